Background: an optimization exercise with open tools, aiming at small area. Do not read the settings as production practice.
Where RTL was checked, it was by simulation tests only, not by an equivalence proof against the original.
Order is by start time. A run may have started before the one above it ended, and the first run may already hold edits.
The series may have gaps, and a smaller design here may also do less where the tests do not look.
Function not checked in runs 1, 9 to 11, 13, 24 and 25: the RTL went through the layout flow alone.
The clock port is modelled as an ideal driver; clocking choices that lean on that would not hold on a real chip.
Power is estimated from default activity; no workload was simulated.

`design/flow/config.mk`:
```
export PLATFORM = sky130hd
export DESIGN_NAME = main
export DESIGN_NICKNAME = main
export VERILOG_FILES = /design/flow/design.v
export SDC_FILE = /design/flow/constraint.sdc
export NUM_CORES = 4
export LEC_CHECK = 0
export ABC_AREA = 1
export CAP_MARGIN = 20
export CORE_MARGIN = 2
export CORE_UTILIZATION = 40
export SLEW_MARGIN = 20
```
`design/flow/constraint.sdc`:
```
create_clock -name core_clock -period 150.0 [get_ports {clk}]
set_input_delay 30.0000 -clock core_clock [delete_from_list [all_inputs] [get_ports {clk}]]
set_output_delay 30.0000 -clock core_clock [all_outputs]
set_load 0.01 [all_outputs]
```
`design/flow/design.v`:
```
`timescale 1ns / 1ps
module main
(clk, rst, JA,Left, Right,Up, Down,  sw,led, seg, an );
input clk,rst,Up,Down,Left,Right;
input [7:0] sw;
parameter BeginState = 0;
parameter Upp = 10;
parameter Downn = 11;
parameter Leftt = 12;
parameter Rightt = 13;
parameter UpandDown = 14;
parameter UpandLeft = 15; 
parameter upandRight = 16;
parameter DownandLeft = 17;
parameter DownandRight = 18;
parameter LeftandRight = 19;
parameter NO = 20;
output [7:0] JA;
output [7:0] led;
output [6:0] seg;
output [3:0] an;
wire oneHz;
wire display;
wire combo_en;
wire [13:0] score;
wire [13:0] comboCount;
wire [6:0] randomNum;
wire [4:0] randomArrow;
wire [1:0] state;
wire [4:0] curArrow0;
wire [4:0] curArrow1;
wire [4:0] curArrow2;
wire [4:0] curArrow3;
wire correctHit;
wire incorrectHit;
wire [3:0] multiplier;
wire partialArrow;
wire left_key_press,right_key_press,up_key_press,down_key_press;
clock firstclock ( 
.clk(clk),
 .rst(rst),
 .state(state),
 .oneHz_CLK(oneHz),
 .display_CLK(display)
 );
stateGenerator Findstate (
.output_state(state), 
.display_combo_en(combo_en), 
.clk(clk), .rst(rst), .pauseSwitch(sw[6]), 
.Right(Right), 
.Left(Left),
.combo(sw[7]));
random Numberrandom(
.clk(clk), 
.rst(rst), 
.metronome_clk(oneHz), 
.sw(sw[7:1]), 
.random_num(randomNum), 
.random_arrow(randomArrow), 
.state(state));
score Findscore (
.clk(clk), 
.rst(rst), 
.state(state), 
.multiplier(multiplier), 
.comboCount(comboCount),
 .score(score),
 .correctHit(correctHit),
 .incorrectHit(incorrectHit));
arrow Calarrow(
.state(state),
 .clk(clk),
 .rst(rst),
 .metronome_clk(oneHz),
 .next_arrow(randomArrow),
 .arrow0(curArrow0),
 .arrow1(curArrow1),
 .arrow2(curArrow2),
 .arrow3(curArrow3));
display Display (
.seg(seg),
 .an(an),
 .clk(clk),
 .rst(rst),
 .tick(display),
 .metronome_clk(oneHz),
 .state(state),
 .cur_arrow0(curArrow0),
 .cur_arrow1(curArrow1),
 .cur_arrow2(curArrow2),
 .cur_arrow3(curArrow3),
 .score(score),
 .comboCount(comboCount)
 , .combo_enable(combo_en));
collision Calmatch(
.partialArrow(partialArrow),
 .clk(clk),
 .rst(rst),
 .state(state),
 .metronome_clk(oneHz),
 .Up(Up),
 .Down(Down),
 .Left(Left),
 .Right(Right),
 .arrow(curArrow3),
 .correctHit(correctHit),
 .incorrectHit(incorrectHit));
music music(.clk(clk), .rst(rst),
    .speaker(JA[0]));
assign JA[4] = 0;
assign JA[3:1] = 3'b000;
assign JA[7:5] = 3'b000;
assign led[7] = correctHit;assign led[6] = incorrectHit;assign led[5] = state[1];assign led[4] = state[0];assign led[3] = multiplier[3];assign led[2] = multiplier[2];assign led[1] = multiplier[1];assign led[0] = multiplier[0];
endmodule
`timescale 1ns / 1ps             
module clock 
( clk, rst, state,oneHz_CLK,display_CLK);
input clk;
input rst;
input [1:0] state;
parameter ResetState = 2;
parameter val=7;    
wire [2:0] Cscreen;
output oneHz_CLK;
output display_CLK;
wire [8:0]  CountOneHz;
reg [7:0]   DividOneHz;
reg   OneHz_reg;   
reg   Screen_reg; 
reg [2:0] ScreenDivid;
assign CountOneHz= DividOneHz+ 1;
assign Cscreen = ScreenDivid + 1;
always @ (posedge clk)
    if (rst || state == ResetState)     
		begin
			Screen_reg <= 0;ScreenDivid<= 0;DividOneHz<= 0;OneHz_reg<= 0;				
        end
    else                          
		begin
			if(ScreenDivid== val)       
				begin
				  Screen_reg <= 1;ScreenDivid<= 0;           
				end
			else
				begin
					ScreenDivid<= Cscreen[2:0];Screen_reg <= 0; 
				end
			if( Screen_reg)               
				begin
					DividOneHz<= CountOneHz[7:0];OneHz_reg<= ~CountOneHz[8];
				end
		end
assign oneHz_CLK = OneHz_reg;
assign display_CLK =  Screen_reg;
endmodule
module stateGenerator 
(output_state, display_combo_en,Right, clk, rst, Left, pauseSwitch,combo
	);
output [1:0] output_state;
output display_combo_en;
input combo,Right,Left,pauseSwitch,clk,rst;
parameter BeginState = 0;
parameter PauseState = 1;
parameter ResetState = 2;
wire Reset_press;
reg display_combo_reg;
reg [1:0] state;
wire 			Reset;         
reg [1:0]	 Reset_tmp_reg;
assign Reset_press = Right;
assign Reset = Reset_tmp_reg[0];
wire 			ShowCombo;
wire			ShowCombotmp;
reg [1:0]	ShowComboReg;
always @ (posedge clk)              
	if (rst)
		Reset_tmp_reg<= 2'b00;
	else if (Reset_press)
   begin
		Reset_tmp_reg<= 2'b11;
	end
	else begin
		Reset_tmp_reg <= {1'b0, Reset_tmp_reg[1]};
   end
assign ShowCombotmp = combo;
assign ShowCombo = ShowComboReg[0];
always @ (posedge clk)     
	if (rst)
		ShowComboReg <= 2'b00;
	else if (ShowCombotmp)
	begin
		ShowComboReg <= 2'b11;
	end
	else begin
		ShowComboReg <= {1'b0, ShowComboReg[1]};
   end
always @ (posedge clk)  
    if (rst)
        begin
            state <= ResetState;
            display_combo_reg <= 0;
        end
    else
    begin
        if (!pauseSwitch)                                  
            begin
                state <= BeginState;                           
            end
        else
		       begin
                if (Reset)                                 
                    state <= ResetState;                   
                else
                    state <= PauseState;                   
             end
        if (pauseSwitch && ShowCombo)                       
            display_combo_reg <= 1;                                
        else 
            display_combo_reg <= 0;                               
    end   
assign output_state = state;
assign display_combo_en = display_combo_reg;
endmodule 
`timescale 1ns / 1ps
module random
(clk, rst, metronome_clk, sw, state,random_num,random_arrow);
input clk;
input rst;
input metronome_clk;
input [1:0] state;
input [6:0] sw;
output [6:0] random_num;
output [4:0] random_arrow;
parameter Resetstate = 2;
reg [6:0] RandomR;
reg Re;
reg metronome_prev;
wire metronome_rise;
always @ (posedge clk)
    if (rst)
        metronome_prev <= 0;
    else
        metronome_prev <= metronome_clk;
assign metronome_rise = metronome_clk & ~metronome_prev;
always @ (posedge clk)
begin
    if (rst) begin
        RandomR <= 0;
        Re <= 0;
    end
    else if(state == Resetstate)
        RandomR <= sw;
    else if (metronome_rise) begin
        Re <= random_num[6] + RandomR[6-1] + 1;
       RandomR <= {Re, RandomR[6:1]};
    end
end
assign random_num = RandomR;
assign random_arrow = (RandomR % 11) + 10;
endmodule
`timescale 1ns / 1ps 
module score
(clk, rst, correctHit, incorrectHit, state,score, comboCount, multiplier);
input [1:0] state;
input correctHit,incorrectHit,clk,rst;
parameter BeginState = 0;
parameter ResetState = 2;
output [13:0] score;
output [13:0] comboCount;
output [3:0] multiplier;
reg [13:0] score_reg;
reg [3:0] multiplier_reg;
reg [13:0] combos;
reg [2:0] MMissed;
reg [2:0] HHit;
reg isHit;
reg isMissed;
always @ (posedge clk) if (rst) begin
    MMissed <= 0;
    isMissed <= 0;
end else begin                              
    MMissed <= {incorrectHit, MMissed[2:1]};
    isMissed <= ~MMissed[0] & MMissed[1];
end
always @ (posedge clk) if (rst) begin
    HHit <= 0;
    isHit <= 0;
end else begin                              
    HHit <= {correctHit, HHit[2:1]};
    isHit <= ~HHit[0] & HHit[1];
end
reg [13:0] score_reg_n;
reg [3:0] multiplier_reg_n;
reg [13:0] combos_n;
always @(posedge clk) if (rst) begin
    score_reg <= 0;
    multiplier_reg <= 1;
    combos <= 0;
end else begin
    score_reg_n = score_reg; multiplier_reg_n = multiplier_reg; combos_n = combos;
    if (isHit) begin                                       
        if (combos_n >= 6)
            multiplier_reg_n = 4;
        else if (combos_n >= 3)
            multiplier_reg_n = 2;
        else
            multiplier_reg_n = 1;
    end
    if (isMissed) begin                                 
        multiplier_reg_n = 1;   
        combos_n = 0;
    end
    case(state)                                                           
        BeginState: begin 
            score_reg_n = score_reg_n + (isHit * multiplier_reg_n);
            combos_n = combos_n + isHit;
        end
		  ResetState: begin                                                    
            multiplier_reg_n = 1;
				score_reg_n = 0;
            combos_n = 0;
        end
    endcase
    score_reg <= score_reg_n; multiplier_reg <= multiplier_reg_n; combos <= combos_n;
end
assign score = score_reg;
assign comboCount = combos;
assign multiplier = multiplier_reg;
endmodule
`timescale 1ns / 1ps
module arrow
(arrow0, arrow1, arrow2, arrow3,clk, rst, metronome_clk, next_arrow, state);
input clk,rst,metronome_clk;
input [4:0] next_arrow;
input [1:0] state;
parameter BeginState = 0;
parameter ResetState = 2;
output [4:0] arrow0;
output [4:0] arrow1;
output [4:0] arrow2;
output [4:0] arrow3;
reg [4:0] Regtmp;
reg [4:0] Reg1tmp;
reg [4:0] Reg2tmp;
reg [4:0] Reg3tmp;
reg [2:0] clockReg;
reg Isposclock;
always @ (posedge clk) if (rst) begin
    clockReg <= 0;
    Isposclock <= 0;
end else begin                             
    clockReg <= {metronome_clk, clockReg[2:1]};
	 Isposclock <= ~clockReg[0] & clockReg[1];
end
reg [4:0] Regtmp_n, Reg1tmp_n, Reg2tmp_n, Reg3tmp_n;
always @ (posedge clk) if (rst) begin
    Reg3tmp <= 20;Reg2tmp <= 20;Reg1tmp <= 20;Regtmp <= 20;
end else begin
    Regtmp_n = Regtmp; Reg1tmp_n = Reg1tmp; Reg2tmp_n = Reg2tmp; Reg3tmp_n = Reg3tmp;
    case(state)                               
        BeginState: begin
            if(Isposclock) begin
            Reg3tmp_n = Reg2tmp_n;Reg2tmp_n = Reg1tmp_n;Reg1tmp_n = Regtmp_n;Regtmp_n = next_arrow;
            end
        end
        ResetState: begin
            Reg3tmp_n = 20;Reg2tmp_n = 20;Reg1tmp_n = 20;Regtmp_n = 20;
        end
    endcase
    Regtmp <= Regtmp_n; Reg1tmp <= Reg1tmp_n; Reg2tmp <= Reg2tmp_n; Reg3tmp <= Reg3tmp_n;
end
assign arrow0 = Regtmp,arrow1 = Reg1tmp,arrow2 = Reg2tmp,arrow3 = Reg3tmp;
endmodule
`timescale 1ns / 1ps
module display
(seg, an,clk, rst, tick, metronome_clk, state, cur_arrow0, cur_arrow1, cur_arrow2, cur_arrow3, score, comboCount, combo_enable);
input clk,rst,tick,metronome_clk, combo_enable;
input [1:0] state;
input [4:0] cur_arrow3;
input [4:0] cur_arrow2;
input [4:0] cur_arrow1;
input [4:0] cur_arrow0;
input [13:0] score;
input [13:0] comboCount;
parameter BeginState = 0;
parameter PauseState = 1;
parameter NUM_ARROWS = 11,ARROW_UP = 10,ARROW_DOWN = 11,ARROW_LEFT = 12,ARROW_RIGHT = 13,ARROW_UP_DOWN = 14,ARROW_UP_LEFT = 15,ARROW_UP_RIGHT = 16,ARROW_DOWN_LEFT = 17,ARROW_DOWN_RIGHT = 18,ARROW_LEFT_RIGHT = 19,ARROW_NONE = 20;
output [6:0] seg;
output [3:0] an;
reg [1:0] DisReg;  
reg [4:0] NumToBeDis;  
reg [3:0] anToDisplay;
reg [6:0] segToDisplay;
reg [4:0] tmpx;
reg [4:0] tmpy;
reg [4:0] tmpz;
reg [4:0] tmpq;
reg [2:0] PosClockReg;
reg isPosClock;
always @ (posedge clk)
  if (rst) begin
    PosClockReg <= 0;
    isPosClock <= 0;
  end else if (tick) begin
    PosClockReg <= {metronome_clk,PosClockReg[2:1]};
    isPosClock <= ~PosClockReg[1] & PosClockReg[2];
  end
always @(posedge clk)
  if (rst) begin
    DisReg = 0;
    NumToBeDis = 20;
    anToDisplay = 4'b1111;
    segToDisplay = 7'b1111111;
    tmpx = 20;
    tmpy = 20;
    tmpz = 20;
    tmpq = 20;
  end else if (tick) begin
    case(state)
        PauseState: begin       
            if (!combo_enable)
            begin
	            tmpq = score % 10;tmpx = score / 1000;
	            tmpy = (score % 1000) / 100;tmpz = (score % 100) / 10;
            end
				else
            begin
	            tmpq = comboCount % 10;tmpx = comboCount / 1000;
					tmpz = (comboCount % 100) / 10;tmpy = (comboCount % 1000) / 100;
            end
        end
		  BeginState: begin
            if(isPosClock) begin 
                tmpx = cur_arrow0;tmpq = cur_arrow3; 
                tmpz = cur_arrow2;tmpy = cur_arrow1;
            end
        end
    endcase
	DisReg = DisReg + 1;
	case(DisReg)
		3: begin
			anToDisplay = 4'b1110;NumToBeDis = tmpq;
		end
		2: begin
			anToDisplay = 4'b1101;NumToBeDis = tmpz;
		end
		0: begin
			anToDisplay = 4'b0111;NumToBeDis = tmpx;
		end
		1: begin
			anToDisplay = 4'b1011;NumToBeDis = tmpy;
		end
	endcase
    case(NumToBeDis)
        0: segToDisplay = 7'b1000000;                       
        1: segToDisplay = 7'b1111001;                       
        2: segToDisplay = 7'b0100100;                       
        3: segToDisplay = 7'b0110000;                       
        4: segToDisplay = 7'b0011001;                       
        5: segToDisplay = 7'b0010010;                       
        6: segToDisplay = 7'b0000010;                       
        7: segToDisplay = 7'b1111000;                       
        8: segToDisplay = 7'b0000000;                       
        9: segToDisplay = 7'b0011000;                       
        10: segToDisplay = 7'b1111110;                      
        11: segToDisplay = 7'b1110111;                      
        12: segToDisplay = 7'b1001111;                      
        13: segToDisplay = 7'b1111001;                      
        14: segToDisplay = 7'b1111110 & 7'b1110111;         
        15: segToDisplay = 7'b1111110 & 7'b1001111;         
        16: segToDisplay = 7'b1111110 & 7'b1111001;         
        17: segToDisplay = 7'b1110111 & 7'b1001111;         
        18: segToDisplay = 7'b1110111 & 7'b1111001;         
        19: segToDisplay = 7'b1001111 & 7'b1111001;         
        20: segToDisplay =7'b1111111;                       
    endcase
end
assign seg = segToDisplay;
assign an = anToDisplay;
endmodule
`timescale 1ns / 1ps
module collision
(clk, rst, metronome_clk, Up,correctHit, Down, Left, Right, arrow,partialArrow, state, incorrectHit);
input clk,rst,metronome_clk,Up,Down,Left,Right;
input [1:0] state;
input [4:0] arrow;
output correctHit,incorrectHit,partialArrow;
parameter BeginState = 0;
parameter Upp = 10;
parameter Downn = 11;
parameter Leftt = 12;
parameter Rightt = 13;
parameter UpandDown = 14;
parameter UpandLeft = 15; 
parameter upandRight = 16;
parameter DownandLeft = 17;
parameter DownandRight = 18;
parameter LeftandRight = 19;
parameter NO = 20;
reg [2:0] posedge_up;
reg is_posedge_up;
reg [2:0] posedge_down;
reg is_posedge_down;
reg [2:0] posedge_left;
reg is_posedge_left;
reg [2:0] posedge_right;
reg is_posedge_right;
reg [2:0] posedge_metronome_clk;
reg is_posedge_metronome_clk;
reg hasPressedPartialArrow;
reg [4:0] keysPressed;
reg correctHit_reg;
reg incorrectHit_reg;
always @ (posedge clk) if (rst) begin
    posedge_right <= 0;
    is_posedge_right <= 0;
end else begin
    posedge_right <= {Right, posedge_right[2:1]};                  
    is_posedge_right <= ~posedge_right[0] & posedge_right[1];
end
always @ (posedge clk) if (rst) begin
    posedge_left <= 0;
    is_posedge_left <= 0;
end else begin
    posedge_left <= {Left, posedge_left[2:1]};                   
    is_posedge_left <= ~posedge_left[0] & posedge_left[1];
end
always @ (posedge clk) if (rst) begin
    posedge_up <= 0;
    is_posedge_up <= 0;
end else begin                   
    posedge_up <= {Up, posedge_up[2:1]};                   
    is_posedge_up <= ~posedge_up[0] & posedge_up[1];
end
always @ (posedge clk) if (rst) begin
    posedge_down <= 0;
    is_posedge_down <= 0;
end else begin
    posedge_down <= {Down, posedge_down[2:1]};                   
    is_posedge_down <= ~posedge_down[0] & posedge_down[1];
end
always @ (posedge clk) if (rst) begin
    posedge_metronome_clk <= 0;
    is_posedge_metronome_clk <= 0;
end else begin          
    posedge_metronome_clk <= {metronome_clk, posedge_metronome_clk[2:1]};     
    is_posedge_metronome_clk <= ~posedge_metronome_clk[0] & posedge_metronome_clk[1];
end
reg [4:0] keysPressed_n;
reg correctHit_reg_n, incorrectHit_reg_n, hasPressedPartialArrow_n;
always @(posedge clk) if (rst) begin
    keysPressed <= 20;correctHit_reg <= 0;
    hasPressedPartialArrow <= 0;incorrectHit_reg <= 0;
end else begin
    keysPressed_n = keysPressed; correctHit_reg_n = correctHit_reg; incorrectHit_reg_n = incorrectHit_reg; hasPressedPartialArrow_n = hasPressedPartialArrow;
    if(is_posedge_metronome_clk) begin                  
        keysPressed_n = 20;correctHit_reg_n = 0;
        hasPressedPartialArrow_n = 0;incorrectHit_reg_n = 0;
    end
    if(state == BeginState) begin
        if(metronome_clk && !correctHit_reg_n && !incorrectHit_reg_n) begin
             if(is_posedge_left) begin                          
                case(keysPressed_n) 
                    NO: keysPressed_n = Leftt;Rightt: keysPressed_n = LeftandRight;
                    Upp: keysPressed_n = UpandLeft;Downn: keysPressed_n = DownandLeft;
                    default: incorrectHit_reg_n = 1;
                endcase
            end
            if(is_posedge_right) begin
                case(keysPressed_n)                               
                    NO: keysPressed_n = Rightt;Leftt: keysPressed_n = LeftandRight;
                    Upp: keysPressed_n = upandRight;Downn: keysPressed_n = DownandRight;
                    default: incorrectHit_reg_n = 1;
                endcase
            end
				if(is_posedge_up) begin 
                case(keysPressed_n)                               
                    Leftt: keysPressed_n = UpandLeft; NO: keysPressed_n = Upp; 
                    Rightt: keysPressed_n = upandRight;Downn: keysPressed_n = UpandDown;
                    default: incorrectHit_reg_n = 1;
                endcase
            end
            if(is_posedge_down) begin                            
                case(keysPressed_n) 
                    NO: keysPressed_n = Downn;Leftt: keysPressed_n = DownandLeft;
                    Rightt: keysPressed_n = DownandRight;Upp: keysPressed_n = UpandDown;
                    default: incorrectHit_reg_n = 1;
                endcase
            end
            if(keysPressed_n == arrow) begin       
                correctHit_reg_n = 1;
                hasPressedPartialArrow_n = 0;
            end
            else if(keysPressed_n != NO) begin
                        hasPressedPartialArrow_n = 0;
                if(!hasPressedPartialArrow_n && !correctHit_reg_n)
                    incorrectHit_reg_n = 1;
            end  
        end 
        else if(!metronome_clk) begin    
            if(is_posedge_up || is_posedge_down || is_posedge_left || is_posedge_right) begin
                incorrectHit_reg_n = 1;
            end                       
            if(!incorrectHit_reg_n && !correctHit_reg_n) begin
                incorrectHit_reg_n = 1;
            end
        end
    end 
    keysPressed <= keysPressed_n; correctHit_reg <= correctHit_reg_n; incorrectHit_reg <= incorrectHit_reg_n; hasPressedPartialArrow <= hasPressedPartialArrow_n;
end
assign partialArrow = hasPressedPartialArrow;assign correctHit = correctHit_reg;assign incorrectHit = incorrectHit_reg;
endmodule
 module music(
	input clk,
	input rst,
	output reg speaker
);
reg [1:0] q;
always @(posedge clk)
begin 
    if (rst)
        q <= 0;
    else
        q <= q+1;
end
wire clk25MHz_rise = (q == 2'd2);
reg [19:0] tone;
always @(posedge clk)
    if (rst)
        tone <= 0;
    else if (clk25MHz_rise)
        tone <= tone+20'd1;
wire [7:0] fullnote;
music_ROM get_fullnote(.clk(clk), .rst(rst), .address(tone[19:12]), .note(fullnote));
wire [2:0] octave;
wire [3:0] note;
divide_by12 get_octave_and_note(.numerator(fullnote[5:0]), .quotient(octave), .remainder(note));
reg [8:0] clkdivider;
always @*
case(note)
	 0: clkdivider = 9'd511; 
	 1: clkdivider = 9'd482; 
	 2: clkdivider = 9'd455; 
	 3: clkdivider = 9'd430; 
	 4: clkdivider = 9'd405; 
	 5: clkdivider = 9'd383; 
	 6: clkdivider = 9'd361; 
	 7: clkdivider = 9'd341; 
	 8: clkdivider = 9'd322; 
	 9: clkdivider = 9'd303; 
	10: clkdivider = 9'd286; 
	11: clkdivider = 9'd270; 
	default: clkdivider = 9'd0;
endcase
reg [8:0] counter_note;
reg [7:0] counter_octave;
always @(posedge clk) if (rst) counter_note <= 0; else counter_note <= counter_note==0 ? clkdivider : counter_note-9'd1;
always @(posedge clk) if (rst) counter_octave <= 0; else if(counter_note==0) counter_octave <= counter_octave==0 ? 8'd255 >> octave : counter_octave-8'd1;
always @(posedge clk) if (rst) speaker <= 0; else if(counter_note==0 && counter_octave==0 && fullnote!=0 && tone[11:8]!=0) speaker <= ~speaker;
endmodule
module music_ROM(
	input clk,
	input rst,
	input [7:0] address,
	output reg [7:0] note
);
always @(posedge clk)
if (rst)
	note <= 8'd0;
else
case(address)
      0: note<= 8'd31;   
      1: note<= 8'd31;   
	  2: note<= 8'd31;   
	  3: note<= 8'd31;   
	  4: note<= 8'd31;   
	  5: note<= 8'd31;   
      6: note<= 8'd31;   
      7: note<= 8'd31;   
      8: note<= 8'd31;   
      9: note<= 8'd31;   
      10: note<= 8'd31;   
      11: note<= 8'd31;   
      12: note<= 8'd31;   
	  13: note<= 8'd31;   
	  14: note<= 8'd31;   
	  15: note<= 8'd31;   
	  16: note<= 8'd31;   
	  17: note<= 8'd31;   
      18: note<= 8'd31;   
      19: note<= 8'd31;   
      20: note<= 8'd31;   
      21: note<= 8'd31;   
      22: note<= 8'd21;   
      23: note<= 8'd21;   
      24: note<= 8'd31;   
	  25: note<= 8'd31;   
	  26: note<= 8'd31;   
	  27: note<= 8'd31;   
	  28: note<= 8'd31;   
	  29: note<= 8'd31;   
      30: note<= 8'd31;   
      31: note<= 8'd31;   
      32: note<= 8'd31;   
      33: note<= 8'd31;   
      34: note<= 8'd31;   
      35: note<= 8'd31;   
      36: note<= 8'd31;   
	  37: note<= 8'd31;   
      38: note<= 8'd31;   
	  39: note<= 8'd31;   
      40: note<= 8'd25;   
      41: note<= 8'd25;   
      42: note<= 8'd25;   
      43: note<= 8'd25;   
      44: note<= 8'd23;   
      45: note<= 8'd23;   
      46: note<= 8'd21;  
      47: note<= 8'd21;  
      48: note<= 8'd31;   
      49: note<= 8'd31;   
      50:  note<= 8'd31;   
      51: note<= 8'd31;   
      52: note<= 8'd31;   
      53: note<= 8'd31;   
      54: note<= 8'd28;  
      55: note<= 8'd28;  
      56: note<= 8'd31;  
      57: note<= 8'd31;  
      58: note<= 8'd31;  
      59: note<= 8'd31;  
      60: note<= 8'd21;  
      61: note<= 8'd21;  
      62: note<= 8'd23;  
      63: note<= 8'd23;  
      64: note<= 8'd31;  
      65: note<= 8'd31;  
      66: note<= 8'd21;  
      67: note<= 8'd21;  
      68: note<= 8'd31;  
      69: note<= 8'd31;  
      70: note<= 8'd31;  
      71: note<= 8'd31;  
      72: note<= 8'd25;  
      73: note<= 8'd25;  
      74: note<= 8'd23;  
      75: note<= 8'd23;  
      76: note<= 8'd28;   
      77: note<= 8'd28;   
      78: note<= 8'd26;  
      79: note<= 8'd26;  
      80: note<= 8'd26;  
      81: note<= 8'd26;  
      82: note<= 8'd23;  
      83: note<= 8'd23;  
      84: note<= 8'd21;  
      85: note<= 8'd21;  
      86: note<= 8'd31;   
      87: note <= 8'd31;     
      88: note<= 8'd31;   
      89: note <= 8'd31;     
      90: note<= 8'd31;  
      91: note<= 8'd31;  
      92: note<= 8'd31;  
	  93: note<= 8'd31;  
      94: note<= 8'd31;   
      95: note<= 8'd31;  
      96: note<= 8'd28;   
      97: note<= 8'd28;   
	  98: note<= 8'd26;  
      100: note<= 8'd26;  
      101: note<= 8'd31;  
      102: note<= 8'd31;  
	default: note <= 8'd0;
endcase
endmodule
module divide_by12(
	input [5:0] numerator,   
	output reg [2:0] quotient, 
	output [3:0] remainder
);
reg [1:0] remainder3to2;
always @(numerator[5:2])
case(numerator[5:2])
	 0: begin quotient=0; remainder3to2=0; end
	 1: begin quotient=0; remainder3to2=1; end
	 2: begin quotient=0; remainder3to2=2; end
	 3: begin quotient=1; remainder3to2=0; end
	 4: begin quotient=1; remainder3to2=1; end
	 5: begin quotient=1; remainder3to2=2; end
	 6: begin quotient=2; remainder3to2=0; end
	 7: begin quotient=2; remainder3to2=1; end
	 8: begin quotient=2; remainder3to2=2; end
	 9: begin quotient=3; remainder3to2=0; end
	10: begin quotient=3; remainder3to2=1; end
	11: begin quotient=3; remainder3to2=2; end
	12: begin quotient=4; remainder3to2=0; end
	13: begin quotient=4; remainder3to2=1; end
	14: begin quotient=4; remainder3to2=2; end
	15: begin quotient=5; remainder3to2=0; end
endcase
assign remainder[1:0] = numerator[1:0];   
assign remainder[3:2] = remainder3to2;   
endmodule
```
`design/flow/run.sh`:
```
#!/bin/bash
# synth_recipe.tcl (not shown) runs the flow's synth.tcl, then flattens the netlist and writes it again
# the make line also repeats each setting of config.mk as NAME=value (left out here)
make -C /OpenROAD-flow-scripts/flow DESIGN_CONFIG=/design/flow/config.mk WORK_HOME=/design/flow/orfs CLKGATE_MAP_FILE= SYNTH_SCRIPT=/design/flow/synth_recipe.tcl finish
```
==> results of run 1 <==
[logic make-up (layout without fill, tap and decap cells)]
kind of cell               count (synthesis)  in the layout  share of synthesized area (%)
AOI/OAI and AO/OA                        415            415                           15.9
xor gates and xnor gates                  64             64                           3.76
buffers and inverters                    467            479                           12.4
DFF                                      195            195                           25.8
and+or+nand+nor                         1243           1243                           38.1
muxes                                      2              2                          0.133
adders and majority gates                 45             45                           3.78
other                                      1              8                         0.0248
[final cells by class]
type / instances / area share, %
Multi-Input combinational cell: 1777 / 57.2
Sequential cell: 195 / 23.9
Inverter: 407 / 9.36
Tap cell: 511 / 3.91
Clock buffer: 22 / 2.84
Timing Repair Buffer: 41 / 2.36
Clock inverter: 9 / 0.444
[cell usage after synthesis, types with 44 or more instances]
| master | number | area share (%) |
|---|---|---|
| o21ai_0 | 136 | 4.5 |
| nand2_2 | 54 | 2.2 |
| ha_1 | 44 | 3.6 |
| nor2_1 | 281 | 7.0 |
| inv_2 | 52 | 1.3 |
| nor3_1 | 53 | 1.8 |
| a21oi_1 | 138 | 4.6 |
| inv_1 | 340 | 8.5 |
| nand3_1 | 144 | 4.8 |
| xor2_1 | 56 | 3.2 |
| nand2_1 | 558 | 14 |
| dfxtp_1 | 195 | 26 |
[where the power goes]
group	switching, mW	total, mW	internal (mW)
clock	0.0202	0.0425	0.0223
sequential	0.00202	0.0564	0.0544
combinational	0.0999	0.150	0.0500
total	0.122	0.249	0.127
[layer usage]
| metal | up-vias | wire length (µm) | global-route usage, % |
|---|---|---|---|
| met4 | 0 | 584 | 5.12 |
| met5 | - | 0 | 0 |
| li1 | 7865 | - | - |
| met1 | 6730 | 16700 | 22.5 |
| met3 | 35 | 990 | 1.87 |
| met2 | 219 | 17000 | 33.2 |
[worst reg2reg max path: cells and delay by family, from the launching register on]
family / cells / cell delay, ns
buf+inv: 10 / 1.49
compound gates: 5 / 0.90
fa+ha+maj: 1 / 0.25
simple gates: 67 / 7.69
flops: 1 / 0.32
[path summary, 6_finish.rpt]
| kind | cells after the start | from | to |
|---|---|---|---|
| setup reg to reg | 83 | Findstate.display_combo_reg | Display.segToDisplay[2] |
| setup / recovery | 1 | Findstate.state[0] | led[4] |
| hold reg to reg | 1 | Findscore.HHit[0] | Findscore.isHit |
| hold / removal | 1 | Findscore.HHit[0] | Findscore.isHit |
[stage by stage]
step / setup WS (ns) / utilization, % / instance area, µm² / power, mW / hold WS (ns)
2_1_floorplan: 118.97 / - / 15100 / 0.183 / 0.373
3_3_place_gp: 118.35 / 42.3 / 15800 / 0.203 / 0.376
6_report: 118.21 / 43.7 / 16300 / 0.249 / 0.385
4_1_cts: 118.18 / 43.7 / 16300 / 0.250 / 0.390
5_1_grt: 118.12 / 43.7 / 16300 / 0.276 / 0.397
3_5_place_dp: 118.37 / 42.3 / 15800 / 0.207 / 0.381
==> out/qor.csv, run 1 <==
metric;value;unit
final.min_clock_period;31.79;ns
max_stage_delay;0.70;ns
cts_tree;yes;
cts_max_level;4;
p_leak;7.89;nW
drive_gt1_share;9.83;%
timing.max_cap.violations;0;
ctsHoldBuffers;0;
startpoint_type;flop;
hold_viol_final;0;
multi_input_area;9350;µm²
drc;0;
n_antenna_cell;0;
dieArea;39300;µm²
synth_flop_cell;dfxtp_1;
layout_common_cells;nand2_1, inv_1, nor2_1;
wl;35300;µm
cp_max_fo;13;
path_cells;clkdlybuf4s50_1;
synthArstFlopShare;0;%
syn_inst;2432;
setup.worst_path.class;reg -> out;
die_w;198;µm
max_clock_freq;31.5;MHz
critPathSlowestCell;dfxtp_1;
synth-edff-count;0;
rsz0062_at_grt;false;
cts-root-buf;clkbuf_16;
avgViaCountPerCell;5.01;
fin_crit_sh;21.2;%
grt_pass1_wl;60500;µm
yosysUniqueCellTypes;74;
power_density;15.2;nW/µm²
slew_viol_final;0;
irDropWorstVdd;0.0227;mV
post_cts_resized;0;
clk_pin_slew_worst_paths;0.07;ns
globalplace.congestion;0.852;
antenna_found_initial;0;
numClockSinks;195;
netlist_area;15100;µm²
grt_max_degree;70;
detail-route-antenna-nets;0;
cp_top_family;flip-flops;
io_buffers;32;
final_common_cell;nand2_1;
grt_overflow;0;
initial_utilization;40.4;%
grt_pass1_vias;13619;
r2r_slack;139.21;ns
area_growth;8.26;%
post_cts_buffers;0;
tightest_slew;1.01;ns
finalClockSkew;0.0129;ns
gr-usage-all-layers;18.2;%
setup_tns;0;ns
relSlewSlack;32.3;%
fillers;4004;
worstPathArrival;1.79;ns
dp_hpwl;26800;µm
nets;2498;
vias;14849;
core.rowCount;71;
required;120.00;ns
synth_seq_cells;195;
critPathCaptureType;primary output;
setup_viol;0;
hold_class;reg -> reg;
first_pass_iters;5;
pin_count;41;
cts_made_buffers;17;
register_area;3900;µm²
avgSynthCellArea;6.21;µm²
wire_per_inst;11.9;µm
yosysSeqAreaShare;25.8;%
dp_cells;2931;
outcome;no timing/DRC/antenna violations;
cts.path.max_buffers;2;
core;37400;µm²
fin_cells;2962;
dieHeight;198;µm
clock_latency;0.44;ns
first_iter_violations;728;
cp.buffers_inverters;1;
largest_reg_flops;20;
yosys_warnings;10;
==> run 2: changes to the inputs <==
==> design/flow/design.v (replaced) <==
`timescale 1ns / 1ps
module main
(clk, rst, JA,Left, Right,Up, Down,  sw,led, seg, an );
input clk,rst,Up,Down,Left,Right;
input [7:0] sw;
output [7:0] JA;
output [7:0] led;
output [6:0] seg;
output [3:0] an;
wire oneHz, tick;
wire [1:0] state;
wire combo_en;
wire [2:0] mtr;             
wire is_pm;                 
wire [3:0] nextArrow, a0, a1, a2, a3;
wire correctHit, incorrectHit;
wire [2:0] multiplier;
wire [4:0] s_th, c_th;
wire [3:0] s_h, s_t, s_u, c_h, c_t, c_u;
wire right_d1, right_d2;
clock firstclock (.clk(clk), .rst(rst), .state(state), .oneHz_CLK(oneHz), .display_CLK(tick),
    .mtr(mtr), .is_pm(is_pm));
stateGenerator Findstate (.clk(clk), .rst(rst), .pauseSwitch(sw[6]), .combo(sw[7]),
    .right_d1(right_d1), .right_d2(right_d2), .output_state(state), .display_combo_en(combo_en));
random Numberrandom (.clk(clk), .rst(rst), .metronome_clk(oneHz), .metronome_prev(mtr[2]),
    .sw(sw[7:1]), .state(state), .random_arrow(nextArrow));
arrow Calarrow (.clk(clk), .rst(rst), .state(state), .shift(is_pm), .next_arrow(nextArrow),
    .arrow0(a0), .arrow1(a1), .arrow2(a2), .arrow3(a3));
collision Calmatch (.clk(clk), .rst(rst), .state(state), .metronome_clk(oneHz), .is_pm(is_pm),
    .Up(Up), .Down(Down), .Left(Left), .Right(Right), .arrow(a3),
    .right_d1(right_d1), .right_d2(right_d2),
    .correctHit(correctHit), .incorrectHit(incorrectHit));
score Findscore (.clk(clk), .rst(rst), .state(state), .correctHit(correctHit),
    .incorrectHit(incorrectHit), .multiplier(multiplier),
    .s_th(s_th), .s_h(s_h), .s_t(s_t), .s_u(s_u),
    .c_th(c_th), .c_h(c_h), .c_t(c_t), .c_u(c_u));
display Display (.clk(clk), .rst(rst), .tick(tick), .metronome_clk(oneHz), .state(state),
    .combo_enable(combo_en), .a0(a0), .a1(a1), .a2(a2), .a3(a3),
    .s_th(s_th), .s_h(s_h), .s_t(s_t), .s_u(s_u),
    .c_th(c_th), .c_h(c_h), .c_t(c_t), .c_u(c_u), .seg(seg), .an(an));
music music (.clk(clk), .rst(rst), .speaker(JA[0]));
assign JA[7:1] = 7'b0000000;
assign led = {correctHit, incorrectHit, state, 1'b0, multiplier};
endmodule
`timescale 1ns / 1ps
module clock (clk, rst, state, oneHz_CLK, display_CLK, mtr, is_pm);
input clk, rst;
input [1:0] state;
output oneHz_CLK, display_CLK;
output reg [2:0] mtr;
output reg is_pm;
reg [2:0] ScreenDivid;
reg Screen_reg;
reg [7:0] DividOneHz;
always @(posedge clk)
    if (rst || state == 2'd2) begin
        ScreenDivid <= 0; Screen_reg <= 0; DividOneHz <= 0;
    end else begin
        ScreenDivid <= ScreenDivid + 3'd1;
        Screen_reg <= (ScreenDivid == 3'd7);
        if (Screen_reg) DividOneHz <= DividOneHz + 8'd1;
    end
assign oneHz_CLK = |DividOneHz;
assign display_CLK = Screen_reg;
always @(posedge clk)
    if (rst) begin
        mtr <= 0; is_pm <= 0;
    end else begin
        mtr <= {oneHz_CLK, mtr[2:1]};
        is_pm <= ~mtr[0] & mtr[1];
    end
endmodule
module stateGenerator (clk, rst, pauseSwitch, combo, right_d1, right_d2, output_state, display_combo_en);
input clk, rst, pauseSwitch, combo, right_d1, right_d2;
output reg [1:0] output_state;
output reg display_combo_en;
reg [1:0] ShowComboReg;
wire Reset = right_d1 | right_d2;
always @(posedge clk)
    if (rst)
        ShowComboReg <= 2'b00;
    else if (combo)
        ShowComboReg <= 2'b11;
    else
        ShowComboReg <= {1'b0, ShowComboReg[1]};
always @(posedge clk)
    if (rst) begin
        output_state <= 2'd2;
        display_combo_en <= 0;
    end else begin
        output_state <= !pauseSwitch ? 2'd0 : Reset ? 2'd2 : 2'd1;
        display_combo_en <= pauseSwitch & ShowComboReg[0];
    end
endmodule
`timescale 1ns / 1ps
module random (clk, rst, metronome_clk, metronome_prev, sw, state, random_arrow);
input clk, rst, metronome_clk, metronome_prev;
input [1:0] state;
input [6:0] sw;
output reg [3:0] random_arrow;
reg [6:0] RandomR;
reg Re;
always @(posedge clk)
    if (rst) begin
        RandomR <= 0; Re <= 0;
    end else if (state == 2'd2)
        RandomR <= sw;
    else if (metronome_clk & ~metronome_prev) begin
        Re <= ~(RandomR[6] ^ RandomR[5]);
        RandomR <= {Re, RandomR[6:1]};
    end
always @*
    case (RandomR % 7'd11)
        7'd0: random_arrow = 4'b1000;    
        7'd1: random_arrow = 4'b0100;    
        7'd2: random_arrow = 4'b0010;    
        7'd3: random_arrow = 4'b0001;    
        7'd4: random_arrow = 4'b1100;    
        7'd5: random_arrow = 4'b1010;    
        7'd6: random_arrow = 4'b1001;    
        7'd7: random_arrow = 4'b0110;    
        7'd8: random_arrow = 4'b0101;    
        7'd9: random_arrow = 4'b0011;    
        default: random_arrow = 4'b0000;  
    endcase
endmodule
`timescale 1ns / 1ps
module score (clk, rst, state, correctHit, incorrectHit, multiplier,
    s_th, s_h, s_t, s_u, c_th, c_h, c_t, c_u);
input clk, rst, correctHit, incorrectHit;
input [1:0] state;
output [2:0] multiplier;               
output reg [4:0] s_th, c_th;
output reg [3:0] s_h, s_t, s_u, c_h, c_t, c_u;
reg [2:0] MMissed, HHit;
reg isMissed, isHit;
always @(posedge clk)
    if (rst) begin
        MMissed <= 0; isMissed <= 0; HHit <= 0; isHit <= 0;
    end else begin
        MMissed <= {incorrectHit, MMissed[2:1]};
        isMissed <= ~MMissed[0] & MMissed[1];
        HHit <= {correctHit, HHit[2:1]};
        isHit <= ~HHit[0] & HHit[1];
    end
reg [1:0] mult;                        
assign multiplier = {mult == 2'd2, mult == 2'd1, mult == 2'd0};
function [16:0] dec_add;
    input [4:0] th; input [3:0] h, t, u; input [2:0] k;
    reg [4:0] us; reg [3:0] nu, nt, nh; reg [4:0] nth; reg cu, ct, ch;
    begin
        us = u + k;
        cu = us >= 5'd10;
        nu = cu ? us - 5'd10 : us;
        ct = cu && t == 4'd9;
        nt = ct ? 4'd0 : t + cu;
        ch = ct && h == 4'd9;
        nh = ch ? 4'd0 : h + ct;
        nth = th + ch;
        if (nth == 5'd16 && nh == 4'd3 && nt == 4'd8 && nu >= 4'd4)
            dec_add = {5'd0, 4'd0, 4'd0, nu - 4'd4};
        else
            dec_add = {nth, nh, nt, nu};
    end
endfunction
wire combo_ge3 = c_th != 0 || c_h != 0 || c_t != 0 || c_u >= 4'd3;
wire combo_ge6 = c_th != 0 || c_h != 0 || c_t != 0 || c_u >= 4'd6;
reg [1:0] m;
reg [16:0] cz;
always @(posedge clk)
    if (rst) begin
        mult <= 0;
        {s_th, s_h, s_t, s_u} <= 0;
        {c_th, c_h, c_t, c_u} <= 0;
    end else begin
        m = mult;
        cz = {c_th, c_h, c_t, c_u};
        if (isHit)
            m = combo_ge6 ? 2'd2 : combo_ge3 ? 2'd1 : 2'd0;
        if (isMissed) begin
            m = 0; cz = 0;
        end
        case (state)
            2'd0: begin
                {s_th, s_h, s_t, s_u} <= dec_add(s_th, s_h, s_t, s_u,
                                                 isHit ? (3'd1 << m) : 3'd0);
                {c_th, c_h, c_t, c_u} <= dec_add(cz[16:12], cz[11:8], cz[7:4], cz[3:0],
                                                 {2'b00, isHit});
            end
            2'd2: begin
                m = 0;
                {s_th, s_h, s_t, s_u} <= 0;
                {c_th, c_h, c_t, c_u} <= 0;
            end
            default: {c_th, c_h, c_t, c_u} <= cz;
        endcase
        mult <= m;
    end
endmodule
`timescale 1ns / 1ps
module arrow (clk, rst, state, shift, next_arrow, arrow0, arrow1, arrow2, arrow3);
input clk, rst, shift;
input [1:0] state;
input [3:0] next_arrow;
output reg [3:0] arrow0, arrow1, arrow2, arrow3;
always @(posedge clk)
    if (rst || state == 2'd2) begin
        arrow0 <= 0; arrow1 <= 0; arrow2 <= 0; arrow3 <= 0;
    end else if (state == 2'd0 && shift) begin
        arrow3 <= arrow2; arrow2 <= arrow1; arrow1 <= arrow0; arrow0 <= next_arrow;
    end
endmodule
`timescale 1ns / 1ps
module display (clk, rst, tick, metronome_clk, state, combo_enable, a0, a1, a2, a3,
    s_th, s_h, s_t, s_u, c_th, c_h, c_t, c_u, seg, an);
input clk, rst, tick, metronome_clk, combo_enable;
input [1:0] state;
input [3:0] a0, a1, a2, a3;
input [4:0] s_th, c_th;
input [3:0] s_h, s_t, s_u, c_h, c_t, c_u;
output reg [6:0] seg;
output [3:0] an;
reg [1:0] PosClockReg;
reg isPosClock;
always @(posedge clk)
    if (rst) begin
        PosClockReg <= 0; isPosClock <= 0;
    end else if (tick) begin
        PosClockReg <= {metronome_clk, PosClockReg[1]};
        isPosClock <= ~PosClockReg[0] & PosClockReg[1];
    end
function [4:0] enc_th;
    input [4:0] v;
    case (v)
        5'd10: enc_th = 5'b11000;
        5'd11: enc_th = 5'b10100;
        5'd12: enc_th = 5'b10010;
        5'd13: enc_th = 5'b10001;
        5'd14: enc_th = 5'b11100;
        5'd15: enc_th = 5'b11010;
        5'd16: enc_th = 5'b11001;
        default: enc_th = {1'b0, v[3:0]};
    endcase
endfunction
reg [4:0] tmpx, tmpy, tmpz, tmpq;
reg [1:0] DisReg;
reg ticked;
wire [4:0] th = combo_enable ? c_th : s_th;
wire [3:0] h = combo_enable ? c_h : s_h;
wire [3:0] t = combo_enable ? c_t : s_t;
wire [3:0] u = combo_enable ? c_u : s_u;
always @(posedge clk)
    if (rst) begin
        DisReg <= 0; ticked <= 0;
        tmpx <= 5'b10000; tmpy <= 5'b10000; tmpz <= 5'b10000; tmpq <= 5'b10000;
    end else if (tick) begin
        if (state == 2'd1) begin
            tmpx <= enc_th(th); tmpy <= {1'b0, h}; tmpz <= {1'b0, t}; tmpq <= {1'b0, u};
        end else if (state == 2'd0 && isPosClock) begin
            tmpx <= {1'b1, a0}; tmpy <= {1'b1, a1}; tmpz <= {1'b1, a2}; tmpq <= {1'b1, a3};
        end
        DisReg <= DisReg + 2'd1;
        ticked <= 1;
    end
assign an = ticked ? ~(4'b1000 >> DisReg) : 4'b1111;
reg [4:0] num;
always @*
    case (DisReg)
        2'd0: num = tmpx;
        2'd1: num = tmpy;
        2'd2: num = tmpz;
        default: num = tmpq;
    endcase
always @*
    if (num[4])
        seg = {1'b1, ~num[1], ~num[1], ~num[2], ~num[0], ~num[0], ~num[3]};
    else
        case (num[3:0])
            4'd0: seg = 7'b1000000;
            4'd1: seg = 7'b1111001;
            4'd2: seg = 7'b0100100;
            4'd3: seg = 7'b0110000;
            4'd4: seg = 7'b0011001;
            4'd5: seg = 7'b0010010;
            4'd6: seg = 7'b0000010;
            4'd7: seg = 7'b1111000;
            4'd8: seg = 7'b0000000;
            4'd9: seg = 7'b0011000;
            default: seg = 7'b1111111;
        endcase
endmodule
`timescale 1ns / 1ps
module collision (clk, rst, state, metronome_clk, is_pm, Up, Down, Left, Right, arrow,
    right_d1, right_d2, correctHit, incorrectHit);
input clk, rst, metronome_clk, is_pm, Up, Down, Left, Right;
input [1:0] state;
input [3:0] arrow;
output right_d1, right_d2;
output reg correctHit, incorrectHit;
reg [2:0] pu, pd, pl, pr;
reg eu, ed, el, er;
always @(posedge clk)
    if (rst) begin
        pu <= 0; pd <= 0; pl <= 0; pr <= 0;
        eu <= 0; ed <= 0; el <= 0; er <= 0;
    end else begin
        pu <= {Up, pu[2:1]}; pd <= {Down, pd[2:1]};
        pl <= {Left, pl[2:1]}; pr <= {Right, pr[2:1]};
        eu <= ~pu[0] & pu[1]; ed <= ~pd[0] & pd[1];
        el <= ~pl[0] & pl[1]; er <= ~pr[0] & pr[1];
    end
assign right_d1 = pr[2];
assign right_d2 = pr[1];
reg [3:0] keys;
reg [3:0] k;
reg c, i;
function [4:0] press;    
    input [3:0] m;
    input [3:0] key;
    if ((m & key) != 0 || (m[3] + m[2] + m[1] + m[0]) == 2)
        press = {1'b1, m};
    else
        press = {1'b0, m | key};
endfunction
always @(posedge clk)
    if (rst) begin
        keys <= 0; correctHit <= 0; incorrectHit <= 0;
    end else begin
        k = keys; c = correctHit; i = incorrectHit;
        if (is_pm) begin
            k = 0; c = 0; i = 0;
        end
        if (state == 2'd0) begin
            if (metronome_clk && !c && !i) begin
                if (el) begin {i, k} = press(k, 4'b0010) | {i, 4'b0000}; end
                if (er) begin {i, k} = press(k, 4'b0001) | {i, 4'b0000}; end
                if (eu) begin {i, k} = press(k, 4'b1000) | {i, 4'b0000}; end
                if (ed) begin {i, k} = press(k, 4'b0100) | {i, 4'b0000}; end
                if (k == arrow)
                    c = 1;
                else if (k != 0)
                    i = 1;
            end else if (!metronome_clk) begin
                if (eu | ed | el | er | !c)
                    i = 1;
            end
        end
        keys <= k; correctHit <= c; incorrectHit <= i;
    end
endmodule
module music(
    input clk,
    input rst,
    output reg speaker
);
reg [21:0] tone_cnt;
always @(posedge clk)
    if (rst) tone_cnt <= 22'd1;
    else tone_cnt <= tone_cnt + 22'd1;
wire [2:0] rom_code;
music_ROM get_fullnote(.address(tone_cnt[21:14]), .code(rom_code));
reg [2:0] note_code;           
always @(posedge clk)
    if (rst) note_code <= 0;
    else note_code <= rom_code;
wire [8:0] clkdivider;
wire [7:0] octave_reload;
divide_by12 get_divider(.code(note_code), .clkdivider(clkdivider), .octave_reload(octave_reload));
reg [8:0] counter_note;
reg [7:0] counter_octave;
always @(posedge clk) if (rst) counter_note <= 0; else counter_note <= counter_note == 0 ? clkdivider : counter_note - 9'd1;
always @(posedge clk) if (rst) counter_octave <= 0; else if (counter_note == 0) counter_octave <= counter_octave == 0 ? octave_reload : counter_octave - 8'd1;
always @(posedge clk) if (rst) speaker <= 0; else if (counter_note == 0 && counter_octave == 0 && note_code != 0 && tone_cnt[13:10] != 0) speaker <= ~speaker;
endmodule
module music_ROM(input [7:0] address, output reg [2:0] code);
always @*
case (address)
  8'd0: code = 3'd6;
  8'd1: code = 3'd6;
  8'd2: code = 3'd6;
  8'd3: code = 3'd6;
  8'd4: code = 3'd6;
  8'd5: code = 3'd6;
  8'd6: code = 3'd6;
  8'd7: code = 3'd6;
  8'd8: code = 3'd6;
  8'd9: code = 3'd6;
  8'd10: code = 3'd6;
  8'd11: code = 3'd6;
  8'd12: code = 3'd6;
  8'd13: code = 3'd6;
  8'd14: code = 3'd6;
  8'd15: code = 3'd6;
  8'd16: code = 3'd6;
  8'd17: code = 3'd6;
  8'd18: code = 3'd6;
  8'd19: code = 3'd6;
  8'd20: code = 3'd6;
  8'd21: code = 3'd6;
  8'd22: code = 3'd1;
  8'd23: code = 3'd1;
  8'd24: code = 3'd6;
  8'd25: code = 3'd6;
  8'd26: code = 3'd6;
  8'd27: code = 3'd6;
  8'd28: code = 3'd6;
  8'd29: code = 3'd6;
  8'd30: code = 3'd6;
  8'd31: code = 3'd6;
  8'd32: code = 3'd6;
  8'd33: code = 3'd6;
  8'd34: code = 3'd6;
  8'd35: code = 3'd6;
  8'd36: code = 3'd6;
  8'd37: code = 3'd6;
  8'd38: code = 3'd6;
  8'd39: code = 3'd6;
  8'd40: code = 3'd3;
  8'd41: code = 3'd3;
  8'd42: code = 3'd3;
  8'd43: code = 3'd3;
  8'd44: code = 3'd2;
  8'd45: code = 3'd2;
  8'd46: code = 3'd1;
  8'd47: code = 3'd1;
  8'd48: code = 3'd6;
  8'd49: code = 3'd6;
  8'd50: code = 3'd6;
  8'd51: code = 3'd6;
  8'd52: code = 3'd6;
  8'd53: code = 3'd6;
  8'd54: code = 3'd5;
  8'd55: code = 3'd5;
  8'd56: code = 3'd6;
  8'd57: code = 3'd6;
  8'd58: code = 3'd6;
  8'd59: code = 3'd6;
  8'd60: code = 3'd1;
  8'd61: code = 3'd1;
  8'd62: code = 3'd2;
  8'd63: code = 3'd2;
  8'd64: code = 3'd6;
  8'd65: code = 3'd6;
  8'd66: code = 3'd1;
  8'd67: code = 3'd1;
  8'd68: code = 3'd6;
  8'd69: code = 3'd6;
  8'd70: code = 3'd6;
  8'd71: code = 3'd6;
  8'd72: code = 3'd3;
  8'd73: code = 3'd3;
  8'd74: code = 3'd2;
  8'd75: code = 3'd2;
  8'd76: code = 3'd5;
  8'd77: code = 3'd5;
  8'd78: code = 3'd4;
  8'd79: code = 3'd4;
  8'd80: code = 3'd4;
  8'd81: code = 3'd4;
  8'd82: code = 3'd2;
  8'd83: code = 3'd2;
  8'd84: code = 3'd1;
  8'd85: code = 3'd1;
  8'd86: code = 3'd6;
  8'd87: code = 3'd6;
  8'd88: code = 3'd6;
  8'd89: code = 3'd6;
  8'd90: code = 3'd6;
  8'd91: code = 3'd6;
  8'd92: code = 3'd6;
  8'd93: code = 3'd6;
  8'd94: code = 3'd6;
  8'd95: code = 3'd6;
  8'd96: code = 3'd5;
  8'd97: code = 3'd5;
  8'd98: code = 3'd4;
  8'd100: code = 3'd4;
  8'd101: code = 3'd6;
  8'd102: code = 3'd6;
  default: code = 3'd0;
endcase
endmodule
module divide_by12(
    input [2:0] code,
    output reg [8:0] clkdivider,
    output reg [7:0] octave_reload
);
always @*
    case (code)
        3'd1: begin clkdivider = 9'd303; octave_reload = 8'd127; end    
        3'd2: begin clkdivider = 9'd270; octave_reload = 8'd127; end    
        3'd3: begin clkdivider = 9'd482; octave_reload = 8'd63;  end    
        3'd4: begin clkdivider = 9'd455; octave_reload = 8'd63;  end    
        3'd5: begin clkdivider = 9'd405; octave_reload = 8'd63;  end    
        3'd6: begin clkdivider = 9'd341; octave_reload = 8'd63;  end    
        default: begin clkdivider = 9'd511; octave_reload = 8'd255; end  
    endcase
endmodule
==> out/qor.csv, run 2 <==
metric;value;unit
dieArea;26300;µm²
io_buffers;31;
dp_cells;1704;
globalplace.congestion;0.825;
r2r_slack;142.39;ns
die_w;162;µm
finalClockSkew;0.0112;ns
routed.top_layer;met4;
netlist_area;10000;µm²
avgSynthCellArea;7.23;µm²
grt_pass1_vias;7967;
swShare;33.3;%
cts_max_level;4;
comb_power_share;21.5;%
core.rowCount;57;
synth_top_area_share;35.6;%
ys_top_cells_by_area;dfxtp_1, nand2_1, ha_1;
clock_latency;0.43;ns
min-delay-start;Calmatch.pd[0];
pin_count;41;
clk_pin_slew_worst_paths;0.08;ns
fillers;2455;
grt_overflow;0;
layout_common_cells;nand2_1, inv_1, dfxtp_1;
drive_gt1_share;7.22;%
setup_viol;0;
numClockSinks;178;
ctsHoldBuffers;0;
timing.rr.start;firstclock.is_pm;
final.min_clock_period;33.24;ns
cts-root-buf;clkbuf_16;
rr_worst_depth;40;
timing.max_cap.violations;0;
met2_length;10100;µm
cp_top_family;compound AO/OA/AOI/OAI gates;
top_register;music.tone_cnt;
wire_per_inst;12.7;µm
cts_tree;yes;
synth_flop_cell;dfxtp_1;
wl;22100;µm
synth_common_cells;nand2_1, inv_1, dfxtp_1;
fin_crit_sh;22.2;%
holdPathEnd;Calmatch.ed;
max_clock_freq;30.1;MHz
outcome;no timing/DRC/antenna violations;
gr-usage-all-layers;17.3;%
grt_pass1_wl;37700;µm
yosysUniqueCellTypes;59;
yosysMostFrequentCell;nand2_1;
hold_viol_final;0;
antenna_found_initial;0;
cp_max_fo;7;
tightest_slew;0.860;ns
detail-route-antenna-nets;0;
startpoint_type;flop;
dp_hpwl;16100;µm
clock_power_share;36.4;%
vias;8641;
avgViaCountPerCell;4.98;
critPathSlowestCell;clkdlybuf4s50_1;
switchingPower;41.0;µW
required;120.00;ns
dr_wl_met3;739;µm
rsz0062_at_grt;false;
first_pass_iters;4;
first_iter_violations;557;
setup_tns;0;ns
relSlewSlack;42.4;%
p_seq_share;42.0;%
n_antenna_cell;0;
largest_reg_flops;22;
synthArstFlopShare;0;%
place_ws;117.20;ns
cp.buffers_inverters;3;
post_cts_resized;0;
setup_slack;116.76;ns
worst_hold_slack;0.389;ns
yosysSeqAreaShare;35.6;%
synth_seq_cells;178;
final_common_cell;nand2_1;
grt_max_degree;65;
slew_viol_final;0;
initial_utilization;40.9;%
finalCoreUtilization;45.7;%
post_cts_buffers;0;
drc;0;
synth_area_leader_cell;dfxtp_1;
setup.worst_path.class;reg -> out;
dieHeight;162;µm
fin_cells;1736;
irDropWorstVdd;0.00864;mV
synth-edff-count;0;
path_cells;inv_1 > ha_1 > a22o_1 > o22ai_1 > inv_1 > ha_1 > or2_2 > o211ai_1 > nand3_1 > clkdlybuf4s50_1;
r2r_end;Calmatch.incorrectHit;
cts_made_buffers;17;
holdPathStages;1;
syn_inst;1385;
power_density;11.0;nW/µm²
worstPathArrival;3.24;ns
p_int;82.2;µW
area_growth;11.8;%
cts.path.max_buffers;2;
core;24500;µm²
p_leak;4.82;nW
drt-met1-wl;11000;µm
yosys_warnings;10;
nets;1479;
max_stage_delay;0.51;ns
critPathCaptureType;primary output;
hold_class;reg -> reg;
-- run 2: power groups by stage --
stage | Combinational, mW | Clock [mW] | Sequential [mW]
finish | 0.0265 | 0.0449 | 0.0518
global route | 0.0307 | 0.0481 | 0.0521
CTS | 0.0267 | 0.0461 | 0.0518
floorplan | 0.0222 | 0 | 0.0524
global placement | 0.0264 | 0 | 0.0529
detailed placement | 0.0266 | 0 | 0.0528
-- run 2: stage by stage --
stage / power [mW] / instance area (µm²)
final: 0.123 / 11200
after global routing: 0.131 / 11200
after CTS: 0.125 / 11200
after detailed placement: 0.0794 / 10600
after global placement: 0.0792 / 10600
after floorplan: 0.0746 / 10000
-- run 2: final cells by class --
cell class / count / area, µm² / area share, %
multi-input combinational: 969 / 5510 / 49.2
sequential: 178 / 3560 / 31.8
inverter: 194 / 731 / 6.53
clock buffer: 17 / 425 / 3.80
tap: 324 / 405 / 3.62
timing repair buffer: 39 / 368 / 3.29
clock inverter: 15 / 188 / 1.68
-- run 2: per-layer routing --
metal	global-route usage, %	vias up
met3	2.71	17
met2	28.6	124
met4	4.51	0
met5	0	-
li1	-	4596
met1	23.7	3904
-- run 2: cell families after synthesis --
logic type                 count (synthesis)  synth area share [%]
other                                      1                0.0375
adders and majority gates                 66                  8.63
DFF                                      178                  35.6
AOI/OAI and AO/OA                        288                  16.8
and+or+nand+nor                          577                  26.7
buffers and inverters                    245                  9.64
xor gates and xnor gates                  30                  2.70
-- run 2: worst max path at each step --
stage,from,to,slack (ns),cells after the start
after floorplan,Display.DisReg[0],seg[6],117.95,9
after global placement,Display.DisReg[0],seg[6],117.18,10
after detailed placement,Display.DisReg[0],seg[6],117.20,10
after CTS,Display.DisReg[0],seg[6],116.73,10
after global routing,Display.DisReg[0],seg[3],116.48,9
final,Display.DisReg[0],seg[6],116.76,10
==> run 3: changes to the inputs <==
--- a/design/flow/design.v
+++ b/design/flow/design.v
@@ -52,14 +52,25 @@
 reg [2:0] ScreenDivid;
 reg Screen_reg;
 reg [7:0] DividOneHz;
-always @(posedge clk)
-    if (rst || state == 2'd2) begin
-        ScreenDivid <= 0; Screen_reg <= 0; DividOneHz <= 0;
-    end else begin
-        ScreenDivid <= ScreenDivid + 3'd1;
-        Screen_reg <= (ScreenDivid == 3'd7);
-        if (Screen_reg) DividOneHz <= DividOneHz + 8'd1;
+function [7:0] inc8;
+    input [7:0] x; input ci;
+    integer j; reg c;
+    begin
+        c = ci;
+        for (j = 0; j < 8; j = j + 1) begin
+            inc8[j] = x[j] ^ c;
+            c = c & x[j];
+        end
     end
+endfunction
+wire clr = rst | (state == 2'd2);
+wire [7:0] sd_n = inc8({5'd0, ScreenDivid}, 1'b1);
+wire [7:0] dv_n = inc8(DividOneHz, Screen_reg);
+always @(posedge clk) begin
+    ScreenDivid <= clr ? 3'd0 : sd_n[2:0];
+    Screen_reg <= ~clr & (ScreenDivid == 3'd7);
+    DividOneHz <= clr ? 8'd0 : dv_n;
+end
 assign oneHz_CLK = |DividOneHz;
 assign display_CLK = Screen_reg;
 always @(posedge clk)
@@ -97,7 +108,7 @@
 input clk, rst, metronome_clk, metronome_prev;
 input [1:0] state;
 input [6:0] sw;
-output reg [3:0] random_arrow;
+output [3:0] random_arrow;
 reg [6:0] RandomR;
 reg Re;
 always @(posedge clk)
@@ -109,20 +120,15 @@
         Re <= ~(RandomR[6] ^ RandomR[5]);
         RandomR <= {Re, RandomR[6:1]};
     end
-always @*
-    case (RandomR % 7'd11)
-        7'd0: random_arrow = 4'b1000;    
-        7'd1: random_arrow = 4'b0100;    
-        7'd2: random_arrow = 4'b0010;    
-        7'd3: random_arrow = 4'b0001;    
-        7'd4: random_arrow = 4'b1100;    
-        7'd5: random_arrow = 4'b1010;    
-        7'd6: random_arrow = 4'b1001;    
-        7'd7: random_arrow = 4'b0110;    
-        7'd8: random_arrow = 4'b0101;    
-        7'd9: random_arrow = 4'b0011;    
-        default: random_arrow = 4'b0000;  
-    endcase
+localparam [63:0] HI_MOD = 64'ha2580369147a2580;    
+localparam [127:0] MASK = 128'h3569ac124803569ac124803569ac1248;
+wire [3:0] h = HI_MOD[RandomR[6:3] * 4 +: 4];
+wire [2:0] l = RandomR[2:0];
+wire c1 = l[0] & h[0];
+wire c2 = (l[1] & h[1]) | (c1 & (l[1] ^ h[1]));
+wire c3 = (l[2] & h[2]) | (c2 & (l[2] ^ h[2]));
+wire [4:0] s = {h[3] & c3, h[3] ^ c3, l[2] ^ h[2] ^ c2, l[1] ^ h[1] ^ c1, l[0] ^ h[0]};
+assign random_arrow = MASK[s * 4 +: 4];
 endmodule
 `timescale 1ns / 1ps
 module score (clk, rst, state, correctHit, incorrectHit, multiplier,
@@ -144,58 +150,113 @@
         isHit <= ~HHit[0] & HHit[1];
     end
 reg [1:0] mult;                        
-assign multiplier = {mult == 2'd2, mult == 2'd1, mult == 2'd0};
-function [16:0] dec_add;
-    input [4:0] th; input [3:0] h, t, u; input [2:0] k;
-    reg [4:0] us; reg [3:0] nu, nt, nh; reg [4:0] nth; reg cu, ct, ch;
+assign multiplier = {mult[1], mult[0], ~mult[1] & ~mult[0]};
+function [4:0] dinc;
+    input [3:0] d; input ci;
+    reg co, c1, c2, c3;
     begin
-        us = u + k;
-        cu = us >= 5'd10;
-        nu = cu ? us - 5'd10 : us;
-        ct = cu && t == 4'd9;
-        nt = ct ? 4'd0 : t + cu;
-        ch = ct && h == 4'd9;
-        nh = ch ? 4'd0 : h + ct;
-        nth = th + ch;
-        if (nth == 5'd16 && nh == 4'd3 && nt == 4'd8 && nu >= 4'd4)
-            dec_add = {5'd0, 4'd0, 4'd0, nu - 4'd4};
-        else
-            dec_add = {nth, nh, nt, nu};
+        co = ci & d[3] & d[0];
+        c1 = ci & d[0]; c2 = c1 & d[1]; c3 = c2 & d[2];
+        dinc = {co, (d[3] ^ c3) & ~co, d[2] ^ c2, (d[1] ^ c1) & ~co, d[0] ^ ci};
     end
 endfunction
-wire combo_ge3 = c_th != 0 || c_h != 0 || c_t != 0 || c_u >= 4'd3;
-wire combo_ge6 = c_th != 0 || c_h != 0 || c_t != 0 || c_u >= 4'd6;
-reg [1:0] m;
-reg [16:0] cz;
-always @(posedge clk)
-    if (rst) begin
-        mult <= 0;
-        {s_th, s_h, s_t, s_u} <= 0;
-        {c_th, c_h, c_t, c_u} <= 0;
-    end else begin
-        m = mult;
-        cz = {c_th, c_h, c_t, c_u};
-        if (isHit)
-            m = combo_ge6 ? 2'd2 : combo_ge3 ? 2'd1 : 2'd0;
-        if (isMissed) begin
-            m = 0; cz = 0;
-        end
-        case (state)
-            2'd0: begin
-                {s_th, s_h, s_t, s_u} <= dec_add(s_th, s_h, s_t, s_u,
-                                                 isHit ? (3'd1 << m) : 3'd0);
-                {c_th, c_h, c_t, c_u} <= dec_add(cz[16:12], cz[11:8], cz[7:4], cz[3:0],
-                                                 {2'b00, isHit});
-            end
-            2'd2: begin
-                m = 0;
-                {s_th, s_h, s_t, s_u} <= 0;
-                {c_th, c_h, c_t, c_u} <= 0;
-            end
-            default: {c_th, c_h, c_t, c_u} <= cz;
-        endcase
-        mult <= m;
+function [4:0] uadd;
+    input [3:0] u; input [1:0] sel;
+    case ({u, sel})
+        6'd0: uadd = 5'd0;
+        6'd1: uadd = 5'd1;
+        6'd2: uadd = 5'd2;
+        6'd3: uadd = 5'd4;
+        6'd4: uadd = 5'd1;
+        6'd5: uadd = 5'd2;
+        6'd6: uadd = 5'd3;
+        6'd7: uadd = 5'd5;
+        6'd8: uadd = 5'd2;
+        6'd9: uadd = 5'd3;
+        6'd10: uadd = 5'd4;
+        6'd11: uadd = 5'd6;
+        6'd12: uadd = 5'd3;
+        6'd13: uadd = 5'd4;
+        6'd14: uadd = 5'd5;
+        6'd15: uadd = 5'd7;
+        6'd16: uadd = 5'd4;
+        6'd17: uadd = 5'd5;
+        6'd18: uadd = 5'd6;
+        6'd19: uadd = 5'd8;
+        6'd20: uadd = 5'd5;
+        6'd21: uadd = 5'd6;
+        6'd22: uadd = 5'd7;
+        6'd23: uadd = 5'd9;
+        6'd24: uadd = 5'd6;
+        6'd25: uadd = 5'd7;
+        6'd26: uadd = 5'd8;
+        6'd27: uadd = 5'd16;
+        6'd28: uadd = 5'd7;
+        6'd29: uadd = 5'd8;
+        6'd30: uadd = 5'd9;
+        6'd31: uadd = 5'd17;
+        6'd32: uadd = 5'd8;
+        6'd33: uadd = 5'd9;
+        6'd34: uadd = 5'd16;
+        6'd35: uadd = 5'd18;
+        6'd36: uadd = 5'd9;
+        6'd37: uadd = 5'd16;
+        6'd38: uadd = 5'd17;
+        6'd39: uadd = 5'd19;
+        6'd40: uadd = 5'd10;
+        6'd41: uadd = 5'd11;
+        6'd42: uadd = 5'd12;
+        6'd43: uadd = 5'd14;
+        6'd44: uadd = 5'd11;
+        6'd45: uadd = 5'd12;
+        6'd46: uadd = 5'd13;
+        6'd47: uadd = 5'd15;
+        6'd48: uadd = 5'd12;
+        6'd49: uadd = 5'd13;
+        6'd50: uadd = 5'd14;
+        6'd51: uadd = 5'd0;
+        6'd52: uadd = 5'd13;
+        6'd53: uadd = 5'd14;
+        6'd54: uadd = 5'd15;
+        6'd55: uadd = 5'd1;
+        6'd56: uadd = 5'd14;
+        6'd57: uadd = 5'd15;
+        6'd58: uadd = 5'd0;
+        6'd59: uadd = 5'd2;
+        6'd60: uadd = 5'd15;
+        6'd61: uadd = 5'd0;
+        6'd62: uadd = 5'd1;
+        6'd63: uadd = 5'd3;
+    endcase
+endfunction
+function [16:0] dnext;
+    input [4:0] th; input [3:0] h, t; input [4:0] ures;
+    reg [4:0] rt, rh; reg [4:0] nth; reg c4, w;
+    begin
+        rt = dinc(t, ures[4]);
+        rh = dinc(h, rt[4]);
+        c4 = rh[4];
+        nth = {th[4] ^ (c4 & th[3] & th[2] & th[1] & th[0]), th[3] ^ (c4 & th[2] & th[1] & th[0]),
+               th[2] ^ (c4 & th[1] & th[0]), th[1] ^ (c4 & th[0]), th[0] ^ c4};
+        w = th[4] & h[1] & h[0] & t[3] & ures[2];
+        dnext = {nth[4] & ~w, nth[3:0], rh[3:2], rh[1:0] & ~{w, w}, rt[3] & ~w, rt[2:0],
+                 ures[3], ures[2] & ~w, ures[1:0]};
     end
+endfunction
+wire clr = rst | (state == 2'd2);
+wire hit = isHit & (state == 2'd0) & ~rst;
+wire combo_big = (c_th != 0) | (c_h != 0) | (c_t != 0);
+wire combo_ge3 = combo_big | (c_u >= 4'd3);
+wire combo_ge6 = combo_big | (c_u >= 4'd6);
+wire [1:0] m = (isMissed | clr) ? 2'd0 : isHit ? {combo_ge6, ~combo_ge6 & combo_ge3} : mult;
+wire [16:0] sb = clr ? 17'd0 : {s_th, s_h, s_t, s_u};
+wire [16:0] cb = (clr | isMissed) ? 17'd0 : {c_th, c_h, c_t, c_u};
+always @(posedge clk) begin
+    mult <= m;
+    {s_th, s_h, s_t, s_u} <= dnext(sb[16:12], sb[11:8], sb[7:4],
+                                   uadd(sb[3:0], hit ? m + 2'd1 : 2'd0));
+    {c_th, c_h, c_t, c_u} <= dnext(cb[16:12], cb[11:8], cb[7:4], dinc(cb[3:0], hit));
+end
 endmodule
 `timescale 1ns / 1ps
 module arrow (clk, rst, state, shift, next_arrow, arrow0, arrow1, arrow2, arrow3);
@@ -294,7 +355,7 @@
     right_d1, right_d2, correctHit, incorrectHit);
 input clk, rst, metronome_clk, is_pm, Up, Down, Left, Right;
 input [1:0] state;
-input [3:0] arrow;
+input [3:0] arrow;                    
 output right_d1, right_d2;
 output reg correctHit, incorrectHit;
 reg [2:0] pu, pd, pl, pr;
@@ -311,41 +372,21 @@
     end
 assign right_d1 = pr[2];
 assign right_d2 = pr[1];
-reg [3:0] keys;
-reg [3:0] k;
-reg c, i;
-function [4:0] press;    
-    input [3:0] m;
-    input [3:0] key;
-    if ((m & key) != 0 || (m[3] + m[2] + m[1] + m[0]) == 2)
-        press = {1'b1, m};
-    else
-        press = {1'b0, m | key};
-endfunction
+wire any = eu | ed | el | er;
+wire many = (eu & ed & (el | er)) | (el & er & (eu | ed));
+wire [3:0] keys = !many ? {eu, ed, el, er} : (el & er) ? 4'b0011 : {2'b10, el, er};
+wire match = keys == arrow;
+wire c = correctHit & ~is_pm;
+wire i = incorrectHit & ~is_pm;
+wire play = state == 2'd0;
+wire judge = play & metronome_clk & ~c & ~i;
 always @(posedge clk)
     if (rst) begin
-        keys <= 0; correctHit <= 0; incorrectHit <= 0;
+        correctHit <= 0; incorrectHit <= 0;
     end else begin
-        k = keys; c = correctHit; i = incorrectHit;
-        if (is_pm) begin
-            k = 0; c = 0; i = 0;
-        end
-        if (state == 2'd0) begin
-            if (metronome_clk && !c && !i) begin
-                if (el) begin {i, k} = press(k, 4'b0010) | {i, 4'b0000}; end
-                if (er) begin {i, k} = press(k, 4'b0001) | {i, 4'b0000}; end
-                if (eu) begin {i, k} = press(k, 4'b1000) | {i, 4'b0000}; end
-                if (ed) begin {i, k} = press(k, 4'b0100) | {i, 4'b0000}; end
-                if (k == arrow)
-                    c = 1;
-                else if (k != 0)
-                    i = 1;
-            end else if (!metronome_clk) begin
-                if (eu | ed | el | er | !c)
-                    i = 1;
-            end
-        end
-        keys <= k; correctHit <= c; incorrectHit <= i;
+        correctHit <= judge ? match : c;
+        incorrectHit <= judge ? (many | (~match & (keys != 4'b0000)))
+                      : (play & ~metronome_clk) ? (i | any | ~c) : i;
     end
 endmodule
 module music(
@@ -353,24 +394,50 @@
     input rst,
     output reg speaker
 );
+function [21:0] inc22;
+    input [21:0] x;
+    integer j; reg c;
+    begin
+        c = 1'b1;
+        for (j = 0; j < 22; j = j + 1) begin
+            inc22[j] = x[j] ^ c;
+            c = c & x[j];
+        end
+    end
+endfunction
+function [8:0] dec9;
+    input [8:0] x;
+    integer j; reg b;
+    begin
+        b = 1'b1;
+        for (j = 0; j < 9; j = j + 1) begin
+            dec9[j] = x[j] ^ b;
+            b = b & ~x[j];
+        end
+    end
+endfunction
 reg [21:0] tone_cnt;
 always @(posedge clk)
-    if (rst) tone_cnt <= 22'd1;
-    else tone_cnt <= tone_cnt + 22'd1;
+    tone_cnt <= rst ? 22'd1 : inc22(tone_cnt);
 wire [2:0] rom_code;
 music_ROM get_fullnote(.address(tone_cnt[21:14]), .code(rom_code));
 reg [2:0] note_code;           
 always @(posedge clk)
-    if (rst) note_code <= 0;
-    else note_code <= rom_code;
+    note_code <= rst ? 3'd0 : rom_code;
 wire [8:0] clkdivider;
 wire [7:0] octave_reload;
 divide_by12 get_divider(.code(note_code), .clkdivider(clkdivider), .octave_reload(octave_reload));
 reg [8:0] counter_note;
 reg [7:0] counter_octave;
-always @(posedge clk) if (rst) counter_note <= 0; else counter_note <= counter_note == 0 ? clkdivider : counter_note - 9'd1;
-always @(posedge clk) if (rst) counter_octave <= 0; else if (counter_note == 0) counter_octave <= counter_octave == 0 ? octave_reload : counter_octave - 8'd1;
-always @(posedge clk) if (rst) speaker <= 0; else if (counter_note == 0 && counter_octave == 0 && note_code != 0 && tone_cnt[13:10] != 0) speaker <= ~speaker;
+wire note_zero = counter_note == 9'd0;
+wire octave_zero = counter_octave == 8'd0;
+wire [8:0] note_dec = dec9(counter_note);
+wire [8:0] octave_dec = dec9({1'b0, counter_octave});
+always @(posedge clk) begin
+    counter_note <= rst ? 9'd0 : note_zero ? clkdivider : note_dec;
+    counter_octave <= rst ? 8'd0 : !note_zero ? counter_octave : octave_zero ? octave_reload : octave_dec[7:0];
+    speaker <= rst ? 1'b0 : speaker ^ (note_zero & octave_zero & (note_code != 3'd0) & (tone_cnt[13:10] != 4'd0));
+end
 endmodule
 module music_ROM(input [7:0] address, output reg [2:0] code);
 always @*
==> out/qor.csv, run 3 <==
metric;value;unit
outcome;no timing/DRC/antenna violations;
p_int;79.5;µW
final.min_clock_period;33.48;ns
largest_reg_flops;22;
worstPathArrival;33.81;ns
n_antenna_cell;0;
synthArstFlopShare;0;%
switchingPower;35.2;µW
hold_viol_final;0;
vias;7139;
cts_max_level;4;
wl;18500;µm
dieHeight;153;µm
final_common_cell;inv_1;
avgViaCountPerCell;4.84;
die_w;153;µm
setup_viol;0;
numClockSinks;174;
yosysMostFrequentCell;inv_1;
required;150.33;ns
gr-usage-all-layers;16.0;%
critPathCaptureType;flop;
cts_made_buffers;17;
fin_cells;1474;
syn_inst;1166;
core;21800;µm²
io_buffers;31;
layout_common_cells;inv_1, dfxtp_1, nor2_1;
swShare;30.7;%
synth-edff-count;0;
irDropWorstVdd;0.00648;mV
finalClockSkew;0.00942;ns
synth_seq_cells;174;
post_cts_resized;0;
yosysSeqAreaShare;39.2;%
fin_crit_sh;22.3;%
synth_area_leader_cell;dfxtp_1;
place_ws;116.04;ns
dp_cells;1442;
synth_flop_cell;dfxtp_1;
dp_hpwl;13300;µm
detail-route-antenna-nets;0;
ctsHoldBuffers;0;
hold_class;reg -> reg;
clk_pin_slew_worst_paths;0.07;ns
synth_top_area_share;39.2;%
wire_per_inst;12.5;µm
design_area;9980;µm²
setup_slack;116.52;ns
grt_pass1_wl;31100;µm
setup_tns;0;ns
finalCoreUtilization;45.7;%
globalplace.congestion;0.844;
pin_count;41;
drc;0;
core.rowCount;54;
p_seq_share;43.7;%
yosysUniqueCellTypes;53;
drive_gt1_share;5.44;%
rsz0062_at_grt;false;
dpl_cell_area;9370;µm²
cp_max_fo;81;
relSlewSlack;34.9;%
timing.max_cap.violations;0;
power_density;11.5;nW/µm²
initial_utilization;40.7;%
cts-root-buf;clkbuf_16;
grt_pass1_vias;6459;
grt_overflow;0;
p_leak;4.50;nW
cts_tree;yes;
startpoint_type;primary input;
max_clock_freq;29.9;MHz
synth_common_cells;inv_1, dfxtp_1, nor2_1;
antenna_found_initial;0;
post_cts_buffers;0;
area_growth;12.4;%
tightest_slew;0.975;ns
clock_power_share;38.9;%
grt_max_degree;82;
comb_power_share;17.5;%
cts.path.max_buffers;2;
slew_viol_final;0;
dieArea;23400;µm²
yosys_warnings;10;
ys_top_cells_by_area;dfxtp_1, ha_1, inv_1;
clock_latency;0.43;ns
setup.worst_path.class;in -> reg;
nets;1290;
first_iter_violations;371;
first_pass_iters;5;
netlist_area;8880;µm²
top_register;music.tone_cnt;
avgSynthCellArea;7.62;µm²
run 3: changes by cell type after synthesis, sizes merged, moves of 11 or more:
| cell | delta |
|---|---|
| ha | +32 |
| nand2 | -132 |
| nand3 | -33 |
| nor2 | +19 |
| xor2 | -13 |
| o211ai | -11 |
| a21oi | -51 |
run 3: power groups by stage:
| stage | clock [mW] | combinational (mW) | sequential [mW] |
|---|---|---|---|
| after floorplan | 0 | 0.0160 | 0.0507 |
| after global placement | 0 | 0.0195 | 0.0511 |
| after detailed placement | 0 | 0.0198 | 0.0511 |
| after CTS | 0.0457 | 0.0202 | 0.0501 |
| after global routing | 0.0478 | 0.0230 | 0.0504 |
| final | 0.0446 | 0.0201 | 0.0501 |
run 3: kinds of logic (layout without fill, tap and decap cells):
logic type,after synthesis,in the layout,share of synthesized area (%)
flops,174,174,39.2
simple gates,412,412,20.3
xor+xnor,17,17,1.68
buf+inv,242,263,10.8
compound gates,225,225,14.5
fa+ha+maj,95,95,13.5
other cells,1,8,0.0422
run 3: worst paths after layout:
check | from | cells after the start | slack, ns | end
worst max-delay path | rst | 22 | 116.52 | Findscore.s_h[3]
worst min-delay path | firstclock.mtr[0] | 1 | 0.39 | firstclock.is_pm
worst max register to register | music.tone_cnt[0] | 22 | 145.35 | music.tone_cnt[21]
worst min register to register | firstclock.mtr[0] | 1 | 0.39 | firstclock.is_pm
run 3: per-stage QoR:
stage,hold WS (ns),power [mW]
floorplan,0.371,0.0667
finish,0.386,0.115
global route,0.395,0.121
global placement,0.378,0.0706
CTS,0.389,0.116
detailed placement,0.378,0.0709
run 3: layout make-up:
type	instances	area (µm²)
Multi-Input combinational cell	757	4470
Fill cell	2182	11800
Timing Repair Buffer	33	320
Tap cell	280	350
Clock inverter	14	171
Inverter	198	746
Clock buffer	18	439
Sequential cell	174	3480
run 3: critical path, cell delays in order:
cell	delay [ns]
buf_2	0.08
buf_4	0.63
inv_2	0.47
nand2_4	0.48
nor2_8	0.09
inv_4	0.20
nor2_4	0.05
nand3_2	0.11
nand2_1	0.11
inv_1	0.09
ha_1	0.14
nand2_1	0.08
nand4_2	0.12
nand2_2	0.11
nand2_1	0.08
inv_1	0.07
ha_1	0.20
ha_1	0.19
ha_1	0.20
xor2_1	0.16
nand2_1	0.07
inv_1	0.03
run 3: per-layer routing:
layer | part of all wire, % | track usage (%)
met5 | 0 | 0
met4 | 0.75 | 4.10
met3 | 4.2 | 3.71
met2 | 44 | 24.9
met1 | 51 | 22.4
==> run 4: changes to the inputs <==
==> design/flow/flow/run.sh (new file) <==
#!/bin/bash
# Own flow: the standard synthesis, the logic (not the flip-flops) mapped again with a
# stronger ABC area script, then the standard layout from floorplan to finish.
set -euo pipefail
W=$PWD
R=$W/orfs/results/$FLOW_PLATFORM/main/base
YOSYS=$FLOW_HOME/../tools/install/yosys/bin/yosys
LIB=$FLOW_HOME/platforms/sky130hd/lib/sky130_fd_sc_hd__tt_025C_1v80.lib

bash standard.sh synth > synth.log 2>&1
cp "$R/1_2_yosys.v" std.v
sed "s#@LIB@#$LIB#g; s#@DIR@#$W/flow#g" flow/remap1.ys > remap1.ys
sed "s#@LIB@#$LIB#g; s#@DIR@#$W/flow#g" flow/remap2.ys > remap2.ys
"$YOSYS" -s remap1.ys > remap1.log 2>&1
"$YOSYS" -s remap2.ys > remap2.log 2>&1
cp new.v "$R/1_2_yosys.v"
rm -f "$R/1_synth.odb" "$R/1_synth.sdc"
bash standard.sh finish > finish.log 2>&1
==> design/flow/flow/remap.abc (new file) <==
strash
dc2
balance; rewrite; refactor; balance; rewrite; rewrite -z; balance; refactor -z; rewrite -z; balance
dch -f
map -a
strash
balance; resub -K 6; rewrite; resub -K 6 -N 2; refactor; resub -K 8; balance; resub -K 8 -N 2; rewrite; resub -K 10; rewrite -z; resub -K 10 -N 2; balance; resub -K 12; refactor -z; resub -K 12 -N 2; rewrite -z; balance
dch -f
map -a
mfs2
strash
dch -f
map -a
topo
==> design/flow/flow/remap1.ys (new file) <==
# Flatten the standard synthesis netlist's logic cells into generic gates; flip-flops stay cells.
read_liberty -ignore_miss_func @LIB@
blackbox sky130_fd_sc_hd__df* sky130_fd_sc_hd__dl* sky130_fd_sc_hd__sdf* sky130_fd_sc_hd__edf*
read_verilog std.v
hierarchy -top main
flatten
opt_clean -purge
write_verilog -noattr generic.v
==> design/flow/flow/remap2.ys (new file) <==
# Map the logic again with a stronger ABC area script; the flip-flops are untouched.
read_liberty -lib @LIB@
read_verilog generic.v
hierarchy -top main
opt_clean -purge
techmap
opt -fast
abc -script @DIR@/remap.abc -liberty @LIB@ -dont_use sky130_fd_sc_hd__probe_p_8 -dont_use sky130_fd_sc_hd__probec_p_8 -dont_use sky130_fd_sc_hd__lpflow_bleeder_1 -dont_use sky130_fd_sc_hd__lpflow_clkbufkapwr_1 -dont_use sky130_fd_sc_hd__lpflow_clkbufkapwr_16 -dont_use sky130_fd_sc_hd__lpflow_clkbufkapwr_2 -dont_use sky130_fd_sc_hd__lpflow_clkbufkapwr_4 -dont_use sky130_fd_sc_hd__lpflow_clkbufkapwr_8 -dont_use sky130_fd_sc_hd__lpflow_clkinvkapwr_1 -dont_use sky130_fd_sc_hd__lpflow_clkinvkapwr_16 -dont_use sky130_fd_sc_hd__lpflow_clkinvkapwr_2 -dont_use sky130_fd_sc_hd__lpflow_clkinvkapwr_4 -dont_use sky130_fd_sc_hd__lpflow_clkinvkapwr_8 -dont_use sky130_fd_sc_hd__lpflow_decapkapwr_12 -dont_use sky130_fd_sc_hd__lpflow_decapkapwr_3 -dont_use sky130_fd_sc_hd__lpflow_decapkapwr_4 -dont_use sky130_fd_sc_hd__lpflow_decapkapwr_6 -dont_use sky130_fd_sc_hd__lpflow_decapkapwr_8 -dont_use sky130_fd_sc_hd__lpflow_inputiso0n_1 -dont_use sky130_fd_sc_hd__lpflow_inputiso0p_1 -dont_use sky130_fd_sc_hd__lpflow_inputiso1n_1 -dont_use sky130_fd_sc_hd__lpflow_inputiso1p_1 -dont_use sky130_fd_sc_hd__lpflow_inputisolatch_1 -dont_use sky130_fd_sc_hd__lpflow_isobufsrc_1 -dont_use sky130_fd_sc_hd__lpflow_isobufsrc_16 -dont_use sky130_fd_sc_hd__lpflow_isobufsrc_2 -dont_use sky130_fd_sc_hd__lpflow_isobufsrc_4 -dont_use sky130_fd_sc_hd__lpflow_isobufsrc_8 -dont_use sky130_fd_sc_hd__lpflow_isobufsrckapwr_16 -dont_use sky130_fd_sc_hd__lpflow_lsbuf_lh_hl_isowell_tap_1 -dont_use sky130_fd_sc_hd__lpflow_lsbuf_lh_hl_isowell_tap_2 -dont_use sky130_fd_sc_hd__lpflow_lsbuf_lh_hl_isowell_tap_4 -dont_use sky130_fd_sc_hd__lpflow_lsbuf_lh_isowell_4 -dont_use sky130_fd_sc_hd__lpflow_lsbuf_lh_isowell_tap_1 -dont_use sky130_fd_sc_hd__lpflow_lsbuf_lh_isowell_tap_2 -dont_use sky130_fd_sc_hd__lpflow_lsbuf_lh_isowell_tap_4 
opt_clean -purge
hilomap -singleton -hicell sky130_fd_sc_hd__conb_1 HI -locell sky130_fd_sc_hd__conb_1 LO
insbuf -buf sky130_fd_sc_hd__buf_4 A X
splitnets
opt_clean -purge
tee -o remap.stat stat -liberty @LIB@
check -assert
write_verilog -noattr -nohex -nodec new.v
==> design/flow/standard.sh (new file) <==
#!/bin/bash
# synth_recipe.tcl (not shown) runs the flow's synth.tcl, then flattens the netlist and writes it again
# the make line also repeats each setting of config.mk as NAME=value (left out here)
make -C /OpenROAD-flow-scripts/flow DESIGN_CONFIG=/design/flow/config.mk WORK_HOME=/design/flow/orfs CLKGATE_MAP_FILE= SYNTH_SCRIPT=/design/flow/synth_recipe.tcl "${@:-finish}"
removed: design/flow/run.sh
==> out/qor.csv, run 4 <==
metric;value;unit
outcome;no timing/DRC/antenna violations;
hold_viol_final;0;
core.rowCount;50;
cp_max_fo;13;
top_register;music.tone_cnt;
io_buffers;31;
startpoint_type;primary input;
worstPathArrival;34.54;ns
n_antenna_cell;0;
grt_pass1_wl;27200;µm
final_common_cell;nor2_1;
avgSynthCellArea;7.16;µm²
dieHeight;142;µm
syn_inst;1059;
wl;16100;µm
p_leak;3.11;nW
ctsHoldBuffers;0;
first_iter_violations;315;
post_cts_buffers;0;
numClockSinks;174;
hold_class;reg -> reg;
grt_max_degree;49;
timing.max_cap.violations;0;
cts_max_level;4;
worst_hold_slack;0.382;ns
cts_made_buffers;17;
dp_hpwl;11900;µm
core;18600;µm²
tightest_slew;1.02;ns
setup_viol;0;
netlist_area;7590;µm²
cts-root-buf;clkbuf_16;
relSlewSlack;31.9;%
dieArea;20100;µm²
die_w;142;µm
yosys_warnings;10;
slew_viol_final;0;
first_pass_iters;5;
critPathCaptureType;flop;
setup.worst_path.class;in -> reg;
globalplace.congestion;0.849;
pin_count;41;
drc;0;
cts_tree;yes;
avgViaCountPerCell;4.90;
clk_pin_slew_worst_paths;0.06;ns
cts.path.max_buffers;2;
post_cts_resized;0;
wire_per_inst;12.1;µm
grt_overflow;0;
largest_reg_flops;22;
fin_crit_sh;22.8;%
drive_gt1_share;3.71;%
grt_pass1_vias;5772;
clock_latency;0.43;ns
detail-route-antenna-nets;0;
max_clock_freq;29.2;MHz
vias;6553;
finalClockSkew;0.0172;ns
irDropWorstVdd;0.00791;mV
final.min_clock_period;34.21;ns
nets;1106;
power_density;12.4;nW/µm²
rsz0062_at_grt;false;
initial_utilization;40.7;%
gr-usage-all-layers;16.7;%
required;150.33;ns
area_growth;13.8;%
antenna_found_initial;0;
layout_common_cells;nor2_1, clkinv_1, dfxtp_1;
setup_tns;0;ns
## run 4: final cells by class
cell class | instances | area (µm²)
inverters | 183 | 687
fillers | 1904 | 10000
flip-flops and latches | 174 | 3480
repair buffers | 34 | 328
clock buffers | 20 | 457
clock inverters | 11 | 141
well taps | 234 | 293
multi-input cells | 682 | 3240
## run 4: path summary, 6_finish.rpt
check | startpoint | endpoint | slack [ns] | cells past startpoint
min reg2reg | Findscore.HHit[0] | Findscore.isHit | 0.38 | 1
max reg2reg | Findstate.output_state[0] | Findscore.s_th[4] | 144.55 | 26
max | rst | Findscore.s_th[4] | 115.79 | 24
min | Findscore.HHit[0] | Findscore.isHit | 0.38 | 1
## run 4: power by group
part / switching (mW) / total (mW) / internal (mW)
Sequential: 0.00133 / 0.0500 / 0.0486
Clock: 0.0178 / 0.0447 / 0.0269
Combinational: 0.00795 / 0.0123 / 0.00435
## run 4: through the flow
step           instances  setup slack [ns]  total power [mW]  utilization [%]  cell area (µm²)
2_1_floorplan       1066            115.63            0.0605                -             7610
3_3_place_gp        1307            115.42            0.0631             43.1             8030
3_5_place_dp        1307            115.43            0.0633             43.1             8030
4_1_cts             1338            115.82             0.108             46.3             8630
5_1_grt             1338            115.25             0.112             46.3             8630
6_report            1338            115.79             0.107             46.3             8630
## run 4: metal layers
layer,share of wire (%),global-route usage (%)
met1,51,22.4
met2,45,26.9
met3,2.8,3.64
met4,1.3,5.21
met5,0,0
## run 4: worst max-delay path: stages
cell	delay, ns
buf_2	0.20
nor2_2	0.16
clkinv_1	0.43
nor2_1	0.83
clkinv_1	0.50
a21oi_1	0.29
nand2_1	0.10
nand2_1	0.11
a21oi_1	0.07
nor3_1	0.25
a21oi_1	0.07
clkinv_1	0.09
nand2_1	0.07
clkinv_1	0.11
nand2_1	0.08
clkinv_1	0.08
nand2_1	0.07
nor3_1	0.33
nand2_1	0.10
clkinv_1	0.09
nand2_1	0.07
nor2_1	0.20
a21oi_1	0.06
a211oi_1	0.17
==> run 5: changes to the inputs <==
==> design/flow/run.sh (new file) <==
#!/bin/bash
# synth_recipe.tcl (not shown) runs the flow's synth.tcl, then flattens the netlist and writes it again
# the make line also repeats each setting of config.mk as NAME=value (left out here)
make -C /OpenROAD-flow-scripts/flow DESIGN_CONFIG=/design/flow/config.mk WORK_HOME=/design/flow/orfs CLKGATE_MAP_FILE= SYNTH_SCRIPT=/design/flow/synth_recipe.tcl finish
--- a/design/flow/config.mk
+++ b/design/flow/config.mk
@@ -9,4 +9,5 @@
 export CAP_MARGIN = 20
 export CORE_MARGIN = 2
 export CORE_UTILIZATION = 40
+export CTS_BUF_LIST = sky130_fd_sc_hd__clkbuf_8
 export SLEW_MARGIN = 20
removed: design/flow/flow/run.sh
removed: design/flow/flow/remap.abc
removed: design/flow/flow/remap1.ys
removed: design/flow/flow/remap2.ys
removed: design/flow/standard.sh
==> out/qor.csv, run 5 <==
metric;value;unit
yosysMostFrequentCell;inv_1;
dpl_cell_area;9370;µm²
rsz0062_at_grt;false;
startpoint_type;primary input;
synth_flop_cell;dfxtp_1;
synth_top_area_share;39.2;%
gr-usage-all-layers;15.8;%
n_antenna_cell;0;
initial_utilization;40.7;%
clock_latency;0.46;ns
required;150.36;ns
design_area;9790;µm²
critPathSlowestCell;buf_4;
synthArstFlopShare;0;%
cts_made_buffers;17;
grt_overflow;0;
dieArea;23400;µm²
r2r_slack;145.35;ns
grt_pass1_wl;30800;µm
tightest_slew;0.986;ns
r2r_end;music.tone_cnt[21];
avgViaCountPerCell;4.81;
timing.max_cap.violations;0;
timing.rr.start;music.tone_cnt[0];
drive_gt1_share;5.44;%
syn_inst;1166;
largest_reg_flops;22;
cp_top_family;buffers and inverters;
power_density;10.6;nW/µm²
worst_hold_slack;0.390;ns
cts_tree;yes;
nets;1290;
path_cells;buf_2 > buf_4 > inv_2 > nand2_4 > nor2_8 > inv_4 > nor2_4 > nand3_2 > nand2_1 > inv_1 > ha_1 > nand2_1 > nand4_2 > nand2_2 > nand2_1 > inv_1 > ha_1 > ha_1 > ha_1 > xor2_1 > nand2_1 > inv_1;
post_cts_resized;0;
clk_pin_slew_worst_paths;0.10;ns
cts_max_level;4;
irDropWorstVdd;0.00554;mV
die_w;153;µm
yosysSeqAreaShare;39.2;%
dieHeight;153;µm
yosys_warnings;10;
yosysUniqueCellTypes;53;
setup.worst_path.class;in -> reg;
max_stage_delay;0.62;ns
slew_viol_final;0;
drc;0;
ctsHoldBuffers;0;
cp_max_fo;81;
synth_common_cells;inv_1, dfxtp_1, nor2_1;
final_common_cell;inv_1;
max_clock_freq;29.9;MHz
p_leak;4.41;nW
first_iter_violations;351;
holdPathStages;1;
antenna_found_initial;0;
worstPathArrival;33.83;ns
synth_area_leader_cell;dfxtp_1;
worst-path-stages;22;
fin_cells;1474;
hold_class;reg -> reg;
synth-edff-count;0;
rr_worst_depth;22;
cts.path.max_buffers;2;
grt_max_degree;82;
wire_per_inst;12.4;µm
dp_hpwl;13300;µm
final.min_clock_period;33.47;ns
area_growth;10.2;%
synth_seq_cells;174;
layout_common_cells;inv_1, dfxtp_1, nor2_1;
relSlewSlack;34.2;%
ys_top_cells_by_area;dfxtp_1, ha_1, inv_1;
avgSynthCellArea;7.62;µm²
io_buffers;31;
numClockSinks;174;
post_cts_buffers;0;
vias;7087;
netlist_area;8880;µm²
cts-root-buf;clkbuf_8;
globalplace.congestion;0.844;
startpoint;rst;
dp_cells;1442;
core.rowCount;54;
finalClockSkew;0.0153;ns
critPathCaptureType;flop;
place_ws;116.04;ns
setup_slack;116.53;ns
critPathCapture;Findscore.s_h[3];
wl;18300;µm
top_register;music.tone_cnt;
hold_viol_final;0;
core;21800;µm²
outcome;no timing/DRC/antenna violations;
detail-route-antenna-nets;0;
first_pass_iters;5;
pin_count;41;
setup_viol;0;
setup_tns;0;ns
fin_crit_sh;22.3;%
cp.buffers_inverters;7;
grt_pass1_vias;6420;
==> run 5: cell types whose count changed in the layout (fill, tap and decap cells not counted), sizes merged, moves of 32 or more <==
cell	delta
nor2	-33
clkinv	-185
o21ai	-40
nand2	+32
inv	+203
ha	+93
==> run 5: worst register-to-register path: stages (launching register included) <==
cell,delay (ns)
dfxtp_1,0.33
ha_1,0.19
ha_1,0.19
ha_1,0.20
ha_1,0.20
ha_1,0.20
ha_1,0.20
ha_1,0.20
ha_1,0.20
ha_1,0.20
ha_1,0.20
ha_1,0.20
ha_1,0.19
ha_1,0.21
ha_1,0.21
ha_1,0.20
ha_1,0.20
ha_1,0.19
ha_1,0.21
ha_1,0.21
ha_1,0.21
xnor2_1,0.14
nor2_1,0.05
==> run 5: cell families after synthesis <==
group	share of synthesized area, %
AND/OR/NAND/NOR	20.3
buffers and inverters	10.8
AO/OA/AOI/OAI	14.5
flip-flops	39.2
adder cells (fa/ha/maj)	13.5
XOR/XNOR	1.68
other	0.0422
==> run 5: per-layer routing <==
layer / global-route usage (%) / part of all wire [%]
met1: 22.3 / 51
met2: 24.4 / 44
met3: 3.80 / 4.1
met4: 3.70 / 0.80
met5: 0 / 0
==> run 5: worst min path at each step <==
| stage | start | end | slack, ns |
|---|---|---|---|
| global route | Calmatch.pr[0] | Calmatch.er | 0.40 |
| CTS | firstclock.mtr[0] | firstclock.is_pm | 0.39 |
| finish | firstclock.mtr[0] | firstclock.is_pm | 0.39 |
| global placement | firstclock.mtr[0] | firstclock.is_pm | 0.38 |
| floorplan | music.tone_cnt[0] | music.tone_cnt[0] | 0.37 |
| detailed placement | firstclock.mtr[0] | firstclock.is_pm | 0.38 |
==> run 5: area by class of cell <==
cell class                      count  area, µm²
Timing Repair Buffer               33        320
Clock inverter                     14        171
Fill cell                        2211      12000
Multi-Input combinational cell    757       4470
Clock buffer                       18        248
Inverter                          198        746
Sequential cell                   174       3480
Tap cell                          280        350
==> run 5: power by group <==
| group | leakage (nW) | total [mW] | internal [mW] | switching [mW] |
|---|---|---|---|---|
| sequential | 1.41 | 0.0500 | 0.0487 | 0.00138 |
| combinational | 2.80 | 0.0201 | 0.00779 | 0.0123 |
| clock | 0.201 | 0.0332 | 0.0132 | 0.0199 |
| total | 4.41 | 0.103 | 0.0697 | 0.0336 |
==> run 5: metrics by stage <==
step | util, % | power (mW)
finish | 44.9 | 0.103
global route | 44.9 | 0.110
CTS | 44.9 | 0.105
detailed placement | 42.9 | 0.0709
global placement | 42.9 | 0.0706
floorplan | - | 0.0667
==> run 6: changes to the inputs <==
==> design/flow/flow/run.sh (new file) <==
#!/bin/bash
# Own flow: the standard synthesis, the logic (not the flip-flops) mapped again with a
# stronger ABC area script, then the standard layout from floorplan to finish.
set -euo pipefail
W=$PWD
R=$W/orfs/results/$FLOW_PLATFORM/main/base
YOSYS=$FLOW_HOME/../tools/install/yosys/bin/yosys
LIB=$FLOW_HOME/platforms/sky130hd/lib/sky130_fd_sc_hd__tt_025C_1v80.lib

bash standard.sh synth > synth.log 2>&1
cp "$R/1_2_yosys.v" std.v
sed "s#@LIB@#$LIB#g; s#@DIR@#$W/flow#g" flow/remap1.ys > remap1.ys
sed "s#@LIB@#$LIB#g; s#@DIR@#$W/flow#g" flow/remap2.ys > remap2.ys
"$YOSYS" -s remap1.ys > remap1.log 2>&1
"$YOSYS" -s remap2.ys > remap2.log 2>&1
cp new.v "$R/1_2_yosys.v"
rm -f "$R/1_synth.odb" "$R/1_synth.sdc"
bash standard.sh finish > finish.log 2>&1
==> design/flow/flow/remap.abc (new file) <==
strash
&get -n
&deepsyn -T 60
&put
&get -n
&dch -f
&nf -R 1000 -a
&put
==> design/flow/flow/remap1.ys (new file) <==
# Flatten the standard synthesis netlist's logic cells into generic gates; flip-flops stay cells.
read_liberty -ignore_miss_func @LIB@
blackbox sky130_fd_sc_hd__df* sky130_fd_sc_hd__dl* sky130_fd_sc_hd__sdf* sky130_fd_sc_hd__edf*
read_verilog std.v
hierarchy -top main
flatten
opt_clean -purge
write_verilog -noattr generic.v
==> design/flow/flow/remap2.ys (new file) <==
# Map the logic again with a stronger ABC area script; the flip-flops are untouched.
read_liberty -lib @LIB@
read_verilog generic.v
hierarchy -top main
opt_clean -purge
techmap
opt -fast
abc -script @DIR@/remap.abc -liberty @LIB@ -dont_use sky130_fd_sc_hd__probe_p_8 -dont_use sky130_fd_sc_hd__probec_p_8 -dont_use sky130_fd_sc_hd__lpflow_bleeder_1 -dont_use sky130_fd_sc_hd__lpflow_clkbufkapwr_1 -dont_use sky130_fd_sc_hd__lpflow_clkbufkapwr_16 -dont_use sky130_fd_sc_hd__lpflow_clkbufkapwr_2 -dont_use sky130_fd_sc_hd__lpflow_clkbufkapwr_4 -dont_use sky130_fd_sc_hd__lpflow_clkbufkapwr_8 -dont_use sky130_fd_sc_hd__lpflow_clkinvkapwr_1 -dont_use sky130_fd_sc_hd__lpflow_clkinvkapwr_16 -dont_use sky130_fd_sc_hd__lpflow_clkinvkapwr_2 -dont_use sky130_fd_sc_hd__lpflow_clkinvkapwr_4 -dont_use sky130_fd_sc_hd__lpflow_clkinvkapwr_8 -dont_use sky130_fd_sc_hd__lpflow_decapkapwr_12 -dont_use sky130_fd_sc_hd__lpflow_decapkapwr_3 -dont_use sky130_fd_sc_hd__lpflow_decapkapwr_4 -dont_use sky130_fd_sc_hd__lpflow_decapkapwr_6 -dont_use sky130_fd_sc_hd__lpflow_decapkapwr_8 -dont_use sky130_fd_sc_hd__lpflow_inputiso0n_1 -dont_use sky130_fd_sc_hd__lpflow_inputiso0p_1 -dont_use sky130_fd_sc_hd__lpflow_inputiso1n_1 -dont_use sky130_fd_sc_hd__lpflow_inputiso1p_1 -dont_use sky130_fd_sc_hd__lpflow_inputisolatch_1 -dont_use sky130_fd_sc_hd__lpflow_isobufsrc_1 -dont_use sky130_fd_sc_hd__lpflow_isobufsrc_16 -dont_use sky130_fd_sc_hd__lpflow_isobufsrc_2 -dont_use sky130_fd_sc_hd__lpflow_isobufsrc_4 -dont_use sky130_fd_sc_hd__lpflow_isobufsrc_8 -dont_use sky130_fd_sc_hd__lpflow_isobufsrckapwr_16 -dont_use sky130_fd_sc_hd__lpflow_lsbuf_lh_hl_isowell_tap_1 -dont_use sky130_fd_sc_hd__lpflow_lsbuf_lh_hl_isowell_tap_2 -dont_use sky130_fd_sc_hd__lpflow_lsbuf_lh_hl_isowell_tap_4 -dont_use sky130_fd_sc_hd__lpflow_lsbuf_lh_isowell_4 -dont_use sky130_fd_sc_hd__lpflow_lsbuf_lh_isowell_tap_1 -dont_use sky130_fd_sc_hd__lpflow_lsbuf_lh_isowell_tap_2 -dont_use sky130_fd_sc_hd__lpflow_lsbuf_lh_isowell_tap_4 
opt_clean -purge
hilomap -singleton -hicell sky130_fd_sc_hd__conb_1 HI -locell sky130_fd_sc_hd__conb_1 LO
insbuf -buf sky130_fd_sc_hd__buf_4 A X
splitnets
opt_clean -purge
tee -o remap.stat stat -liberty @LIB@
check -assert
write_verilog -noattr -nohex -nodec new.v
==> design/flow/standard.sh (new file) <==
#!/bin/bash
# synth_recipe.tcl (not shown) runs the flow's synth.tcl, then flattens the netlist and writes it again
# the make line also repeats each setting of config.mk as NAME=value (left out here)
make -C /OpenROAD-flow-scripts/flow DESIGN_CONFIG=/design/flow/config.mk WORK_HOME=/design/flow/orfs CLKGATE_MAP_FILE= SYNTH_SCRIPT=/design/flow/synth_recipe.tcl "${@:-finish}"
removed: design/flow/run.sh
==> out/qor.csv, run 6 <==
metric;value;unit
cts_tree;yes;
initial_utilization;40.5;%
irDropWorstVdd;0.00594;mV
detail-route-antenna-nets;0;
slew_viol_final;0;
p_leak;3.09;nW
first_pass_iters;9;
nets;882;
hold_class;reg -> reg;
drt-met1-wl;7560;µm
antenna_found_initial;0;
p_int;70.6;µW
register_area;3480;µm²
required;150.35;ns
syn_inst;835;
post_cts_resized;0;
dp_cells;1078;
wire_per_inst;13.5;µm
pin_count;41;
numClockSinks;174;
netlist_area;7200;µm²
core.rowCount;49;
dp_hpwl;10600;µm
ctsHoldBuffers;0;
dieArea;19100;µm²
gr-usage-all-layers;16.0;%
post_cts_buffers;0;
dpl_cell_area;7630;µm²
worstPathArrival;34.07;ns
fin_crit_sh;22.5;%
final.min_clock_period;33.72;ns
swShare;24.8;%
finalCoreUtilization;45.4;%
worst_hold_slack;0.383;ns
grt_pass1_wl;25300;µm
cp_max_fo;78;
outcome;no timing/DRC/antenna violations;
die_w;138;µm
switchingPower;23.3;µW
clk_pin_slew_worst_paths;0.08;ns
place_ws;115.81;ns
top_register;music.tone_cnt;
layout_common_cells;dfxtp_1, nand2_1, nor2_1;
core;17800;µm²
startpoint_type;primary input;
grt_overflow;0;
max_clock_freq;29.7;MHz
fin_cells;1110;
drc;0;
final_common_cell;dfxtp_1;
drive_gt1_share;3.97;%
largest_reg_flops;22;
timing.max_cap.violations;0;
dr_wl_met3;521;µm
tightest_slew;1.11;ns
cts_made_buffers;17;
cts_max_level;4;
wl;15000;µm
setup_viol;0;
clock_power_share;37.6;%
critPathCaptureType;flop;
clock_latency;0.45;ns
p_seq_share;53.1;%
globalplace.congestion;0.828;
routed.top_layer;met4;
setup_tns;0;ns
cts-root-buf;clkbuf_8;
grt_max_degree;79;
power_density;11.6;nW/µm²
n_antenna_cell;0;
fillers;1776;
dieHeight;138;µm
area_growth;12.2;%
cts.path.max_buffers;2;
design_area;8070;µm²
total_power;93.9;µW
multi_input_area;3460;µm²
io_buffers;31;
holdPathStages;1;
grt_pass1_vias;5241;
hold_viol_final;0;
finalClockSkew;0.0105;ns
relSlewSlack;25.9;%
comb_power_share;9.3;%
avgViaCountPerCell;5.22;
rsz0062_at_grt;false;
setup.worst_path.class;in -> reg;
first_iter_violations;414;
avgSynthCellArea;8.62;µm²
met2_length;6740;µm
setup_slack;116.28;ns
rr_worst_depth;15;
yosys_warnings;10;
vias;5794;
-- run 6: per-layer routing --
metal | up-vias | GRT usage [%]
li1 | 3043 | -
met1 | 2640 | 21.8
met2 | 100 | 24.8
met3 | 11 | 3.78
met4 | 0 | 5.75
met5 | - | 0
-- run 6: layout make-up --
| class | instances | area share [%] |
|---|---|---|
| flip-flops and latches | 174 | 43.2 |
| multi-input cells | 621 | 42.9 |
| repair buffers | 34 | 4.06 |
| well taps | 229 | 3.55 |
| clock buffers | 18 | 3.07 |
| clock inverters | 14 | 2.34 |
| inverters | 20 | 0.930 |
-- run 6: final timing paths --
check | from | end | slack, ns
setup / recovery | rst | Findscore.s_th[4] | 116.28
hold / removal | Calmatch.pl[0] | Calmatch.el | 0.38
hold reg to reg | Calmatch.pl[0] | Calmatch.el | 0.38
setup reg to reg | Findstate.output_state[0] | Findscore.s_th[4] | 145.84
-- run 6: critical path, cell delays in order --
cell,delay (ns)
buf_2,0.09
buf_4,0.34
nand2b_1,0.51
nor2_1,0.66
nand3_1,0.24
nor3_1,0.22
nor2_1,0.08
a21oi_1,0.30
and2_0,0.37
and3_1,0.30
and3_1,0.25
nand2_1,0.10
nor2_1,0.19
nand2_1,0.09
xnor2_1,0.12
and3_1,0.17
-- run 6: power groups by stage --
stage	Clock, mW	Sequential [mW]	Combinational (mW)
floorplan	0	0.0506	0.00688
global placement	0	0.0509	0.00861
detailed placement	0	0.0509	0.00870
CTS	0.0365	0.0499	0.00873
global route	0.0384	0.0502	0.0101
finish	0.0353	0.0499	0.00872
==> run 7: changes to the inputs <==
--- a/design/flow/flow/run.sh
+++ b/design/flow/flow/run.sh
@@ -15,4 +15,4 @@
 "$YOSYS" -s remap2.ys > remap2.log 2>&1
 cp new.v "$R/1_2_yosys.v"
 rm -f "$R/1_synth.odb" "$R/1_synth.sdc"
-bash standard.sh finish > finish.log 2>&1
+bash standard.sh finish "BUFFER_PORTS_ARGS=-buffer_cell sky130_fd_sc_hd__buf_1" "CTS_ARGS=-sink_clustering_enable -repair_clock_nets -buf_list sky130_fd_sc_hd__clkbuf_8 -dont_use_dummy_load" > finish.log 2>&1
==> out/qor.csv, run 7 <==
metric;value;unit
outcome;no timing/DRC/antenna violations;
slew_viol_final;0;
clk_pin_slew_worst_paths;0.06;ns
vias;5871;
cts_max_level;4;
grt_pass1_vias;5234;
relSlewSlack;30.7;%
fin_crit_sh;22.4;%
wl;15500;µm
n_antenna_cell;0;
ctsHoldBuffers;0;
worstPathArrival;33.91;ns
cts-root-buf;clkbuf_8;
grt_overflow;0;
avgViaCountPerCell;5.37;
comb_power_share;11.3;%
nets;881;
grtUsageMet3;4.64;%
setup_slack;116.43;ns
wire_per_inst;14.2;µm
io_buffers;31;
largest_reg_flops;22;
core;17800;µm²
holdPathEnd;Calmatch.eu;
dieArea;19100;µm²
grt_use_met2;26.4;%
r2r_slack;145.73;ns
top_register;music.tone_cnt;
min-delay-start;Calmatch.pu[0];
numClockSinks;174;
netlist_area;7220;µm²
area_growth;6.71;%
hold_viol_final;0;
max_clock_freq;29.8;MHz
pin_count;41;
p_seq_share;59.9;%
required;150.33;ns
cts.path.max_buffers;2;
worst_hold_slack;0.388;ns
met1_usage;21.2;%
timing.rr.start;Findstate.output_state[0];
rr_worst_depth;13;
layout_common_cells;dfxtp_1, nor2_1, nand2_1;
clock_latency;0.46;ns
hold_class;reg -> reg;
swShare;25.5;%
p_leak;2.90;nW
total_power;83.7;µW
dp_hpwl;11100;µm
tightest_slew;1.03;ns
rsz0062_at_grt;false;
irDropWorstVdd;0.00746;mV
initial_utilization;40.5;%
syn_inst;834;
clock_power_share;28.7;%
first_iter_violations;405;
avgSynthCellArea;8.65;µm²
setup.worst_path.class;in -> reg;
final.min_clock_period;33.58;ns
finalClockSkew;0.0262;ns
holdPathStages;1;
switchingPower;21.3;µW
post_cts_resized;0;
critPathCaptureType;flop;
dieHeight;138;µm
grt_max_degree;60;
die_w;138;µm
post_cts_buffers;0;
cp_max_fo;19;
power_density;10.9;nW/µm²
core.rowCount;49;
antenna_found_initial;0;
drive_gt1_share;2.43;%
cts_tree;yes;
place_ws;115.99;ns
first_pass_iters;6;
cts_made_buffers;17;
top_usage_layer;met2;
setup_viol;0;
setup_tns;0;ns
yosys_warnings;10;
final_common_cell;dfxtp_1;
p_int;62.4;µW
detail-route-antenna-nets;0;
grt_pass1_wl;25600;µm
startpoint_type;primary input;
gr-usage-all-layers;16.4;%
r2r_end;Findscore.s_th[4];
drc;0;
globalplace.congestion;0.830;
timing.max_cap.violations;0;
-- run 7: worst max-delay path by stage --
stage               startpoint                 to  slack [ns]
finish                     rst  Findscore.s_th[4]      116.43
floorplan                  rst  Findscore.s_th[4]      116.97
CTS                        rst  Findscore.s_th[4]      116.46
global placement           rst  Findscore.s_th[4]      115.97
detailed placement         rst  Findscore.s_th[4]      115.99
global route               rst  Findscore.s_th[4]      116.20
-- run 7: layout make-up --
type	count	area, µm²
flip-flops and latches	174	3480
inverters	18	67.6
well taps	229	287
multi-input cells	622	3490
fillers	1809	10100
clock buffers	17	234
repair buffers	34	140
-- run 7: layer usage --
metal	vias to the layer above	wire length [µm]
met1	2726	7520
met2	76	7140
met4	0	172
met3	16	652
met5	-	0
li1	3053	-
-- run 7: metrics by stage --
stage	cells	util [%]	instance area, µm²
detailed placement	1077	41.9	7470
global placement	1077	41.9	7470
global route	1094	43.2	7700
floorplan	841	-	7240
CTS	1094	43.2	7700
finish	1094	43.2	7700
-- run 7: power groups by stage --
stage	logic (mW)	registers (mW)	clock network (mW)
2_1_floorplan	0.00769	0.0508	0
3_3_place_gp	0.00941	0.0512	0
3_5_place_dp	0.00948	0.0513	0
4_1_cts	0.00955	0.0502	0.0254
5_1_grt	0.0108	0.0505	0.0271
6_report	0.00948	0.0502	0.0241
-- run 7: critical path, cell delays in order --
cell and delay [ns]:
clkbuf_2 0.26, nand2b_1 0.60, nor2_1 0.65, and3_1 0.30, and3_1 0.16, o221a_1 0.30, and2_0 0.37, and3_1 0.31
and3_1 0.25, and2_0 0.26, and3_1 0.24, xnor2_1 0.14, nor2_1 0.05
==> run 8: changes to the inputs <==
--- a/design/flow/flow/run.sh
+++ b/design/flow/flow/run.sh
@@ -15,4 +15,4 @@
 "$YOSYS" -s remap2.ys > remap2.log 2>&1
 cp new.v "$R/1_2_yosys.v"
 rm -f "$R/1_synth.odb" "$R/1_synth.sdc"
-bash standard.sh finish "BUFFER_PORTS_ARGS=-buffer_cell sky130_fd_sc_hd__buf_1" "CTS_ARGS=-sink_clustering_enable -repair_clock_nets -buf_list sky130_fd_sc_hd__clkbuf_8 -dont_use_dummy_load" > finish.log 2>&1
+bash standard.sh finish "BUFFER_PORTS_ARGS=-buffer_cell sky130_fd_sc_hd__buf_1" "CTS_ARGS=-sink_clustering_enable -repair_clock_nets -buf_list {sky130_fd_sc_hd__clkbuf_4 sky130_fd_sc_hd__clkbuf_8} -dont_use_dummy_load" > finish.log 2>&1
==> out/qor.csv, run 8 <==
metric;value;unit
clk_pin_slew_worst_paths;0.09;ns
ctsHoldBuffers;0;
yosys_warnings;10;
dieHeight;138;µm
p_seq_share;60.5;%
worstPathArrival;33.58;ns
grt_overflow;0;
relSlewSlack;33.6;%
post_cts_buffers;0;
holdPathStages;1;
final.min_clock_period;33.25;ns
cts.path.max_buffers;2;
first_iter_violations;425;
irDropWorstVdd;0.00583;mV
total_power;82.5;µW
swShare;25.1;%
met1_usage;21.7;%
cts_tree;yes;
core.rowCount;49;
area_growth;6.87;%
startpoint;rst;
required;150.33;ns
numClockSinks;174;
n_antenna_cell;0;
hold_viol_final;0;
pin_count;41;
r2r_slack;146.03;ns
power_density;10.7;nW/µm²
critPathSlowestCell;nor3_1;
wl;15000;µm
path_cells;clkbuf_2 > nor3_1 > and2_0 > nand3_1 > nor3_1 > nor2_1 > a21oi_1 > and2_0 > and3_1 > and3_1 > nand2_1 > nor2_1 > nand2_1 > xnor2_1 > and3_1;
top_usage_layer;met2;
max_clock_freq;30.1;MHz
die_w;138;µm
grt_max_degree;65;
gr-usage-all-layers;15.9;%
wire_per_inst;13.7;µm
clock_latency;0.45;ns
cts_max_level;4;
tightest_slew;0.995;ns
slew_viol_final;0;
syn_inst;835;
fin_crit_sh;22.2;%
grtUsageMet3;3.71;%
core;17800;µm²
setup_tns;0;ns
avgViaCountPerCell;5.29;
critPathCaptureType;flop;
initial_utilization;40.5;%
rr_worst_depth;12;
final_common_cell;dfxtp_1;
dp_hpwl;10500;µm
io_buffers;31;
layout_common_cells;dfxtp_1, nand2_1, nor2_1;
setup_viol;0;
cp_top_family;simple AND/OR/NAND/NOR gates;
hold_class;reg -> reg;
p_leak;2.91;nW
drive_gt1_share;2.65;%
vias;5797;
setup.worst_path.class;in -> reg;
antenna_found_initial;0;
post_cts_resized;0;
first_pass_iters;7;
p_int;61.8;µW
cp_max_fo;15;
cts-root-buf;clkbuf_8;
outcome;no timing/DRC/antenna violations;
grt_use_met2;25.2;%
drc;0;
cp.buffers_inverters;1;
startpoint_type;primary input;
cts_made_buffers;17;
grt_pass1_vias;5213;
timing.rr.start;music.counter_note[0];
max_stage_delay;0.51;ns
worst-path-stages;15;
detail-route-antenna-nets;0;
netlist_area;7200;µm²
comb_power_share;10.3;%
nets;883;
timing.max_cap.violations;0;
switchingPower;20.7;µW
globalplace.congestion;0.849;
avgSynthCellArea;8.62;µm²
min-delay-start;Calmatch.pr[0];
finalClockSkew;0.0214;ns
crit_top_cell;and3_1;
largest_reg_flops;22;
clock_power_share;29.2;%
top_register;music.tone_cnt;
dieArea;19100;µm²
grt_pass1_wl;25100;µm
rsz0062_at_grt;false;
run 8: path summary, 6_finish.rpt:
kind | end
min | Calmatch.er
max | Findscore.s_th[4]
min reg2reg | Calmatch.er
max reg2reg | music.speaker
run 8: layer usage:
metal  vias to the layer above  wire (µm)
li1                       3029          -
met1                      2665       7470
met2                        92       6730
met3                        11        608
met4                         0        161
met5                         -          0
run 8: worst register-to-register path, cell delays in order (launching register included):
cell,delay (ns)
dfxtp_1,0.34
or3_1,0.38
or2_0,0.31
or4_1,0.51
or3_1,0.49
or3_1,0.43
or3_1,0.35
nor2_1,0.16
nand2b_1,0.12
nor2_1,0.20
nor4b_1,0.38
o21bai_1,0.10
a21oi_1,0.11
run 8: per-stage QoR:
step	worst slack [ns]	instances	utilization, %	area (µm²)	hold slack [ns]
2_1_floorplan	116.91	842	-	7220	0.367
4_1_cts	116.76	1096	43.2	7690	0.374
3_5_place_dp	116.29	1079	41.9	7450	0.371
6_report	116.75	1096	43.3	7690	0.373
3_3_place_gp	116.32	1079	41.9	7450	0.370
5_1_grt	116.46	1096	43.3	7690	0.391
run 8: layout make-up:
class | count | area [µm²]
flip-flops and latches | 174 | 3480
repair buffers | 35 | 148
inverters | 20 | 75.1
fillers | 1831 | 10100
well taps | 229 | 287
clock buffers | 17 | 234
multi-input cells | 621 | 3460
run 8: power by group through the flow:
stage / clock, mW / sequential (mW) / combinational, mW
2_1_floorplan: 0 / 0.0506 / 0.00688
5_1_grt: 0.0269 / 0.0502 / 0.00992
4_1_cts: 0.0253 / 0.0499 / 0.00857
3_3_place_gp: 0 / 0.0509 / 0.00837
6_report: 0.0241 / 0.0499 / 0.00849
3_5_place_dp: 0 / 0.0510 / 0.00851
==> run 9: changes to the inputs <==
--- a/design/flow/design.v
+++ b/design/flow/design.v
@@ -112,14 +112,15 @@
 reg [6:0] RandomR;
 reg Re;
 always @(posedge clk)
-    if (rst) begin
-        RandomR <= 0; Re <= 0;
-    end else if (state == 2'd2)
+    if (state == 2'd2)
         RandomR <= sw;
-    else if (metronome_clk & ~metronome_prev) begin
-        Re <= ~(RandomR[6] ^ RandomR[5]);
+    else if (metronome_clk & ~metronome_prev)
         RandomR <= {Re, RandomR[6:1]};
-    end
+always @(posedge clk)
+    if (rst)
+        Re <= 0;
+    else if (state != 2'd2 && metronome_clk & ~metronome_prev)
+        Re <= ~(RandomR[6] ^ RandomR[5]);
 localparam [63:0] HI_MOD = 64'ha2580369147a2580;    
 localparam [127:0] MASK = 128'h3569ac124803569ac124803569ac1248;
 wire [3:0] h = HI_MOD[RandomR[6:3] * 4 +: 4];
@@ -243,12 +244,12 @@
                  ures[3], ures[2] & ~w, ures[1:0]};
     end
 endfunction
-wire clr = rst | (state == 2'd2);
-wire hit = isHit & (state == 2'd0) & ~rst;
+wire clr = state == 2'd2;
+wire hit = isHit & (state == 2'd0);
 wire combo_big = (c_th != 0) | (c_h != 0) | (c_t != 0);
 wire combo_ge3 = combo_big | (c_u >= 4'd3);
 wire combo_ge6 = combo_big | (c_u >= 4'd6);
-wire [1:0] m = (isMissed | clr) ? 2'd0 : isHit ? {combo_ge6, ~combo_ge6 & combo_ge3} : mult;
+wire [1:0] m = (rst | isMissed | clr) ? 2'd0 : isHit ? {combo_ge6, ~combo_ge6 & combo_ge3} : mult;
 wire [16:0] sb = clr ? 17'd0 : {s_th, s_h, s_t, s_u};
 wire [16:0] cb = (clr | isMissed) ? 17'd0 : {c_th, c_h, c_t, c_u};
 always @(posedge clk) begin
@@ -265,7 +266,7 @@
 input [3:0] next_arrow;
 output reg [3:0] arrow0, arrow1, arrow2, arrow3;
 always @(posedge clk)
-    if (rst || state == 2'd2) begin
+    if (state == 2'd2) begin    
         arrow0 <= 0; arrow1 <= 0; arrow2 <= 0; arrow3 <= 0;
     end else if (state == 2'd0 && shift) begin
         arrow3 <= arrow2; arrow2 <= arrow1; arrow1 <= arrow0; arrow0 <= next_arrow;
@@ -283,13 +284,16 @@
 output [3:0] an;
 reg [1:0] PosClockReg;
 reg isPosClock;
-always @(posedge clk)
-    if (rst) begin
-        PosClockReg <= 0; isPosClock <= 0;
-    end else if (tick) begin
-        PosClockReg <= {metronome_clk, PosClockReg[1]};
+always @(posedge clk) begin
+    if (rst)
+        PosClockReg[1] <= 1'b0;
+    else if (tick)
+        PosClockReg[1] <= metronome_clk;
+    if (tick) begin
+        PosClockReg[0] <= PosClockReg[1];
         isPosClock <= ~PosClockReg[0] & PosClockReg[1];
     end
+end
 function [4:0] enc_th;
     input [4:0] v;
     case (v)
@@ -358,18 +362,18 @@
 input [3:0] arrow;                    
 output right_d1, right_d2;
 output reg correctHit, incorrectHit;
-reg [2:0] pu, pd, pl, pr;
+reg [2:0] pu, pd, pl;
+reg [2:1] pr;
+reg pr0;
 reg eu, ed, el, er;
+always @(posedge clk) begin
+    pu <= {Up, pu[2:1]}; pd <= {Down, pd[2:1]}; pl <= {Left, pl[2:1]};
+    pr0 <= pr[1];
+    eu <= ~pu[0] & pu[1]; ed <= ~pd[0] & pd[1];
+    el <= ~pl[0] & pl[1]; er <= ~pr0 & pr[1];
+end
 always @(posedge clk)
-    if (rst) begin
-        pu <= 0; pd <= 0; pl <= 0; pr <= 0;
-        eu <= 0; ed <= 0; el <= 0; er <= 0;
-    end else begin
-        pu <= {Up, pu[2:1]}; pd <= {Down, pd[2:1]};
-        pl <= {Left, pl[2:1]}; pr <= {Right, pr[2:1]};
-        eu <= ~pu[0] & pu[1]; ed <= ~pd[0] & pd[1];
-        el <= ~pl[0] & pl[1]; er <= ~pr[0] & pr[1];
-    end
+    pr <= rst ? 2'b00 : {Right, pr[2]};
 assign right_d1 = pr[2];
 assign right_d2 = pr[1];
 wire any = eu | ed | el | er;
--- a/design/flow/flow/run.sh
+++ b/design/flow/flow/run.sh
@@ -15,4 +15,4 @@
 "$YOSYS" -s remap2.ys > remap2.log 2>&1
 cp new.v "$R/1_2_yosys.v"
 rm -f "$R/1_synth.odb" "$R/1_synth.sdc"
-bash standard.sh finish "BUFFER_PORTS_ARGS=-buffer_cell sky130_fd_sc_hd__buf_1" "CTS_ARGS=-sink_clustering_enable -repair_clock_nets -buf_list {sky130_fd_sc_hd__clkbuf_4 sky130_fd_sc_hd__clkbuf_8} -dont_use_dummy_load" > finish.log 2>&1
+bash standard.sh finish "BUFFER_PORTS_ARGS=-buffer_cell sky130_fd_sc_hd__buf_1" "CTS_ARGS=-sink_clustering_enable -repair_clock_nets -buf_list sky130_fd_sc_hd__clkbuf_8 -dont_use_dummy_load" > finish.log 2>&1
==> out/qor.csv, run 9 <==
metric;value;unit
post_cts_resized;0;
cp_max_fo;73;
pin_count;41;
worstPathArrival;33.49;ns
max_stage_delay;0.49;ns
io_buffers;31;
syn_inst;825;
setup_slack;116.84;ns
relSlewSlack;24.8;%
drive_gt1_share;2.68;%
die_w;139;µm
startpoint;rst;
power_density;11.0;nW/µm²
cts_made_buffers;17;
first_pass_iters;8;
finalCoreUtilization;43.3;%
hold_viol_final;0;
fillers;1833;
cts.path.max_buffers;2;
grt_pass1_wl;25700;µm
required;150.32;ns
wire_per_inst;14.1;µm
dieArea;19200;µm²
p_leak;2.86;nW
path_cells;clkbuf_2 > buf_4 > nand2b_1 > or3_1 > nor2_1 > o311a_1 > and2_0 > o21a_1 > and2_0 > nand3_1 > nor2_1 > and2_0 > and3_1 > xor2_1 > nor2_1;
setup_viol;0;
vias;5802;
cts-root-buf;clkbuf_8;
outcome;no timing/DRC/antenna violations;
gr-usage-all-layers;16.4;%
clock_latency;0.45;ns
post_cts_buffers;0;
antenna_found_initial;0;
fin_crit_sh;22.1;%
final_common_cell;dfxtp_1;
initial_utilization;40.5;%
setup_tns;0;ns
numClockSinks;174;
largest_reg_flops;22;
place_ws;116.42;ns
first_iter_violations;342;
tightest_slew;1.12;ns
max_clock_freq;30.2;MHz
grt_pass1_vias;5188;
area_growth;6.81;%
timing.max_cap.violations;0;
drc;0;
core.rowCount;49;
avgViaCountPerCell;5.34;
netlist_area;7260;µm²
wl;15400;µm
finalClockSkew;0.0181;ns
grt_overflow;0;
globalplace.congestion;0.860;
layout_common_cells;dfxtp_1, nor2_1, nand2_1;
dieHeight;139;µm
timing.rr.start;Findscore.c_th[4];
core;17900;µm²
critPathCaptureType;flop;
dp_hpwl;10900;µm
detail-route-antenna-nets;0;
n_antenna_cell;0;
holdPathStages;0;
avgSynthCellArea;8.80;µm²
cts_max_level;4;
startpoint_type;primary input;
rsz0062_at_grt;false;
nets;873;
clk_pin_slew_worst_paths;0.08;ns
yosys_warnings;10;
critPathSlowestCell;or3_1;
slew_viol_final;0;
rr_worst_depth;14;
r2r_end;Findscore.s_th[4];
grt_max_degree;74;
ctsHoldBuffers;0;
r2r_slack;146.15;ns
setup.worst_path.class;in -> reg;
irDropWorstVdd;0.00683;mV
critPathCapture;Findscore.s_th[4];
top_register;music.tone_cnt;
final.min_clock_period;33.16;ns
hold_class;reg -> reg;
cts_tree;yes;
## run 9: stage by stage
stage | instances | power [mW] | instance area, µm² | hold WS (ns)
2_1_floorplan | 832 | 0.0601 | 7280 | 0.310
3_3_place_gp | 1069 | 0.0623 | 7510 | 0.310
3_5_place_dp | 1069 | 0.0626 | 7510 | 0.312
4_1_cts | 1086 | 0.0867 | 7750 | 0.332
5_1_grt | 1086 | 0.0906 | 7750 | 0.349
6_report | 1086 | 0.0856 | 7750 | 0.331
## run 9: layer usage
| layer | up-vias | track usage, % | part of all wire (%) |
|---|---|---|---|
| met5 | - | 0 | 0 |
| met3 | 19 | 3.66 | 5.3 |
| li1 | 3003 | - | - |
| met2 | 135 | 24.0 | 42 |
| met1 | 2645 | 23.9 | 52 |
| met4 | 0 | 5.53 | 1.4 |
## run 9: power by group
group          internal, mW  switching (mW)
Clock                0.0100          0.0141
Combinational       0.00418         0.00638
Sequential           0.0491         0.00186
## run 9: how the worst min path moves through the flow
stage,startpoint,endpoint,slack [ns]
finish,Calmatch.pd[2],Calmatch.pd[1],0.33
global route,Calmatch.pl[2],Calmatch.pl[1],0.35
CTS,Calmatch.pu[2],Calmatch.pu[1],0.33
detailed placement,Calmatch.pu[2],Calmatch.pu[1],0.31
global placement,Calmatch.pd[2],Calmatch.pd[1],0.31
floorplan,Calmatch.pd[2],Calmatch.pd[1],0.31
## run 9: worst max-delay path: cells and delay by family
| kind | cells | cell delay (ns) |
|---|---|---|
| compound gates | 2 | 0.46 |
| buf+inv | 2 | 0.40 |
| simple gates | 10 | 2.44 |
| xor+xnor | 1 | 0.15 |
## run 9: cell type report
type                       count  area [µm²]  area share (%)
multi-input combinational    620        3470            44.7
sequential                   174        3570            46.1
clock buffer                  17         234            3.02
inverter                      11        41.3           0.533
tap                          229         287            3.70
timing repair buffer          35         148            1.90
==> run 10: changes to the inputs <==
--- a/design/flow/flow/run.sh
+++ b/design/flow/flow/run.sh
@@ -15,4 +15,4 @@
 "$YOSYS" -s remap2.ys > remap2.log 2>&1
 cp new.v "$R/1_2_yosys.v"
 rm -f "$R/1_synth.odb" "$R/1_synth.sdc"
-bash standard.sh finish "BUFFER_PORTS_ARGS=-buffer_cell sky130_fd_sc_hd__buf_1" "CTS_ARGS=-sink_clustering_enable -repair_clock_nets -buf_list sky130_fd_sc_hd__clkbuf_8 -dont_use_dummy_load" > finish.log 2>&1
+bash standard.sh finish "BUFFER_PORTS_ARGS=-buffer_cell sky130_fd_sc_hd__buf_1" "CTS_ARGS=-sink_clustering_enable -repair_clock_nets -buf_list sky130_fd_sc_hd__clkbuf_8 -sink_clustering_size 30 -sink_clustering_max_diameter 80 -dont_use_dummy_load" > finish.log 2>&1
==> out/qor.csv, run 10 <==
metric;value;unit
final_common_cell;dfxtp_1;
wire_per_inst;14.1;µm
first_iter_violations;342;
io_buffers;31;
ctsHoldBuffers;0;
cp.buffers_inverters;2;
max_clock_freq;30.2;MHz
design_area;7750;µm²
n_antenna_cell;0;
finalCoreUtilization;43.3;%
power_density;11.0;nW/µm²
timing.max_cap.violations;0;
tightest_slew;1.12;ns
dieArea;19200;µm²
p_leak;2.86;nW
vias;5802;
setup_viol;0;
antenna_found_initial;0;
place_ws;116.42;ns
top_register;music.tone_cnt;
avgViaCountPerCell;5.34;
gr-usage-all-layers;16.4;%
cts_max_level;4;
final.min_clock_period;33.16;ns
grt_overflow;0;
cp_max_fo;73;
drive_gt1_share;2.68;%
slew_viol_final;0;
grt_pass1_vias;5188;
cts_tree;yes;
dpl_cell_area;7510;µm²
syn_inst;825;
relSlewSlack;24.8;%
cts_made_buffers;17;
cts.path.max_buffers;2;
fillers;1833;
pin_count;41;
layout_common_cells;dfxtp_1, nor2_1, nand2_1;
finalClockSkew;0.0181;ns
die_w;139;µm
fin_crit_sh;22.1;%
cts-root-buf;clkbuf_8;
area_growth;6.81;%
cp_top_family;simple AND/OR/NAND/NOR gates;
hold_viol_final;0;
max_stage_delay;0.49;ns
yosys_warnings;10;
dieHeight;139;µm
first_pass_iters;8;
setup_tns;0;ns
post_cts_buffers;0;
netlist_area;7260;µm²
numClockSinks;174;
holdPathStages;0;
rr_worst_depth;14;
path_cells;clkbuf_2 > buf_4 > nand2b_1 > or3_1 > nor2_1 > o311a_1 > and2_0 > o21a_1 > and2_0 > nand3_1 > nor2_1 > and2_0 > and3_1 > xor2_1 > nor2_1;
hold_class;reg -> reg;
largest_reg_flops;22;
nets;873;
rsz0062_at_grt;false;
critPathSlowestCell;or3_1;
critPathCaptureType;flop;
clock_latency;0.45;ns
setup_slack;116.84;ns
worst_hold_slack;0.331;ns
wl;15400;µm
worst-path-stages;15;
dp_hpwl;10900;µm
required;150.32;ns
post_cts_resized;0;
core.rowCount;49;
clk_pin_slew_worst_paths;0.08;ns
globalplace.congestion;0.860;
avgSynthCellArea;8.80;µm²
setup.worst_path.class;in -> reg;
startpoint_type;primary input;
detail-route-antenna-nets;0;
initial_utilization;40.5;%
core;17900;µm²
drc;0;
outcome;no timing/DRC/antenna violations;
grt_pass1_wl;25700;µm
grt_max_degree;74;
worstPathArrival;33.49;ns
irDropWorstVdd;0.00683;mV
==> run 10: final cells by class <==
type / count / area, µm² / share of cell area, %
Inverter: 11 / 41.3 / 0.533
Timing Repair Buffer: 35 / 148 / 1.90
Tap cell: 229 / 287 / 3.70
Clock buffer: 17 / 234 / 3.02
Multi-Input combinational cell: 620 / 3470 / 44.7
Sequential cell: 174 / 3570 / 46.1
==> run 10: layer usage <==
metal / track usage (%) / part of all wire (%)
met2: 24.0 / 42
met1: 23.9 / 52
met4: 5.53 / 1.4
met5: 0 / 0
met3: 3.66 / 5.3
==> run 10: report_power, final <==
| group | total (mW) | switching (mW) | internal, mW |
|---|---|---|---|
| combinational | 0.0106 | 0.00638 | 0.00418 |
| clock | 0.0241 | 0.0141 | 0.0100 |
| sequential | 0.0509 | 0.00186 | 0.0491 |
==> run 10: worst paths after layout <==
kind	startpoint	to	slack [ns]
max	rst	Findscore.s_th[4]	116.84
min	Calmatch.pd[2]	Calmatch.pd[1]	0.33
max reg2reg	Findscore.c_th[4]	Findscore.s_th[4]	146.15
min reg2reg	Calmatch.pd[2]	Calmatch.pd[1]	0.33
==> run 10: worst reg2reg max path, cell delays in order, from the launching register on <==
cell	delay, ns
dfxtp_1	0.38
nor4_1	0.38
nand4_1	0.18
o32a_1	0.31
nor3_1	0.36
o311a_1	0.26
and2_0	0.24
o21a_1	0.27
and2_0	0.30
nand3_1	0.19
nor2_1	0.16
and2_0	0.25
and3_1	0.23
xor2_1	0.15
nor2_1	0.05
==> run 10: stage by stage <==
step           power [mW]  std cells
6_report           0.0856       1086
5_1_grt            0.0906       1086
4_1_cts            0.0867       1086
3_5_place_dp       0.0626       1069
3_3_place_gp       0.0623       1069
2_1_floorplan      0.0601        832
==> run 11: changes to the inputs <==
--- a/design/flow/flow/run.sh
+++ b/design/flow/flow/run.sh
@@ -15,4 +15,4 @@
 "$YOSYS" -s remap2.ys > remap2.log 2>&1
 cp new.v "$R/1_2_yosys.v"
 rm -f "$R/1_synth.odb" "$R/1_synth.sdc"
-bash standard.sh finish "BUFFER_PORTS_ARGS=-buffer_cell sky130_fd_sc_hd__buf_1" "CTS_ARGS=-sink_clustering_enable -repair_clock_nets -buf_list sky130_fd_sc_hd__clkbuf_8 -sink_clustering_size 30 -sink_clustering_max_diameter 80 -dont_use_dummy_load" > finish.log 2>&1
+bash standard.sh finish "BUFFER_PORTS_ARGS=-buffer_cell sky130_fd_sc_hd__buf_1" "CTS_ARGS=-repair_clock_nets -buf_list sky130_fd_sc_hd__clkbuf_8 -dont_use_dummy_load" > finish.log 2>&1
==> out/qor.csv, run 11 <==
metric;value;unit
timing.rr.start;Findscore.c_th[4];
design_area;7750;µm²
drc;0;
wl;15400;µm
finalCoreUtilization;43.3;%
r2r_end;Findscore.s_th[4];
cts_tree;yes;
path_cells;clkbuf_2 > buf_4 > nand2b_1 > or3_1 > nor2_1 > o311a_1 > and2_0 > o21a_1 > and2_0 > nand3_1 > nor2_1 > and2_0 > and3_1 > xor2_1 > nor2_1;
vias;5802;
globalplace.congestion;0.860;
hold_class;reg -> reg;
dp_cells;1069;
fin_crit_sh;22.1;%
holdPathEnd;Calmatch.pd[1];
first_pass_iters;8;
n_antenna_cell;0;
largest_reg_flops;22;
initial_utilization;40.5;%
dieArea;19200;µm²
startpoint_type;primary input;
drive_gt1_share;2.68;%
relSlewSlack;24.8;%
critPathSlowestCell;or3_1;
nets;873;
startpoint;rst;
timing.max_cap.violations;0;
critPathCaptureType;flop;
top_register;music.tone_cnt;
worstPathArrival;33.49;ns
grt_pass1_wl;25700;µm
numClockSinks;174;
area_growth;6.81;%
holdPathStages;0;
cts_made_buffers;17;
yosys_warnings;10;
netlist_area;7260;µm²
rsz0062_at_grt;false;
cp_max_fo;73;
dieHeight;139;µm
antenna_found_initial;0;
setup_tns;0;ns
setup_viol;0;
slew_viol_final;0;
layout_common_cells;dfxtp_1, nor2_1, nand2_1;
die_w;139;µm
wire_per_inst;14.1;µm
detail-route-antenna-nets;0;
syn_inst;825;
io_buffers;31;
cts_max_level;4;
setup_slack;116.84;ns
avgSynthCellArea;8.80;µm²
first_iter_violations;342;
irDropWorstVdd;0.00683;mV
total_power;85.6;µW
p_leak;2.86;nW
required;150.32;ns
place_ws;116.42;ns
pin_count;41;
grt_pass1_vias;5188;
final_common_cell;dfxtp_1;
core.rowCount;49;
clock_latency;0.45;ns
max_stage_delay;0.49;ns
core;17900;µm²
gr-usage-all-layers;16.4;%
dp_hpwl;10900;µm
cts.path.max_buffers;2;
outcome;no timing/DRC/antenna violations;
grt_max_degree;74;
setup.worst_path.class;in -> reg;
post_cts_buffers;0;
hold_viol_final;0;
max_clock_freq;30.2;MHz
final.min_clock_period;33.16;ns
ctsHoldBuffers;0;
cts-root-buf;clkbuf_8;
post_cts_resized;0;
rr_worst_depth;14;
fin_cells;1086;
clk_pin_slew_worst_paths;0.08;ns
power_density;11.0;nW/µm²
grt_overflow;0;
r2r_slack;146.15;ns
dpl_cell_area;7510;µm²
finalClockSkew;0.0181;ns
avgViaCountPerCell;5.34;
worst_hold_slack;0.331;ns
tightest_slew;1.12;ns
min-delay-start;Calmatch.pd[2];
run 11: worst max path at each step:
stage	to	slack, ns	cells after the start
after floorplan	Findscore.s_th[4]	117.45	13
after global placement	Findscore.s_th[4]	116.42	15
after detailed placement	Findscore.s_th[4]	116.42	15
after CTS	Findscore.s_th[4]	116.89	15
after global routing	Findscore.s_th[4]	116.56	15
final	Findscore.s_th[4]	116.84	15
run 11: critical path, delay by kind of cell:
| family | cells | cell delay (ns) |
|---|---|---|
| XOR/XNOR | 1 | 0.15 |
| AND/OR/NAND/NOR | 10 | 2.44 |
| buffers and inverters | 2 | 0.40 |
| AO/OA/AOI/OAI | 2 | 0.46 |
run 11: per-layer routing:
metal  GRT usage (%)  wire [µm]
met1            23.9       7950
met2            24.0       6380
met5               0          0
met4            5.53        218
met3            3.66        819
run 11: power breakdown:
group | switching (mW) | internal, mW
Sequential | 0.00186 | 0.0491
Clock | 0.0141 | 0.0100
Combinational | 0.00638 | 0.00418
Total | 0.0224 | 0.0633
run 11: final cells by class:
| cell class | instances | area (µm²) |
|---|---|---|
| Clock buffer | 17 | 234 |
| Timing Repair Buffer | 35 | 148 |
| Multi-Input combinational cell | 620 | 3470 |
| Tap cell | 229 | 287 |
| Sequential cell | 174 | 3570 |
| Inverter | 11 | 41.3 |
| Fill cell | 1833 | 10200 |
==> run 12: changes to the inputs <==
--- a/design/flow/design.v
+++ b/design/flow/design.v
@@ -307,7 +307,9 @@
         default: enc_th = {1'b0, v[3:0]};
     endcase
 endfunction
-reg [4:0] tmpx, tmpy, tmpz, tmpq;
+reg [4:0] tmpx;
+reg [3:0] tmpy, tmpz, tmpq;
+reg ty_arrow;
 reg [1:0] DisReg;
 reg ticked;
 wire [4:0] th = combo_enable ? c_th : s_th;
@@ -317,12 +319,12 @@
 always @(posedge clk)
     if (rst) begin
         DisReg <= 0; ticked <= 0;
-        tmpx <= 5'b10000; tmpy <= 5'b10000; tmpz <= 5'b10000; tmpq <= 5'b10000;
+        tmpx <= 5'b10000; tmpy <= 4'b0000; tmpz <= 4'b0000; tmpq <= 4'b0000; ty_arrow <= 1'b1;
     end else if (tick) begin
         if (state == 2'd1) begin
-            tmpx <= enc_th(th); tmpy <= {1'b0, h}; tmpz <= {1'b0, t}; tmpq <= {1'b0, u};
+            tmpx <= enc_th(th); tmpy <= h; tmpz <= t; tmpq <= u; ty_arrow <= 1'b0;
         end else if (state == 2'd0 && isPosClock) begin
-            tmpx <= {1'b1, a0}; tmpy <= {1'b1, a1}; tmpz <= {1'b1, a2}; tmpq <= {1'b1, a3};
+            tmpx <= {1'b1, a0}; tmpy <= a1; tmpz <= a2; tmpq <= a3; ty_arrow <= 1'b1;
         end
         DisReg <= DisReg + 2'd1;
         ticked <= 1;
@@ -332,9 +334,9 @@
 always @*
     case (DisReg)
         2'd0: num = tmpx;
-        2'd1: num = tmpy;
-        2'd2: num = tmpz;
-        default: num = tmpq;
+        2'd1: num = {ty_arrow, tmpy};
+        2'd2: num = {ty_arrow, tmpz};
+        default: num = {ty_arrow, tmpq};
     endcase
 always @*
     if (num[4])
==> design/flow/flow/run.sh (replaced) <==
#!/bin/bash
# Own flow: the standard synthesis, then the logic (not the flip-flops) mapped again with
# a stronger ABC area script (four random seeds, the smallest result kept), then the standard flow's
# standard layout from floorplan to finish, with the smallest buffer on each port and the
# clock tree built from clkbuf_8 without dummy loads.
set -euo pipefail
W=$PWD
R=$W/orfs/results/$FLOW_PLATFORM/main/base
YOSYS=$FLOW_HOME/../tools/install/yosys/bin/yosys
LIB=$FLOW_HOME/platforms/sky130hd/lib/sky130_fd_sc_hd__tt_025C_1v80.lib

bash standard.sh synth > synth.log 2>&1
cp "$R/1_2_yosys.v" std.v
sed "s#@LIB@#$LIB#g" flow/remap1.ys > remap1.ys
"$YOSYS" -s remap1.ys > remap1.log 2>&1

for S in 1 2 3 4; do
    sed "s#@SEED@#$S#g" flow/remap.abc > remap_$S.abc
    sed "s#@LIB@#$LIB#g; s#@WORK@#$W#g; s#@SEED@#$S#g" flow/remap2.ys > remap2_$S.ys
    ( "$YOSYS" -s remap2_$S.ys > remap2_$S.log 2>&1 || true ) &
done
wait
best=""; best_area=""
for S in 1 2 3 4; do
    [[ -s new_$S.v && -s remap_$S.stat ]] || continue
    a=$(awk '/Chip area/ {print $NF}' remap_$S.stat)
    if [[ -z "$best" ]] || awk -v a="$a" -v b="$best_area" 'BEGIN {exit !(a < b)}'; then
        best=$S; best_area=$a
    fi
done
[[ -n "$best" ]]
echo "remap: seed $best, area $best_area" > remap_choice.log
cp new_$best.v "$R/1_2_yosys.v"
rm -f "$R/1_synth.odb" "$R/1_synth.sdc"
bash standard.sh finish "BUFFER_PORTS_ARGS=-buffer_cell sky130_fd_sc_hd__buf_1" \
    "CTS_ARGS=-sink_clustering_enable -repair_clock_nets -buf_list sky130_fd_sc_hd__clkbuf_8 -dont_use_dummy_load" \
    > finish.log 2>&1
==> design/flow/flow/remap.abc (replaced) <==
strash
&get -n
&deepsyn -T 60 -S @SEED@
&put
&get -n
&dch -f
&nf -R 1000 -a
&put
==> design/flow/flow/remap2.ys (replaced) <==
# Map the logic again with a stronger ABC area script; the flip-flops are untouched.
read_liberty -lib @LIB@
read_verilog generic.v
hierarchy -top main
opt_clean -purge
techmap
opt -fast
abc -script @WORK@/remap_@SEED@.abc -liberty @LIB@ -dont_use sky130_fd_sc_hd__probe_p_8 -dont_use sky130_fd_sc_hd__probec_p_8 -dont_use sky130_fd_sc_hd__lpflow_bleeder_1 -dont_use sky130_fd_sc_hd__lpflow_clkbufkapwr_1 -dont_use sky130_fd_sc_hd__lpflow_clkbufkapwr_16 -dont_use sky130_fd_sc_hd__lpflow_clkbufkapwr_2 -dont_use sky130_fd_sc_hd__lpflow_clkbufkapwr_4 -dont_use sky130_fd_sc_hd__lpflow_clkbufkapwr_8 -dont_use sky130_fd_sc_hd__lpflow_clkinvkapwr_1 -dont_use sky130_fd_sc_hd__lpflow_clkinvkapwr_16 -dont_use sky130_fd_sc_hd__lpflow_clkinvkapwr_2 -dont_use sky130_fd_sc_hd__lpflow_clkinvkapwr_4 -dont_use sky130_fd_sc_hd__lpflow_clkinvkapwr_8 -dont_use sky130_fd_sc_hd__lpflow_decapkapwr_12 -dont_use sky130_fd_sc_hd__lpflow_decapkapwr_3 -dont_use sky130_fd_sc_hd__lpflow_decapkapwr_4 -dont_use sky130_fd_sc_hd__lpflow_decapkapwr_6 -dont_use sky130_fd_sc_hd__lpflow_decapkapwr_8 -dont_use sky130_fd_sc_hd__lpflow_inputiso0n_1 -dont_use sky130_fd_sc_hd__lpflow_inputiso0p_1 -dont_use sky130_fd_sc_hd__lpflow_inputiso1n_1 -dont_use sky130_fd_sc_hd__lpflow_inputiso1p_1 -dont_use sky130_fd_sc_hd__lpflow_inputisolatch_1 -dont_use sky130_fd_sc_hd__lpflow_isobufsrc_1 -dont_use sky130_fd_sc_hd__lpflow_isobufsrc_16 -dont_use sky130_fd_sc_hd__lpflow_isobufsrc_2 -dont_use sky130_fd_sc_hd__lpflow_isobufsrc_4 -dont_use sky130_fd_sc_hd__lpflow_isobufsrc_8 -dont_use sky130_fd_sc_hd__lpflow_isobufsrckapwr_16 -dont_use sky130_fd_sc_hd__lpflow_lsbuf_lh_hl_isowell_tap_1 -dont_use sky130_fd_sc_hd__lpflow_lsbuf_lh_hl_isowell_tap_2 -dont_use sky130_fd_sc_hd__lpflow_lsbuf_lh_hl_isowell_tap_4 -dont_use sky130_fd_sc_hd__lpflow_lsbuf_lh_isowell_4 -dont_use sky130_fd_sc_hd__lpflow_lsbuf_lh_isowell_tap_1 -dont_use sky130_fd_sc_hd__lpflow_lsbuf_lh_isowell_tap_2 -dont_use sky130_fd_sc_hd__lpflow_lsbuf_lh_isowell_tap_4 
opt_clean -purge
hilomap -singleton -hicell sky130_fd_sc_hd__conb_1 HI -locell sky130_fd_sc_hd__conb_1 LO
insbuf -buf sky130_fd_sc_hd__buf_4 A X
splitnets
opt_clean -purge
tee -o remap_@SEED@.stat stat -liberty @LIB@
check -assert
write_verilog -noattr -nohex -nodec new_@SEED@.v
==> out/qor.csv, run 12 <==
metric;value;unit
outcome;no timing/DRC/antenna violations;
drive_gt1_share;2.72;%
cts_max_level;4;
netlist_area;7180;µm²
fin_cells;1070;
post_cts_buffers;0;
tightest_slew;0.992;ns
grt_max_degree;40;
startpoint_type;primary input;
drc;0;
first_pass_iters;5;
detail-route-antenna-nets;0;
wl;14900;µm
core;17400;µm²
slew_viol_final;0;
gr-usage-all-layers;16.7;%
initial_utilization;41.2;%
power_density;11.3;nW/µm²
critPathCapture;Findscore.s_th[4];
numClockSinks;174;
min-delay-start;Calmatch.pl[2];
rsz0062_at_grt;false;
cp_max_fo;39;
fillers;1772;
avgViaCountPerCell;5.37;
hold_class;reg -> reg;
place_ws;115.24;ns
timing.max_cap.violations;0;
cts_tree;yes;
dp_hpwl;10700;µm
antenna_found_initial;0;
final_common_cell;dfxtp_1;
vias;5745;
cts.path.max_buffers;2;
largest_reg_flops;22;
required;150.33;ns
rr_worst_depth;19;
dieHeight;138;µm
setup_slack;115.71;ns
worst_hold_slack;0.329;ns
first_iter_violations;494;
syn_inst;814;
yosys_warnings;10;
post_cts_resized;0;
grt_pass1_vias;4960;
final.min_clock_period;34.29;ns
core.rowCount;48;
worstPathArrival;34.62;ns
timing.rr.start;Findstate.output_state[0];
setup.worst_path.class;in -> reg;
finalCoreUtilization;44.0;%
top_register;music.tone_cnt;
startpoint;rst;
grt_overflow;0;
grt_pass1_wl;24900;µm
setup_tns;0;ns
pin_count;41;
irDropWorstVdd;0.00582;mV
critPathCaptureType;flop;
setup_viol;0;
r2r_end;Findscore.s_th[4];
finalClockSkew;0.0296;ns
nets;861;
n_antenna_cell;0;
relSlewSlack;33.6;%
hold_viol_final;0;
fin_crit_sh;22.9;%
dpl_cell_area;7430;µm²
design_area;7670;µm²
ctsHoldBuffers;0;
globalplace.congestion;0.798;
die_w;138;µm
r2r_slack;145.04;ns
area_growth;6.78;%
clock_latency;0.45;ns
p_leak;2.91;nW
dieArea;19000;µm²
cts-root-buf;clkbuf_8;
layout_common_cells;dfxtp_1, nor2_1, nand2_1;
cts_made_buffers;17;
wire_per_inst;14.0;µm
avgSynthCellArea;8.82;µm²
total_power;86.3;µW
io_buffers;31;
max_clock_freq;29.2;MHz
dp_cells;1053;
clk_pin_slew_worst_paths;0.09;ns
[run 12: cell types whose count changed in the layout (fill, tap and decap cells not counted), moves of 5 or more]
cell and change:
a31oi_1 +5, nor3_1 +17, o21ai_0 -9, nor2b_1 +11, nand3_1 -19, nand2_1 -6, a21oi_1 +8, and3_1 +7
nand2b_1 -9, nor2_1 -8, a211oi_1 +5, xor2_1 -9, a22oi_1 +6
[run 12: layout make-up]
cell class                      count  area, µm²  area share [%]
Inverter                           13       48.8           0.637
Sequential cell                   174       3570            46.6
Tap cell                          225        282            3.67
Timing Repair Buffer               34        140            1.83
Multi-Input combinational cell    607       3390            44.2
Clock buffer                       17        234            3.05
[run 12: worst max-delay path, stage by stage]
cell and delay [ns]:
clkbuf_2 0.43, buf_4 0.43, or3_1 0.48, nor2_1 0.15, or2_0 0.16, nor2_1 0.07, nor3_1 0.34, and2_0 0.28
a221oi_1 0.07, a21o_1 0.19, a31oi_1 0.33, nor2b_1 0.30, and3_1 0.24, and2_0 0.35, and3_1 0.29, and3_1 0.25
and3_1 0.17, nor3_1 0.05
[run 12: worst min-delay path by stage]
stage / to / slack [ns] / cells after the start
after floorplan: Calmatch.pd[1] / 0.31 / 0
after global placement: Calmatch.pd[1] / 0.31 / 0
after detailed placement: Calmatch.pl[1] / 0.31 / 0
after CTS: Calmatch.pl[1] / 0.33 / 0
after global routing: Calmatch.pu[1] / 0.34 / 0
final: Calmatch.pl[1] / 0.33 / 0
[run 12: power breakdown]
part	switching, mW	internal [mW]
logic	0.00609	0.00440
clock network	0.0140	0.0100
registers	0.00228	0.0495
total	0.0224	0.0639
[run 12: routing by layer]
| layer | up-vias | part of all wire, % | global-route usage [%] |
|---|---|---|---|
| met4 | 0 | 1.2 | 5.10 |
| met5 | - | 0 | 0 |
| met1 | 2628 | 52 | 24.6 |
| li1 | 2977 | - | - |
| met2 | 123 | 42 | 24.3 |
| met3 | 17 | 5.1 | 3.40 |
==> run 13: changes to the inputs <==
--- a/design/flow/design.v
+++ b/design/flow/design.v
@@ -294,19 +294,6 @@
         isPosClock <= ~PosClockReg[0] & PosClockReg[1];
     end
 end
-function [4:0] enc_th;
-    input [4:0] v;
-    case (v)
-        5'd10: enc_th = 5'b11000;
-        5'd11: enc_th = 5'b10100;
-        5'd12: enc_th = 5'b10010;
-        5'd13: enc_th = 5'b10001;
-        5'd14: enc_th = 5'b11100;
-        5'd15: enc_th = 5'b11010;
-        5'd16: enc_th = 5'b11001;
-        default: enc_th = {1'b0, v[3:0]};
-    endcase
-endfunction
 reg [4:0] tmpx;
 reg [3:0] tmpy, tmpz, tmpq;
 reg ty_arrow;
@@ -322,7 +309,8 @@
         tmpx <= 5'b10000; tmpy <= 4'b0000; tmpz <= 4'b0000; tmpq <= 4'b0000; ty_arrow <= 1'b1;
     end else if (tick) begin
         if (state == 2'd1) begin
-            tmpx <= enc_th(th); tmpy <= h; tmpz <= t; tmpq <= u; ty_arrow <= 1'b0;
+            tmpx <= {th[4], th[3] | th[4], th[2:1], th[0] | th[4]};
+            tmpy <= h; tmpz <= t; tmpq <= u; ty_arrow <= 1'b0;
         end else if (state == 2'd0 && isPosClock) begin
             tmpx <= {1'b1, a0}; tmpy <= a1; tmpz <= a2; tmpq <= a3; ty_arrow <= 1'b1;
         end
@@ -353,7 +341,12 @@
             4'd7: seg = 7'b1111000;
             4'd8: seg = 7'b0000000;
             4'd9: seg = 7'b0011000;
-            default: seg = 7'b1111111;
+            4'd10: seg = 7'b1111110;    
+            4'd11: seg = 7'b1110111;
+            4'd12: seg = 7'b1001111;
+            4'd13: seg = 7'b1111001;
+            4'd14: seg = 7'b1110110;
+            default: seg = 7'b1001110;
         endcase
 endmodule
 `timescale 1ns / 1ps
==> out/qor.csv, run 13 <==
metric;value;unit
outcome;no timing/DRC/antenna violations;
design_area;7600;µm²
globalplace.congestion;0.794;
setup_viol;0;
routed.top_layer;met4;
largest_reg_flops;22;
critPathSlowestCell;buf_4;
worstPathArrival;33.30;ns
avgSynthCellArea;8.93;µm²
fin_cells;1054;
tightest_slew;1.01;ns
max_clock_freq;30.3;MHz
vias;5604;
dieHeight;137;µm
yosys_warnings;10;
grt_overflow;0;
slew_viol_final;0;
dieArea;18900;µm²
rsz0062_at_grt;false;
drive_gt1_share;2.77;%
cts_max_level;4;
drt-met1-wl;7850;µm
required;150.33;ns
avgViaCountPerCell;5.32;
total_power;85.1;µW
cts_made_buffers;17;
post_cts_resized;0;
r2r_end;Findscore.s_th[4];
r2r_slack;146.06;ns
nets;845;
top_register;music.tone_cnt;
grt_pass1_vias;4937;
final.min_clock_period;32.97;ns
core.rowCount;48;
dpl_cell_area;7370;µm²
startpoint_type;primary input;
met2_length;6570;µm
grt_pass1_wl;24900;µm
grt_max_degree;66;
worst_hold_slack;0.333;ns
gr-usage-all-layers;16.9;%
place_ws;116.58;ns
max_stage_delay;0.54;ns
io_buffers;31;
antenna_found_initial;0;
power_density;11.2;nW/µm²
syn_inst;796;
die_w;137;µm
post_cts_buffers;0;
cts_tree;yes;
netlist_area;7110;µm²
rr_worst_depth;16;
finalCoreUtilization;43.8;%
cp_max_fo;65;
dr_wl_met3;537;µm
crit_top_cell;nand2_1;
path_cells;clkbuf_2 > buf_4 > or3_1 > nand3_1 > o21bai_1 > nand2_1 > nand3_1 > nand2_1 > and2_0 > and3_1 > nand2_1 > nor2_1 > nand4_1 > xnor2_1 > and2_0;
hold_viol_final;0;
clock_latency;0.46;ns
drc;0;
timing.max_cap.violations;0;
final_common_cell;dfxtp_1;
wire_per_inst;14.3;µm
fillers;1692;
holdPathEnd;Calmatch.pd[1];
fin_crit_sh;22.0;%
finalClockSkew;0.0247;ns
setup_tns;0;ns
relSlewSlack;32.4;%
area_growth;6.95;%
timing.rr.start;Findscore.c_th[3];
n_antenna_cell;0;
setup.worst_path.class;in -> reg;
ctsHoldBuffers;0;
cts-root-buf;clkbuf_8;
cts.path.max_buffers;2;
critPathCaptureType;flop;
numClockSinks;174;
detail-route-antenna-nets;0;
setup_slack;117.03;ns
irDropWorstVdd;0.00660;mV
hold_class;reg -> reg;
clk_pin_slew_worst_paths;0.09;ns
dp_hpwl;10500;µm
first_pass_iters;5;
core;17400;µm²
dp_cells;1037;
min-delay-start;Calmatch.pd[2];
pin_count;41;
initial_utilization;41.0;%
holdPathStages;0;
p_leak;2.87;nW
wl;15100;µm
first_iter_violations;435;
layout_common_cells;dfxtp_1, nor2_1, nand2_1;
-- run 13: worst max-delay path, delay by kind of cell --
family / cells / cell delay, ns
and+or+nand+nor: 11 / 2.18
buffers and inverters: 2 / 0.65
AOI/OAI and AO/OA: 1 / 0.25
xor gates and xnor gates: 1 / 0.15
-- run 13: worst max-delay path by stage --
stage,from,endpoint,slack (ns)
after floorplan,rst,Findscore.s_th[4],117.63
after global placement,rst,Findscore.s_th[4],116.62
after detailed placement,rst,Findscore.s_th[4],116.58
after CTS,rst,Findscore.s_th[4],117.04
after global routing,rst,Findscore.s_th[4],116.73
final,rst,Findscore.s_th[4],117.03
-- run 13: per-layer routing --
metal	vias to the layer above	GRT usage, %
li1	2922	-
met1	2574	24.0
met2	100	25.4
met3	8	4.27
met4	0	4.81
met5	-	0
-- run 13: where the power goes --
group,internal (mW),switching [mW]
Sequential,0.0491,0.00198
Combinational,0.00409,0.00603
Clock,0.0100,0.0139
Total,0.0632,0.0219
-- run 13: final cells by class --
class | instances | area [µm²] | share of cell area [%]
inverter | 8 | 30.0 | 0.395
sequential | 174 | 3570 | 47.0
timing repair buffer | 36 | 155 | 2.04
multi-input combinational | 594 | 3330 | 43.8
clock buffer | 17 | 234 | 3.08
tap | 225 | 282 | 3.70
==> run 14: changes to the inputs <==
--- a/design/flow/design.v
+++ b/design/flow/design.v
@@ -250,13 +250,12 @@
 wire combo_ge3 = combo_big | (c_u >= 4'd3);
 wire combo_ge6 = combo_big | (c_u >= 4'd6);
 wire [1:0] m = (rst | isMissed | clr) ? 2'd0 : isHit ? {combo_ge6, ~combo_ge6 & combo_ge3} : mult;
-wire [16:0] sb = clr ? 17'd0 : {s_th, s_h, s_t, s_u};
-wire [16:0] cb = (clr | isMissed) ? 17'd0 : {c_th, c_h, c_t, c_u};
+wire [16:0] s_next = dnext(s_th, s_h, s_t, uadd(s_u, hit ? m + 2'd1 : 2'd0));
+wire [16:0] c_next = dnext(c_th, c_h, c_t, dinc(c_u, hit));
 always @(posedge clk) begin
     mult <= m;
-    {s_th, s_h, s_t, s_u} <= dnext(sb[16:12], sb[11:8], sb[7:4],
-                                   uadd(sb[3:0], hit ? m + 2'd1 : 2'd0));
-    {c_th, c_h, c_t, c_u} <= dnext(cb[16:12], cb[11:8], cb[7:4], dinc(cb[3:0], hit));
+    {s_th, s_h, s_t, s_u} <= clr ? 17'd0 : s_next;
+    {c_th, c_h, c_t, c_u} <= clr ? 17'd0 : isMissed ? {16'd0, hit} : c_next;
 end
 endmodule
 `timescale 1ns / 1ps
@@ -393,49 +392,43 @@
     input rst,
     output reg speaker
 );
-function [21:0] inc22;
-    input [21:0] x;
+reg [9:0] prescale;
+reg [11:0] tone;               
+wire wrap = prescale == 10'h200;
+wire prescale_fb = prescale[9] ^ prescale[6] ^ (prescale[8:0] == 9'd0);
+function [11:0] inc12;
+    input [11:0] x; input ci;
     integer j; reg c;
     begin
-        c = 1'b1;
-        for (j = 0; j < 22; j = j + 1) begin
-            inc22[j] = x[j] ^ c;
+        c = ci;
+        for (j = 0; j < 12; j = j + 1) begin
+            inc12[j] = x[j] ^ c;
             c = c & x[j];
         end
     end
 endfunction
-function [8:0] dec9;
-    input [8:0] x;
-    integer j; reg b;
-    begin
-        b = 1'b1;
-        for (j = 0; j < 9; j = j + 1) begin
-            dec9[j] = x[j] ^ b;
-            b = b & ~x[j];
-        end
-    end
-endfunction
-reg [21:0] tone_cnt;
-always @(posedge clk)
-    tone_cnt <= rst ? 22'd1 : inc22(tone_cnt);
+always @(posedge clk) begin
+    prescale <= rst ? 10'h001 : {prescale[8:0], prescale_fb};
+    tone <= rst ? 12'd0 : inc12(tone, wrap);
+end
 wire [2:0] rom_code;
-music_ROM get_fullnote(.address(tone_cnt[21:14]), .code(rom_code));
+music_ROM get_fullnote(.address(tone[11:4]), .code(rom_code));
 reg [2:0] note_code;           
 always @(posedge clk)
     note_code <= rst ? 3'd0 : rom_code;
-wire [8:0] clkdivider;
-wire [7:0] octave_reload;
-divide_by12 get_divider(.code(note_code), .clkdivider(clkdivider), .octave_reload(octave_reload));
-reg [8:0] counter_note;
-reg [7:0] counter_octave;
-wire note_zero = counter_note == 9'd0;
-wire octave_zero = counter_octave == 8'd0;
-wire [8:0] note_dec = dec9(counter_note);
-wire [8:0] octave_dec = dec9({1'b0, counter_octave});
+wire [9:0] note_reload;
+wire [8:0] octave_reload;
+divide_by12 get_divider(.code(note_code), .note_reload(note_reload), .octave_reload(octave_reload));
+reg [9:0] counter_note;        
+reg [8:0] counter_octave;      
+wire note_zero = counter_note == 10'h02f;
+wire octave_zero = counter_octave == 9'h1c4;
 always @(posedge clk) begin
-    counter_note <= rst ? 9'd0 : note_zero ? clkdivider : note_dec;
-    counter_octave <= rst ? 8'd0 : !note_zero ? counter_octave : octave_zero ? octave_reload : octave_dec[7:0];
-    speaker <= rst ? 1'b0 : speaker ^ (note_zero & octave_zero & (note_code != 3'd0) & (tone_cnt[13:10] != 4'd0));
+    counter_note <= rst ? 10'h02f : note_zero ? note_reload
+                  : {counter_note[8:0], counter_note[9] ^ counter_note[6]};
+    counter_octave <= rst ? 9'h1c4 : !note_zero ? counter_octave : octave_zero ? octave_reload
+                    : {counter_octave[7:0], counter_octave[8] ^ counter_octave[4]};
+    speaker <= rst ? 1'b0 : speaker ^ (note_zero & octave_zero & (note_code != 3'd0) & (tone[3:0] != 4'd0));
 end
 endmodule
 module music_ROM(input [7:0] address, output reg [2:0] code);
@@ -548,17 +541,17 @@
 endmodule
 module divide_by12(
     input [2:0] code,
-    output reg [8:0] clkdivider,
-    output reg [7:0] octave_reload
+    output reg [9:0] note_reload,
+    output reg [8:0] octave_reload
 );
 always @*
     case (code)
-        3'd1: begin clkdivider = 9'd303; octave_reload = 8'd127; end    
-        3'd2: begin clkdivider = 9'd270; octave_reload = 8'd127; end    
-        3'd3: begin clkdivider = 9'd482; octave_reload = 8'd63;  end    
-        3'd4: begin clkdivider = 9'd455; octave_reload = 8'd63;  end    
-        3'd5: begin clkdivider = 9'd405; octave_reload = 8'd63;  end    
-        3'd6: begin clkdivider = 9'd341; octave_reload = 8'd63;  end    
-        default: begin clkdivider = 9'd511; octave_reload = 8'd255; end  
+        3'd1: begin note_reload = 10'h0d3; octave_reload = 9'h01d; end    
+        3'd2: begin note_reload = 10'h063; octave_reload = 9'h01d; end    
+        3'd3: begin note_reload = 10'h358; octave_reload = 9'h09d; end    
+        3'd4: begin note_reload = 10'h0e9; octave_reload = 9'h09d; end    
+        3'd5: begin note_reload = 10'h1e8; octave_reload = 9'h09d; end    
+        3'd6: begin note_reload = 10'h052; octave_reload = 9'h09d; end    
+        default: begin note_reload = 10'h0e2; octave_reload = 9'h02d; end  
     endcase
 endmodule
--- a/design/flow/flow/run.sh
+++ b/design/flow/flow/run.sh
@@ -32,6 +32,6 @@
 echo "remap: seed $best, area $best_area" > remap_choice.log
 cp new_$best.v "$R/1_2_yosys.v"
 rm -f "$R/1_synth.odb" "$R/1_synth.sdc"
-bash standard.sh finish "BUFFER_PORTS_ARGS=-buffer_cell sky130_fd_sc_hd__buf_1" \
+bash standard.sh finish "SKIP_REPAIR_TIE_FANOUT=1" "BUFFER_PORTS_ARGS=-buffer_cell sky130_fd_sc_hd__buf_1" \
     "CTS_ARGS=-sink_clustering_enable -repair_clock_nets -buf_list sky130_fd_sc_hd__clkbuf_8 -dont_use_dummy_load" \
     > finish.log 2>&1
==> out/qor.csv, run 14 <==
metric;value;unit
outcome;no timing/DRC/antenna violations;
yosys_warnings;10;
swShare;24.0;%
initial_utilization;40.9;%
final_common_cell;dfxtp_1;
core;17200;µm²
design_area;7530;µm²
cts.path.max_buffers;2;
setup_tns;0;ns
cts-root-buf;clkbuf_8;
grt_pass1_wl;24500;µm
avgViaCountPerCell;5.32;
power_density;10.6;nW/µm²
io_buffers;31;
clock_power_share;30.5;%
core.rowCount;48;
gr-usage-all-layers;16.7;%
hold_class;reg -> reg;
grt_max_degree;43;
die_w;137;µm
n_antenna_cell;0;
clk_pin_slew_worst_paths;0.10;ns
startpoint;Display.DisReg[0];
critPathCaptureType;primary output;
timing.rr.start;Findscore.c_th[0];
post_cts_buffers;0;
dp_hpwl;10400;µm
vias;5506;
post_cts_resized;0;
fin_cells;1035;
grt_overflow;0;
netlist_area;7050;µm²
numClockSinks;176;
antenna_found_initial;0;
timing.max_cap.violations;0;
ctsHoldBuffers;0;
p_leak;2.87;nW
cts_made_buffers;17;
comb_power_share;7.9;%
tightest_slew;1.13;ns
layout_common_cells;dfxtp_1, nor2_1, nand2_1;
first_iter_violations;422;
detail-route-antenna-nets;0;
drive_gt1_share;3.09;%
min-delay-start;Calmatch.pd[2];
relSlewSlack;24.6;%
cts_max_level;4;
required;120.00;ns
dieArea;18700;µm²
dp_cells;1018;
fin_crit_sh;22.2;%
switchingPower;19.2;µW
max_clock_freq;30.0;MHz
globalplace.congestion;0.798;
grt_pass1_vias;4942;
top_register;music.tone;
slew_viol_final;0;
setup_viol;0;
total_power;80.1;µW
pin_count;41;
largest_reg_flops;12;
startpoint_type;flop;
avgSynthCellArea;9.01;µm²
p_int;60.8;µW
clock_latency;0.46;ns
irDropWorstVdd;0.00573;mV
final.min_clock_period;33.33;ns
worstPathArrival;3.33;ns
syn_inst;782;
area_growth;6.85;%
first_pass_iters;7;
drc;0;
nets;826;
hold_viol_final;0;
p_seq_share;61.6;%
worst_hold_slack;0.303;ns
dieHeight;137;µm
dpl_cell_area;7300;µm²
wire_per_inst;14.2;µm
finalClockSkew;0.0365;ns
setup.worst_path.class;reg -> out;
fillers;1756;
wl;14700;µm
rsz0062_at_grt;false;
cp_max_fo;12;
cts_tree;yes;
[run 14: worst max-delay path, cell delays in order, from the launching register on]
cell      delay [ns]
dfxtp_1         0.53
nor2_1          0.22
a22oi_1         0.24
nand2_1         0.08
a21oi_1         0.65
a21o_1          0.26
nand2_1         0.06
a21oi_1         0.21
a21oi_1         0.07
nor2_1          0.21
o211ai_1        0.12
nand2_1         0.10
buf_1           0.15
[run 14: final timing paths]
| kind | endpoint | slack [ns] | depth (start not counted) |
|---|---|---|---|
| hold reg to reg | Calmatch.pd[1] | 0.30 | 0 |
| setup reg to reg | Findscore.s_th[4] | 146.44 | 14 |
| setup / recovery | seg[1] | 116.67 | 12 |
| hold / removal | Calmatch.pd[1] | 0.30 | 0 |
[run 14: layout make-up]
class	count	area [µm²]	share of cell area, %
multi-input cells	568	3190	42.4
flip-flops and latches	176	3610	48.0
inverters	11	41.3	0.548
well taps	225	282	3.74
clock buffers	17	234	3.11
repair buffers	38	170	2.26
[run 14: routing by layer]
| layer | routed length, µm | GRT usage [%] |
|---|---|---|
| met1 | 7420 | 23.4 |
| met2 | 6440 | 25.4 |
| met3 | 659 | 4.15 |
| met4 | 136 | 4.57 |
| met5 | 0 | 0 |
[run 14: power by group through the flow]
stage / registers [mW] / clock network, mW / logic, mW
global placement: 0.0504 / 0 / 0.00630
finish: 0.0493 / 0.0244 / 0.00634
detailed placement: 0.0504 / 0 / 0.00635
floorplan: 0.0501 / 0 / 0.00494
global route: 0.0495 / 0.0273 / 0.00731
CTS: 0.0493 / 0.0254 / 0.00638
[run 14: per-stage QoR]
| stage | utilization, % | setup WS (ns) |
|---|---|---|
| 3_3_place_gp | 42.3 | 117.20 |
| 3_5_place_dp | 42.3 | 117.18 |
| 4_1_cts | 43.7 | 116.71 |
| 2_1_floorplan | - | 117.68 |
| 5_1_grt | 43.7 | 116.38 |
| 6_report | 43.7 | 116.67 |
==> run 15: changes to the inputs <==
--- a/design/flow/flow/run.sh
+++ b/design/flow/flow/run.sh
@@ -32,6 +32,6 @@
 echo "remap: seed $best, area $best_area" > remap_choice.log
 cp new_$best.v "$R/1_2_yosys.v"
 rm -f "$R/1_synth.odb" "$R/1_synth.sdc"
-bash standard.sh finish "SKIP_REPAIR_TIE_FANOUT=1" "BUFFER_PORTS_ARGS=-buffer_cell sky130_fd_sc_hd__buf_1" \
+bash standard.sh finish "BUFFER_PORTS_ARGS=-buffer_cell sky130_fd_sc_hd__buf_1" \
     "CTS_ARGS=-sink_clustering_enable -repair_clock_nets -buf_list sky130_fd_sc_hd__clkbuf_8 -dont_use_dummy_load" \
     > finish.log 2>&1
==> out/qor.csv, run 15 <==
metric;value;unit
relSlewSlack;30.7;%
wl;14900;µm
final.min_clock_period;33.30;ns
final_common_cell;dfxtp_1;
dieArea;18700;µm²
hold_class;reg -> reg;
setup.worst_path.class;reg -> out;
detail-route-antenna-nets;0;
clk_pin_slew_worst_paths;0.08;ns
pin_count;41;
dieHeight;137;µm
finalCoreUtilization;43.9;%
top_register;music.tone;
required;120.00;ns
rsz0062_at_grt;false;
core;17200;µm²
syn_inst;782;
nets;833;
grt_overflow;0;
path_cells;nor2_1 > a22oi_1 > nand2_1 > a21oi_1 > a21o_1 > nand2_1 > a21oi_1 > a21oi_1 > nor2_1 > o211ai_1 > nand2_1 > buf_1;
avgViaCountPerCell;5.32;
cts-root-buf;clkbuf_8;
holdPathStages;0;
largest_reg_flops;12;
core.rowCount;48;
cp.buffers_inverters;1;
wire_per_inst;14.3;µm
io_buffers;31;
first_iter_violations;405;
worstPathArrival;3.30;ns
max_stage_delay;0.65;ns
clock_latency;0.44;ns
min-delay-start;Calmatch.pl[2];
max_clock_freq;30.0;MHz
grt_pass1_vias;5110;
n_antenna_cell;0;
die_w;137;µm
rr_worst_depth;14;
initial_utilization;40.9;%
finalClockSkew;0.0254;ns
critPathCaptureType;primary output;
r2r_end;Findscore.s_th[4];
fin_crit_sh;22.2;%
total_power;79.8;µW
critPathSlowestCell;a21oi_1;
outcome;no timing/DRC/antenna violations;
setup_tns;0;ns
setup_viol;0;
post_cts_resized;0;
yosys_warnings;10;
drc;0;
r2r_slack;146.37;ns
antenna_found_initial;0;
netlist_area;7050;µm²
gr-usage-all-layers;17.1;%
grt_max_degree;46;
globalplace.congestion;0.818;
tightest_slew;1.03;ns
dpl_cell_area;7320;µm²
post_cts_buffers;0;
cts_made_buffers;17;
cp_top_family;compound AO/OA/AOI/OAI gates;
slew_viol_final;0;
timing.rr.start;Findscore.c_th[0];
timing.max_cap.violations;0;
cp_max_fo;12;
power_density;10.6;nW/µm²
startpoint_type;flop;
hold_viol_final;0;
cts_tree;yes;
cts_max_level;4;
avgSynthCellArea;9.01;µm²
p_leak;2.89;nW
design_area;7560;µm²
dp_hpwl;10500;µm
ctsHoldBuffers;0;
first_pass_iters;7;
area_growth;7.26;%
drive_gt1_share;3.18;%
grt_pass1_wl;25300;µm
holdPathEnd;Calmatch.pl[1];
irDropWorstVdd;0.00557;mV
layout_common_cells;dfxtp_1, nor2_1, nand2_1;
numClockSinks;176;
vias;5540;
cts.path.max_buffers;2;
-- run 15: report_power, final --
group | internal [mW] | total, mW | leakage, nW | switching [mW]
Combinational | 0.00243 | 0.00636 | 1.33 | 0.00393
Clock | 0.0100 | 0.0241 | 0.122 | 0.0141
Sequential | 0.0484 | 0.0493 | 1.44 | 0.000926
-- run 15: how the worst max path moves through the flow --
stage / startpoint / end / cells after the start
after floorplan: Display.DisReg[0] / seg[1] / 12
after global placement: rst / Findscore.s_th[4] / 11
after detailed placement: rst / Findscore.s_th[4] / 11
after CTS: Display.DisReg[0] / seg[1] / 12
after global routing: Display.DisReg[0] / seg[1] / 12
final: Display.DisReg[0] / seg[1] / 12
-- run 15: layer usage --
metal  track usage [%]  part of all wire (%)  routed length [µm]
met5                 0                     0                   0
met4              4.63                  0.74                 110
met3              4.22                   3.9                 585
met2              25.8                    44                6540
met1              24.4                    51                7670
-- run 15: cell type report --
cell class | instances | area [µm²]
Fill cell | 1728 | 9680
Multi-Input combinational cell | 575 | 3220
Tap cell | 225 | 282
Timing Repair Buffer | 38 | 170
Clock buffer | 17 | 234
Sequential cell | 176 | 3610
Inverter | 11 | 41.3
-- run 15: per-stage QoR --
stage          hold slack (ns)  cells  setup slack (ns)
2_1_floorplan            0.310    789            117.68
3_3_place_gp             0.310   1025            117.21
3_5_place_dp             0.312   1025            117.20
4_1_cts                  0.333   1042            116.73
5_1_grt                  0.351   1042            116.30
6_report                 0.332   1042            116.70
==> run 16: changes to the inputs <==
--- a/design/flow/flow/run.sh
+++ b/design/flow/flow/run.sh
@@ -32,6 +32,6 @@
 echo "remap: seed $best, area $best_area" > remap_choice.log
 cp new_$best.v "$R/1_2_yosys.v"
 rm -f "$R/1_synth.odb" "$R/1_synth.sdc"
-bash standard.sh finish "BUFFER_PORTS_ARGS=-buffer_cell sky130_fd_sc_hd__buf_1" \
+bash standard.sh finish "SKIP_REPAIR_TIE_FANOUT=1" "BUFFER_PORTS_ARGS=-buffer_cell sky130_fd_sc_hd__buf_1" \
     "CTS_ARGS=-sink_clustering_enable -repair_clock_nets -buf_list sky130_fd_sc_hd__clkbuf_8 -dont_use_dummy_load" \
     > finish.log 2>&1
--- a/design/flow/config.mk
+++ b/design/flow/config.mk
@@ -6,8 +6,9 @@
 export NUM_CORES = 4
 export LEC_CHECK = 0
 export ABC_AREA = 1
-export CAP_MARGIN = 20
+export CAP_MARGIN = 0
 export CORE_MARGIN = 2
 export CORE_UTILIZATION = 40
 export CTS_BUF_LIST = sky130_fd_sc_hd__clkbuf_8
-export SLEW_MARGIN = 20
+export GPL_TIMING_DRIVEN = 0
+export SLEW_MARGIN = 0
==> out/qor.csv, run 16 <==
metric;value;unit
fin_crit_sh;22.2;%
relSlewSlack;13.0;%
ctsHoldBuffers;0;
top_register;music.tone;
comb_power_share;8.2;%
initial_utilization;40.9;%
avgSynthCellArea;9.01;µm²
p_seq_share;61.5;%
first_pass_iters;5;
final_common_cell;dfxtp_1;
tightest_slew;1.30;ns
grt_pass1_wl;25300;µm
grt_max_degree;44;
globalplace.congestion;0.828;
cts.path.max_buffers;2;
nets;848;
dpl_cell_area;7480;µm²
cts_max_level;4;
required;120.00;ns
vias;5602;
wl;14800;µm
startpoint;Display.DisReg[0];
avgViaCountPerCell;5.30;
netlist_area;7050;µm²
clock_power_share;30.3;%
finalCoreUtilization;44.8;%
cts-root-buf;clkbuf_8;
setup_viol;0;
switchingPower;19.1;µW
pin_count;41;
post_cts_buffers;0;
irDropWorstVdd;0.00781;mV
swShare;23.9;%
setup.worst_path.class;reg -> out;
die_w;137;µm
drc;0;
finalClockSkew;0.0270;ns
core;17200;µm²
power_density;10.4;nW/µm²
dieHeight;137;µm
grt_overflow;0;
slew_viol_final;0;
io_buffers;31;
yosys_warnings;10;
area_growth;9.50;%
setup_tns;0;ns
grt_pass1_vias;5152;
drive_gt1_share;5.77;%
timing.rr.start;Findstate.output_state[0];
layout_common_cells;dfxtp_1, nor2_1, nand2_1;
n_antenna_cell;0;
syn_inst;782;
hold_viol_final;0;
cts_made_buffers;17;
outcome;no timing/DRC/antenna violations;
rsz0062_at_grt;false;
min-delay-start;Calmatch.pl[2];
startpoint_type;flop;
clock_latency;0.44;ns
final.min_clock_period;33.32;ns
hold_class;reg -> reg;
detail-route-antenna-nets;0;
worstPathArrival;3.32;ns
post_cts_resized;0;
largest_reg_flops;12;
critPathCaptureType;primary output;
antenna_found_initial;0;
design_area;7720;µm²
numClockSinks;176;
core.rowCount;48;
dp_hpwl;10500;µm
p_leak;2.98;nW
dieArea;18700;µm²
max_clock_freq;30.0;MHz
first_iter_violations;431;
p_int;61.0;µW
clk_pin_slew_worst_paths;0.09;ns
gr-usage-all-layers;16.8;%
cp_max_fo;12;
timing.max_cap.violations;0;
cts_tree;yes;
wire_per_inst;14.0;µm
run 16: layout make-up:
| type | count | area, µm² |
|---|---|---|
| clock buffer | 17 | 234 |
| timing repair buffer | 33 | 149 |
| inverter | 11 | 41.3 |
| fill | 1705 | 9520 |
| tap | 225 | 282 |
| multi-input combinational | 568 | 3190 |
| buffer | 27 | 203 |
| sequential | 176 | 3610 |
run 16: per-layer routing:
layer / vias up / track usage [%] / wire, µm
met1: 2609 / 23.7 / 7620
li1: 2878 / - / -
met3: 10 / 4.00 / 635
met2: 105 / 26.1 / 6360
met5: - / 0 / 0
met4: 0 / 3.82 / 140
run 16: worst paths after layout:
check | endpoint | slack [ns] | cells past startpoint
max | seg[1] | 116.68 | 13
min | Calmatch.pl[1] | 0.30 | 0
max reg2reg | Findscore.s_th[4] | 146.08 | 11
min reg2reg | Calmatch.pl[1] | 0.30 | 0
run 16: critical path: stages, from the launching register on:
cell      delay [ns]
dfxtp_1         0.52
nor2_1          0.20
a22oi_1         0.22
nand2_1         0.07
a21oi_1         0.66
a21o_1          0.26
nand2_1         0.06
a21oi_1         0.22
a21oi_1         0.06
nor2_1          0.19
o211ai_1        0.12
nand2_1         0.10
buf_4           0.09
buf_1           0.14
run 16: stage by stage:
step	power (mW)	instances	setup slack, ns	hold slack, ns
6_report	0.0801	1057	116.68	0.300
3_5_place_dp	0.0569	1040	117.16	0.312
2_1_floorplan	0.0550	782	117.68	0.310
3_3_place_gp	0.0568	1038	115.19	0.310
4_1_cts	0.0810	1057	116.69	0.301
5_1_grt	0.0838	1057	116.26	0.318
run 16: power groups by stage:
stage | sequential, mW | combinational [mW] | clock (mW)
3_3_place_gp | 0.0504 | 0.00643 | 0
2_1_floorplan | 0.0501 | 0.00494 | 0
3_5_place_dp | 0.0504 | 0.00657 | 0
6_report | 0.0493 | 0.00658 | 0.0243
4_1_cts | 0.0493 | 0.00659 | 0.0251
5_1_grt | 0.0495 | 0.00750 | 0.0268
==> run 17: changes to the inputs <==
--- a/design/flow/flow/run.sh
+++ b/design/flow/flow/run.sh
@@ -1,6 +1,6 @@
 #!/bin/bash
 # Own flow: the standard synthesis, then the logic (not the flip-flops) mapped again with
-# a stronger ABC area script (four random seeds, the smallest result kept), then the standard flow's
+# a stronger ABC area script (eight random seeds, the smallest result kept), then the standard flow's
 # standard layout from floorplan to finish, with the smallest buffer on each port and the
 # clock tree built from clkbuf_8 without dummy loads.
 set -euo pipefail
@@ -14,14 +14,16 @@
 sed "s#@LIB@#$LIB#g" flow/remap1.ys > remap1.ys
 "$YOSYS" -s remap1.ys > remap1.log 2>&1
 
-for S in 1 2 3 4; do
-    sed "s#@SEED@#$S#g" flow/remap.abc > remap_$S.abc
-    sed "s#@LIB@#$LIB#g; s#@WORK@#$W#g; s#@SEED@#$S#g" flow/remap2.ys > remap2_$S.ys
-    ( "$YOSYS" -s remap2_$S.ys > remap2_$S.log 2>&1 || true ) &
+for B in 0 4; do
+    for S in $((B + 1)) $((B + 2)) $((B + 3)) $((B + 4)); do
+        sed "s#@SEED@#$S#g" flow/remap.abc > remap_$S.abc
+        sed "s#@LIB@#$LIB#g; s#@WORK@#$W#g; s#@SEED@#$S#g" flow/remap2.ys > remap2_$S.ys
+        ( "$YOSYS" -s remap2_$S.ys > remap2_$S.log 2>&1 || true ) &
+    done
+    wait
 done
-wait
 best=""; best_area=""
-for S in 1 2 3 4; do
+for S in 1 2 3 4 5 6 7 8; do
     [[ -s new_$S.v && -s remap_$S.stat ]] || continue
     a=$(awk '/Chip area/ {print $NF}' remap_$S.stat)
     if [[ -z "$best" ]] || awk -v a="$a" -v b="$best_area" 'BEGIN {exit !(a < b)}'; then
--- a/design/flow/config.mk
+++ b/design/flow/config.mk
@@ -6,9 +6,8 @@
 export NUM_CORES = 4
 export LEC_CHECK = 0
 export ABC_AREA = 1
-export CAP_MARGIN = 0
+export CAP_MARGIN = 20
 export CORE_MARGIN = 2
 export CORE_UTILIZATION = 40
 export CTS_BUF_LIST = sky130_fd_sc_hd__clkbuf_8
-export GPL_TIMING_DRIVEN = 0
-export SLEW_MARGIN = 0
+export SLEW_MARGIN = 20
==> out/qor.csv, run 17 <==
metric;value;unit
top_register;music.tone;
n_antenna_cell;0;
first_pass_iters;7;
avgSynthCellArea;8.93;µm²
power_density;10.6;nW/µm²
critPathCaptureType;flop;
r2r_slack;145.04;ns
antenna_found_initial;0;
clk_pin_slew_worst_paths;0.08;ns
dr_wl_met3;653;µm
place_ws;116.15;ns
cts_made_buffers;17;
core;17200;µm²
detail-route-antenna-nets;0;
setup.worst_path.class;in -> reg;
comb_power_share;7.7;%
drive_gt1_share;3.07;%
io_buffers;31;
met2_length;6380;µm
finalClockSkew;0.0298;ns
wire_per_inst;14.2;µm
switchingPower;19.2;µW
nets;831;
ctsHoldBuffers;0;
setup_viol;0;
cts_tree;yes;
largest_reg_flops;12;
wl;14800;µm
grt_max_degree;50;
routed.top_layer;met4;
dieHeight;137;µm
area_growth;6.77;%
dp_hpwl;10300;µm
slew_viol_final;0;
worstPathArrival;33.71;ns
grt_overflow;0;
clock_latency;0.45;ns
drc;0;
final.min_clock_period;33.41;ns
p_int;60.6;µW
cp_max_fo;21;
setup_tns;0;ns
tightest_slew;1.06;ns
first_iter_violations;505;
grt_pass1_vias;5141;
cts_max_level;4;
min-delay-start;Calmatch.pd[2];
fin_crit_sh;22.3;%
required;150.31;ns
startpoint;rst;
layout_common_cells;dfxtp_1, nor2_1, nand2_1;
die_w;137;µm
pin_count;41;
cts-root-buf;clkbuf_8;
startpoint_type;primary input;
core.rowCount;48;
avgViaCountPerCell;5.37;
gr-usage-all-layers;17.1;%
yosys_warnings;10;
setup_slack;116.59;ns
grt_pass1_wl;25200;µm
irDropWorstVdd;0.00766;mV
globalplace.congestion;0.803;
outcome;no timing/DRC/antenna violations;
p_leak;2.87;nW
cts.path.max_buffers;2;
initial_utilization;40.9;%
netlist_area;7040;µm²
max_clock_freq;29.9;MHz
post_cts_buffers;0;
relSlewSlack;28.6;%
final_common_cell;dfxtp_1;
hold_class;reg -> reg;
rsz0062_at_grt;false;
swShare;24.0;%
total_power;79.8;µW
timing.max_cap.violations;0;
numClockSinks;176;
hold_viol_final;0;
design_area;7520;µm²
post_cts_resized;0;
clock_power_share;30.5;%
dieArea;18700;µm²
syn_inst;789;
vias;5580;
dpl_cell_area;7280;µm²
drt-met1-wl;7540;µm
timing.rr.start;Findstate.output_state[0];
p_seq_share;61.8;%
==> run 17: cell types whose count changed in the layout (fill, tap and decap cells not counted), sizes merged, moves of 7 or more <==
cell,change
and2,-7
nor2,+10
o21ai,-9
a21oi,+7
buf,-25
xor2,-8
nand2,+11
==> run 17: power groups by stage <==
| stage | Combinational, mW | Clock [mW] | Sequential (mW) |
|---|---|---|---|
| 2_1_floorplan | 0.00475 | 0 | 0.0501 |
| 3_3_place_gp | 0.00611 | 0 | 0.0504 |
| 3_5_place_dp | 0.00615 | 0 | 0.0504 |
| 4_1_cts | 0.00616 | 0.0254 | 0.0494 |
| 5_1_grt | 0.00706 | 0.0271 | 0.0496 |
| 6_report | 0.00613 | 0.0243 | 0.0494 |
==> run 17: metrics by stage <==
stage	util (%)	hold slack (ns)	std cells
after floorplan	-	0.310	789
after global placement	42.2	0.311	1023
after detailed placement	42.3	0.312	1023
after CTS	43.6	0.328	1040
after global routing	43.6	0.350	1040
final	43.6	0.328	1040
==> run 17: layer usage <==
| metal | GRT usage, % | vias to the layer above |
|---|---|---|
| met4 | 5.50 | 0 |
| met5 | 0 | - |
| met2 | 26.3 | 121 |
| met3 | 3.59 | 15 |
| li1 | - | 2874 |
| met1 | 23.8 | 2570 |
==> run 17: critical path, stage by stage <==
cell and delay [ns]:
clkbuf_2 0.32, nor3_1 0.75, nor4_1 0.14, nand3b_1 0.28, or3b_1 0.46, nor2_1 0.13, a31oi_1 0.06, nor2b_1 0.25
and2_0 0.35, and3_1 0.29, and3_1 0.21, and2_0 0.23, and3_1 0.18, nor3_1 0.04
==> run 17: path summary, 6_finish.rpt <==
check,end,cells after the start
setup / recovery,Findscore.s_th[4],14
hold / removal,Calmatch.pd[1],0
setup reg to reg,Findscore.s_th[4],15
hold reg to reg,Calmatch.pd[1],0
==> run 17: layout make-up <==
type / count / area, µm²
timing repair buffer: 36 / 155
clock buffer: 17 / 234
tap: 225 / 282
multi-input combinational: 579 / 3210
inverter: 7 / 26.3
sequential: 176 / 3610
fill: 1718 / 9720
==> run 18: changes to the inputs <==
==> design/flow/flow/run.sh (replaced) <==
#!/bin/bash
# Own flow: the standard synthesis, then the logic (not the flip-flops) mapped again with
# a stronger ABC area script (four random seeds, the smallest result kept), then the standard flow's
# standard layout from floorplan to finish, with the smallest buffer on each port and the
# clock tree built from clkbuf_8 without dummy loads.
set -euo pipefail
W=$PWD
R=$W/orfs/results/$FLOW_PLATFORM/main/base
YOSYS=$FLOW_HOME/../tools/install/yosys/bin/yosys
LIB=$FLOW_HOME/platforms/sky130hd/lib/sky130_fd_sc_hd__tt_025C_1v80.lib

bash standard.sh synth > synth.log 2>&1
cp "$R/1_2_yosys.v" std.v
sed "s#@LIB@#$LIB#g" flow/remap1.ys > remap1.ys
"$YOSYS" -s remap1.ys > remap1.log 2>&1

for S in 1 2 3 4; do
    sed "s#@SEED@#$S#g" flow/remap.abc > remap_$S.abc
    sed "s#@LIB@#$LIB#g; s#@WORK@#$W#g; s#@SEED@#$S#g" flow/remap2.ys > remap2_$S.ys
    ( "$YOSYS" -s remap2_$S.ys > remap2_$S.log 2>&1 || true ) &
done
wait
best=""; best_area=""
for S in 1 2 3 4; do
    [[ -s new_$S.v && -s remap_$S.stat ]] || continue
    a=$(awk '/Chip area/ {print $NF}' remap_$S.stat)
    if [[ -z "$best" ]] || awk -v a="$a" -v b="$best_area" 'BEGIN {exit !(a < b)}'; then
        best=$S; best_area=$a
    fi
done
[[ -n "$best" ]]
echo "remap: seed $best, area $best_area" > remap_choice.log
cp new_$best.v "$R/1_2_yosys.v"
rm -f "$R/1_synth.odb" "$R/1_synth.sdc"
bash standard.sh finish "SKIP_REPAIR_TIE_FANOUT=1" "GPL_KEEP_OVERFLOW=0" "BUFFER_PORTS_ARGS=-buffer_cell sky130_fd_sc_hd__buf_1" \
    "CTS_ARGS=-sink_clustering_enable -repair_clock_nets -buf_list sky130_fd_sc_hd__clkbuf_8 -dont_use_dummy_load" \
    > finish.log 2>&1
==> out/qor.csv, run 18 <==
metric;value;unit
outcome;no timing/DRC/antenna violations;
dieHeight;137;µm
slew_viol_final;0;
cts_max_level;4;
grt_overflow;0;
relSlewSlack;36.9;%
critPathCapture;seg[1];
worst_hold_slack;0.315;ns
ctsHoldBuffers;0;
post_cts_buffers;0;
finalClockSkew;0.0402;ns
first_iter_violations;359;
p_leak;2.85;nW
rsz0062_at_grt;false;
avgViaCountPerCell;5.32;
die_w;137;µm
wl;14600;µm
cts.path.max_buffers;2;
cp_max_fo;12;
fin_crit_sh;22.2;%
drive_gt1_share;2.98;%
nets;821;
drc;0;
critPathCaptureType;primary output;
hold_class;reg -> reg;
gr-usage-all-layers;16.6;%
fillers;1748;
grt_max_degree;39;
setup_tns;0;ns
hold_viol_final;0;
dieArea;18700;µm²
r2r_slack;146.21;ns
cts_made_buffers;17;
pin_count;41;
irDropWorstVdd;0.00503;mV
globalplace.congestion;0.790;
timing.rr.start;Findstate.output_state[0];
clk_pin_slew_worst_paths;0.10;ns
antenna_found_initial;0;
first_pass_iters;7;
vias;5479;
syn_inst;782;
avgSynthCellArea;9.01;µm²
cts-root-buf;clkbuf_8;
initial_utilization;40.9;%
largest_reg_flops;12;
detail-route-antenna-nets;0;
required;120.00;ns
max_clock_freq;30.0;MHz
cts_tree;yes;
dpl_cell_area;7280;µm²
numClockSinks;176;
top_register;music.tone;
core;17200;µm²
layout_common_cells;dfxtp_1, nor2_1, nand2_1;
startpoint;Display.DisReg[0];
worstPathArrival;3.28;ns
dp_hpwl;10300;µm
setup.worst_path.class;reg -> out;
power_density;10.6;nW/µm²
design_area;7520;µm²
final.min_clock_period;33.28;ns
io_buffers;31;
clock_latency;0.45;ns
n_antenna_cell;0;
rr_worst_depth;11;
timing.max_cap.violations;0;
grt_pass1_vias;5026;
yosys_warnings;10;
r2r_end;Findscore.s_th[4];
netlist_area;7050;µm²
grt_pass1_wl;24600;µm
final_common_cell;dfxtp_1;
tightest_slew;0.944;ns
setup_viol;0;
post_cts_resized;0;
core.rowCount;48;
startpoint_type;flop;
area_growth;6.73;%
wire_per_inst;14.2;µm
run 18: critical path, stage by stage (launching register included):
cell	delay, ns
dfxtp_1	0.51
nor2_1	0.21
a22oi_1	0.23
nand2_1	0.07
a21oi_1	0.65
a21o_1	0.26
nand2_1	0.06
a21oi_1	0.22
a21oi_1	0.07
nor2_1	0.21
o211ai_1	0.12
nand2_1	0.11
buf_1	0.15
run 18: how the worst min path moves through the flow:
stage	endpoint	slack (ns)	startpoint	depth (start not counted)
CTS	Calmatch.pd[1]	0.32	Calmatch.pd[2]	0
finish	Calmatch.pd[1]	0.32	Calmatch.pd[2]	0
detailed placement	Calmatch.pu[1]	0.31	Calmatch.pu[2]	0
global route	Calmatch.pd[1]	0.32	Calmatch.pd[2]	0
floorplan	Calmatch.pd[1]	0.31	Calmatch.pd[2]	0
global placement	Calmatch.pd[1]	0.31	Calmatch.pd[2]	0
run 18: per-layer routing:
layer  global-route usage [%]  up-vias  wire length, µm
met5                        0        -                0
met4                     4.75        0              110
met3                     4.30        6              588
met2                     25.9       84             6440
met1                     22.6     2565             7450
li1                         -     2824                -
run 18: cell type report:
class,count,area [µm²],area share [%]
Tap cell,225,282,3.74
Sequential cell,176,3610,48.0
Inverter,11,41.3,0.549
Multi-Input combinational cell,568,3210,42.6
Timing Repair Buffer,33,145,1.93
Clock buffer,17,234,3.11
run 18: power breakdown:
part           total (mW)  internal (mW)  switching, mW
combinational     0.00636        0.00241        0.00395
sequential         0.0493         0.0484       0.000928
clock              0.0241         0.0100         0.0140
run 18: per-stage QoR:
step	worst slack [ns]	total power [mW]	util, %	cells
after detailed placement	117.14	0.0567	42.2	1013
after floorplan	117.68	0.0550	-	782
after global placement	115.29	0.0566	42.0	1011
final	116.72	0.0797	43.6	1030
after global routing	116.38	0.0839	43.6	1030
after CTS	116.71	0.0808	43.6	1030
==> run 19: changes to the inputs <==
==> design/flow/flow/run.sh (replaced) <==
#!/bin/bash
# Own flow: the standard synthesis, then the logic (not the flip-flops, which keep their
# names and cell types) mapped again with a stronger ABC area script (eight random seeds, the
# smallest result kept), then the standard layout from floorplan to finish with these
# changes: the smallest buffer (buf_1) on each port, one tie cell for the constant outputs,
# no buffers kept from timing-driven global placement, and the clock tree built from clkbuf_8
# without dummy loads. Each tool's output goes to a log file in the work folder.
set -euo pipefail
W=$PWD
R=$W/orfs/results/$FLOW_PLATFORM/main/base
YOSYS=$FLOW_HOME/../tools/install/yosys/bin/yosys
LIB=$FLOW_HOME/platforms/sky130hd/lib/sky130_fd_sc_hd__tt_025C_1v80.lib

bash standard.sh synth > synth.log 2>&1
cp "$R/1_2_yosys.v" std.v
sed "s#@LIB@#$LIB#g" flow/remap1.ys > remap1.ys
"$YOSYS" -s remap1.ys > remap1.log 2>&1

for B in 0 4; do
    for S in $((B + 1)) $((B + 2)) $((B + 3)) $((B + 4)); do
        sed "s#@SEED@#$S#g" flow/remap.abc > remap_$S.abc
        sed "s#@LIB@#$LIB#g; s#@WORK@#$W#g; s#@SEED@#$S#g" flow/remap2.ys > remap2_$S.ys
        ( "$YOSYS" -s remap2_$S.ys > remap2_$S.log 2>&1 || true ) &
    done
    wait
done
best=""; best_area=""
for S in 1 2 3 4 5 6 7 8; do
    [[ -s new_$S.v && -s remap_$S.stat ]] || continue
    a=$(awk '/Chip area/ {print $NF}' remap_$S.stat)
    if [[ -z "$best" ]] || awk -v a="$a" -v b="$best_area" 'BEGIN {exit !(a < b)}'; then
        best=$S; best_area=$a
    fi
done
[[ -n "$best" ]]
echo "remap: seed $best, area $best_area" > remap_choice.log
cp new_$best.v "$R/1_2_yosys.v"
rm -f "$R/1_synth.odb" "$R/1_synth.sdc"
bash standard.sh finish "SKIP_REPAIR_TIE_FANOUT=1" "GPL_KEEP_OVERFLOW=0" "BUFFER_PORTS_ARGS=-buffer_cell sky130_fd_sc_hd__buf_1" \
    "CTS_ARGS=-sink_clustering_enable -repair_clock_nets -buf_list sky130_fd_sc_hd__clkbuf_8 -dont_use_dummy_load" \
    > finish.log 2>&1
==> out/qor.csv, run 19 <==
metric;value;unit
globalplace.congestion;0.790;
first_iter_violations;359;
grt_max_degree;39;
initial_utilization;40.9;%
wire_per_inst;14.2;µm
path_cells;nor2_1 > a22oi_1 > nand2_1 > a21oi_1 > a21o_1 > nand2_1 > a21oi_1 > a21oi_1 > nor2_1 > o211ai_1 > nand2_1 > buf_1;
setup.worst_path.class;reg -> out;
grt_overflow;0;
dp_hpwl;10300;µm
fin_crit_sh;22.2;%
ctsHoldBuffers;0;
avgViaCountPerCell;5.32;
p_seq_share;61.8;%
core.rowCount;48;
cts-root-buf;clkbuf_8;
fin_cells;1030;
critPathCaptureType;primary output;
startpoint_type;flop;
slew_viol_final;0;
timing.max_cap.violations;0;
hold_viol_final;0;
avgSynthCellArea;9.01;µm²
cts.path.max_buffers;2;
multi_input_area;3210;µm²
switchingPower;18.9;µW
p_leak;2.85;nW
numClockSinks;176;
cts_made_buffers;17;
grt_pass1_vias;5026;
post_cts_resized;0;
outcome;no timing/DRC/antenna violations;
vias;5479;
hold_class;reg -> reg;
pin_count;41;
netlist_area;7050;µm²
p_int;60.8;µW
gr-usage-all-layers;16.6;%
cts_tree;yes;
nets;821;
setup_tns;0;ns
rsz0062_at_grt;false;
register_area;3610;µm²
dieArea;18700;µm²
io_buffers;31;
finalClockSkew;0.0402;ns
grt_pass1_wl;24600;µm
dieHeight;137;µm
relSlewSlack;36.9;%
clk_pin_slew_worst_paths;0.10;ns
layout_common_cells;dfxtp_1, nor2_1, nand2_1;
antenna_found_initial;0;
cts_max_level;4;
required;120.00;ns
fillers;1748;
comb_power_share;8.0;%
swShare;23.7;%
irDropWorstVdd;0.00503;mV
max_clock_freq;30.0;MHz
clock_latency;0.45;ns
clock_power_share;30.2;%
cp_top_family;compound AO/OA/AOI/OAI gates;
yosys_warnings;10;
core;17200;µm²
cp_max_fo;12;
n_antenna_cell;0;
cp.buffers_inverters;1;
max_stage_delay;0.65;ns
worstPathArrival;3.28;ns
setup_viol;0;
power_density;10.6;nW/µm²
post_cts_buffers;0;
drc;0;
critPathSlowestCell;a21oi_1;
die_w;137;µm
first_pass_iters;7;
largest_reg_flops;12;
final_common_cell;dfxtp_1;
final.min_clock_period;33.28;ns
top_register;music.tone;
dp_cells;1013;
detail-route-antenna-nets;0;
area_growth;6.73;%
syn_inst;782;
wl;14600;µm
tightest_slew;0.944;ns
drive_gt1_share;2.98;%
[run 19: worst register-to-register path, cell delays in order, from the launching register on]
cell	delay, ns
dfxtp_1	0.41
nand2b_1	0.58
nand2b_1	0.29
or3_1	0.45
o21ai_0	0.35
and3_1	0.27
and2_0	0.34
and3_1	0.30
and3_1	0.26
and3_1	0.22
xnor2_1	0.13
nor2_1	0.05
[run 19: final timing paths]
kind | from | cells past startpoint | endpoint | slack, ns
setup / recovery | Display.DisReg[0] | 12 | seg[1] | 116.72
hold / removal | Calmatch.pd[2] | 0 | Calmatch.pd[1] | 0.32
setup reg to reg | Findstate.output_state[0] | 11 | Findscore.s_th[4] | 146.21
hold reg to reg | Calmatch.pd[2] | 0 | Calmatch.pd[1] | 0.32
[run 19: cell type report]
type                            instances  area share [%]
Clock buffer                           17            3.11
Timing Repair Buffer                   33            1.93
Sequential cell                       176            48.0
Inverter                               11           0.549
Tap cell                              225            3.74
Multi-Input combinational cell        568            42.6
[run 19: power by group through the flow]
stage | logic [mW] | registers [mW] | clock network [mW]
floorplan | 0.00494 | 0.0501 | 0
global placement | 0.00621 | 0.0504 | 0
detailed placement | 0.00634 | 0.0504 | 0
CTS | 0.00638 | 0.0493 | 0.0251
global route | 0.00743 | 0.0495 | 0.0269
finish | 0.00636 | 0.0493 | 0.0241
[run 19: per-layer routing]
| layer | up-vias | share of wire, % | global-route usage (%) |
|---|---|---|---|
| met5 | - | 0 | 0 |
| met4 | 0 | 0.75 | 4.75 |
| met3 | 6 | 4.0 | 4.30 |
| met2 | 84 | 44 | 25.9 |
| met1 | 2565 | 51 | 22.6 |
| li1 | 2824 | - | - |
[run 19: stage by stage]
step	power [mW]	instance area, µm²	util, %	hold WS (ns)	setup slack, ns
finish	0.0797	7520	43.6	0.315	116.72
floorplan	0.0550	7050	-	0.310	117.68
CTS	0.0808	7510	43.6	0.320	116.71
detailed placement	0.0567	7280	42.2	0.312	117.14
global route	0.0839	7520	43.6	0.322	116.38
global placement	0.0566	7240	42.0	0.311	115.29
==> run 20: changes to the inputs <==
--- a/design/flow/flow/run.sh
+++ b/design/flow/flow/run.sh
@@ -36,6 +36,6 @@
 echo "remap: seed $best, area $best_area" > remap_choice.log
 cp new_$best.v "$R/1_2_yosys.v"
 rm -f "$R/1_synth.odb" "$R/1_synth.sdc"
-bash standard.sh finish "SKIP_REPAIR_TIE_FANOUT=1" "GPL_KEEP_OVERFLOW=0" "BUFFER_PORTS_ARGS=-buffer_cell sky130_fd_sc_hd__buf_1" \
+bash standard.sh finish "POST_CTS_TCL=$W/flow/post_cts.tcl" "SKIP_REPAIR_TIE_FANOUT=1" "GPL_KEEP_OVERFLOW=0" "BUFFER_PORTS_ARGS=-buffer_cell sky130_fd_sc_hd__buf_1" \
     "CTS_ARGS=-sink_clustering_enable -repair_clock_nets -buf_list sky130_fd_sc_hd__clkbuf_8 -dont_use_dummy_load" \
     > finish.log 2>&1
==> design/flow/flow/post_cts.tcl (new file) <==
# Run at the end of ORFS's CTS step (POST_CTS_TCL): leaf clock buffers (those that drive
# flip-flop clock pins) are changed from clkbuf_8 to clkbuf_4 one at a time, keeping each
# change only while every flip-flop clock pin's slew stays at most 110 ps; if the hold slack
# then falls below 50 ps, all changes are undone.
proc my_worst_clk_slew {} {
  set worst 0
  foreach pin [get_pins -hierarchical */CLK] {
    set s [get_property $pin slew_max]
    if {$s > $worst} { set worst $s }
  }
  return $worst
}
proc my_is_leaf {inst} {
  foreach pin [get_pins -of_objects $inst -filter "direction == output"] {
    foreach load [get_pins -of_objects [get_nets -of_objects $pin] -filter "direction == input"] {
      if {[get_property $load lib_pin_name] == "CLK"} { return 1 }
    }
  }
  return 0
}
estimate_parasitics -placement
set my_changed {}
foreach inst [get_cells *] {
  if {[get_property $inst ref_name] != "sky130_fd_sc_hd__clkbuf_8"} { continue }
  if {![my_is_leaf $inst]} { continue }
  replace_cell $inst sky130_fd_sc_hd__clkbuf_4
  estimate_parasitics -placement
  if {[my_worst_clk_slew] > 0.110} {
    replace_cell $inst sky130_fd_sc_hd__clkbuf_8
    estimate_parasitics -placement
  } else {
    lappend my_changed $inst
  }
}
set my_hold [expr {[sta::worst_slack_cmd min] * 1e9}]
if {$my_hold < 0.05} {
  foreach inst $my_changed { replace_cell $inst sky130_fd_sc_hd__clkbuf_8 }
  estimate_parasitics -placement
  puts "post_cts: hold slack $my_hold, changes undone"
} else {
  puts "post_cts: [llength $my_changed] leaf clock buffers now clkbuf_4; worst clock pin slew [my_worst_clk_slew], hold slack $my_hold"
}
==> out/qor.csv, run 20 <==
metric;value;unit
grt_pass1_vias;5023;
swShare;24.0;%
slew_viol_final;0;
drt-met1-wl;7460;µm
dieHeight;137;µm
routed.top_layer;met4;
irDropWorstVdd;0.00477;mV
grt_pass1_wl;24600;µm
pin_count;41;
design_area;7490;µm²
outcome;no timing/DRC/antenna violations;
dieArea;18700;µm²
final.min_clock_period;33.33;ns
p_leak;2.84;nW
syn_inst;782;
numClockSinks;176;
finalCoreUtilization;43.5;%
tightest_slew;0.941;ns
setup_viol;0;
comb_power_share;8.1;%
hold_class;reg -> reg;
setup.worst_path.class;reg -> out;
clk_pin_slew_worst_paths;0.10;ns
vias;5484;
cp_max_fo;12;
wl;14600;µm
max_clock_freq;30.0;MHz
first_pass_iters;9;
startpoint_type;flop;
clock_power_share;28.8;%
wire_per_inst;14.2;µm
clock_latency;0.45;ns
top_register;music.tone;
grt_max_degree;39;
fin_crit_sh;22.2;%
yosys_warnings;10;
switchingPower;18.8;µW
antenna_found_initial;0;
grt_overflow;0;
largest_reg_flops;12;
worst_hold_slack;0.315;ns
multi_input_area;3210;µm²
core;17200;µm²
met2_length;6460;µm
p_seq_share;63.0;%
dpl_cell_area;7280;µm²
drc;0;
avgViaCountPerCell;5.32;
die_w;137;µm
dr_wl_met3;568;µm
rsz0062_at_grt;false;
timing.max_cap.violations;0;
avgSynthCellArea;9.01;µm²
critPathCaptureType;primary output;
final_common_cell;dfxtp_1;
gr-usage-all-layers;16.6;%
setup_tns;0;ns
n_antenna_cell;0;
first_iter_violations;432;
drive_gt1_share;2.98;%
initial_utilization;40.9;%
register_area;3610;µm²
area_growth;6.29;%
cts_tree;yes;
dp_hpwl;10300;µm
io_buffers;31;
place_ws;117.14;ns
power_density;10.4;nW/µm²
finalClockSkew;0.0356;ns
setup_slack;116.67;ns
hold_viol_final;0;
fillers;1752;
core.rowCount;48;
detail-route-antenna-nets;0;
nets;821;
worstPathArrival;3.33;ns
relSlewSlack;37.1;%
p_int;59.4;µW
layout_common_cells;dfxtp_1, nor2_1, nand2_1;
globalplace.congestion;0.790;
required;120.00;ns
netlist_area;7050;µm²
[run 20: per-layer routing]
layer  track usage (%)  up-vias
met5                 0        -
met1              22.7     2570
met4              4.75        0
met3              4.26        8
met2              26.0       78
li1                  -     2828
[run 20: power groups by stage]
stage	registers, mW	clock network [mW]	logic [mW]
3_3_place_gp	0.0504	0	0.00621
2_1_floorplan	0.0501	0	0.00494
6_report	0.0493	0.0226	0.00637
3_5_place_dp	0.0504	0	0.00634
5_1_grt	0.0495	0.0254	0.00743
[run 20: area by class of cell]
cell class                      instances  share of cell area (%)
Timing Repair Buffer                   33                    1.94
Multi-Input combinational cell        568                    42.8
Sequential cell                       176                    48.2
Inverter                               11                   0.551
Tap cell                              225                    3.76
Clock buffer                           17                    2.71
[run 20: worst paths after layout]
path	slack, ns	endpoint	cells past startpoint	startpoint
max	116.67	seg[1]	12	Display.DisReg[0]
min	0.31	Calmatch.pd[1]	0	Calmatch.pd[2]
max reg2reg	146.17	Findscore.s_th[4]	11	Findstate.output_state[0]
min reg2reg	0.31	Calmatch.pd[1]	0	Calmatch.pd[2]
[run 20: per-stage QoR]
stage | cells | total power [mW]
finish | 1030 | 0.0782
detailed placement | 1013 | 0.0567
global placement | 1011 | 0.0566
floorplan | 782 | 0.0550
global route | 1030 | 0.0824
[run 20: critical path, cell delays in order, from the launching register on]
cell and delay, ns:
dfxtp_1 0.52, nor2_1 0.21, a22oi_1 0.24, nand2_1 0.07, a21oi_1 0.66, a21o_1 0.27
nand2_1 0.06, a21oi_1 0.22, a21oi_1 0.07, nor2_1 0.21, o211ai_1 0.12, nand2_1 0.11
buf_1 0.15
==> run 21: changes to the inputs <==
--- a/design/flow/design.v
+++ b/design/flow/design.v
@@ -112,7 +112,9 @@
 reg [6:0] RandomR;
 reg Re;
 always @(posedge clk)
-    if (state == 2'd2)
+    if (rst)
+        RandomR <= 7'd0;
+    else if (state == 2'd2)
         RandomR <= sw;
     else if (metronome_clk & ~metronome_prev)
         RandomR <= {Re, RandomR[6:1]};
@@ -283,16 +285,13 @@
 output [3:0] an;
 reg [1:0] PosClockReg;
 reg isPosClock;
-always @(posedge clk) begin
-    if (rst)
-        PosClockReg[1] <= 1'b0;
-    else if (tick)
-        PosClockReg[1] <= metronome_clk;
-    if (tick) begin
-        PosClockReg[0] <= PosClockReg[1];
+always @(posedge clk)
+    if (rst) begin
+        PosClockReg <= 0; isPosClock <= 0;
+    end else if (tick) begin
+        PosClockReg <= {metronome_clk, PosClockReg[1]};
         isPosClock <= ~PosClockReg[0] & PosClockReg[1];
     end
-end
 reg [4:0] tmpx;
 reg [3:0] tmpy, tmpz, tmpq;
 reg ty_arrow;
==> out/qor.csv, run 21 <==
metric;value;unit
cts_tree;yes;
clk_pin_slew_worst_paths;0.11;ns
grt_overflow;0;
worst_hold_slack;0.332;ns
grt_use_met2;25.0;%
first_pass_iters;6;
finalCoreUtilization;43.2;%
wire_per_inst;14.0;µm
dieHeight;136;µm
top_register;music.tone;
hold_viol_final;0;
path_cells;buf_2 > buf_12 > nand2b_1 > nor3_1 > nor4_1 > nor2_1 > a21oi_1 > a21oi_1 > nor2_1 > and3_1 > and2_0 > and3_1 > and3_1 > nand3_1 > xor2_1 > nor2_1;
rsz0062_at_grt;false;
top_usage_layer;met2;
wl;14500;µm
syn_inst;786;
dp_hpwl;10500;µm
gr-usage-all-layers;16.6;%
detail-route-antenna-nets;0;
first_iter_violations;546;
tightest_slew;0.999;ns
grt_pass1_vias;4930;
drive_gt1_share;2.84;%
relSlewSlack;33.2;%
cp.buffers_inverters;2;
area_growth;6.27;%
irDropWorstVdd;0.00583;mV
fin_crit_sh;22.2;%
antenna_found_initial;0;
io_buffers;31;
setup.worst_path.class;in -> reg;
outcome;no timing/DRC/antenna violations;
pin_count;41;
globalplace.congestion;0.795;
largest_reg_flops;12;
grt_pass1_wl;24300;µm
core.rowCount;48;
setup_tns;0;ns
dieArea;18500;µm²
cp_max_fo;36;
hold_class;reg -> reg;
startpoint_type;primary input;
slew_viol_final;0;
critPathSlowestCell;buf_2;
yosys_warnings;10;
drc;0;
max_clock_freq;30.0;MHz
final.min_clock_period;33.29;ns
finalClockSkew;0.0379;ns
netlist_area;6980;µm²
cp_top_family;simple AND/OR/NAND/NOR gates;
power_density;10.3;nW/µm²
max_stage_delay;0.43;ns
die_w;136;µm
avgSynthCellArea;8.88;µm²
core;17200;µm²
fillers;1766;
critPathCaptureType;flop;
nets;826;
worstPathArrival;33.63;ns
met1_usage;23.5;%
grt_max_degree;37;
initial_utilization;40.6;%
vias;5504;
p_leak;2.80;nW
avgViaCountPerCell;5.31;
final_common_cell;dfxtp_1;
timing.max_cap.violations;0;
setup_viol;0;
clock_latency;0.46;ns
required;150.34;ns
numClockSinks;176;
grtUsageMet3;3.58;%
layout_common_cells;dfxtp_1, nand2_1, nor2_1;
## run 21: worst paths after layout
path	from	to	slack [ns]	cells past startpoint
worst max-delay path	rst	Findscore.s_th[4]	116.71	16
worst min-delay path	Calmatch.pd[2]	Calmatch.pd[1]	0.33	0
worst max register to register	Findstate.output_state[0]	Findscore.s_th[4]	145.81	14
worst min register to register	Calmatch.pd[2]	Calmatch.pd[1]	0.33	0
## run 21: metrics by stage
stage,area [µm²],worst slack (ns),power (mW),instances
5_1_grt,7420,116.29,0.0799,1035
3_5_place_dp,7230,116.23,0.0553,1018
6_report,7420,116.71,0.0762,1036
3_3_place_gp,7180,114.82,0.0552,1015
2_1_floorplan,6980,117.60,0.0538,786
## run 21: cell type report
cell class	count	area [µm²]	area share, %
inverters	14	52.6	0.708
well taps	225	282	3.79
multi-input cells	569	3210	43.3
repair buffers	34	156	2.11
clock buffers	17	190	2.56
flip-flops and latches	176	3520	47.5
diodes	1	2.50	0.0337
## run 21: worst register-to-register path, delay by kind of cell (launching register included)
family | cells | cell delay [ns]
simple gates | 12 | 3.42
compound gates | 1 | 0.12
flops | 1 | 0.40
xor+xnor | 1 | 0.16
## run 21: where the power goes
part | switching (mW) | total, mW | internal [mW] | leakage (nW)
clock network | 0.0139 | 0.0220 | 0.00809 | 0.104
registers | 0.000845 | 0.0487 | 0.0478 | 1.43
logic | 0.00348 | 0.00554 | 0.00205 | 1.27
total | 0.0182 | 0.0762 | 0.0580 | 2.80
## run 21: per-layer routing
| layer | vias to the layer above | part of all wire (%) |
|---|---|---|
| li1 | 2850 | - |
| met5 | - | 0 |
| met2 | 101 | 43 |
| met4 | 0 | 1.7 |
| met3 | 22 | 3.8 |
| met1 | 2531 | 52 |
==> run 22: changes to the inputs <==
--- a/design/flow/flow/run.sh
+++ b/design/flow/flow/run.sh
@@ -1,10 +1,12 @@
 #!/bin/bash
 # Own flow: the standard synthesis, then the logic (not the flip-flops, which keep their
-# names and cell types) mapped again with a stronger ABC area script (eight random seeds, the
-# smallest result kept), then the standard layout from floorplan to finish with these
-# changes: the smallest buffer (buf_1) on each port, one tie cell for the constant outputs,
-# no buffers kept from timing-driven global placement, and the clock tree built from clkbuf_8
-# without dummy loads. Each tool's output goes to a log file in the work folder.
+# names and cell types) mapped again with a stronger ABC area script (deep synthesis, then
+# mapping with two rounds of don't-care resynthesis; eight random seeds, the smallest result
+# kept), then the standard layout from floorplan to finish with these changes: the
+# smallest buffer (buf_1) on each port, one tie cell for the constant outputs, no buffers kept
+# from timing-driven global placement, leaf clock buffers downsized where the clock-pin slew
+# allows (flow/post_cts.tcl), and the clock tree built from clkbuf_8 without dummy loads.
+# Each tool's output goes to a log file in the work folder.
 set -euo pipefail
 W=$PWD
 R=$W/orfs/results/$FLOW_PLATFORM/main/base
==> design/flow/flow/remap.abc (replaced) <==
strash
&get -n
&deepsyn -T 60 -S @SEED@
&put
&get -n
&dch -f
&nf -R 1000 -a
&put
mfs2
strash
&get -n
&dch -f
&nf -R 1000 -a
&put
mfs2
strash
&get -n
&dch -f
&nf -R 1000 -a
&put
==> out/qor.csv, run 22 <==
metric;value;unit
outcome;no timing/DRC/antenna violations;
first_pass_iters;6;
dp_hpwl;10300;µm
swShare;24.4;%
holdPathEnd;Calmatch.pl[1];
grt_overflow;0;
antenna_found_initial;0;
core;17100;µm²
clk_pin_slew_worst_paths;0.11;ns
clock_latency;0.45;ns
max_stage_delay;0.53;ns
p_seq_share;63.3;%
power_density;10.5;nW/µm²
min-delay-start;Calmatch.pl[2];
netlist_area;6950;µm²
n_antenna_cell;0;
total_power;77.6;µW
avgSynthCellArea;8.79;µm²
required;150.33;ns
grt_pass1_vias;5028;
vias;5512;
largest_reg_flops;12;
first_iter_violations;402;
syn_inst;790;
r2r_end;Findscore.s_th[4];
die_w;136;µm
drive_gt1_share;3.07;%
dieArea;18400;µm²
fin_crit_sh;22.1;%
dieHeight;136;µm
irDropWorstVdd;0.00476;mV
timing.max_cap.violations;0;
grt_pass1_wl;24700;µm
globalplace.congestion;0.814;
slew_viol_final;0;
max_clock_freq;30.1;MHz
layout_common_cells;dfxtp_1, nand2_1, nor2_1;
relSlewSlack;24.2;%
multi_input_area;3180;µm²
r2r_slack;145.68;ns
cp_max_fo;26;
cp.buffers_inverters;1;
top_register;music.tone;
area_growth;6.54;%
setup_tns;0;ns
switchingPower;18.9;µW
register_area;3520;µm²
path_cells;buf_2 > nand2b_1 > or3_1 > nor2_1 > a22oi_1 > xnor2_1 > a21oi_1 > nor2_1 > and2_0 > and3_1 > and3_1 > and3_1 > nand3_1 > xor2_1 > nor2_1;
fillers;1737;
avgViaCountPerCell;5.30;
cp_top_family;simple AND/OR/NAND/NOR gates;
detail-route-antenna-nets;0;
rr_worst_depth;15;
critPathSlowestCell;or3_1;
tightest_slew;1.13;ns
setup.worst_path.class;in -> reg;
wl;14600;µm
yosys_warnings;10;
numClockSinks;176;
gr-usage-all-layers;16.9;%
rsz0062_at_grt;false;
pin_count;41;
grt_max_degree;38;
finalClockSkew;0.0355;ns
final.min_clock_period;33.18;ns
drc;0;
clock_power_share;28.7;%
final_common_cell;dfxtp_1;
worst_hold_slack;0.333;ns
cts_tree;yes;
hold_class;reg -> reg;
p_int;58.7;µW
core.rowCount;48;
startpoint_type;primary input;
initial_utilization;40.6;%
holdPathStages;0;
hold_viol_final;0;
p_leak;2.78;nW
worstPathArrival;33.51;ns
io_buffers;31;
setup_viol;0;
comb_power_share;8.0;%
wire_per_inst;14.0;µm
nets;831;
timing.rr.start;Findstate.output_state[0];
critPathCaptureType;flop;
-- run 22: cell type report --
type,instances,area share (%)
Clock buffer,17,2.65
Multi-Input combinational cell,573,43.0
Timing Repair Buffer,35,2.22
Tap cell,225,3.80
Inverter,14,0.710
Sequential cell,176,47.6
-- run 22: worst max-delay path by stage --
| stage | startpoint | to | slack (ns) | cells past startpoint |
|---|---|---|---|---|
| 2_1_floorplan | rst | Findscore.s_th[4] | 117.38 | 14 |
| 3_3_place_gp | rst | Findscore.s_th[4] | 114.73 | 16 |
| 3_5_place_dp | rst | Findscore.s_th[4] | 116.37 | 16 |
| 5_1_grt | rst | Findscore.s_th[4] | 116.45 | 16 |
| 6_report | rst | Findscore.s_th[4] | 116.82 | 15 |
-- run 22: worst register-to-register path: stages, from the launching register on --
cell	delay (ns)
dfxtp_1	0.45
nand2b_1	0.53
nand2b_1	0.45
or3_1	0.54
nor2_1	0.22
a22oi_1	0.12
xnor2_1	0.16
a21oi_1	0.10
nor2_1	0.17
and2_0	0.25
and3_1	0.32
and3_1	0.31
and3_1	0.29
nand3_1	0.12
xor2_1	0.15
nor2_1	0.05
-- run 22: per-layer routing --
layer  part of all wire, %  global-route usage [%]  vias up  wire length (µm)
li1                      -                       -     2872                 -
met1                    51                    23.5     2503              7400
met2                    43                    25.5      115              6270
met3                   4.3                    3.67       22               626
met4                   2.1                    6.42        0               312
met5                     0                       0        -                 0
-- run 22: through the flow --
step           area, µm²  instances  setup WS, ns  util (%)
2_1_floorplan       6950        790        117.38         -
3_3_place_gp        7140       1019        114.73      41.7
3_5_place_dp        7200       1023        116.37      42.1
5_1_grt             7400       1040        116.45      43.2
6_report            7400       1040        116.82      43.2
-- run 22: power groups by stage --
stage / combinational, mW / clock [mW] / sequential (mW)
global route: 0.00715 / 0.0250 / 0.0494
global placement: 0.00607 / 0 / 0.0502
floorplan: 0.00482 / 0 / 0.0499
detailed placement: 0.00618 / 0 / 0.0502
finish: 0.00623 / 0.0222 / 0.0492
==> run 23: changes to the inputs <==
--- a/design/flow/flow/run.sh
+++ b/design/flow/flow/run.sh
@@ -1,7 +1,7 @@
 #!/bin/bash
 # Own flow: the standard synthesis, then the logic (not the flip-flops, which keep their
 # names and cell types) mapped again with a stronger ABC area script (deep synthesis, then
-# mapping with two rounds of don't-care resynthesis; eight random seeds, the smallest result
+# mapping with two rounds of don't-care resynthesis; twelve random seeds, the smallest result
 # kept), then the standard layout from floorplan to finish with these changes: the
 # smallest buffer (buf_1) on each port, one tie cell for the constant outputs, no buffers kept
 # from timing-driven global placement, leaf clock buffers downsized where the clock-pin slew
@@ -18,7 +18,7 @@
 sed "s#@LIB@#$LIB#g" flow/remap1.ys > remap1.ys
 "$YOSYS" -s remap1.ys > remap1.log 2>&1
 
-for B in 0 4; do
+for B in 0 4 8; do
     for S in $((B + 1)) $((B + 2)) $((B + 3)) $((B + 4)); do
         sed "s#@SEED@#$S#g" flow/remap.abc > remap_$S.abc
         sed "s#@LIB@#$LIB#g; s#@WORK@#$W#g; s#@SEED@#$S#g" flow/remap2.ys > remap2_$S.ys
@@ -27,7 +27,7 @@
     wait
 done
 best=""; best_area=""
-for S in 1 2 3 4 5 6 7 8; do
+for S in 1 2 3 4 5 6 7 8 9 10 11 12; do
     [[ -s new_$S.v && -s remap_$S.stat ]] || continue
     a=$(awk '/Chip area/ {print $NF}' remap_$S.stat)
     if [[ -z "$best" ]] || awk -v a="$a" -v b="$best_area" 'BEGIN {exit !(a < b)}'; then
==> out/qor.csv, run 23 <==
metric;value;unit
rsz0062_at_grt;false;
max_clock_freq;30.1;MHz
n_antenna_cell;0;
comb_power_share;8.0;%
p_int;58.7;µW
clk_pin_slew_worst_paths;0.11;ns
startpoint_type;primary input;
cp_max_fo;26;
dieArea;18400;µm²
place_ws;116.37;ns
timing.max_cap.violations;0;
die_w;136;µm
dpl_cell_area;7200;µm²
nets;831;
pin_count;41;
top_register;music.tone;
clock_latency;0.45;ns
netlist_area;6950;µm²
max_stage_delay;0.53;ns
p_seq_share;63.3;%
relSlewSlack;24.2;%
wire_per_inst;14.0;µm
grt_pass1_wl;24700;µm
core;17100;µm²
core.rowCount;48;
finalCoreUtilization;43.2;%
grt_overflow;0;
setup_slack;116.82;ns
critPathSlowestCell;or3_1;
detail-route-antenna-nets;0;
largest_reg_flops;12;
switchingPower;18.9;µW
rr_worst_depth;15;
irDropWorstVdd;0.00476;mV
cp.buffers_inverters;1;
layout_common_cells;dfxtp_1, nand2_1, nor2_1;
io_buffers;31;
final.min_clock_period;33.18;ns
swShare;24.4;%
total_power;77.6;µW
grt_pass1_vias;5028;
drc;0;
holdPathStages;0;
first_iter_violations;402;
yosys_warnings;10;
cp_top_family;simple AND/OR/NAND/NOR gates;
avgViaCountPerCell;5.30;
final_common_cell;dfxtp_1;
grt_max_degree;38;
antenna_found_initial;0;
first_pass_iters;6;
path_cells;buf_2 > nand2b_1 > or3_1 > nor2_1 > a22oi_1 > xnor2_1 > a21oi_1 > nor2_1 > and2_0 > and3_1 > and3_1 > and3_1 > nand3_1 > xor2_1 > nor2_1;
setup_tns;0;ns
syn_inst;790;
avgSynthCellArea;8.79;µm²
design_area;7400;µm²
critPathCaptureType;flop;
r2r_end;Findscore.s_th[4];
numClockSinks;176;
area_growth;6.54;%
dieHeight;136;µm
hold_class;reg -> reg;
worstPathArrival;33.51;ns
setup.worst_path.class;in -> reg;
vias;5512;
cts_tree;yes;
hold_viol_final;0;
p_leak;2.78;nW
tightest_slew;1.13;ns
holdPathEnd;Calmatch.pl[1];
globalplace.congestion;0.814;
timing.rr.start;Findstate.output_state[0];
power_density;10.5;nW/µm²
slew_viol_final;0;
setup_viol;0;
outcome;no timing/DRC/antenna violations;
drive_gt1_share;3.07;%
fin_crit_sh;22.1;%
r2r_slack;145.68;ns
wl;14600;µm
finalClockSkew;0.0355;ns
clock_power_share;28.7;%
required;150.33;ns
initial_utilization;40.6;%
min-delay-start;Calmatch.pl[2];
gr-usage-all-layers;16.9;%
dp_hpwl;10300;µm
run 23: how the worst max path moves through the flow:
stage	startpoint	endpoint	slack (ns)	depth (start not counted)
6_report	rst	Findscore.s_th[4]	116.82	15
5_1_grt	rst	Findscore.s_th[4]	116.45	16
3_5_place_dp	rst	Findscore.s_th[4]	116.37	16
3_3_place_gp	rst	Findscore.s_th[4]	114.73	16
2_1_floorplan	rst	Findscore.s_th[4]	117.38	14
run 23: power groups by stage:
stage	Sequential (mW)	Clock, mW	Combinational, mW
3_3_place_gp	0.0502	0	0.00607
2_1_floorplan	0.0499	0	0.00482
6_report	0.0492	0.0222	0.00623
5_1_grt	0.0494	0.0250	0.00715
3_5_place_dp	0.0502	0	0.00618
run 23: metal layers:
layer | vias up | routed length, µm | share of wire (%) | track usage, %
met5 | - | 0 | 0 | 0
li1 | 2872 | - | - | -
met3 | 22 | 626 | 4.3 | 3.67
met2 | 115 | 6270 | 43 | 25.5
met4 | 0 | 312 | 2.1 | 6.42
met1 | 2503 | 7400 | 51 | 23.5
run 23: cell type report:
cell class / instances / area [µm²]
fillers: 1737 / 9720
clock buffers: 17 / 196
repair buffers: 35 / 164
multi-input cells: 573 / 3180
well taps: 225 / 282
flip-flops and latches: 176 / 3520
inverters: 14 / 52.6
run 23: metrics by stage:
step	hold slack (ns)	std cells
after detailed placement	0.312	1023
final	0.333	1040
after global placement	0.313	1019
after global routing	0.345	1040
after floorplan	0.310	790
==> run 24: changes to the inputs <==
--- a/design/flow/design.v
+++ b/design/flow/design.v
@@ -301,19 +301,24 @@
 wire [3:0] h = combo_enable ? c_h : s_h;
 wire [3:0] t = combo_enable ? c_t : s_t;
 wire [3:0] u = combo_enable ? c_u : s_u;
+wire load_p = tick & (state == 2'd1);
+wire load_a = tick & (state == 2'd0) & isPosClock;
+wire hold = ~(load_p | load_a);
+wire [4:0] x_p = {th[4], th[3] | th[4], th[2:1], th[0] | th[4]};    
 always @(posedge clk)
     if (rst) begin
         DisReg <= 0; ticked <= 0;
         tmpx <= 5'b10000; tmpy <= 4'b0000; tmpz <= 4'b0000; tmpq <= 4'b0000; ty_arrow <= 1'b1;
-    end else if (tick) begin
-        if (state == 2'd1) begin
-            tmpx <= {th[4], th[3] | th[4], th[2:1], th[0] | th[4]};
-            tmpy <= h; tmpz <= t; tmpq <= u; ty_arrow <= 1'b0;
-        end else if (state == 2'd0 && isPosClock) begin
-            tmpx <= {1'b1, a0}; tmpy <= a1; tmpz <= a2; tmpq <= a3; ty_arrow <= 1'b1;
+    end else begin
+        tmpx <= ({5{load_p}} & x_p) | ({5{load_a}} & {1'b1, a0}) | ({5{hold}} & tmpx);
+        tmpy <= ({4{load_p}} & h) | ({4{load_a}} & a1) | ({4{hold}} & tmpy);
+        tmpz <= ({4{load_p}} & t) | ({4{load_a}} & a2) | ({4{hold}} & tmpz);
+        tmpq <= ({4{load_p}} & u) | ({4{load_a}} & a3) | ({4{hold}} & tmpq);
+        ty_arrow <= load_a | (hold & ty_arrow);
+        if (tick) begin
+            DisReg <= DisReg + 2'd1;
+            ticked <= 1;
         end
-        DisReg <= DisReg + 2'd1;
-        ticked <= 1;
     end
 assign an = ticked ? ~(4'b1000 >> DisReg) : 4'b1111;
 reg [4:0] num;
--- a/design/flow/flow/run.sh
+++ b/design/flow/flow/run.sh
@@ -1,7 +1,7 @@
 #!/bin/bash
 # Own flow: the standard synthesis, then the logic (not the flip-flops, which keep their
 # names and cell types) mapped again with a stronger ABC area script (deep synthesis, then
-# mapping with two rounds of don't-care resynthesis; twelve random seeds, the smallest result
+# mapping with two rounds of don't-care resynthesis; eight random seeds, the smallest result
 # kept), then the standard layout from floorplan to finish with these changes: the
 # smallest buffer (buf_1) on each port, one tie cell for the constant outputs, no buffers kept
 # from timing-driven global placement, leaf clock buffers downsized where the clock-pin slew
@@ -18,7 +18,7 @@
 sed "s#@LIB@#$LIB#g" flow/remap1.ys > remap1.ys
 "$YOSYS" -s remap1.ys > remap1.log 2>&1
 
-for B in 0 4 8; do
+for B in 0 4; do
     for S in $((B + 1)) $((B + 2)) $((B + 3)) $((B + 4)); do
         sed "s#@SEED@#$S#g" flow/remap.abc > remap_$S.abc
         sed "s#@LIB@#$LIB#g; s#@WORK@#$W#g; s#@SEED@#$S#g" flow/remap2.ys > remap2_$S.ys
@@ -27,7 +27,7 @@
     wait
 done
 best=""; best_area=""
-for S in 1 2 3 4 5 6 7 8 9 10 11 12; do
+for S in 1 2 3 4 5 6 7 8; do
     [[ -s new_$S.v && -s remap_$S.stat ]] || continue
     a=$(awk '/Chip area/ {print $NF}' remap_$S.stat)
     if [[ -z "$best" ]] || awk -v a="$a" -v b="$best_area" 'BEGIN {exit !(a < b)}'; then
==> out/qor.csv, run 24 <==
metric;value;unit
timing.max_cap.violations;0;
netlist_area;6930;µm²
final_common_cell;dfxtp_1;
syn_inst;778;
drc;0;
initial_utilization;40.5;%
holdPathStages;0;
min-delay-start;Calmatch.pl[1];
dp_hpwl;10600;µm
cts_tree;yes;
swShare;24.6;%
io_buffers;31;
grt_max_degree;44;
avgSynthCellArea;8.91;µm²
p_leak;2.79;nW
fin_crit_sh;22.2;%
clock_latency;0.47;ns
finalClockSkew;0.0359;ns
final.min_clock_period;33.29;ns
clk_pin_slew_worst_paths;0.11;ns
clock_power_share;30.6;%
worstPathArrival;33.65;ns
p_seq_share;61.1;%
cp_max_fo;33;
grt_pass1_vias;4933;
vias;5487;
r2r_slack;145.21;ns
startpoint;rst;
irDropWorstVdd;0.00618;mV
yosys_warnings;10;
comb_power_share;8.3;%
area_growth;6.84;%
die_w;136;µm
first_iter_violations;548;
hold_viol_final;0;
gr-usage-all-layers;16.8;%
rsz0062_at_grt;false;
required;150.36;ns
detail-route-antenna-nets;0;
layout_common_cells;dfxtp_1, nor2_1, nand2_1;
setup.worst_path.class;in -> reg;
hold_class;reg -> reg;
numClockSinks;176;
n_antenna_cell;0;
first_pass_iters;8;
avgViaCountPerCell;5.34;
critPathCaptureType;flop;
outcome;no timing/DRC/antenna violations;
setup_tns;0;ns
relSlewSlack;37.1;%
core;17100;µm²
wl;14800;µm
fin_cells;1027;
dieArea;18400;µm²
setup_viol;0;
r2r_end;Findscore.s_th[4];
pin_count;41;
power_density;10.8;nW/µm²
total_power;80.1;µW
tightest_slew;0.941;ns
largest_reg_flops;12;
fillers;1725;
drive_gt1_share;2.87;%
globalplace.congestion;0.805;
nets;818;
grt_pass1_wl;24600;µm
antenna_found_initial;0;
timing.rr.start;Findstate.output_state[0];
grt_overflow;0;
top_register;music.tone;
rr_worst_depth;18;
wire_per_inst;14.4;µm
multi_input_area;3170;µm²
holdPathEnd;Calmatch.pl[0];
dieHeight;136;µm
core.rowCount;48;
register_area;3520;µm²
slew_viol_final;0;
startpoint_type;primary input;
max_clock_freq;30.0;MHz
dp_cells;1010;
p_int;60.4;µW
switchingPower;19.7;µW
==> run 24: area by class of cell <==
type	count	share of cell area, %
Sequential cell	176	47.6
Timing Repair Buffer	34	2.03
Tap cell	225	3.80
Multi-Input combinational cell	562	42.8
Inverter	13	0.659
Clock buffer	17	3.16
==> run 24: how the worst max path moves through the flow <==
stage / endpoint / slack (ns)
global placement: Findscore.s_th[4] / 114.36
detailed placement: Findscore.s_th[4] / 116.35
finish: Findscore.s_th[4] / 116.71
global route: Findscore.s_th[4] / 116.21
floorplan: Findscore.s_th[4] / 117.32
==> run 24: power by group through the flow <==
| stage | Combinational, mW | Sequential (mW) | Clock, mW |
|---|---|---|---|
| after detailed placement | 0.00659 | 0.0501 | 0 |
| after global placement | 0.00649 | 0.0500 | 0 |
| after global routing | 0.00761 | 0.0492 | 0.0271 |
| after floorplan | 0.00512 | 0.0498 | 0 |
| final | 0.00662 | 0.0490 | 0.0245 |
==> run 24: worst max-delay path, cell delays in order <==
cell	delay, ns
buf_2	0.49
or3_1	0.24
nor2_1	0.07
nor4_1	0.32
nor2_1	0.13
o21ai_0	0.13
nor3_1	0.08
a21oi_1	0.28
nand2_1	0.09
nand3_1	0.08
nand2_1	0.08
nor2_1	0.19
and3_1	0.31
and3_1	0.34
and3_1	0.24
and2_0	0.27
a21oi_1	0.10
a311oi_1	0.18
==> run 24: metal layers <==
metal | wire length [µm] | GRT usage, % | part of all wire, % | vias to the layer above
met4 | 224 | 5.56 | 1.5 | 0
met2 | 6420 | 25.3 | 44 | 123
li1 | - | - | - | 2817
met1 | 7410 | 23.8 | 50 | 2530
met5 | 0 | 0 | 0 | -
met3 | 692 | 3.78 | 4.7 | 17
==> run 24: metrics by stage <==
stage	setup WS [ns]	utilization (%)	hold slack [ns]	instance area [µm²]
3_3_place_gp	114.36	41.7	0.327	7130
3_5_place_dp	116.35	41.9	0.319	7170
6_report	116.71	43.3	0.333	7410
5_1_grt	116.21	43.3	0.345	7410
2_1_floorplan	117.32	-	0.310	6930
==> run 25: changes to the inputs <==
--- a/design/flow/design.v
+++ b/design/flow/design.v
@@ -428,8 +428,8 @@
 wire note_zero = counter_note == 10'h02f;
 wire octave_zero = counter_octave == 9'h1c4;
 always @(posedge clk) begin
-    counter_note <= rst ? 10'h02f : note_zero ? note_reload
-                  : {counter_note[8:0], counter_note[9] ^ counter_note[6]};
+    counter_note <= rst ? 10'h02f : ({10{note_zero}} & note_reload)
+                  | ({10{~note_zero}} & {counter_note[8:0], counter_note[9] ^ counter_note[6]});
     counter_octave <= rst ? 9'h1c4 : !note_zero ? counter_octave : octave_zero ? octave_reload
                     : {counter_octave[7:0], counter_octave[8] ^ counter_octave[4]};
     speaker <= rst ? 1'b0 : speaker ^ (note_zero & octave_zero & (note_code != 3'd0) & (tone[3:0] != 4'd0));
==> out/qor.csv, run 25 <==
metric;value;unit
clock_latency;0.45;ns
top_register;music.tone;
startpoint_type;flop;
area_growth;6.64;%
first_pass_iters;7;
n_antenna_cell;0;
nets;814;
slew_viol_final;0;
detail-route-antenna-nets;0;
relSlewSlack;28.1;%
syn_inst;774;
setup_viol;0;
power_density;10.5;nW/µm²
irDropWorstVdd;0.00540;mV
p_leak;2.79;nW
io_buffers;31;
grt_pass1_wl;24300;µm
hold_viol_final;0;
setup_tns;0;ns
max_clock_freq;30.2;MHz
holdPathStages;0;
hold_class;reg -> reg;
initial_utilization;40.5;%
tightest_slew;1.07;ns
layout_common_cells;dfxtp_1, nand2_1, nor2_1;
avgSynthCellArea;8.97;µm²
required;120.00;ns
rr_worst_depth;12;
dp_hpwl;10500;µm
core;17100;µm²
numClockSinks;176;
outcome;no timing/DRC/antenna violations;
timing.max_cap.violations;0;
grt_overflow;0;
grt_max_degree;30;
drive_gt1_share;2.88;%
rsz0062_at_grt;false;
largest_reg_flops;12;
core.rowCount;48;
cts_tree;yes;
vias;5442;
finalClockSkew;0.0322;ns
grt_pass1_vias;4955;
wire_per_inst;14.3;µm
first_iter_violations;306;
wl;14700;µm
netlist_area;6940;µm²
dieHeight;136;µm
critPathCaptureType;primary output;
final_common_cell;dfxtp_1;
die_w;136;µm
cp_max_fo;12;
setup.worst_path.class;reg -> out;
antenna_found_initial;0;
globalplace.congestion;0.820;
avgViaCountPerCell;5.32;
finalCoreUtilization;43.2;%
yosys_warnings;10;
pin_count;41;
gr-usage-all-layers;16.7;%
worstPathArrival;3.07;ns
fin_crit_sh;22.0;%
dieArea;18400;µm²
drc;0;
final.min_clock_period;33.07;ns
clk_pin_slew_worst_paths;0.09;ns
run 25: per-stage QoR:
step                      power (mW)  instance area (µm²)  instances  hold WS, ns  worst slack [ns]
after floorplan               0.0546                 6940        774        0.310            117.89
after global placement        0.0562                 7130       1003        0.311            115.00
after detailed placement      0.0564                 7200       1006        0.317            117.01
after global routing          0.0812                 7400       1023        0.341            116.48
final                         0.0776                 7400       1023        0.334            116.93
run 25: final timing paths:
path	startpoint	endpoint	slack, ns
setup / recovery	Display.DisReg[0]	seg[1]	116.93
hold / removal	Calmatch.pl[2]	Calmatch.pl[1]	0.33
setup reg to reg	Findstate.output_state[0]	Findscore.s_th[4]	145.90
hold reg to reg	Calmatch.pl[2]	Calmatch.pl[1]	0.33
run 25: layer usage:
metal,up-vias,GRT usage (%),wire length [µm]
met2,106,25.7,6470
met1,2504,22.8,7340
li1,2811,-,-
met4,0,5.73,255
met3,21,4.19,604
met5,-,0,0
run 25: area by class of cell:
type                    instances  area, µm²
fillers                      1753       9720
multi-input cells             558       3170
clock buffers                  17        196
repair buffers                 34        176
well taps                     225        282
flip-flops and latches        176       3520
inverters                      13       48.8
run 25: worst max-delay path, stage by stage, from the launching register on:
cell	delay [ns]
dfxtp_1	0.56
or2_0	0.34
o22ai_1	0.15
nor2_1	0.42
nand2_1	0.16
a21oi_1	0.21
clkinv_1	0.08
a21oi_1	0.27
clkinv_1	0.09
o21ai_0	0.16
buf_1	0.18
run 25: report_power, final:
part	internal, mW	switching, mW
Clock	0.00838	0.0139
Sequential	0.0480	0.000947
Combinational	0.00238	0.00401
==> run 26: changes to the inputs <==
--- a/design/flow/design.v
+++ b/design/flow/design.v
@@ -301,24 +301,19 @@
 wire [3:0] h = combo_enable ? c_h : s_h;
 wire [3:0] t = combo_enable ? c_t : s_t;
 wire [3:0] u = combo_enable ? c_u : s_u;
-wire load_p = tick & (state == 2'd1);
-wire load_a = tick & (state == 2'd0) & isPosClock;
-wire hold = ~(load_p | load_a);
-wire [4:0] x_p = {th[4], th[3] | th[4], th[2:1], th[0] | th[4]};    
 always @(posedge clk)
     if (rst) begin
         DisReg <= 0; ticked <= 0;
         tmpx <= 5'b10000; tmpy <= 4'b0000; tmpz <= 4'b0000; tmpq <= 4'b0000; ty_arrow <= 1'b1;
-    end else begin
-        tmpx <= ({5{load_p}} & x_p) | ({5{load_a}} & {1'b1, a0}) | ({5{hold}} & tmpx);
-        tmpy <= ({4{load_p}} & h) | ({4{load_a}} & a1) | ({4{hold}} & tmpy);
-        tmpz <= ({4{load_p}} & t) | ({4{load_a}} & a2) | ({4{hold}} & tmpz);
-        tmpq <= ({4{load_p}} & u) | ({4{load_a}} & a3) | ({4{hold}} & tmpq);
-        ty_arrow <= load_a | (hold & ty_arrow);
-        if (tick) begin
-            DisReg <= DisReg + 2'd1;
-            ticked <= 1;
+    end else if (tick) begin
+        if (state == 2'd1) begin
+            tmpx <= {th[4], th[3] | th[4], th[2:1], th[0] | th[4]};
+            tmpy <= h; tmpz <= t; tmpq <= u; ty_arrow <= 1'b0;
+        end else if (state == 2'd0 && isPosClock) begin
+            tmpx <= {1'b1, a0}; tmpy <= a1; tmpz <= a2; tmpq <= a3; ty_arrow <= 1'b1;
         end
+        DisReg <= DisReg + 2'd1;
+        ticked <= 1;
     end
 assign an = ticked ? ~(4'b1000 >> DisReg) : 4'b1111;
 reg [4:0] num;
@@ -428,8 +423,8 @@
 wire note_zero = counter_note == 10'h02f;
 wire octave_zero = counter_octave == 9'h1c4;
 always @(posedge clk) begin
-    counter_note <= rst ? 10'h02f : ({10{note_zero}} & note_reload)
-                  | ({10{~note_zero}} & {counter_note[8:0], counter_note[9] ^ counter_note[6]});
+    counter_note <= rst ? 10'h02f : note_zero ? note_reload
+                  : {counter_note[8:0], counter_note[9] ^ counter_note[6]};
     counter_octave <= rst ? 9'h1c4 : !note_zero ? counter_octave : octave_zero ? octave_reload
                     : {counter_octave[7:0], counter_octave[8] ^ counter_octave[4]};
     speaker <= rst ? 1'b0 : speaker ^ (note_zero & octave_zero & (note_code != 3'd0) & (tone[3:0] != 4'd0));
--- a/design/flow/flow/remap.abc
+++ b/design/flow/flow/remap.abc
@@ -1,6 +1,6 @@
 strash
 &get -n
-&deepsyn -T 60 -S @SEED@
+&deepsyn -T 180 -S @SEED@
 &put
 &get -n
 &dch -f
==> out/qor.csv, run 26 <==
metric;value;unit
outcome;no timing/DRC/antenna violations;
core;17100;µm²
core.rowCount;48;
first_pass_iters;5;
globalplace.congestion;0.817;
clk_pin_slew_worst_paths;0.10;ns
critPathSlowestCell;a21boi_0;
grt_pass1_vias;4951;
slew_viol_final;0;
top_register;music.tone;
setup_viol;0;
wire_per_inst;14.1;µm
cp_max_fo;9;
setup.worst_path.class;reg -> out;
detail-route-antenna-nets;0;
die_w;135;µm
hold_class;reg -> reg;
design_area;7360;µm²
fin_cells;1020;
irDropWorstVdd;0.00680;mV
yosys_warnings;10;
wl;14400;µm
setup_tns;0;ns
startpoint_type;flop;
worstPathArrival;3.49;ns
max_clock_freq;29.9;MHz
max_stage_delay;0.66;ns
hold_viol_final;0;
finalCoreUtilization;43.1;%
avgViaCountPerCell;5.27;
avgSynthCellArea;8.95;µm²
numClockSinks;176;
dp_cells;1003;
final.min_clock_period;33.49;ns
io_buffers;31;
dp_hpwl;10400;µm
area_growth;6.54;%
rr_worst_depth;13;
drc;0;
pin_count;41;
p_leak;2.79;nW
clock_latency;0.45;ns
grt_pass1_wl;24100;µm
antenna_found_initial;0;
drive_gt1_share;3.14;%
worst_hold_slack;0.338;ns
cp.buffers_inverters;1;
fin_crit_sh;22.3;%
critPathCaptureType;primary output;
finalClockSkew;0.0319;ns
comb_power_share;8.0;%
initial_utilization;40.5;%
grt_max_degree;32;
rsz0062_at_grt;false;
r2r_end;Findscore.s_th[4];
gr-usage-all-layers;16.5;%
register_area;3520;µm²
holdPathEnd;Calmatch.pd[1];
p_int;58.7;µW
grt_overflow;0;
nets;811;
dpl_cell_area;7160;µm²
fillers;1744;
dieHeight;135;µm
crit_top_cell;nand2_1;
path_cells;nor2_1 > a222oi_1 > a21boi_0 > or2_0 > nor3b_1 > a21oi_1 > or4_1 > a2bb2oi_1 > nand2_1 > nand2_1 > buf_1;
vias;5379;
required;120.00;ns
power_density;10.5;nW/µm²
n_antenna_cell;0;
syn_inst;771;
r2r_slack;146.08;ns
switchingPower;18.6;µW
p_seq_share;63.4;%
cp_top_family;compound AO/OA/AOI/OAI gates;
holdPathStages;0;
first_iter_violations;428;
multi_input_area;3160;µm²
relSlewSlack;32.2;%
final_common_cell;dfxtp_1;
dieArea;18300;µm²
worst-path-stages;11;
timing.max_cap.violations;0;
swShare;24.1;%
cts_tree;yes;
min-delay-start;Calmatch.pd[2];
largest_reg_flops;12;
timing.rr.start;Findstate.output_state[0];
tightest_slew;1.02;ns
netlist_area;6900;µm²
clock_power_share;28.6;%
layout_common_cells;dfxtp_1, nand2_1, a21oi_1;
==> run 26: stage by stage <==
stage | power, mW | setup WS, ns
after floorplan | 0.0546 | 117.39
final | 0.0773 | 116.51
after detailed placement | 0.0563 | 116.80
after global placement | 0.0561 | 115.08
after global routing | 0.0812 | 116.17
==> run 26: worst reg2reg max path, cell delays in order (launching register included) <==
cell and delay (ns):
dfxtp_1 0.39, nand2b_1 0.36, nand2b_1 0.33, nor3_1 0.61, nor2_1 0.10, nand2_1 0.12
o21a_1 0.23, and3_1 0.29, and2_0 0.33, and3_1 0.31, and3_1 0.24, and2_0 0.20
a21oi_1 0.08, a311oi_1 0.24
==> run 26: worst max-delay path by stage <==
stage	from	to	slack, ns
after floorplan	Display.DisReg[0]	seg[5]	117.39
after global placement	rst	Numberrandom.RandomR[5]	115.08
after detailed placement	rst	Findscore.s_th[4]	116.80
after global routing	Display.DisReg[0]	seg[5]	116.17
final	Display.DisReg[0]	seg[5]	116.51
==> run 26: power groups by stage <==
stage | registers [mW] | logic [mW] | clock network (mW)
3_5_place_dp | 0.0501 | 0.00618 | 0
5_1_grt | 0.0493 | 0.00709 | 0.0248
3_3_place_gp | 0.0501 | 0.00597 | 0
6_report | 0.0490 | 0.00619 | 0.0221
2_1_floorplan | 0.0498 | 0.00475 | 0
==> run 26: final cells by class <==
cell class / instances / area share, %
sequential: 176 / 47.9
tap: 225 / 3.83
clock buffer: 17 / 2.67
inverter: 11 / 0.561
timing repair buffer: 34 / 2.14
multi-input combinational: 557 / 42.9
==> run 26: layer usage <==
layer	GRT usage, %	wire (µm)	vias to the layer above
met2	26.9	6530	72
li1	-	-	2807
met3	3.70	474	14
met4	5.90	210	0
met5	0	0	-
met1	21.6	7190	2486
==> run 27: changes to the inputs <==
--- a/design/flow/flow/remap.abc
+++ b/design/flow/flow/remap.abc
@@ -1,6 +1,6 @@
 strash
 &get -n
-&deepsyn -T 180 -S @SEED@
+&deepsyn -T 300 -S @SEED@
 &put
 &get -n
 &dch -f
==> out/qor.csv, run 27 <==
metric;value;unit
outcome;no timing/DRC/antenna violations;
max_clock_freq;29.9;MHz
design_area;7360;µm²
r2r_slack;146.08;ns
initial_utilization;40.5;%
die_w;135;µm
final.min_clock_period;33.49;ns
detail-route-antenna-nets;0;
finalCoreUtilization;43.1;%
required;120.00;ns
rsz0062_at_grt;false;
cp_max_fo;9;
gr-usage-all-layers;16.5;%
area_growth;6.54;%
netlist_area;6900;µm²
grt_pass1_vias;4951;
dieArea;18300;µm²
power_density;10.5;nW/µm²
finalClockSkew;0.0319;ns
irDropWorstVdd;0.00680;mV
hold_class;reg -> reg;
core;17100;µm²
worstPathArrival;3.49;ns
hold_viol_final;0;
startpoint_type;flop;
wire_per_inst;14.1;µm
p_leak;2.79;nW
avgSynthCellArea;8.95;µm²
drc;0;
setup_tns;0;ns
fin_crit_sh;22.3;%
cts_tree;yes;
top_register;music.tone;
antenna_found_initial;0;
drive_gt1_share;3.14;%
layout_common_cells;dfxtp_1, nand2_1, a21oi_1;
io_buffers;31;
wl;14400;µm
register_area;3520;µm²
clock_latency;0.45;ns
yosys_warnings;10;
numClockSinks;176;
n_antenna_cell;0;
dp_cells;1003;
core.rowCount;48;
grt_max_degree;32;
largest_reg_flops;12;
first_iter_violations;428;
pin_count;41;
slew_viol_final;0;
tightest_slew;1.02;ns
relSlewSlack;32.2;%
fin_cells;1020;
avgViaCountPerCell;5.27;
timing.max_cap.violations;0;
setup.worst_path.class;reg -> out;
dieHeight;135;µm
first_pass_iters;5;
globalplace.congestion;0.817;
grt_overflow;0;
dp_hpwl;10400;µm
syn_inst;771;
multi_input_area;3160;µm²
dpl_cell_area;7160;µm²
final_common_cell;dfxtp_1;
setup_viol;0;
clk_pin_slew_worst_paths;0.10;ns
vias;5379;
nets;811;
fillers;1744;
critPathCaptureType;primary output;
grt_pass1_wl;24100;µm
run 27: path summary, 6_finish.rpt:
check                            startpoint           endpoint  depth (start not counted)
setup / recovery          Display.DisReg[0]             seg[5]                         11
hold / removal               Calmatch.pd[2]     Calmatch.pd[1]                          0
setup reg to reg  Findstate.output_state[0]  Findscore.s_th[4]                         13
hold reg to reg              Calmatch.pd[2]     Calmatch.pd[1]                          0
run 27: critical path, cell delays in order (launching register included):
cell       delay, ns
dfxtp_1         0.43
nor2_1          0.18
a222oi_1        0.35
a21boi_0        0.66
or2_0           0.25
nor3b_1         0.21
a21oi_1         0.06
or4_1           0.44
a2bb2oi_1       0.22
nand2_1         0.07
nand2_1         0.06
buf_1           0.14
run 27: routing by layer:
layer | track usage [%] | part of all wire [%]
met3 | 3.70 | 3.3
met1 | 21.6 | 50
met5 | 0 | 0
met4 | 5.90 | 1.5
met2 | 26.9 | 45
run 27: cell type report:
| class | count | share of cell area, % |
|---|---|---|
| Sequential cell | 176 | 47.9 |
| Multi-Input combinational cell | 557 | 42.9 |
| Tap cell | 225 | 3.83 |
| Clock buffer | 17 | 2.67 |
| Timing Repair Buffer | 34 | 2.14 |
| Inverter | 11 | 0.561 |
run 27: per-stage QoR:
stage	setup WS, ns	hold WS, ns	total power, mW
after floorplan	117.39	0.310	0.0546
after global placement	115.08	0.313	0.0561
after detailed placement	116.80	0.313	0.0563
after global routing	116.17	0.354	0.0812
final	116.51	0.338	0.0773
run 27: power by group:
part | switching (mW) | leakage (nW) | internal, mW | total [mW]
Combinational | 0.00379 | 1.25 | 0.00240 | 0.00619
Sequential | 0.00107 | 1.43 | 0.0480 | 0.0490
Clock | 0.0138 | 0.107 | 0.00837 | 0.0221

re-timing with driven ports:
The results above use ideal ports. As a check the final layouts listed here were re-extracted and re-timed, cells and wires unchanged.
Step 1: set_driving_cell puts a clkbuf_16 on clk and a buf_2 on each other input, an assumption about the parent block.
Step 2, shift: input delay + t, output delay - t, t = (earliest + latest rising clock arrival at the registers) / 2. This alone moves slack from input paths to output paths.
a / b / c = ideal / step 1 / step 2; a / b = the first two.
| run | shift t [ns] | setup slack, ns | hold WS [ns] | worst setup path after step 2 | latest minus earliest clock arrival (ns) |
|---|---|---|---|---|---|
| run 1 | 0.482 | 118.207 / 118.160 / 118.318 | 0.385 / 0.385 / 0.385 | input to register | 0.013 / 0.013 |
| run 2 | 0.469 | 116.757 / 116.713 / 117.182 | 0.389 / 0.389 / 0.389 | register to output | 0.012 / 0.012 |
| run 3 | 0.470 | 116.517 / 116.539 / 116.070 | 0.386 / 0.386 / 0.386 | input to register | 0.011 / 0.011 |
| run 4 | 0.459 | 115.794 / 115.813 / 115.354 | 0.382 / 0.382 / 0.382 | input to register | 0.018 / 0.019 |
| run 5 | 0.486 | 116.534 / 116.552 / 116.066 | 0.390 / 0.390 / 0.390 | input to register | 0.018 / 0.018 |
| run 6 | 0.487 | 116.279 / 116.302 / 115.814 | 0.383 / 0.383 / 0.383 | input to register | 0.015 / 0.015 |
| run 7 | 0.484 | 116.425 / 116.441 / 115.956 | 0.388 / 0.388 / 0.388 | input to register | 0.028 / 0.027 |
| run 8 | 0.482 | 116.754 / 116.771 / 116.288 | 0.373 / 0.373 / 0.373 | input to register | 0.025 / 0.025 |
| run 9 | 0.483 | 116.837 / 116.854 / 116.371 | 0.331 / 0.331 / 0.331 | input to register | 0.021 / 0.020 |
| run 10 | 0.483 | 116.837 / 116.854 / 116.371 | 0.331 / 0.331 / 0.331 | input to register | 0.021 / 0.020 |
| run 11 | 0.483 | 116.837 / 116.854 / 116.371 | 0.331 / 0.331 / 0.331 | input to register | 0.021 / 0.020 |
| run 12 | 0.480 | 115.711 / 115.730 / 115.251 | 0.329 / 0.329 / 0.329 | input to register | 0.031 / 0.031 |
| run 13 | 0.485 | 117.027 / 117.044 / 116.559 | 0.333 / 0.333 / 0.333 | input to register | 0.028 / 0.028 |
| run 14 | 0.479 | 116.672 / 116.635 / 117.114 | 0.303 / 0.303 / 0.303 | register to output | 0.037 / 0.037 |
| run 15 | 0.472 | 116.701 / 116.662 / 117.134 | 0.332 / 0.332 / 0.332 | register to output | 0.026 / 0.026 |
| run 16 | 0.470 | 116.681 / 116.641 / 117.111 | 0.300 / 0.300 / 0.300 | register to output | 0.032 / 0.032 |
| run 17 | 0.473 | 116.594 / 116.606 / 116.133 | 0.328 / 0.328 / 0.328 | input to register | 0.032 / 0.032 |
| run 18 | 0.471 | 116.717 / 116.678 / 117.129 | 0.315 / 0.315 / 0.315 | input to register | 0.043 / 0.043 |
| run 19 | 0.471 | 116.717 / 116.678 / 117.129 | 0.315 / 0.315 / 0.315 | input to register | 0.043 / 0.043 |
| run 20 | 0.472 | 116.671 / 116.632 / 117.104 | 0.315 / 0.315 / 0.315 | register to output | 0.036 / 0.037 |
| run 21 | 0.474 | 116.706 / 116.722 / 116.248 | 0.332 / 0.332 / 0.332 | input to register | 0.038 / 0.038 |
| run 22 | 0.470 | 116.820 / 116.839 / 116.369 | 0.333 / 0.333 / 0.333 | input to register | 0.036 / 0.036 |
| run 23 | 0.470 | 116.820 / 116.839 / 116.369 | 0.333 / 0.333 / 0.333 | input to register | 0.036 / 0.036 |
| run 24 | 0.489 | 116.706 / 116.724 / 116.236 | 0.333 / 0.333 / 0.333 | input to register | 0.051 / 0.051 |
| run 25 | 0.474 | 116.931 / 116.891 / 117.001 | 0.334 / 0.334 / 0.334 | input to register | 0.032 / 0.033 |
| run 26 | 0.468 | 116.509 / 116.472 / 116.830 | 0.338 / 0.338 / 0.338 | input to register | 0.032 / 0.033 |
| run 27 | 0.468 | 116.509 / 116.472 / 116.830 | 0.338 / 0.338 / 0.338 | input to register | 0.032 / 0.033 |
After both steps setup and hold are still met in every run listed. The setup slack of run 24, which loses most, moves by +0.018 ns with the drivers and by -0.470 ns with both steps.
